What follows belongs to an exercise in optimizing a design on an open flow for small area and a short achievable clock period; a production flow would make more cautious choices. The RTL was checked by simulation tests, not by an equivalence proof against the original design. The runs stand in the order in which they began. Some may have run side by side, so a run need not build on the results above it, and the first need not be the original design. Not every run is shown, and edits may drop behaviour that the tests do not exercise. No activity file was given, so power comes from the tool's default toggle rates.

==> design.v <==
module add32(
	input wire [31:0] a,
	input wire [31:0] b,
	output wire [31:0] y
);
assign y = a + b;
endmodule
module imm_extender(
	input wire [15:0] imm,
	input wire sign,
	output wire [31:0] imm_ext
);
	assign imm_ext = (sign) ? {{16{imm[15]}},imm} : {16'b0, imm};
endmodule
module shifter(
	input wire [31:0] a,
	input wire [4:0] shamt,  
	input wire [1:0] mode,  
	output wire [31:0] y
);
assign y = (mode == 2'b00) ? (a << shamt):  
				(mode == 2'b01) ? (a >> shamt) :  
				(mode == 2'b10) ? ($signed(a) >>> shamt) :  
				32'b0;
endmodule
module alu(
	input wire [31:0] a,
	input wire [31:0] b,
	input wire [4:0] shamt,  
	input wire [4:0] sel,  
	output wire [31:0] y,
	output wire zero  
);
wire [31:0] shift_result;
shifter shft_inst(
	.a(b),  
	.shamt(shamt),
	.mode(sel[1:0]),  
	.y(shift_result)
);
    wire [31:0] logic_res;
    wire [31:0] add_sub_res;
    wire        slt_res;
assign add_sub_res = (sel == 5'b00110) ? (a-b) : (a+b);
assign slt_res = ($signed(a) < $signed(b)) ? 1'b1 : 1'b0;
wire sltu_res = (a < b) ? 1'b1 : 1'b0;
assign y = (sel == 5'b00000) ? (a & b) :  
				(sel == 5'b00001) ? (a | b) :  
				(sel == 5'b00100) ? (a ^ b) :  
				(sel == 5'b00101) ? ~(a | b) :  
				(sel == 5'b00010) ? add_sub_res:  
				(sel == 5'b00110) ? add_sub_res:  
				(sel == 5'b00111) ? {31'b0, slt_res} :  
				(sel == 5'b01011) ? {31'b0, sltu_res} :  
				(sel[4:3] == 2'b01) ? shift_result:  
				32'b0;
assign zero = (y == 32'b0) ? 1'b1 : 1'b0;
endmodule
module alu_control(
	input wire [3:0] alu_op,
	input wire [5:0] funct ,  
	output wire [4:0] alu_sel  
);
wire [4:0] r_type_sel;
assign r_type_sel = (funct == 6'h20) ? 5'b00010:  
							(funct == 6'h21) ? 5'b00010:  
							(funct == 6'h22) ? 5'b00110:  
							(funct == 6'h23) ? 5'b00110:  
							(funct == 6'h24) ? 5'b00000:  
							(funct == 6'h25) ? 5'b00001:  
							(funct == 6'h26) ? 5'b00100:  
							(funct == 6'h27) ? 5'b00101:  
							(funct == 6'h2A) ? 5'b00111:  
							(funct == 6'h2B) ? 5'b01011:  
							(funct == 6'h20) ? 5'b01000:  
							(funct == 6'h00) ? 5'b01001:  
							(funct == 6'h02) ? 5'b00010:  
							5'b11111;
assign alu_sel = (alu_op == 4'b0010) ? r_type_sel:  
						(alu_op == 4'b0000) ? 5'b00010:  
						(alu_op == 4'b0001) ? 5'b00110:  
						(alu_op == 4'b0011) ? 5'b00000:  
						(alu_op == 4'b0100) ? 5'b00001:  
						(alu_op == 4'b0101) ? 5'b00111:  
						5'b00010;  
endmodule
module control_unit(
	input  wire [5:0] op,          
	input  wire [5:0] funct,       
	input  wire [4:0] rt,          
	output wire       reg_dst,     
	output wire       alu_src,     
	output wire       mem_to_reg,  
	output wire       reg_write,   
	output wire       mem_read,    
	output wire       mem_write,   
	output wire       branch,      
	output wire [2:0] branch_type, 
	output wire       jump,        
	output wire       link,        
	output wire       jr,          
	output wire [3:0] alu_op       
);
    localparam R_TYPE = 6'b000000;
    localparam LW     = 6'b100011;
    localparam SW     = 6'b101011;
    localparam BEQ    = 6'b000100;
    localparam BNE    = 6'b000101;
    localparam ADDI   = 6'b001000;
    localparam ADDIU  = 6'b001001;  
    localparam ANDI   = 6'b001100;
    localparam ORI    = 6'b001101;
    localparam XORI   = 6'b001110;
    localparam SLTI   = 6'b001010;
    localparam SLTIU  = 6'b001011;
    localparam LUI    = 6'b001111;  
    localparam J      = 6'b000010;
    localparam JAL    = 6'b000011;
    localparam REGIMM = 6'b000001;  
    localparam BLEZ   = 6'b000110;
    localparam BGTZ   = 6'b000111;
wire is_r_type = (op == R_TYPE);
wire is_jr = is_r_type && (funct == 6'b001000);  
assign jr = is_jr;
assign reg_dst = is_r_type;
assign alu_src = (op == LW || op == SW || op == ADDI || op == ADDIU ||
					op == ANDI || op == ORI || op == XORI || op == SLTI ||
					op == SLTIU || op == LUI);
assign mem_to_reg = (op == LW);
assign reg_write = (is_r_type && !is_jr) ||
							(op == LW) || (op == ADDI) || (op == ADDIU) ||
							(op == ANDI) || (op == ORI) || (op == XORI) ||
							(op == SLTI) || (op == SLTIU) || (op == LUI) ||
							(op == JAL);  
assign mem_read = (op == LW);
assign mem_write = (op == SW);
assign branch = (op == BEQ || op == BNE || op == BLEZ || op == BGTZ || op == REGIMM);
assign branch_type = (op == BEQ) ? 3'd0:
							(op == BNE) ? 3'd1 :
							(op == REGIMM && rt == 5'b00000) ? 3'd2 :  
							(op == REGIMM && rt == 5'b00001) ? 3'd3 :  
							(op == BLEZ) ? 3'd4 :
                     (op == BGTZ) ? 3'd5 : 3'd0;
assign jump = (op == J || op == JAL);
assign link = (op == JAL);  
assign alu_op = (is_r_type)   ? 4'b0010 :
                    (op == LW || op == SW || op == ADDI || op == ADDIU) ? 4'b0000 : 
                    (op == BEQ || op == BNE || op == BLEZ || op == BGTZ || op == REGIMM) ? 4'b0001 :  
                    (op == ANDI)  ? 4'b0011 :
                    (op == ORI)   ? 4'b0100 :
                    (op == SLTI)  ? 4'b0101 :
                    (op == LUI)   ? 4'b0110 :  
                    4'b0000;  
endmodule
module reg_file(
	input wire clk,
	input wire rst,
	input wire we,  
	input wire [4:0] ra1,  
	input wire [4:0] ra2,  
	input wire [4:0] wa,  
	input wire [31:0] wd,  
	output wire [31:0] rd1,  
	output wire [31:0] rd2  
);
reg [31:0] registers [31:0];
integer i;
assign rd1 = (ra1 == 5'b0) ? 32'b0: registers[ra1];
assign rd2 = (ra2 == 5'b0) ? 32'b0: registers[ra2];
always @(posedge clk or posedge rst) begin
	if(rst) begin
		for(i = 0;i< 32;i = i +1) begin
			registers[i] <= 32'b0;
		end
	end else begin
		if(we && (wa != 5'b0)) begin
			registers[wa] <= wd;
		end
	end
end
endmodule
module pc_reg(
	input wire clk,
	input wire rst,
	input wire [31:0] pc_next,
	output reg [31:0] pc
);
always @(posedge clk or posedge rst) begin
	if(rst) begin
		pc <= 32'b0;
	end else begin
		pc <= pc_next;
	end
end
endmodule
module mips_cpu (
    input  wire        clk,
    input  wire        rst,
    output wire [31:0] imem_addr,    
    input  wire [31:0] imem_rdata,   
    output wire [31:0] dmem_addr,    
    output wire [31:0] dmem_wdata,   
    output wire        dmem_we,      
    output wire        dmem_re,      
    input  wire [31:0] dmem_rdata    
);
    wire [31:0] pc, pc_next, pc_plus4;
    wire [31:0] instr;
    wire [31:0] rd1, rd2;        
    wire [31:0] result_w;        
    wire [31:0] sign_imm, zero_imm, imm_ext;  
    wire [31:0] src_a, src_b;    
    wire [31:0] alu_result;
    wire [31:0] read_data;       
    wire [4:0]  write_reg;       
    wire [31:0] branch_target;   
    wire [31:0] jump_target;     
    wire reg_dst, alu_src, mem_to_reg, reg_write, mem_read, mem_write;
    wire branch, jump, link, jr;
    wire [2:0] branch_type;
    wire [3:0] alu_op;
    wire [4:0] alu_sel;
    wire zero_flag;  
    assign imem_addr  = pc;
    assign instr      = imem_rdata;
    assign dmem_addr  = alu_result;
    assign dmem_wdata = rd2;
    assign dmem_we    = mem_write;
    assign dmem_re    = mem_read;
    assign read_data  = dmem_rdata;
    pc_reg pcreg_inst (
        .clk(clk),
        .rst(rst),
        .pc_next(pc_next),
        .pc(pc)
    );
    add32 pc_adder (
        .a(pc),
        .b(32'd4),
        .y(pc_plus4)
    );
    control_unit ctrl_inst (
        .op(instr[31:26]),
        .funct(instr[5:0]),
        .rt(instr[20:16]),
        .reg_dst(reg_dst),
        .alu_src(alu_src),
        .mem_to_reg(mem_to_reg),
        .reg_write(reg_write),
        .mem_read(mem_read),
        .mem_write(mem_write),
        .branch(branch),
        .branch_type(branch_type),
        .jump(jump),
        .link(link),
        .jr(jr),
        .alu_op(alu_op)
    );
    wire [4:0] write_reg_tmp;
    assign write_reg_tmp = (reg_dst) ? instr[15:11] : instr[20:16];
    assign write_reg = (link) ? 5'd31 : write_reg_tmp;
    reg_file rf_inst (
        .clk(clk),
        .rst(rst),
        .we(reg_write),
        .ra1(instr[25:21]),  
        .ra2(instr[20:16]),  
        .wa(write_reg),
        .wd(result_w),
        .rd1(rd1),
        .rd2(rd2)
    );
    imm_extender ext_inst (
        .imm(instr[15:0]),
        .sign(1'b1),  
        .imm_ext(sign_imm)
    );
    assign imm_ext = sign_imm;
    alu_control alu_ctrl_inst (
        .alu_op(alu_op),
        .funct(instr[5:0]),
        .alu_sel(alu_sel)
    );
    assign src_a = rd1;
    assign src_b = (alu_src) ? imm_ext : rd2;
    alu alu_inst (
        .a(src_a),
        .b(src_b),
        .shamt(instr[10:6]),  
        .sel(alu_sel),
        .y(alu_result),
        .zero(zero_flag)
    );
    wire is_lui = (instr[31:26] == 6'b001111);
    wire [31:0] lui_result = {instr[15:0], 16'b0};
    assign result_w = (link)       ? pc_plus4 :
                      (is_lui)     ? lui_result :
                      (mem_to_reg) ? read_data : 
                                     alu_result;
    wire [31:0] branch_offset = {imm_ext[29:0], 2'b00};
    add32 br_adder (
        .a(pc_plus4),
        .b(branch_offset),
        .y(branch_target)
    );
    assign jump_target = {pc_plus4[31:28], instr[25:0], 2'b00};
    wire is_equal = zero_flag;
    wire is_neg   = alu_result[31];  
    wire is_pos   = !is_neg && !is_equal;  
    reg take_branch;
    always @(*) begin
        case (branch_type)
            3'd0: take_branch = is_equal;             
            3'd1: take_branch = !is_equal;            
            3'd2: take_branch = is_neg;               
            3'd3: take_branch = !is_neg;              
            3'd4: take_branch = is_neg || is_equal;   
            3'd5: take_branch = is_pos;               
            default: take_branch = 1'b0;
        endcase
    end
    assign pc_next = (jr) ? rd1 :
                     (jump) ? jump_target :
                     (branch && take_branch) ? branch_target :
                     pc_plus4;
endmodule
==> run.sh <==
#!/bin/bash
# synth_recipe.tcl (not shown) runs the flow's synth.tcl, then flattens the netlist and writes it again
# the make line also repeats each setting of config.mk as NAME=value (left out here)
make -C /OpenROAD-flow-scripts/flow DESIGN_CONFIG=/design/flow/config.mk WORK_HOME=/design/flow/orfs CLKGATE_MAP_FILE= SYNTH_SCRIPT=/design/flow/synth_recipe.tcl finish
==> config.mk <==
export PLATFORM = sky130hd
export DESIGN_NAME = mips_cpu
export DESIGN_NICKNAME = mips_cpu
export VERILOG_FILES = /design/flow/design.v
export SDC_FILE = /design/flow/constraint.sdc
export NUM_CORES = 4
export LEC_CHECK = 0
export CAP_MARGIN = 20
export CORE_MARGIN = 2
export CORE_UTILIZATION = 40
export SETUP_SLACK_MARGIN = 0.5
export SLEW_MARGIN = 20
==> constraint.sdc <==
create_clock -name core_clock -period 15.0 [get_ports {clk}]
set_input_delay 3.0000 -clock core_clock [delete_from_list [all_inputs] [get_ports {clk}]]
set_output_delay 3.0000 -clock core_clock [all_outputs]
set_load 0.01 [all_outputs]
==> notes.md, run 1 <==
status=no timing/DRC/antenna violations; Setup Skew=0.0549 ns; Power Density=around 130 nW/um^2; MaxCap Viol Count=0; Total Power=around 9.1 mW; maximum buffer depth of the clock tree=3; post-synth net total=~7,700; sequential share of the synthesized area=0.409; met2 routed WL=roughly 160,000 microns; clock-pin slew on the worst setup and hold paths=around 0.060 ns; Min Hold Slack=between 0.5 and 0.6 ns; Area after DPL=67,600 sq um; Final #Nets=7,648; achievable frequency=a little under 70 MHz; PortBufs=163; synth-to-layout area growth=14.5%; met3 wire len=between 50,000 and 60,000 microns; share of cells above drive strength 1=0.105; boundary pin count=between 150 and 200; min cycle time layout=between 10 and 15 ns; drt via density=around 7.3; dpl hpwl=263,000 microns; Leak Pwr=31.9 nW; Peak VDD IR=0.000114 V; vias in the first global route=~64,000; CP dominant cell by count=buf_4; Highest Signal Layer=met5; startpoint types=input pin; fin crit share=0.965; Die W=400 microns; hold path depth=2; met1 wire length=~140,000 microns; Rel. slew slack=0.123; Top FF cell, synth=dfrtp_1; routed wire length=391,000 microns; ranking of synthesized cells by area=dfrtp_1, o21ai_0, nand2_1; DR iter-0 viols=between 10,000 and 15,000; flops & latches, synth=about 1,000; Largest register FFs=992; Initial Util=0.402; Yosys top cell by area=dfrtp_1; Slew @ Worst Pin=roughly 1.3 ns; post_cts resized=0; post-synth cell types=~110; critical path arrival=~11 ns; Post-Syn Area=62,700 sq um; number of synthesized flops with an enable pin=0; num rows=between 100 and 150; post-cts hold buffer count=0; core area=around 160,000 sq um; max incr delay on CP=between 0.8 and 0.9 ns; clock insertion delay at the later pin of the skew report=0.80 ns; drt pass-1 iters=10; Async S/R FF share, synth=1.00; Syn. warnings=4; WP data required=roughly 12 ns; max-slew violations=0; Final Cell Area=71,800 sq um; WL/cell=roughly 41 microns; Min-Delay Path Class=flip-flop to flip-flop; Post-DRT Antenna Nets=0; total grt overflow=0; largest net degree at the start of global routing=around 160; CTS tree=yes; clk sinks=about 1,000; DIE AREA=around 160,000 sq um; CP Class=input pin to primary output; GP Congestion=approximately 1.1; GRT Overall Usage=0.476; Setup Viol. Count Final=0; RSZ-0062 raised after global routing=false; Worst setup EP type=primary output; Synth Instances=~7,500; DRC viols=0; post-layout util=0.460; Max FO, Critical Path=29; CTS Buf Count=around 110; worst reg-to-reg path cell count=28; vias=roughly 70,000; Slowest cell on crit path=a211oi_1; CTS root buffer=clkbuf_16; initial antenna violation count=29; number of setup buffers added after CTS=0; Final Hold Vio Count=0; Vert. Die Dim=about 400 microns; first-pass GRT wire length=roughly 530,000 microns; syn_area_per_cell=roughly 8.3 sq um; area fraction of the dominant cell type after synthesis=0.409; H-Tree Depth=3
==> where the power goes <==
group	switching [mW]	internal, mW	total [mW]
registers	0.401	3.08	3.48
logic	1.77	0.838	2.61
clock network	1.28	1.71	2.99
total	3.45	5.63	9.08
==> synthesized netlist by cell type (all sizes together) (21+ instances only) <==
master / number
nand2: 1281
o21ai: 1132
dfrtp: 1024
clkbuf: 616
and3: 566
nor2: 284
a21oi: 274
a22oi: 216
a221oi: 167
a2111oi: 140
nand3: 134
inv: 129
a22o: 127
ha: 126
nand4: 122
buf: 119
nor3: 107
a211oi: 62
xnor2: 62
mux2i: 57
o22ai: 49
or2: 39
o211ai: 38
a222oi: 35
nor4: 33
a2111o: 30
nand2b: 30
a21o: 29
o31ai: 25
or3: 23
a221o: 22
nand3b: 22
o221ai: 22
a31oi: 21
xor2: 21
==> metrics by stage <==
step           worst slack [ns]  instances  TNS (ns)
2_1_floorplan             -2.11       7539  -2164.67
3_3_place_gp              0.984       9392         0
3_5_place_dp               1.05       9393         0
4_1_cts                    1.04       9600         0
5_1_grt                   0.538       9606         0
6_report                  0.526       9643         0
==> final timing paths <==
path                       slack, ns                             startpoint                                    end
max in group asynchronous       9.04                                    rst  rf_inst.registers[26][20]$_DFFE_PP0P_
hold / removal                  0.51  rf_inst.registers[19][10]$_DFFE_PP0P_  rf_inst.registers[19][10]$_DFFE_PP0P_
setup / recovery                0.53                         imem_rdata[19]                          dmem_addr[31]
setup reg to reg                5.91   rf_inst.registers[19][9]$_DFFE_PP0P_            pcreg_inst.pc[15]$_DFF_PP0_
min in group asynchronous       2.77                                    rst  rf_inst.registers[23][16]$_DFFE_PP0P_
hold reg to reg                 0.51  rf_inst.registers[19][10]$_DFFE_PP0P_  rf_inst.registers[19][10]$_DFFE_PP0P_
==> worst max-delay path: cells and delay by family <==
family | cells | cell delay (ns)
buffers and inverters | 8 | 2.67
AO/OA/AOI/OAI | 10 | 2.87
XOR/XNOR | 1 | 0.08
AND/OR/NAND/NOR | 7 | 2.46
adder cells (fa/ha/maj) | 1 | 0.33
==> layout by cell type (no fill, tap or decap), types with 122 or more instances in the layout <==
| cell type | instances |
|---|---|
| a221oi_1 | 166 |
| dfrtp_1 | 1024 |
| o21ai_0 | 1107 |
| buf_4 | 352 |
| nor2_1 | 231 |
| a22o_1 | 127 |
| nand2_1 | 1281 |
| inv_1 | 127 |
| ha_1 | 126 |
| nand4_1 | 122 |
| a22oi_1 | 210 |
| clkdlybuf4s50_1 | 156 |
| and3_1 | 565 |
| a21oi_1 | 252 |
| nand3_1 | 132 |
| a2111oi_0 | 138 |
==> layer usage <==
| layer | vias to the layer above | track usage |
|---|---|---|
| met2 | 6552 | 0.675 |
| li1 | 27650 | - |
| met3 | 2044 | 0.187 |
| met4 | 18 | 0.384 |
| met1 | 33838 | 0.570 |
| met5 | - | 0.00333 |
==> final cells by class <==
cell class                 count  area, sq um
clock buffer                 152         3210
inverter                     130          492
timing repair buffer         535         4680
tap                         2058         2570
multi-input combinational   5650        34400
fill                       15224        84100
antenna                       39         97.6
sequential                  1024        25600
clock inverter                55          726
==> cell families after synthesis <==
kind of cell / after synthesis / share of synthesized area
mux: 76 / 0.0136
compound gates: 2591 / 0.271
simple gates: 2770 / 0.214
fa+ha+maj: 130 / 0.0263
buf+inv: 865 / 0.0546
xor+xnor: 83 / 0.0116
flops: 1024 / 0.409
==> inputs of run 2 (changes only) <==
==> design.v (replaced) <==
module add32(
	input wire [31:0] an,
	input wire [15:0] imm,
	output wire [31:0] y
);
wire [15:0] b = imm;
wire [15:0] bn = ~imm;
wire [15:0] xx, yy;
add32_hi_pre pre (.an(an[31:16]), .s(imm[15]), .x(xx), .y(yy));
wire g0_0;
wire p0_0;
wire g0_1;
wire p0_1;
wire g0_2;
wire p0_2;
wire g0_3;
wire p0_3;
wire g0_4;
wire p0_4;
wire g0_5;
wire p0_5;
wire g0_6;
wire p0_6;
wire g0_7;
wire p0_7;
wire g0_8;
wire p0_8;
wire g0_9;
wire p0_9;
wire g0_10;
wire p0_10;
wire g0_11;
wire p0_11;
wire g0_12;
wire p0_12;
wire g0_13;
wire p0_13;
wire g0_14;
wire p0_14;
wire g0_15;
wire p0_15;
wire g1_0;
wire g1_1;
wire g1_2;
wire q1_2;
wire g1_3;
wire q1_3;
wire g1_4;
wire q1_4;
wire g1_5;
wire q1_5;
wire g1_6;
wire q1_6;
wire g1_7;
wire q1_7;
wire g1_8;
wire q1_8;
wire g1_9;
wire q1_9;
wire g1_10;
wire q1_10;
wire g1_11;
wire q1_11;
wire g1_12;
wire q1_12;
wire g1_13;
wire q1_13;
wire g1_14;
wire q1_14;
wire g1_15;
wire q1_15;
wire g2_0;
wire g2_1;
wire g2_2;
wire g2_3;
wire g2_4;
wire q2_4;
wire g2_5;
wire q2_5;
wire g2_6;
wire q2_6;
wire g2_7;
wire q2_7;
wire g2_8;
wire q2_8;
wire g2_9;
wire q2_9;
wire g2_10;
wire q2_10;
wire g2_11;
wire q2_11;
wire g2_12;
wire q2_12;
wire g2_13;
wire q2_13;
wire g2_14;
wire q2_14;
wire g2_15;
wire q2_15;
wire g3_0;
wire g3_1;
wire g3_2;
wire g3_3;
wire g3_4;
wire g3_5;
wire g3_6;
wire g3_7;
wire g3_8;
wire q3_8;
wire g3_9;
wire q3_9;
wire g3_10;
wire q3_10;
wire g3_11;
wire q3_11;
wire g3_12;
wire q3_12;
wire g3_13;
wire q3_13;
wire g3_14;
wire q3_14;
wire g3_15;
wire q3_15;
wire g4_0;
wire g4_1;
wire g4_2;
wire g4_3;
wire g4_4;
wire g4_5;
wire g4_6;
wire g4_7;
wire g4_8;
wire g4_9;
wire g4_10;
wire g4_11;
wire g4_12;
wire g4_13;
wire g4_14;
wire g4_15;
wire fn_0;
wire fn_1;
wire fn_2;
wire fn_3;
wire fn_4;
wire fn_5;
wire fn_6;
wire fn_7;
wire fn_8;
wire fn_9;
wire fn_10;
wire fn_11;
wire fn_12;
wire fn_13;
wire fn_14;
wire fn_15;
  c_nor2 u1 (.a(an[0]), .b(bn[0]), .y(g0_0));
  c_xnor2 u2 (.a(an[0]), .b(b[0]), .y(p0_0));
  c_nor2 u3 (.a(an[1]), .b(bn[1]), .y(g0_1));
  c_xnor2 u4 (.a(an[1]), .b(b[1]), .y(p0_1));
  c_nor2 u5 (.a(an[2]), .b(bn[2]), .y(g0_2));
  c_xnor2 u6 (.a(an[2]), .b(b[2]), .y(p0_2));
  c_nor2 u7 (.a(an[3]), .b(bn[3]), .y(g0_3));
  c_xnor2 u8 (.a(an[3]), .b(b[3]), .y(p0_3));
  c_nor2 u9 (.a(an[4]), .b(bn[4]), .y(g0_4));
  c_xnor2 u10 (.a(an[4]), .b(b[4]), .y(p0_4));
  c_nor2 u11 (.a(an[5]), .b(bn[5]), .y(g0_5));
  c_xnor2 u12 (.a(an[5]), .b(b[5]), .y(p0_5));
  c_nor2 u13 (.a(an[6]), .b(bn[6]), .y(g0_6));
  c_xnor2 u14 (.a(an[6]), .b(b[6]), .y(p0_6));
  c_nor2 u15 (.a(an[7]), .b(bn[7]), .y(g0_7));
  c_xnor2 u16 (.a(an[7]), .b(b[7]), .y(p0_7));
  c_nor2 u17 (.a(an[8]), .b(bn[8]), .y(g0_8));
  c_xnor2 u18 (.a(an[8]), .b(b[8]), .y(p0_8));
  c_nor2 u19 (.a(an[9]), .b(bn[9]), .y(g0_9));
  c_xnor2 u20 (.a(an[9]), .b(b[9]), .y(p0_9));
  c_nor2 u21 (.a(an[10]), .b(bn[10]), .y(g0_10));
  c_xnor2 u22 (.a(an[10]), .b(b[10]), .y(p0_10));
  c_nor2 u23 (.a(an[11]), .b(bn[11]), .y(g0_11));
  c_xnor2 u24 (.a(an[11]), .b(b[11]), .y(p0_11));
  c_nor2 u25 (.a(an[12]), .b(bn[12]), .y(g0_12));
  c_xnor2 u26 (.a(an[12]), .b(b[12]), .y(p0_12));
  c_nor2 u27 (.a(an[13]), .b(bn[13]), .y(g0_13));
  c_xnor2 u28 (.a(an[13]), .b(b[13]), .y(p0_13));
  c_nor2 u29 (.a(an[14]), .b(bn[14]), .y(g0_14));
  c_xnor2 u30 (.a(an[14]), .b(b[14]), .y(p0_14));
  c_nor2 u31 (.a(an[15]), .b(bn[15]), .y(g0_15));
  c_xnor2 u32 (.a(an[15]), .b(b[15]), .y(p0_15));
  c_inv u33 (.a(g0_0), .y(g1_0));
  c_a21oi u34 (.a1(p0_1), .a2(g0_0), .b1(g0_1), .y(g1_1));
  c_a21oi u35 (.a1(p0_2), .a2(g0_1), .b1(g0_2), .y(g1_2));
  c_nand2 u36 (.a(p0_2), .b(p0_1), .y(q1_2));
  c_a21oi u37 (.a1(p0_3), .a2(g0_2), .b1(g0_3), .y(g1_3));
  c_nand2 u38 (.a(p0_3), .b(p0_2), .y(q1_3));
  c_a21oi u39 (.a1(p0_4), .a2(g0_3), .b1(g0_4), .y(g1_4));
  c_nand2 u40 (.a(p0_4), .b(p0_3), .y(q1_4));
  c_a21oi u41 (.a1(p0_5), .a2(g0_4), .b1(g0_5), .y(g1_5));
  c_nand2 u42 (.a(p0_5), .b(p0_4), .y(q1_5));
  c_a21oi u43 (.a1(p0_6), .a2(g0_5), .b1(g0_6), .y(g1_6));
  c_nand2 u44 (.a(p0_6), .b(p0_5), .y(q1_6));
  c_a21oi u45 (.a1(p0_7), .a2(g0_6), .b1(g0_7), .y(g1_7));
  c_nand2 u46 (.a(p0_7), .b(p0_6), .y(q1_7));
  c_a21oi u47 (.a1(p0_8), .a2(g0_7), .b1(g0_8), .y(g1_8));
  c_nand2 u48 (.a(p0_8), .b(p0_7), .y(q1_8));
  c_a21oi u49 (.a1(p0_9), .a2(g0_8), .b1(g0_9), .y(g1_9));
  c_nand2 u50 (.a(p0_9), .b(p0_8), .y(q1_9));
  c_a21oi u51 (.a1(p0_10), .a2(g0_9), .b1(g0_10), .y(g1_10));
  c_nand2 u52 (.a(p0_10), .b(p0_9), .y(q1_10));
  c_a21oi u53 (.a1(p0_11), .a2(g0_10), .b1(g0_11), .y(g1_11));
  c_nand2 u54 (.a(p0_11), .b(p0_10), .y(q1_11));
  c_a21oi u55 (.a1(p0_12), .a2(g0_11), .b1(g0_12), .y(g1_12));
  c_nand2 u56 (.a(p0_12), .b(p0_11), .y(q1_12));
  c_a21oi u57 (.a1(p0_13), .a2(g0_12), .b1(g0_13), .y(g1_13));
  c_nand2 u58 (.a(p0_13), .b(p0_12), .y(q1_13));
  c_a21oi u59 (.a1(p0_14), .a2(g0_13), .b1(g0_14), .y(g1_14));
  c_nand2 u60 (.a(p0_14), .b(p0_13), .y(q1_14));
  c_a21oi u61 (.a1(p0_15), .a2(g0_14), .b1(g0_15), .y(g1_15));
  c_nand2 u62 (.a(p0_15), .b(p0_14), .y(q1_15));
  c_inv u63 (.a(g1_0), .y(g2_0));
  c_inv u64 (.a(g1_1), .y(g2_1));
  c_o21ai u65 (.a1(q1_2), .a2(g1_0), .b1(g1_2), .y(g2_2));
  c_o21ai u66 (.a1(q1_3), .a2(g1_1), .b1(g1_3), .y(g2_3));
  c_o21ai u67 (.a1(q1_4), .a2(g1_2), .b1(g1_4), .y(g2_4));
  c_nor2 u68 (.a(q1_4), .b(q1_2), .y(q2_4));
  c_o21ai u69 (.a1(q1_5), .a2(g1_3), .b1(g1_5), .y(g2_5));
  c_nor2 u70 (.a(q1_5), .b(q1_3), .y(q2_5));
  c_o21ai u71 (.a1(q1_6), .a2(g1_4), .b1(g1_6), .y(g2_6));
  c_nor2 u72 (.a(q1_6), .b(q1_4), .y(q2_6));
  c_o21ai u73 (.a1(q1_7), .a2(g1_5), .b1(g1_7), .y(g2_7));
  c_nor2 u74 (.a(q1_7), .b(q1_5), .y(q2_7));
  c_o21ai u75 (.a1(q1_8), .a2(g1_6), .b1(g1_8), .y(g2_8));
  c_nor2 u76 (.a(q1_8), .b(q1_6), .y(q2_8));
  c_o21ai u77 (.a1(q1_9), .a2(g1_7), .b1(g1_9), .y(g2_9));
  c_nor2 u78 (.a(q1_9), .b(q1_7), .y(q2_9));
  c_o21ai u79 (.a1(q1_10), .a2(g1_8), .b1(g1_10), .y(g2_10));
  c_nor2 u80 (.a(q1_10), .b(q1_8), .y(q2_10));
  c_o21ai u81 (.a1(q1_11), .a2(g1_9), .b1(g1_11), .y(g2_11));
  c_nor2 u82 (.a(q1_11), .b(q1_9), .y(q2_11));
  c_o21ai u83 (.a1(q1_12), .a2(g1_10), .b1(g1_12), .y(g2_12));
  c_nor2 u84 (.a(q1_12), .b(q1_10), .y(q2_12));
  c_o21ai u85 (.a1(q1_13), .a2(g1_11), .b1(g1_13), .y(g2_13));
  c_nor2 u86 (.a(q1_13), .b(q1_11), .y(q2_13));
  c_o21ai u87 (.a1(q1_14), .a2(g1_12), .b1(g1_14), .y(g2_14));
  c_nor2 u88 (.a(q1_14), .b(q1_12), .y(q2_14));
  c_o21ai u89 (.a1(q1_15), .a2(g1_13), .b1(g1_15), .y(g2_15));
  c_nor2 u90 (.a(q1_15), .b(q1_13), .y(q2_15));
  c_inv u91 (.a(g2_0), .y(g3_0));
  c_inv u92 (.a(g2_1), .y(g3_1));
  c_inv u93 (.a(g2_2), .y(g3_2));
  c_inv u94 (.a(g2_3), .y(g3_3));
  c_a21oi u95 (.a1(q2_4), .a2(g2_0), .b1(g2_4), .y(g3_4));
  c_a21oi u96 (.a1(q2_5), .a2(g2_1), .b1(g2_5), .y(g3_5));
  c_a21oi u97 (.a1(q2_6), .a2(g2_2), .b1(g2_6), .y(g3_6));
  c_a21oi u98 (.a1(q2_7), .a2(g2_3), .b1(g2_7), .y(g3_7));
  c_a21oi u99 (.a1(q2_8), .a2(g2_4), .b1(g2_8), .y(g3_8));
  c_nand2 u100 (.a(q2_8), .b(q2_4), .y(q3_8));
  c_a21oi u101 (.a1(q2_9), .a2(g2_5), .b1(g2_9), .y(g3_9));
  c_nand2 u102 (.a(q2_9), .b(q2_5), .y(q3_9));
  c_a21oi u103 (.a1(q2_10), .a2(g2_6), .b1(g2_10), .y(g3_10));
  c_nand2 u104 (.a(q2_10), .b(q2_6), .y(q3_10));
  c_a21oi u105 (.a1(q2_11), .a2(g2_7), .b1(g2_11), .y(g3_11));
  c_nand2 u106 (.a(q2_11), .b(q2_7), .y(q3_11));
  c_a21oi u107 (.a1(q2_12), .a2(g2_8), .b1(g2_12), .y(g3_12));
  c_nand2 u108 (.a(q2_12), .b(q2_8), .y(q3_12));
  c_a21oi u109 (.a1(q2_13), .a2(g2_9), .b1(g2_13), .y(g3_13));
  c_nand2 u110 (.a(q2_13), .b(q2_9), .y(q3_13));
  c_a21oi u111 (.a1(q2_14), .a2(g2_10), .b1(g2_14), .y(g3_14));
  c_nand2 u112 (.a(q2_14), .b(q2_10), .y(q3_14));
  c_a21oi u113 (.a1(q2_15), .a2(g2_11), .b1(g2_15), .y(g3_15));
  c_nand2 u114 (.a(q2_15), .b(q2_11), .y(q3_15));
  c_inv u115 (.a(g3_0), .y(g4_0));
  c_inv u116 (.a(g3_1), .y(g4_1));
  c_inv u117 (.a(g3_2), .y(g4_2));
  c_inv u118 (.a(g3_3), .y(g4_3));
  c_inv u119 (.a(g3_4), .y(g4_4));
  c_inv u120 (.a(g3_5), .y(g4_5));
  c_inv u121 (.a(g3_6), .y(g4_6));
  c_inv u122 (.a(g3_7), .y(g4_7));
  c_o21ai u123 (.a1(q3_8), .a2(g3_0), .b1(g3_8), .y(g4_8));
  c_o21ai u124 (.a1(q3_9), .a2(g3_1), .b1(g3_9), .y(g4_9));
  c_o21ai u125 (.a1(q3_10), .a2(g3_2), .b1(g3_10), .y(g4_10));
  c_o21ai u126 (.a1(q3_11), .a2(g3_3), .b1(g3_11), .y(g4_11));
  c_o21ai u127 (.a1(q3_12), .a2(g3_4), .b1(g3_12), .y(g4_12));
  c_o21ai u128 (.a1(q3_13), .a2(g3_5), .b1(g3_13), .y(g4_13));
  c_o21ai u129 (.a1(q3_14), .a2(g3_6), .b1(g3_14), .y(g4_14));
  c_o21ai u130 (.a1(q3_15), .a2(g3_7), .b1(g3_15), .y(g4_15));
  assign y[0] = p0_0;
  c_xor2 u131 (.a(p0_1), .b(g4_0), .y(y[1]));
  c_xor2 u132 (.a(p0_2), .b(g4_1), .y(y[2]));
  c_xor2 u133 (.a(p0_3), .b(g4_2), .y(y[3]));
  c_xor2 u134 (.a(p0_4), .b(g4_3), .y(y[4]));
  c_xor2 u135 (.a(p0_5), .b(g4_4), .y(y[5]));
  c_xor2 u136 (.a(p0_6), .b(g4_5), .y(y[6]));
  c_xor2 u137 (.a(p0_7), .b(g4_6), .y(y[7]));
  c_xor2 u138 (.a(p0_8), .b(g4_7), .y(y[8]));
  c_xor2 u139 (.a(p0_9), .b(g4_8), .y(y[9]));
  c_xor2 u140 (.a(p0_10), .b(g4_9), .y(y[10]));
  c_xor2 u141 (.a(p0_11), .b(g4_10), .y(y[11]));
  c_xor2 u142 (.a(p0_12), .b(g4_11), .y(y[12]));
  c_xor2 u143 (.a(p0_13), .b(g4_12), .y(y[13]));
  c_xor2 u144 (.a(p0_14), .b(g4_13), .y(y[14]));
  c_xor2 u145 (.a(p0_15), .b(g4_14), .y(y[15]));
  c_mux2i u146 (.a0(yy[0]), .a1(xx[0]), .s(g4_15), .y(fn_0));
  c_xor2 u147 (.a(an[16]), .b(fn_0), .y(y[16]));
  c_mux2i u148 (.a0(yy[1]), .a1(xx[1]), .s(g4_15), .y(fn_1));
  c_xor2 u149 (.a(an[17]), .b(fn_1), .y(y[17]));
  c_mux2i u150 (.a0(yy[2]), .a1(xx[2]), .s(g4_15), .y(fn_2));
  c_xor2 u151 (.a(an[18]), .b(fn_2), .y(y[18]));
  c_mux2i u152 (.a0(yy[3]), .a1(xx[3]), .s(g4_15), .y(fn_3));
  c_xor2 u153 (.a(an[19]), .b(fn_3), .y(y[19]));
  c_mux2i u154 (.a0(yy[4]), .a1(xx[4]), .s(g4_15), .y(fn_4));
  c_xor2 u155 (.a(an[20]), .b(fn_4), .y(y[20]));
  c_mux2i u156 (.a0(yy[5]), .a1(xx[5]), .s(g4_15), .y(fn_5));
  c_xor2 u157 (.a(an[21]), .b(fn_5), .y(y[21]));
  c_mux2i u158 (.a0(yy[6]), .a1(xx[6]), .s(g4_15), .y(fn_6));
  c_xor2 u159 (.a(an[22]), .b(fn_6), .y(y[22]));
  c_mux2i u160 (.a0(yy[7]), .a1(xx[7]), .s(g4_15), .y(fn_7));
  c_xor2 u161 (.a(an[23]), .b(fn_7), .y(y[23]));
  c_mux2i u162 (.a0(yy[8]), .a1(xx[8]), .s(g4_15), .y(fn_8));
  c_xor2 u163 (.a(an[24]), .b(fn_8), .y(y[24]));
  c_mux2i u164 (.a0(yy[9]), .a1(xx[9]), .s(g4_15), .y(fn_9));
  c_xor2 u165 (.a(an[25]), .b(fn_9), .y(y[25]));
  c_mux2i u166 (.a0(yy[10]), .a1(xx[10]), .s(g4_15), .y(fn_10));
  c_xor2 u167 (.a(an[26]), .b(fn_10), .y(y[26]));
  c_mux2i u168 (.a0(yy[11]), .a1(xx[11]), .s(g4_15), .y(fn_11));
  c_xor2 u169 (.a(an[27]), .b(fn_11), .y(y[27]));
  c_mux2i u170 (.a0(yy[12]), .a1(xx[12]), .s(g4_15), .y(fn_12));
  c_xor2 u171 (.a(an[28]), .b(fn_12), .y(y[28]));
  c_mux2i u172 (.a0(yy[13]), .a1(xx[13]), .s(g4_15), .y(fn_13));
  c_xor2 u173 (.a(an[29]), .b(fn_13), .y(y[29]));
  c_mux2i u174 (.a0(yy[14]), .a1(xx[14]), .s(g4_15), .y(fn_14));
  c_xor2 u175 (.a(an[30]), .b(fn_14), .y(y[30]));
  c_mux2i u176 (.a0(yy[15]), .a1(xx[15]), .s(g4_15), .y(fn_15));
  c_xor2 u177 (.a(an[31]), .b(fn_15), .y(y[31]));
endmodule
module add32_hi_pre(
	input wire [15:0] an,
	input wire s,
	output wire [15:0] x,
	output wire [15:0] y
);
genvar k;
generate
	for (k = 0; k < 16; k = k + 1) begin : g
		if (k == 0) begin : z
			assign x[k] = ~s;
			assign y[k] = s;
		end else begin : nz
			assign x[k] = ~s & ~|an[k-1:0];
			assign y[k] = s & &an[k-1:0];
		end
	end
endgenerate
endmodule
module c_inv(input wire a, output wire y); assign y = ~a; endmodule
module c_nand2(input wire a, b, output wire y); assign y = ~(a & b); endmodule
module c_nor2(input wire a, b, output wire y); assign y = ~(a | b); endmodule
module c_xor2(input wire a, b, output wire y); assign y = a ^ b; endmodule
module c_xnor2(input wire a, b, output wire y); assign y = ~(a ^ b); endmodule
module c_a21oi(input wire a1, a2, b1, output wire y); assign y = ~((a1 & a2) | b1); endmodule
module c_o21ai(input wire a1, a2, b1, output wire y); assign y = ~((a1 | a2) & b1); endmodule
module c_mux2i(input wire a0, a1, s, output wire y); assign y = ~(s ? a1 : a0); endmodule
module imm_extender(
	input wire sel_link,
	input wire sel_lui,
	input wire sel_load,
	input wire [31:0] pc_plus4,
	input wire [15:0] imm,
	input wire [31:0] load_data,
	input wire [31:0] alu_y,
	output wire [31:0] wd
);
assign wd = ({32{sel_link}} & pc_plus4) |
            ({32{sel_lui}}  & {imm, 16'd0}) |
            ({32{sel_load}} & load_data) |
            alu_y;
endmodule
module shifter(
	input wire [31:0] a,
	input wire [4:0] shamt,
	output wire [31:0] y
);
assign y = a >> shamt;
endmodule
module alu(
	input wire [31:0] an,        
	input wire [31:0] bn,        
	input wire [15:0] imm,
	input wire [31:0] addr,      
	input wire [4:0] shamt,
	input wire sel_add, sel_addr, sel_and, sel_or, sel_xor, sel_nor,
	input wire sel_slt, sel_sltu, sel_srl,
	input wire use_imm,
	input wire sub,
	output wire [31:0] y,
	output wire d_neg,           
	output wire eq               
);
wire [31:0] a = ~an;
wire [31:0] b = ~bn;
wire [31:0] simm = {{16{imm[15]}}, imm};
wire [31:0] bb = use_imm ? simm : b;
wire [32:0] s = {1'b0, a} + {1'b0, bb ^ {32{sub}}} + {32'd0, sub};
wire ltu = ~s[32];
wire lt = (a[31] ^ bb[31]) ? a[31] : s[31];
wire [31:0] sh;
shifter shft_inst(.a(b), .shamt(shamt), .y(sh));
assign d_neg = s[31];
assign eq = (an == bn);
assign y = ({32{sel_add}}  & s[31:0]) |
           ({32{sel_addr}} & addr) |
           ({32{sel_and}}  & (a & bb)) |
           ({32{sel_or}}   & (a | bb)) |
           ({32{sel_xor}}  & (a ^ bb)) |
           ({32{sel_nor}}  & ~(a | bb)) |
           ({32{sel_srl}}  & sh) |
           {31'd0, (sel_slt & lt) | (sel_sltu & ltu)};
endmodule
module alu_control(
	input wire [31:0] instr,
	output wire sel_add,      
	output wire sel_addr,     
	output wire sel_and,
	output wire sel_or,
	output wire sel_xor,
	output wire sel_nor,
	output wire sel_slt,
	output wire sel_sltu,
	output wire sel_srl,
	output wire sel_lui,
	output wire sel_load,
	output wire sel_link,
	output wire use_imm,      
	output wire sub           
);
wire [5:0] op = instr[31:26];
wire [5:0] fn = instr[5:0];
wire r = (op == 6'h00);
assign sel_add  = r & ((fn == 6'h20) | (fn == 6'h21) | (fn == 6'h02) | (fn == 6'h22) | (fn == 6'h23));
assign sel_addr = (op == 6'h08) | (op == 6'h09) | (op == 6'h0E) | (op == 6'h0B);
assign sel_and  = (r & (fn == 6'h24)) | (op == 6'h0C);
assign sel_or   = (r & (fn == 6'h25)) | (op == 6'h0D);
assign sel_xor  = r & (fn == 6'h26);
assign sel_nor  = r & (fn == 6'h27);
assign sel_slt  = (r & (fn == 6'h2A)) | (op == 6'h0A);
assign sel_sltu = r & (fn == 6'h2B);
assign sel_srl  = r & (fn == 6'h00);
assign sel_lui  = (op == 6'h0F);
assign sel_load = (op == 6'h23);
assign sel_link = (op == 6'h03);
assign use_imm  = ~r & (op != 6'h01) & (op[5:2] != 4'b0001);
assign sub      = ~r | (fn == 6'h22) | (fn == 6'h23) | (fn == 6'h2A) | (fn == 6'h2B);
endmodule
module control_unit(
	input  wire [31:0] instr,
	output wire        reg_write,
	output wire [4:0]  wa,
	output wire        mem_read,
	output wire        mem_write,
	output wire        jr,
	output wire        jump,
	output wire        br_eq,     
	output wire        br_ne,     
	output wire        br_neg,    
	output wire        br_nneg,   
	output wire        br_le,     
	output wire        br_gt      
);
wire [5:0] op = instr[31:26];
wire [5:0] fn = instr[5:0];
wire [4:0] rt = instr[20:16];
wire r = (op == 6'h00);
assign jr = r & (fn == 6'h08);
assign jump = (op == 6'h02) | (op == 6'h03);
assign mem_read = (op == 6'h23);
assign mem_write = (op == 6'h2B);
assign reg_write = (r & (fn != 6'h08)) | (op == 6'h23) | (op == 6'h03) |
                   (op[5:3] == 3'b001);
assign wa = (op == 6'h03) ? 5'd31 : r ? instr[15:11] : rt;
wire regimm = (op == 6'h01);
assign br_eq   = (op == 6'h04) | (regimm & (rt[4:1] != 4'd0));
assign br_ne   = (op == 6'h05);
assign br_neg  = regimm & (rt == 5'd0);
assign br_nneg = regimm & (rt == 5'd1);
assign br_le   = (op == 6'h06);
assign br_gt   = (op == 6'h07);
endmodule
module reg_file(
	input wire clk,
	input wire rst,
	input wire we,
	input wire [4:0] ra1,
	input wire [4:0] ra2,
	input wire [4:0] wa,
	input wire [31:0] wd,
	output wire [31:0] rd1n,  
	output wire [31:0] rd2n   
);
reg [31:0] registers [31:1];
reg [31:1] valid;
integer i;
always @(posedge clk) begin
	for (i = 1; i < 32; i = i + 1)
		if (we && wa == i)
			registers[i] <= wd;
end
always @(posedge clk or posedge rst) begin
	if (rst)
		valid <= 31'd0;
	else
		for (i = 1; i < 32; i = i + 1)
			if (we && wa == i)
				valid[i] <= 1'b1;
end
wire [31:1] sel1, sel2;
rf_dec dec1 (.ra(ra1), .valid(valid), .sel(sel1));
rf_dec dec2 (.ra(ra2), .valid(valid), .sel(sel2));
genvar b, r;
generate
	for (b = 0; b < 32; b = b + 1) begin : col
		wire [31:1] q;
		for (r = 1; r < 32; r = r + 1) begin : row
			assign q[r] = registers[r][b];
		end
		rf_mux31 m1 (.q(q), .sel(sel1), .yn(rd1n[b]));
		rf_mux31 m2 (.q(q), .sel(sel2), .yn(rd2n[b]));
	end
endgenerate
endmodule
module rf_dec(
	input wire [4:0] ra,
	input wire [31:1] valid,
	output wire [31:1] sel
);
genvar i;
generate
	for (i = 1; i < 32; i = i + 1) begin : s
		assign sel[i] = valid[i] & (ra == i);
	end
endgenerate
endmodule
module rf_mux31(
	input wire [31:1] q,
	input wire [31:1] sel,
	output wire yn
);
wire [10:0] n;
genvar g;
generate
	for (g = 0; g < 10; g = g + 1) begin : t
		rf_ao222n c (.a(q[3*g+1]), .b(sel[3*g+1]), .c(q[3*g+2]), .d(sel[3*g+2]),
		             .e(q[3*g+3]), .f(sel[3*g+3]), .y(n[g]));
	end
endgenerate
rf_nand2 c10 (.a(q[31]), .b(sel[31]), .y(n[10]));
wire [2:0] m;
rf_nand4 k0 (.a(n[0]), .b(n[1]), .c(n[2]), .d(n[3]), .y(m[0]));
rf_nand4 k1 (.a(n[4]), .b(n[5]), .c(n[6]), .d(n[7]), .y(m[1]));
rf_nand3 k2 (.a(n[8]), .b(n[9]), .c(n[10]), .y(m[2]));
rf_nor3 k3 (.a(m[0]), .b(m[1]), .c(m[2]), .y(yn));
endmodule
module rf_ao222n(input wire a, b, c, d, e, f, output wire y);
assign y = ~((a & b) | (c & d) | (e & f));
endmodule
module rf_nand2(input wire a, b, output wire y);
assign y = ~(a & b);
endmodule
module rf_nand4(input wire a, b, c, d, output wire y);
assign y = ~(a & b & c & d);
endmodule
module rf_nand3(input wire a, b, c, output wire y);
assign y = ~(a & b & c);
endmodule
module rf_nor3(input wire a, b, c, output wire y);
assign y = ~(a | b | c);
endmodule
module pc_reg(
	input wire clk,
	input wire rst,
	input wire [31:0] rsn,       
	input wire [25:0] instr,     
	input wire jr,
	input wire jump,
	input wire taken,
	output reg [31:0] pc,
	output wire [31:0] pc_plus4
);
wire [29:0] pc4_hi = pc[31:2] + 30'd1;
wire [29:0] br_hi = pc4_hi + {{14{instr[15]}}, instr[15:0]};
assign pc_plus4 = {pc4_hi, pc[1:0]};
wire [31:0] pc_next = jr    ? ~rsn :
                      jump  ? {pc4_hi[29:26], instr[25:0], 2'b00} :
                      taken ? {br_hi, pc[1:0]} :
                              pc_plus4;
always @(posedge clk or posedge rst) begin
	if (rst)
		pc <= 32'b0;
	else
		pc <= pc_next;
end
endmodule
module mips_cpu (
    input  wire        clk,
    input  wire        rst,
    output wire [31:0] imem_addr,    
    input  wire [31:0] imem_rdata,   
    output wire [31:0] dmem_addr,    
    output wire [31:0] dmem_wdata,   
    output wire        dmem_we,      
    output wire        dmem_re,      
    input  wire [31:0] dmem_rdata    
);
    wire [31:0] instr = imem_rdata;
    wire [31:0] pc, pc_plus4;
    wire [31:0] rs_n, rt_n;          
    wire [31:0] addr;
    wire [31:0] alu_y;
    wire [31:0] wd;
    wire d_neg, eq;
    wire reg_write, mem_read, mem_write, jr, jump;
    wire br_eq, br_ne, br_neg, br_nneg, br_le, br_gt;
    wire [4:0] wa;
    wire sel_add, sel_addr, sel_and, sel_or, sel_xor, sel_nor, sel_slt, sel_sltu, sel_srl;
    wire sel_lui, sel_load, sel_link, use_imm, sub;
    control_unit ctrl_inst (
        .instr(instr), .reg_write(reg_write), .wa(wa), .mem_read(mem_read),
        .mem_write(mem_write), .jr(jr), .jump(jump), .br_eq(br_eq), .br_ne(br_ne),
        .br_neg(br_neg), .br_nneg(br_nneg), .br_le(br_le), .br_gt(br_gt)
    );
    alu_control alu_ctrl_inst (
        .instr(instr), .sel_add(sel_add), .sel_addr(sel_addr), .sel_and(sel_and),
        .sel_or(sel_or), .sel_xor(sel_xor), .sel_nor(sel_nor), .sel_slt(sel_slt),
        .sel_sltu(sel_sltu), .sel_srl(sel_srl), .sel_lui(sel_lui), .sel_load(sel_load),
        .sel_link(sel_link), .use_imm(use_imm), .sub(sub)
    );
    reg_file rf_inst (
        .clk(clk), .rst(rst), .we(reg_write),
        .ra1(instr[25:21]), .ra2(instr[20:16]), .wa(wa), .wd(wd),
        .rd1n(rs_n), .rd2n(rt_n)
    );
    add32 addr_adder (.an(rs_n), .imm(instr[15:0]), .y(addr));
    alu alu_inst (
        .an(rs_n), .bn(rt_n), .imm(instr[15:0]), .addr(addr), .shamt(instr[10:6]),
        .sel_add(sel_add), .sel_addr(sel_addr), .sel_and(sel_and), .sel_or(sel_or),
        .sel_xor(sel_xor), .sel_nor(sel_nor), .sel_slt(sel_slt), .sel_sltu(sel_sltu),
        .sel_srl(sel_srl), .use_imm(use_imm), .sub(sub), .y(alu_y), .d_neg(d_neg), .eq(eq)
    );
    wire taken = (br_eq & eq) | (br_ne & ~eq) | (br_neg & d_neg) | (br_nneg & ~d_neg) |
                 (br_le & (d_neg | eq)) | (br_gt & ~d_neg & ~eq);
    pc_reg pcreg_inst (
        .clk(clk), .rst(rst), .rsn(rs_n), .instr(instr[25:0]), .jr(jr), .jump(jump),
        .taken(taken), .pc(pc), .pc_plus4(pc_plus4)
    );
    imm_extender wb_inst (
        .sel_link(sel_link), .sel_lui(sel_lui), .sel_load(sel_load),
        .pc_plus4(pc_plus4), .imm(instr[15:0]), .load_data(dmem_rdata), .alu_y(alu_y),
        .wd(wd)
    );
    assign imem_addr  = pc;
    assign dmem_addr  = addr;
    assign dmem_wdata = ~rt_n;
    assign dmem_we    = mem_write;
    assign dmem_re    = mem_read;
endmodule
--- a/config.mk
+++ b/config.mk
@@ -12 +12,2 @@
 export SLEW_MARGIN = 20
+export SYNTH_HIERARCHICAL = 1
==> run 2 against run 1 <==
  * Clock skew rose by 0.014 ns
  * Combinational power fell by 27%
  * Register-to-register slack improved by 0.74 ns
  * Flip-flop and latch count rose by 31
  * Die area fell by 14%
  * Area after synthesis fell by 14%
  * Routed wire length fell by 39%
  * Synthesized cell count fell by 46%
  * Largest power group unchanged
  * Maximum frequency rose by 14%
  * Setup slack improved by 1.8 ns
  * Power fell by 12%
  * Count of clock-buffer cells in the layout fell by 12
==> notes.md, run 2 <==
CTS root buffer=clkbuf_16; Syn. warnings=9 (+5); Min-Delay Path Class=flip-flop to flip-flop; Max FO, Critical Path=17 (-41%); most common cell after layout, fill and taps aside=edfxtp_1; ranking of synthesized cells by area=edfxtp_1, a222oi_1, ha_1; syn_area_per_cell=13.2 sq um (+59%); MaxCap Viol Count=0 (unchanged); flip-flop and latch area=31,400 sq um (+22%); routed wire length=238,000 microns (-39%); Crit path max-delay family=simple AND/OR/NAND/NOR gates; Synth Instances=4,085 (-46%); drt via density=7.26 (about the same); largest net degree at the start of global routing=50 (-69%); Async S/R FF share, synth=0.0597 (-0.940); post_cts resized=0 (unchanged); Peak VDD IR=0.000104 V (-8.2%); Final Hold Vio Count=0 (unchanged); H-Tree Depth=3 (unchanged); post-synthesis mux area share=0.0277 (+0.0141); Setup Viol. Count Final=0 (unchanged); Power Density=127 nW/um^2 (+0.74%); share of cells above drive strength 1=0.138 (+0.0326); Multi-input gate area=21,600 sq um (-37%); number of setup buffers added after CTS=0 (unchanged); Worst setup EP type=primary output; max-slew violations=0 (unchanged); area fraction of the dominant cell type after synthesis=0.553 (+0.144); dpl hpwl=156,000 microns (-41%); post-synthesis simple-gate area fraction=0.105 (-0.110); Yosys top cell by area=edfxtp_1; maximum buffer depth of the clock tree=3 (unchanged); Rel. slew slack=0.147 (+0.0244); Slowest cell on crit path=nor3_2; post-cts hold buffer count=0 (unchanged); Leak Pwr=22.5 nW (-29%); Die W=371 microns (-7.2%); total grt overflow=0 (unchanged); XOR/XNOR share of the synthesized area=0.0289 (+0.0173); CTS tree=yes; PortBufs=163 (unchanged); core area=134,000 sq um (-14%); vias=45,806 (-35%); clk sinks=1,055 (+3.0%); Vert. Die Dim=371 microns (-7.2%); Setup TNS=0 ns (unchanged); Min Hold Slack=0.493 ns (-0.0147 ns); Synth Area in Adders=0.0312 (+0.00489); GP Congestion=1.03 (-5.5%); clock insertion delay at the later pin of the skew report=0.75 ns (-0.05 ns); post-synth cell types=114 (+7.5%); min cycle time layout=12.69 ns (-1.78 ns); status=no timing/DRC/antenna violations; CTS Buf Count=110 (-1.8%); initial antenna violation count=6 (-79%); number of synthesized flops with an enable pin=992 (+992); Initial Util=0.403 (+0.00102); DIE AREA=138,000 sq um (-14%); Top FF cell, synth=edfxtp_1; WP data required=12.00 ns (about the same); crit path cell chain=clkdlybuf4s50_1 -> and3b_2 -> and3_2 -> buf_4 -> a222oi_1 -> nand4_1 -> nor3_2 -> xnor2_1 -> nand2_1 -> nor2_1 -> nand2_1 -> o21ai_2 -> buf_4 -> mux2i_1 -> xor2_1 -> clkdlybuf4s50_1; DR iter-0 viols=11,393 (-9.8%); startpoint types=input pin; CP Class=input pin to primary output; Slew @ Worst Pin=1.28 ns (-0.0374 ns); Setup Skew=0.0684 ns (+0.0135 ns); fin crit share=0.846 (-0.119); boundary pin count=164 (unchanged); flops & latches, synth=1,055 (+3.0%); post-synth net total=4,284 (-45%); WL/cell=37.8 microns (-6.7%); max incr delay on CP=1.15 ns (+0.30 ns); RSZ-0062 raised after global routing=false; Synth Area in Compound Gates=0.201 (-0.0698); Largest register FFs=992 (unchanged); first-pass GRT wire length=326,000 microns (-39%); achievable frequency=78.8 MHz (+14%); most frequent cells in the layout=edfxtp_1, a222oi_1, nand2_1, inv_1, buf_4; drt pass-1 iters=14 (+4); Final #Nets=4,639 (-39%); synth-to-layout area growth=16.0%; critical path arrival=9.69 ns (-1.78 ns); clock-pin slew on the worst setup and hold paths=0.06 ns (about the same); DRC viols=0 (unchanged); Post-Syn Area=53,900 sq um (-14%); most common cell in the netlist=edfxtp_1; main combinational cell family by area after synthesis=compound AO/OA/AOI/OAI gates; worst path buffer plus inverter count=4 (-4); sequential share of the synthesized area=0.582 (+0.173); Filler Cells Inserted=11,805 (-22%); GRT Overall Usage=0.334 (-0.142); num rows=134 (-7.6%); list of most frequent post-synthesis cells=edfxtp_1, a222oi_1, nand2_1; Post-DRT Antenna Nets=0 (unchanged); vias in the first global route=42,787 (-33%)
==> run 2: changes by cell type in the layout (fill, tap and decap cells not counted), sizes merged, moves of 137 or more <==
cell,change
edfxtp,+992
a221oi,-149
buf,-186
a21oi,-141
a2111oi,-139
and3,-483
o21ai,-1021
nand2,-1054
a22oi,-137
a222oi,+605
dfrtp,-961
==> run 2: final timing paths <==
kind                                                     from                            end  slack, ns  depth (start not counted)
worst max register to register  rf_inst.valid[15]$_DFFE_PP0P_    pcreg_inst.pc[31]$_DFF_PP0_       6.65                         21
worst min-delay path            rf_inst.valid[13]$_DFFE_PP0P_  rf_inst.valid[13]$_DFFE_PP0P_       0.49                          1
max in group asynchronous                                 rst     pcreg_inst.pc[2]$_DFF_PP0_      11.74                          3
worst max-delay path                           imem_rdata[22]                  dmem_addr[22]       2.31                         16
worst min register to register  rf_inst.valid[13]$_DFFE_PP0P_  rf_inst.valid[13]$_DFFE_PP0P_       0.49                          1
min in group asynchronous                                 rst  rf_inst.valid[11]$_DFFE_PP0P_       2.88                          3
==> run 2: per-module statistics from Yosys (local to each module, per instance), a selection <==
module / flip-flops and latches / times used / cells / cell area [sq um]
add32: 0 / 1 / 17 / 67.6
add32_hi_pre: 0 / 1 / 59 / 347
alu_control: 0 / 1 / 38 / 233
c_a21oi: 0 / 27 / 1 / 8.76
c_inv: 0 / 15 / 1 / 3.75
c_mux2i: 0 / 16 / 1 / 10.0
c_nand2: 0 / 22 / 1 / 3.75
c_xor2: 0 / 31 / 1 / 8.76
control_unit: 0 / 1 / 41 / 279
imm_extender: 0 / 1 / 72 / 492
reg_file: 1023 / 1 / 1114 / 31100
rf_ao222n: 0 / 640 / 1 / 10.0
rf_nor3: 0 / 64 / 1 / 10.0
==> run 2: cell type report <==
cell class                 instances  share of cell area
multi-input combinational       2718               0.345
sequential                      1055               0.502
antenna                            6            0.000240
timing repair buffer             353              0.0488
inverter                         202              0.0121
tap                             1768              0.0354
clock inverter                    64              0.0100
clock buffer                     140              0.0463
==> run 2: kinds of logic after synthesis <==
logic type	after synthesis
buffers and inverters	312
multiplexers	136
XOR/XNOR	178
AND/OR/NAND/NOR	1011
adder cells (fa/ha/maj)	133
AO/OA/AOI/OAI	1260
flip-flops	1055
==> run 2: layer usage <==
metal / vias to the layer above / wire, microns / GRT usage / share of wire
li1: 18445 / - / - / -
met1: 22550 / 86300 / 0.436 / 0.36
met2: 4108 / 99400 / 0.483 / 0.42
met3: 695 / 34600 / 0.102 / 0.15
met4: 8 / 17700 / 0.210 / 0.074
met5: - / 201 / 0.00874 / 0.00084
==> run 2: per-stage QoR <==
step / std cells / setup WS, ns / total power [mW] / area, sq um / utilization
final: 6306 / 2.31 / 7.96 / 62500 / 0.468
after floorplan: 4085 / 5.15 / 4.49 / 53900 / -
after global placement: 6096 / 2.62 / 5.28 / 59000 / 0.441
after detailed placement: 6096 / 2.78 / 5.27 / 59000 / 0.441
after global routing: 6300 / 2.33 / 8.19 / 62500 / 0.468
after CTS: 6300 / 2.75 / 7.92 / 62500 / 0.468
==> run 2: worst reg2reg max path: cells and delay by family (launching register included) <==
family,cells,cell delay (ns)
compound gates,9,2.51
simple gates,4,2.26
buf+inv,5,1.83
xor+xnor,2,0.84
fa+ha+maj,1,0.42
flops,1,0.38
==> run 2: report_power, final <==
part | internal [mW] | switching, mW
registers | 3.30 | 0.0833
logic | 0.686 | 1.22
clock network | 1.50 | 1.18
total | 5.48 | 2.48
==> inputs of run 3 (changes only) <==
--- a/config.mk
+++ b/config.mk
@@ -9,4 +9,4 @@
 export CORE_MARGIN = 2
-export CORE_UTILIZATION = 40
-export SETUP_SLACK_MARGIN = 0.5
+export CORE_UTILIZATION = 55
+export SETUP_SLACK_MARGIN = 5
 export SLEW_MARGIN = 20
==> run 3 against run 2 <==
  * Clock skew shrank 0.022 ns
  * Largest cell class unchanged
  * Cell count shrank 6.2%
  * Routed wire length grew 0.89%
  * Critical endpoint unchanged
  * Area after synthesis is the same
==> notes.md, run 3 <==
CP dominant cell by count=buf_12; drt pass-1 iters=13 (-1); Post-DRT Antenna Nets=0 (unchanged); first-pass GRT wire length=328,000 microns (+0.65%); critical path arrival=7.24 ns (-2.45 ns); dpl hpwl=154,000 microns (-1.4%); number of synthesized flops with an enable pin=992 (unchanged); Yosys top cell by area=edfxtp_1; Total Power=8.12 mW (+2.0%); Syn. warnings=9 (unchanged); CP Class=input pin to primary output; sequential share of the synthesized area=0.582 (unchanged); Leak Pwr=23.5 nW (+4.6%); Final Cell Area=63,900 sq um (+2.2%); worst path buffer plus inverter count=9 (+5); Vert. Die Dim=317 microns (-15%); post-synth net total=4,284 (unchanged); PortBufs=163 (unchanged); vias=47,268 (+3.2%); area fraction of the dominant cell type after synthesis=0.553 (unchanged); largest net degree at the start of global routing=50 (unchanged); post-synthesis mux area share=0.0277 (unchanged); Min-Delay Path Class=flip-flop to flip-flop; vias in the first global route=43,803 (+2.4%); cell count after placement=5,590 (-8.3%); main combinational cell family by area after synthesis=compound AO/OA/AOI/OAI gates; Peak VDD IR=0.000137 V (+32%); most frequent cells in the layout=edfxtp_1, a222oi_1, buf_4, nand2_1, inv_1; routed wire length=240,000 microns (+0.89%); Initial Util=0.556 (+0.153); num rows=114 (-15%); min cycle time layout=10.24 ns (-2.45 ns); Final #Nets=4,746 (+2.3%); achievable frequency=97.7 MHz (+24%); Max FO, Critical Path=8 (-9); startpoint types=input pin; post-cts hold buffer count=0 (unchanged); max incr delay on CP=0.47 ns (-0.68 ns); status=no timing/DRC/antenna violations; Crit path max-delay family=buffers and inverters; total grt overflow=0 (unchanged); initial antenna violation count=5 (-1); MaxCap Viol Count=0 (unchanged); fin crit share=0.683 (-0.164); crit path cell chain=buf_12 -> nor3b_4 -> and3_4 -> buf_12 -> buf_12 -> buf_4 -> a222oi_1 -> nand4_1 -> nor3_4 -> buf_4 -> buf_6 -> nor2_1 -> a21oi_2 -> o21ai_2 -> a21oi_2 -> o21ai_4 -> buf_12 -> buf_16 -> mux2i_1 -> xor2_1 -> buf_2; Area after DPL=58,200 sq um (-1.2%); synth-to-layout area growth=18.5%; DR iter-0 viols=12,444 (+9.2%); Final Hold Vio Count=0 (unchanged); Largest register FFs=992 (unchanged); Async S/R FF share, synth=0.0597 (unchanged); final non-filler cell total=5,915 (-6.2%); Synth Area in Adders=0.0312 (unchanged); XOR/XNOR share of the synthesized area=0.0289 (unchanged); maximum buffer depth of the clock tree=3 (unchanged); GRT Overall Usage=0.466 (+0.132); CTS root buffer=clkbuf_16; post-layout util=0.660 (+0.192); Rel. slew slack=0.232 (+0.0850); core area=96,900 sq um (-28%); drt via density=7.99 (+10%); Slowest cell on crit path=nand4_1; most common cell after layout, fill and taps aside=edfxtp_1; GP Congestion=1.04 (+0.97%); ranking of synthesized cells by area=edfxtp_1, a222oi_1, ha_1; clock-pin slew on the worst setup and hold paths=0.06 ns (about the same); CTS tree=yes; CTS Buf Count=105 (-4.5%); flops & latches, synth=1,055 (unchanged); boundary pin count=164 (unchanged); most common cell in the netlist=edfxtp_1; Worst setup EP type=primary output; syn_area_per_cell=13.2 sq um (unchanged); Setup Skew=0.0468 ns (-0.0216 ns); share of cells above drive strength 1=0.178 (+0.0401); WP data required=12.00 ns (about the same); Setup TNS=0 ns (unchanged); clk sinks=1,055 (unchanged); H-Tree Depth=3 (unchanged); Setup Viol. Count Final=0 (unchanged); Die W=317 microns (-15%); WL/cell=40.6 microns (+7.6%); DIE AREA=100,000 sq um (-27%); list of most frequent post-synthesis cells=edfxtp_1, a222oi_1, nand2_1; Power Density=127 nW/um^2 (-0.21%); Slew @ Worst Pin=1.15 ns (-0.127 ns); Top FF cell, synth=edfxtp_1; post-synth cell types=114 (unchanged); DRC viols=0 (unchanged); post-synthesis simple-gate area fraction=0.105 (unchanged); Synth Instances=4,085 (unchanged); Post-Syn Area=53,900 sq um (unchanged); RSZ-0062 raised after global routing=true; clock insertion delay at the later pin of the skew report=0.73 ns (-0.02 ns); max-slew violations=0 (unchanged); Synth Area in Compound Gates=0.201 (unchanged)
## run 3: report_power, final
| part | internal, mW | switching (mW) |
|---|---|---|
| registers | 3.30 | 0.0878 |
| clock network | 1.52 | 1.15 |
| logic | 0.756 | 1.30 |
## run 3: timing repair
action                     4_1_cts  5_1_grt
gates resized for setup        230       98
setup endpoints to repair      125      150
cloned                           6        6
setup buffers                   77       37
pin swaps                       79       34
## run 3: path summary, 6_finish.rpt
check / startpoint / end / slack (ns) / cells after the start
max: imem_rdata[24] / dmem_addr[22] / 4.76 / 21
min: rf_inst.valid[23]$_DFFE_PP0P_ / rf_inst.valid[23]$_DFFE_PP0P_ / 0.48 / 1
max reg2reg: rf_inst.valid[2]$_DFFE_PP0P_ / pcreg_inst.pc[24]$_DFF_PP0_ / 7.83 / 22
min reg2reg: rf_inst.valid[23]$_DFFE_PP0P_ / rf_inst.valid[23]$_DFFE_PP0P_ / 0.48 / 1
max in group asynchronous: rst / rf_inst.valid[16]$_DFFE_PP0P_ / 11.82 / 3
min in group asynchronous: rst / pcreg_inst.pc[25]$_DFF_PP0_ / 2.79 / 3
## run 3: final cells by class
class,count,area [sq um]
Antenna cell,4,10.0
Clock buffer,125,2700
Clock inverter,70,766
Fill cell,7214,33000
Inverter,202,761
Multi-Input combinational cell,2720,22300
Sequential cell,1055,31400
Tap cell,1276,1600
Timing Repair Buffer,463,4350
## run 3: per-module statistics from Yosys (local to each module, per instance), excerpt
module,cells inside,area [sq um],times used
c_nand2,1,3.75,22
mips_cpu,38,160,1
rf_ao222n,1,10.0,640
rf_dec,47,318,2
imm_extender,72,492,1
c_nor2,1,3.75,28
reg_file,1114,31100,1
rf_nand4,1,6.26,128
## run 3: cell families after synthesis
logic type | Yosys count
multiplexers | 136
AO/OA/AOI/OAI | 1260
adder cells (fa/ha/maj) | 133
XOR/XNOR | 178
buffers and inverters | 312
AND/OR/NAND/NOR | 1011
flip-flops | 1055
## run 3: metrics by stage
step	hold WS (ns)	setup WS, ns
2_1_floorplan	0.448	5.15
6_report	0.484	4.76
3_3_place_gp	0.476	2.49
5_1_grt	0.523	4.74
3_5_place_dp	0.471	2.44
4_1_cts	0.488	4.92
## run 3: metal layers
layer / up-vias / global-route usage / share of wire
li1: 18658 / - / -
met1: 22833 / 0.592 / 0.33
met2: 4785 / 0.673 / 0.41
met3: 990 / 0.155 / 0.17
met4: 2 / 0.334 / 0.091
met5: - / 0.00142 / 0.000054
==> inputs of run 4 (changes only) <==
--- a/design.v
+++ b/design.v
@@ -495,2 +495,3 @@
 	output wire [31:0] rd1n,  
+	output wire [31:0] rd1an,  
 	output wire [31:0] rd2n   
@@ -523,3 +524,3 @@
 		end
-		rf_mux31 m1 (.q(q), .sel(sel1), .yn(rd1n[b]));
+		rf_mux31d m1 (.q(q), .sel(sel1), .yn(rd1n[b]), .yn2(rd1an[b]));
 		rf_mux31 m2 (.q(q), .sel(sel2), .yn(rd2n[b]));
@@ -560,2 +561,24 @@
 endmodule
+module rf_mux31d(
+	input wire [31:1] q,
+	input wire [31:1] sel,
+	output wire yn,
+	output wire yn2
+);
+wire [10:0] n;
+genvar g;
+generate
+	for (g = 0; g < 10; g = g + 1) begin : t
+		rf_ao222n c (.a(q[3*g+1]), .b(sel[3*g+1]), .c(q[3*g+2]), .d(sel[3*g+2]),
+		             .e(q[3*g+3]), .f(sel[3*g+3]), .y(n[g]));
+	end
+endgenerate
+rf_nand2 c10 (.a(q[31]), .b(sel[31]), .y(n[10]));
+wire [2:0] m;
+rf_nand4 k0 (.a(n[0]), .b(n[1]), .c(n[2]), .d(n[3]), .y(m[0]));
+rf_nand4 k1 (.a(n[4]), .b(n[5]), .c(n[6]), .d(n[7]), .y(m[1]));
+rf_nand3 k2 (.a(n[8]), .b(n[9]), .c(n[10]), .y(m[2]));
+rf_nor3 k3 (.a(m[0]), .b(m[1]), .c(m[2]), .y(yn));
+rf_nor3 k4 (.a(m[0]), .b(m[1]), .c(m[2]), .y(yn2));
+endmodule
 module rf_ao222n(input wire a, b, c, d, e, f, output wire y);
@@ -614,2 +637,3 @@
     wire [31:0] rs_n, rt_n;          
+    wire [31:0] rs_an;               
     wire [31:0] addr;
@@ -637,5 +661,5 @@
         .ra1(instr[25:21]), .ra2(instr[20:16]), .wa(wa), .wd(wd),
-        .rd1n(rs_n), .rd2n(rt_n)
+        .rd1n(rs_n), .rd1an(rs_an), .rd2n(rt_n)
     );
-    add32 addr_adder (.an(rs_n), .imm(instr[15:0]), .y(addr));
+    add32 addr_adder (.an(rs_an), .imm(instr[15:0]), .y(addr));
     alu alu_inst (
==> flow/run.sh (new file) <==
#!/bin/bash
set -euo pipefail
export BUFFER_PORTS_ARGS="-buffer_cell sky130_fd_sc_hd__buf_2"
bash standard.sh SETUP_SLACK_MARGIN=${MARGIN:-7.5} finish > make_finish.log 2>&1
==> standard.sh (new file) <==
#!/bin/bash
# synth_recipe.tcl (not shown) runs the flow's synth.tcl, then flattens the netlist and writes it again
# the make line also repeats each setting of config.mk as NAME=value (left out here)
make -C /OpenROAD-flow-scripts/flow DESIGN_CONFIG=/design/flow/config.mk WORK_HOME=/design/flow/orfs CLKGATE_MAP_FILE= SYNTH_SCRIPT=/design/flow/synth_recipe.tcl "${@:-finish}"
--- a/config.mk
+++ b/config.mk
@@ -9,4 +9,3 @@
 export CORE_MARGIN = 2
-export CORE_UTILIZATION = 55
-export SETUP_SLACK_MARGIN = 5
+export CORE_UTILIZATION = 60
 export SLEW_MARGIN = 20
removed: run.sh
==> run 4 against run 3 <==
  * The run now fails in global routing
  * Area after synthesis increased by 0.59%
  * Synthesized cell count is 0.78% higher
==> notes.md, run 4 <==
area fraction of the dominant cell type after synthesis=0.550 (-0.00327); H-Tree Depth=3 (unchanged); Yosys top cell by area=edfxtp_1; CTS root buffer=clkbuf_16; clk sinks=1,055 (unchanged); Post-Syn Area=54,200 sq um (+0.59%); list of most frequent post-synthesis cells=edfxtp_1, a222oi_1, nand2_1; post-cts hold buffer count=0 (unchanged); Async S/R FF share, synth=0.0597 (unchanged); most common cell in the netlist=edfxtp_1; maximum buffer depth of the clock tree=3 (unchanged); dpl hpwl=155,000 microns (+0.76%); num rows=110 (-3.5%); Synth Instances=4,117 (+0.78%); PortBufs=163 (unchanged); boundary pin count=164 (unchanged); ranking of synthesized cells by area=edfxtp_1, a222oi_1, ha_1; sequential share of the synthesized area=0.579 (-0.00344); GP Congestion=1.06 (+2.3%); syn_area_per_cell=13.2 sq um (-0.19%); post-synth cell types=114 (unchanged); total grt overflow=8; status=stopped before the end; Initial Util=0.604 (+0.0477); flops & latches, synth=1,055 (unchanged); Vert. Die Dim=305 microns (-3.9%); post-synth net total=4,316 (+0.75%); CTS Buf Count=103 (-1.9%); Die W=305 microns (-3.9%); GRT Overall Usage=0.683; number of synthesized flops with an enable pin=992 (unchanged); Halt Stage=global routing; Top FF cell, synth=edfxtp_1; Err=[ERROR GRT-0232] Routing congestion too high. Check the congestion heatmap in the GUI.; Syn. warnings=9 (unchanged); largest net degree at the start of global routing=50
## run 4: cells by family after synthesis
kind of cell | count (synthesis) | share of synthesized area
compound gates | 1260 | 0.200
xor+xnor | 178 | 0.0288
fa+ha+maj | 133 | 0.0310
buf+inv | 312 | 0.0241
flops | 1055 | 0.579
mux | 136 | 0.0276
simple gates | 1043 | 0.110
## run 4: worst max path at each step
stage | start | endpoint | cells after the start
global placement | imem_rdata[21] | dmem_addr[30] | 14
detailed placement | imem_rdata[21] | dmem_addr[30] | 14
CTS | imem_rdata[21] | dmem_addr[30] | 14
floorplan | imem_rdata[25] | dmem_addr[18] | 12
## run 4: through the flow
stage                     cells  utilization  setup slack [ns]  area (sq um)  hold slack, ns
after CTS                  6198        0.774              5.43         69400           0.543
after detailed placement   5471        0.643              4.14         57700           0.488
after global placement     5471        0.643              4.18         57700           0.486
after floorplan            4117            -              6.21         54700           0.448
## run 4: per-module statistics from Yosys, one instance, submodules excluded, excerpt
module / cell area, sq um / copies in the design
c_o21ai: 5.00 / 22
alu_control: 233 / 1
rf_nor3: 10.0 / 96
shifter: 1840 / 1
rf_nand2: 3.75 / 64
c_a21oi: 8.76 / 27
pc_reg: 3920 / 1
add32_hi_pre: 347 / 1
c_mux2i: 10.0 / 16
imm_extender: 492 / 1
alu: 5220 / 1
mips_cpu: 160 / 1
## run 4: per-layer routing
metal / track usage / GRT overflow
met1: 0.730 / 0
met5: 0.286 / 0
met4: 0.606 / 3
met2: 0.834 / 5
met3: 0.518 / 0
## run 4: what timing repair did
item                       4_1_cts
gates cloned                   100
setup endpoints to repair     1086
setup buffers                  436
pin swaps                      407
resized for setup              700
## run 4: power by group through the flow
stage	Sequential, mW	Clock (mW)	Combinational [mW]
3_3_place_gp	3.45	0	1.77
2_1_floorplan	3.44	0	1.08
4_1_cts	3.42	2.65	2.16
3_5_place_dp	3.44	0	1.77
==> inputs of run 5 (changes only) <==
==> flow/run.sh (replaced) <==
#!/bin/bash
# Own layout flow: the standard flow (standard.sh, standard synthesis
# unchanged) with changes only to how the layout is made:
#  - the port buffers are sky130_fd_sc_hd__buf_2 instead of the delay cell
#    that buffer_ports picks by default;
#  - clock tree synthesis without dummy loads, with larger sink clusters.
# The clock period, constraints, tap cells and power grid are the standard ones.
# make's full output goes to make_finish.log; ORFS keeps each step's log in orfs/logs.
set -euo pipefail
export BUFFER_PORTS_ARGS="-buffer_cell sky130_fd_sc_hd__buf_2"
export CTS_ARGS="-sink_clustering_enable -repair_clock_nets -dont_use_dummy_load -sink_clustering_size 30 -sink_clustering_max_diameter 100"
bash standard.sh finish > make_finish.log 2>&1
--- a/config.mk
+++ b/config.mk
@@ -9,3 +9,4 @@
 export CORE_MARGIN = 2
-export CORE_UTILIZATION = 60
+export CORE_UTILIZATION = 55
+export SETUP_SLACK_MARGIN = 5
 export SLEW_MARGIN = 20
==> run 5 against run 4 <==
  * Area after synthesis unchanged
  * Synthesized cell count unchanged
  * Now clean on timing, DRC and antenna
==> notes.md, run 5 <==
status=no timing/DRC/antenna violations; DP Worst Slack=3.97 ns (-0.164 ns); clk sinks=1,055 (unchanged); core area=between 90,000 and 100,000 sq um; Initial Util=0.553 (-0.0509); crit path cell chain=clkbuf_4 -> and3b_2 -> and3_2 -> buf_4 -> a222oi_1 -> nand4_1 -> buf_4 -> nor3_4 -> xnor2_2 -> nand2_1 -> o21ai_1 -> a21oi_2 -> o21ai_1 -> xor2_1 -> buf_2; largest net degree at the start of global routing=50; most common cell after layout, fill and taps aside=edfxtp_1; Setup WS post-layout=about 5 ns; Die W=318 microns (+4.4%); drt via density=7.98; Highest Signal Layer=met5; WP data required=approximately 12 ns; clock-pin slew on the worst setup and hold paths=roughly 0.11 ns; vias in the first global route=41,873; Top FF cell, synth=edfxtp_1; Final #Nets=~4,700; DIE AREA=slightly above 100,000 sq um; dpl hpwl=156,000 microns (+0.90%); Crit path max-delay family=simple AND/OR/NAND/NOR gates; Post-Syn Area=54,200 sq um (unchanged); Peak VDD IR=between 0.0001 and 0.00015 V; Vert. Die Dim=318 microns (+4.4%); RSZ-0062 raised after global routing=false; Slowest cell on crit path=xor2_1; Yosys top cell by area=edfxtp_1; DRC viols=0; Leak Pwr=~22 nW; Area after DPL=57,700 sq um (about the same); CTS tree=yes; vias=approximately 46,000; Setup TNS=0 ns; most frequent cells in the layout=edfxtp_1, a222oi_1, buf_4, nand2_1, inv_1; fin crit share=0.670; CP Class=input pin to primary output; clock insertion delay at the later pin of the skew report=0.70 ns; startpoint types=input pin; met2 routed WL=98,900 microns; first-pass GRT wire length=roughly 320,000 microns; WL/cell=40.6 microns; Final Cell Area=approximately 60,000 sq um; Synth Instances=4,117 (unchanged); ranking of synthesized cells by area=edfxtp_1, a222oi_1, ha_1; max incr delay on CP=0.80 ns; post-synth net total=4,316 (unchanged); number of synthesized flops with an enable pin=992 (unchanged); flops & latches, synth=1,055 (unchanged); critical path arrival=around 7.0 ns; area fraction of the dominant cell type after synthesis=0.550 (unchanged); post-cts hold buffer count=0 (unchanged); PortBufs=163 (unchanged); Setup Skew=0.112 ns; MaxCap Viol Count=0; Largest register FFs=just under 1,000; Power Density=112 nW/um^2; Worst setup EP type=primary output; Min Hold Slack=between 0.5 and 0.6 ns; post-synth cell types=114 (unchanged); met3 wire len=roughly 37,000 microns; initial antenna violation count=8; Min-Delay Path Class=flip-flop to flip-flop; Final Hold Vio Count=0; Post-DRT Antenna Nets=0; met1 wire length=a little under 80,000 microns; syn_area_per_cell=13.2 sq um (unchanged); min cycle time layout=roughly 10 ns; Slew @ Worst Pin=roughly 1.2 ns; GRT Overall Usage=0.447; achievable frequency=approximately 100 MHz; drt pass-1 iters=22; maximum buffer depth of the clock tree=3 (unchanged); routed wire length=about 230,000 microns; Rel. slew slack=0.199; worst path buffer plus inverter count=4; total grt overflow=0; share of cells above drive strength 1=0.179; Max FO, Critical Path=32; boundary pin count=164 (unchanged); synth-to-layout area growth=10.6%; sequential share of the synthesized area=0.579 (unchanged); CTS root buffer=clkbuf_16; H-Tree Depth=2 (-1); Setup Viol. Count Final=0; num rows=115 (+4.5%); GP Congestion=1.07 (+0.80%); max-slew violations=0; Total Power=just under 7 mW; CTS Buf Count=43 (-58%); most common cell in the netlist=edfxtp_1; Async S/R FF share, synth=0.0597 (unchanged); Syn. warnings=9 (unchanged); list of most frequent post-synthesis cells=edfxtp_1, a222oi_1, nand2_1; DR iter-0 viols=roughly 12,000
## run 5: cell counts after synthesis
No cell type changed its count.
## run 5: modules after synthesis, one instance, submodules excluded, excerpt
module	cells inside	flops+latches
c_nand2	1	0
shifter	264	0
reg_file	1114	1023
c_nor2	1	0
c_inv	1	0
mips_cpu	38	0
add32_hi_pre	59	0
## run 5: final timing paths
check / start / endpoint / slack [ns] / cells past startpoint
max: imem_rdata[21] / dmem_addr[15] / 4.96 / 15
min: rf_inst.valid[2]$_DFFE_PP0P_ / rf_inst.valid[2]$_DFFE_PP0P_ / 0.52 / 1
max reg2reg: rf_inst.valid[3]$_DFFE_PP0P_ / pcreg_inst.pc[24]$_DFF_PP0_ / 7.51 / 22
min reg2reg: rf_inst.valid[2]$_DFFE_PP0P_ / rf_inst.valid[2]$_DFFE_PP0P_ / 0.52 / 1
max in group asynchronous: rst / pcreg_inst.pc[7]$_DFF_PP0_ / 12.09 / 3
min in group asynchronous: rst / rf_inst.valid[3]$_DFFE_PP0P_ / 2.49 / 3
## run 5: layer usage
layer  vias to the layer above  GRT usage
li1                      18448          -
met1                     22545      0.586
met2                      4242      0.653
met3                       695      0.125
met4                         4      0.294
met5                         -          0
## run 5: metrics by stage
step / std cells / util
after floorplan: 4117 / -
after global placement: 5624 / 0.589
after global routing: 5757 / 0.612
final: 5759 / 0.612
after CTS: 5727 / 0.608
after detailed placement: 5624 / 0.589
## run 5: power breakdown
group	total, mW	internal, mW	switching, mW
Sequential	3.39	3.30	0.0931
Combinational	1.96	0.646	1.32
Clock	1.39	0.517	0.871
Total	6.74	4.46	2.28
## run 5: final cells by class
class,count,area [sq um]
inverter,202,762
sequential,1055,31400
clock buffer,43,1080
multi-input combinational,2750,22400
tap,1287,1610
antenna,5,12.5
timing repair buffer,417,2790
fill,7758,38000
## run 5: repair_timing
| action | 4_1_cts | 5_1_grt |
|---|---|---|
| setup buffers | 60 | 27 |
| resized for setup | 58 | 40 |
| gates cloned | 0 | 0 |
| pin swaps | 46 | 35 |
| endpoints found under the setup margin | 38 | 39 |
## run 5: cells by family after synthesis
logic type / after synthesis / share of synthesized area
compound gates: 1260 / 0.200
flops: 1055 / 0.579
simple gates: 1043 / 0.110
buf+inv: 312 / 0.0241
xor+xnor: 178 / 0.0288
mux: 136 / 0.0276
fa+ha+maj: 133 / 0.0310
## run 5: worst reg2reg max path, stage by stage, from the launching register on
cell and delay (ns):
dfrtp_1 0.43, and3_1 0.43, buf_4 0.37, a222oi_1 0.38, nand4_1 0.49, nor3_2 0.82
inv_1 0.29, mux2i_1 0.35, xnor2_1 0.11, ha_1 0.39, a21oi_1 0.30, o211ai_1 0.15
a21bo_2 0.23, a32oi_2 0.32, a31oi_1 0.17, xnor2_1 0.30, inv_1 0.17, o2111ai_2 0.25
buf_4 0.39, nand2_1 0.18, a21oi_1 0.36, nor4b_2 0.40, nor3_1 0.08
==> inputs of run 6 (changes only) <==
--- a/design.v
+++ b/design.v
@@ -377,3 +377,3 @@
 module shifter(
-	input wire [31:0] a,
+	input wire [31:0] an,
 	input wire [4:0] shamt,
@@ -381,3 +381,3 @@
 );
-assign y = a >> shamt;
+assign y = (~an) >> shamt;
 endmodule
@@ -389,4 +389,4 @@
 	input wire [4:0] shamt,
-	input wire sel_add, sel_addr, sel_and, sel_or, sel_xor, sel_nor,
-	input wire sel_slt, sel_sltu, sel_srl,
+	input wire [3:0] lut,        
+	input wire sel_add, sel_addr, sel_slt, sel_sltu, sel_srl,
 	input wire use_imm,
@@ -397,19 +397,27 @@
 );
-wire [31:0] a = ~an;
-wire [31:0] b = ~bn;
-wire [31:0] simm = {{16{imm[15]}}, imm};
-wire [31:0] bb = use_imm ? simm : b;
-wire [32:0] s = {1'b0, a} + {1'b0, bb ^ {32{sub}}} + {32'd0, sub};
-wire ltu = ~s[32];
-wire lt = (a[31] ^ bb[31]) ? a[31] : s[31];
+wire [15:0] immn = ~imm;
+wire [31:0] simmn = {{16{immn[15]}}, immn};
+wire [31:0] bb;              
+wire [31:0] lg;              
+genvar i;
+generate
+	for (i = 0; i < 32; i = i + 1) begin : bt
+		c_mux2i bsel (.a0(bn[i]), .a1(simmn[i]), .s(use_imm), .y(bb[i]));
+		c_mux4 lop (.d0(lut[2]), .d1(lut[3]), .d2(lut[0]), .d3(lut[1]),
+		            .s0(bb[i]), .s1(an[i]), .y(lg[i]));
+	end
+endgenerate
+wire [31:0] s;
+wire co;
+alu_add add_inst (.an(an), .b(bb ^ {32{sub}}), .cin(sub), .s(s), .co(co));
+wire a31 = ~an[31];
+wire ltu = ~co;
+wire lt = (a31 ^ bb[31]) ? a31 : s[31];
 wire [31:0] sh;
-shifter shft_inst(.a(b), .shamt(shamt), .y(sh));
+shifter shft_inst(.an(bn), .shamt(shamt), .y(sh));
 assign d_neg = s[31];
 assign eq = (an == bn);
-assign y = ({32{sel_add}}  & s[31:0]) |
+assign y = ({32{sel_add}}  & s) |
            ({32{sel_addr}} & addr) |
-           ({32{sel_and}}  & (a & bb)) |
-           ({32{sel_or}}   & (a | bb)) |
-           ({32{sel_xor}}  & (a ^ bb)) |
-           ({32{sel_nor}}  & ~(a | bb)) |
+           lg |
            ({32{sel_srl}}  & sh) |
@@ -417,2 +425,14 @@
 endmodule
+module alu_add(
+	input wire [31:0] an,
+	input wire [31:0] b,
+	input wire cin,
+	output wire [31:0] s,
+	output wire co
+);
+assign {co, s} = {1'b0, ~an} + {1'b0, b} + {32'd0, cin};
+endmodule
+module c_mux4(input wire d0, d1, d2, d3, s0, s1, output wire y);
+assign y = s1 ? (s0 ? d3 : d2) : (s0 ? d1 : d0);
+endmodule
 module alu_control(
@@ -421,6 +441,3 @@
 	output wire sel_addr,     
-	output wire sel_and,
-	output wire sel_or,
-	output wire sel_xor,
-	output wire sel_nor,
+	output wire [3:0] lut,    
 	output wire sel_slt,
@@ -439,6 +456,7 @@
 assign sel_addr = (op == 6'h08) | (op == 6'h09) | (op == 6'h0E) | (op == 6'h0B);
-assign sel_and  = (r & (fn == 6'h24)) | (op == 6'h0C);
-assign sel_or   = (r & (fn == 6'h25)) | (op == 6'h0D);
-assign sel_xor  = r & (fn == 6'h26);
-assign sel_nor  = r & (fn == 6'h27);
+wire sel_and = (r & (fn == 6'h24)) | (op == 6'h0C);
+wire sel_or  = (r & (fn == 6'h25)) | (op == 6'h0D);
+wire sel_xor = r & (fn == 6'h26);
+wire sel_nor = r & (fn == 6'h27);
+assign lut = {sel_and | sel_or, sel_or | sel_xor, sel_or | sel_xor, sel_nor};
 assign sel_slt  = (r & (fn == 6'h2A)) | (op == 6'h0A);
@@ -645,3 +663,4 @@
     wire [4:0] wa;
-    wire sel_add, sel_addr, sel_and, sel_or, sel_xor, sel_nor, sel_slt, sel_sltu, sel_srl;
+    wire sel_add, sel_addr, sel_slt, sel_sltu, sel_srl;
+    wire [3:0] lut;
     wire sel_lui, sel_load, sel_link, use_imm, sub;
@@ -653,4 +672,3 @@
     alu_control alu_ctrl_inst (
-        .instr(instr), .sel_add(sel_add), .sel_addr(sel_addr), .sel_and(sel_and),
-        .sel_or(sel_or), .sel_xor(sel_xor), .sel_nor(sel_nor), .sel_slt(sel_slt),
+        .instr(instr), .sel_add(sel_add), .sel_addr(sel_addr), .lut(lut), .sel_slt(sel_slt),
         .sel_sltu(sel_sltu), .sel_srl(sel_srl), .sel_lui(sel_lui), .sel_load(sel_load),
@@ -666,4 +684,3 @@
         .an(rs_n), .bn(rt_n), .imm(instr[15:0]), .addr(addr), .shamt(instr[10:6]),
-        .sel_add(sel_add), .sel_addr(sel_addr), .sel_and(sel_and), .sel_or(sel_or),
-        .sel_xor(sel_xor), .sel_nor(sel_nor), .sel_slt(sel_slt), .sel_sltu(sel_sltu),
+        .sel_add(sel_add), .sel_addr(sel_addr), .lut(lut), .sel_slt(sel_slt), .sel_sltu(sel_sltu),
         .sel_srl(sel_srl), .use_imm(use_imm), .sub(sub), .y(alu_y), .d_neg(d_neg), .eq(eq)
--- a/flow/run.sh
+++ b/flow/run.sh
@@ -10,3 +10,3 @@
 export BUFFER_PORTS_ARGS="-buffer_cell sky130_fd_sc_hd__buf_2"
-export CTS_ARGS="-sink_clustering_enable -repair_clock_nets -dont_use_dummy_load -sink_clustering_size 30 -sink_clustering_max_diameter 100"
+export CTS_ARGS="-sink_clustering_enable -repair_clock_nets -dont_use_dummy_load -sink_clustering_size 25 -sink_clustering_max_diameter 90"
 bash standard.sh finish > make_finish.log 2>&1
==> run 6 against run 5 <==
  * Power rose by 0.47%
  * Synthesized cell count fell by 5.0%
  * Setup slack lost 0.055 ns
  * Sequential share of layout area increased by 0.89 points
  * Via count fell by 2.4%
  * Maximum frequency down 0.54%
  * Routed wire length shrank 1.8%
  * Utilization up 0.68 points
  * First-iteration DRC count up 0.32%
  * Largest cell class unchanged
==> notes.md, run 6 <==
GRT Overall Usage=0.444 (-0.00305); DP Worst Slack=3.74 ns (-0.232 ns); WL/cell=41.4 microns (+2.0%); largest net degree at the start of global routing=65 (+30%); Rel. slew slack=0.197 (-0.00171); synth-to-layout area growth=11.1%; GP Congestion=1.01 (-5.0%); crit path cell chain=clkbuf_4 -> nor3b_4 -> buf_4 -> buf_12 -> and3_2 -> a222oi_1 -> nand4_1 -> nor3_4 -> nand4_1 -> nor4_1 -> mux2i_2 -> xor2_2 -> buf_2; post-synth net total=4,046 (-6.3%); Setup TNS=0 ns (unchanged); most common cell after layout, fill and taps aside=edfxtp_1; Vert. Die Dim=315 microns (-1.0%); number of synthesized flops with an enable pin=992 (unchanged); drt via density=8.08 (+1.3%); post-synthesis mux area share=0.0378 (+0.0102); status=no timing/DRC/antenna violations; maximum buffer depth of the clock tree=3 (unchanged); CTS tree=yes; Synth Area in Adders=0.0169 (-0.0140); initial antenna violation count=6 (-2); PortBufs=163 (unchanged); DRC viols=0 (unchanged); post-synth cell types=110 (-3.5%); Worst setup EP type=primary output; MaxCap Viol Count=0 (unchanged); min cycle time layout=10.10 ns (+0.0546 ns); max incr delay on CP=0.65 ns (-0.15 ns); Max FO, Critical Path=16 (-50%); Largest register FFs=992 (unchanged); Synth Area in Compound Gates=0.193 (-0.00712); fin crit share=0.673 (+0.00364); Top FF cell, synth=edfxtp_1; Synth Instances=3,910 (-5.0%); Async S/R FF share, synth=0.0597 (unchanged); Final Hold Vio Count=0 (unchanged); Final #Nets=4,415 (-5.4%); XOR/XNOR share of the synthesized area=0.0309 (+0.00210); r2r setup slk=7.67 ns (+0.16 ns); list of most frequent post-synthesis cells=edfxtp_1, a222oi_1, nand2_1; startpoint types=input pin; flops & latches, synth=1,055 (unchanged); Syn. warnings=9 (unchanged); Yosys top cell by area=edfxtp_1; post-layout util=0.619 (+0.00682); dpl hpwl=147,000 microns (-5.9%); sequential share of the synthesized area=0.591 (+0.0124); Initial Util=0.557 (+0.00374); DR iter-0 viols=12,025 (+0.32%); area fraction of the dominant cell type after synthesis=0.561 (+0.0117); Setup Skew=0.0940 ns (-0.0181 ns); Post-DRT Antenna Nets=0 (unchanged); clock-pin slew on the worst setup and hold paths=0.10 ns (about the same); share of cells above drive strength 1=0.191 (+0.0117); RSZ-0062 raised after global routing=true; post-synthesis simple-gate area fraction=0.110 (+0.000368); first-pass GRT wire length=309,000 microns (-3.8%); worst path buffer plus inverter count=4 (unchanged); DIE AREA=99,000 sq um (-2.1%); Leak Pwr=21.2 nW (-3.7%); routed wire length=229,000 microns (-1.8%); total grt overflow=0 (unchanged); critical path arrival=7.10 ns (+0.06 ns); Peak VDD IR=0.0000951 V (-21%); clock insertion delay at the later pin of the skew report=0.70 ns (about the same); achievable frequency=99.0 MHz (-0.54%); num rows=113 (-1.7%); Area after DPL=56,500 sq um (-2.0%); ranking of synthesized cells by area=edfxtp_1, a222oi_1, dfrtp_1; Post-Syn Area=53,100 sq um (-2.1%); Final Cell Area=59,000 sq um (-1.7%); CTS root buffer=clkbuf_16; Setup WS post-layout=4.90 ns (-0.0546 ns); most frequent cells in the layout=edfxtp_1, a222oi_1, nand2_1, buf_4, buf_2; clk sinks=1,055 (unchanged); Power Density=115 nW/um^2 (+2.2%); H-Tree Depth=2 (unchanged); vias in the first global route=41,002 (-2.1%); WP data required=12.00 ns (about the same); Setup Viol. Count Final=0 (unchanged); vias=44,810 (-2.4%); syn_area_per_cell=13.6 sq um (+3.1%); CTS Buf Count=50 (+16%); boundary pin count=164 (unchanged); Total Power=6.77 mW (+0.47%); Min-Delay Path Class=flip-flop to flip-flop; CP Class=input pin to primary output; main combinational cell family by area after synthesis=compound AO/OA/AOI/OAI gates; most common cell in the netlist=edfxtp_1; CP dominant cell by count=nand4_1; drt pass-1 iters=14 (-36%); Die W=315 microns (-1.0%); max-slew violations=0 (unchanged); Crit path max-delay family=simple AND/OR/NAND/NOR gates; Slew @ Worst Pin=1.20 ns (+0.0243 ns); core area=95,300 sq um (-2.7%); Slowest cell on crit path=nor3_4
[run 6: changes by cell type after synthesis, moves of 24 or more]
cell	previous run	this run
ha_1	131	67
inv_1	199	154
mux4_2	6	43
xor2_1	92	125
a21oi_1	102	134
a22oi_1	78	50
clkbuf_1	68	41
xnor2_1	86	62
[run 6: power by group]
| part | internal (mW) | switching, mW | leakage (nW) |
|---|---|---|---|
| Clock | 0.594 | 0.883 | 0.616 |
| Combinational | 0.629 | 1.27 | 10.6 |
| Sequential | 3.30 | 0.0968 | 10.0 |
[run 6: metrics by stage]
step                instances  hold slack, ns
floorplan                3910           0.448
global placement         5406           0.464
detailed placement       5406           0.476
CTS                      5507           0.512
global route             5543           0.544
finish                   5546           0.521
[run 6: worst paths after layout]
| check | start | end | cells after the start |
|---|---|---|---|
| setup / recovery | imem_rdata[23] | dmem_addr[31] | 13 |
| hold / removal | rf_inst.valid[14]$_DFFE_PP0P_ | rf_inst.valid[14]$_DFFE_PP0P_ | 1 |
| setup reg to reg | rf_inst.valid[16]$_DFFE_PP0P_ | pcreg_inst.pc[10]$_DFF_PP0_ | 20 |
| hold reg to reg | rf_inst.valid[14]$_DFFE_PP0P_ | rf_inst.valid[14]$_DFFE_PP0P_ | 1 |
| max in group asynchronous | rst | pcreg_inst.pc[3]$_DFF_PP0_ | 3 |
| min in group asynchronous | rst | rf_inst.valid[10]$_DFFE_PP0P_ | 3 |
[run 6: cells by family after synthesis]
logic type               Yosys count
flip-flops                      1055
adder cells (fa/ha/maj)           70
XOR/XNOR                         187
multiplexers                     143
AND/OR/NAND/NOR                 1024
AO/OA/AOI/OAI                   1185
buffers and inverters            246
[run 6: per-layer routing]
layer | up-vias | routed length [microns] | GRT usage | share of wire
li1 | 17787 | - | - | -
met4 | 6 | 20400 | 0.312 | 0.089
met2 | 4302 | 96300 | 0.639 | 0.42
met3 | 811 | 37700 | 0.156 | 0.16
met5 | - | 84 | 0.00338 | 0.00037
met1 | 21904 | 75000 | 0.560 | 0.33
[run 6: layout make-up]
cell class | count | area, sq um
Antenna cell | 4 | 10.0
Inverter | 158 | 597
Fill cell | 7375 | 36300
Clock buffer | 50 | 1250
Sequential cell | 1055 | 31400
Multi-Input combinational cell | 2621 | 21500
Timing Repair Buffer | 393 | 2640
Tap cell | 1265 | 1580
[run 6: modules after synthesis, one instance, submodules excluded, excerpt]
module	times used	cells
reg_file	1	1114
shifter	1	220
alu	1	205
imm_extender	1	72
add32_hi_pre	1	59
mips_cpu	1	38
c_mux4	32	1
c_mux2i	48	1
rf_nand4	128	1
rf_nand3	64	1
c_nand2	22	1
c_nor2	28	1
[run 6: repair_timing]
action / in CTS / in global routing
endpoints found under the setup margin: 29 / 44
gates resized for setup: 46 / 65
pin swaps: 38 / 28
hold buffers: 0 / 0
buffers inserted: 46 / 28
cloned: 5 / 7
==> inputs of run 7 (changes only) <==
--- a/design.v
+++ b/design.v
@@ -627,5 +627,28 @@
 );
-wire [29:0] pc4_hi = pc[31:2] + 30'd1;
-wire [29:0] br_hi = pc4_hi + {{14{instr[15]}}, instr[15:0]};
+wire [29:0] hi = pc[31:2];
+wire [30:0] ci;
+wire [29:0] pc4_hi;
+assign ci[0] = 1'b1;
+wire [14:0] ui, ud;
+wire [13:0] up, dn;
+assign ui[0] = 1'b1;
+assign ud[0] = 1'b1;
+genvar k;
+generate
+	for (k = 0; k < 30; k = k + 1) begin : inc
+		assign ci[k+1] = ci[k] & hi[k];
+		assign pc4_hi[k] = hi[k] ^ ci[k];
+	end
+	for (k = 0; k < 14; k = k + 1) begin : updn
+		assign ui[k+1] = ui[k] & hi[16+k];
+		assign ud[k+1] = ud[k] & ~hi[16+k];
+		assign up[k] = hi[16+k] ^ ui[k];
+		assign dn[k] = hi[16+k] ^ ud[k];
+	end
+endgenerate
 assign pc_plus4 = {pc4_hi, pc[1:0]};
+wire [16:0] lo = {1'b0, hi[15:0]} + {1'b0, instr[15:0]} + 17'd1;
+wire c = lo[16], s = instr[15];
+wire [13:0] br_up = (c == s) ? hi[29:16] : c ? up : dn;
+wire [29:0] br_hi = {br_up, lo[15:0]};
 wire [31:0] pc_next = jr    ? ~rsn :
==> run 7 against run 6 <==
  * Combinational power decreased by 16%
  * Register-to-register slack got worse by 0.07 ns
  * Power decreased by 4.4%
  * Utilization decreased by 0.37 points
  * Largest cell class unchanged
  * Clock skew increased by 0.019 ns
  * Largest power group unchanged
  * Sequential share of layout area increased by 0.64 points
  * Count of clock-buffer cells in the layout increased by 1
  * Design area decreased by 1.2%
  * Setup slack improved by 0.016 ns
  * Highest routed layer unchanged
==> notes.md, run 7 <==
status=no timing/DRC/antenna violations; fin crit share=0.672 (-0.00106); flops & latches, synth=1,055 (unchanged); num rows=113 (unchanged); clock-pin slew on the worst setup and hold paths=0.07 ns (-0.03 ns); maximum buffer depth of the clock tree=3 (unchanged); worst path buffer plus inverter count=3 (-1); DIE AREA=97,700 sq um (-1.3%); Worst setup EP type=primary output; Min-Delay Path Class=flip-flop to flip-flop; cell count after placement=5,322 (-1.6%); Setup Viol. Count Final=0 (unchanged); DR iter-0 viols=12,630 (+5.0%); post-synth net total=3,943 (-2.5%); final non-filler cell total=5,437 (-2.0%); Leak Pwr=20.9 nW (-1.3%); most frequent cells in the layout=edfxtp_1, a222oi_1, buf_4, nand2_1, buf_2; Syn. warnings=9 (unchanged); share of cells above drive strength 1=0.195 (+0.00418); initial antenna violation count=3 (-3); drt via density=8.18 (+1.2%); number of synthesized flops with an enable pin=992 (unchanged); first-pass GRT wire length=310,000 microns (+0.21%); synth-to-layout area growth=11.3%; CTS root buffer=clkbuf_16; Async S/R FF share, synth=0.0597 (unchanged); post-synth cell types=108 (-1.8%); Yosys top cell by area=edfxtp_1; Post-DRT Antenna Nets=0 (unchanged); GP Congestion=0.999 (-1.6%); largest net degree at the start of global routing=65 (unchanged); Post-Syn Area=52,400 sq um (-1.3%); max incr delay on CP=0.56 ns (-0.09 ns); max-slew violations=0 (unchanged); H-Tree Depth=2 (unchanged); WL/cell=41.7 microns (+0.77%); drt pass-1 iters=17 (+3); most common cell in the netlist=edfxtp_1; Synth Instances=3,799 (-2.8%); Rel. slew slack=0.213 (+0.0161); Total Power=6.47 mW (-4.4%); dpl hpwl=147,000 microns (about the same); Final Hold Vio Count=0 (unchanged); area fraction of the dominant cell type after synthesis=0.569 (+0.00747); vias in the first global route=41,407 (+0.99%); Slowest cell on crit path=nor3_2; Largest register FFs=992 (unchanged); Vert. Die Dim=313 microns (-0.65%); achievable frequency=99.2 MHz (+0.16%); min cycle time layout=10.08 ns (-0.0160 ns); Max FO, Critical Path=16 (unchanged); ranking of synthesized cells by area=edfxtp_1, a222oi_1, dfrtp_1; CP Class=input pin to primary output; vias=44,474 (-0.75%); Die W=313 microns (-0.65%); Initial Util=0.553 (-0.00403); Crit path max-delay family=simple AND/OR/NAND/NOR gates; routed wire length=227,000 microns (-1.2%); most common cell after layout, fill and taps aside=edfxtp_1; core area=94,700 sq um (-0.59%); Slew @ Worst Pin=1.17 ns (-0.0220 ns); RSZ-0062 raised after global routing=true; CTS tree=yes; Peak VDD IR=0.000112 V (+18%); sequential share of the synthesized area=0.599 (+0.00786); PortBufs=163 (unchanged); list of most frequent post-synthesis cells=edfxtp_1, a222oi_1, nand2_1; clk sinks=1,055 (unchanged); boundary pin count=164 (unchanged); Area after DPL=56,000 sq um (-0.86%); GRT Overall Usage=0.448 (+0.00380); critical path arrival=7.08 ns (-0.02 ns); Final #Nets=4,316 (-2.2%); syn_area_per_cell=13.8 sq um (+1.6%); CTS Buf Count=51 (+2.0%); Setup TNS=0 ns (unchanged); Filler Cells Inserted=7,296 (-1.1%); WP data required=12.00 ns (about the same); crit path cell chain=buf_2 -> nor3b_4 -> buf_4 -> and3_2 -> a222oi_1 -> nand4_1 -> nor3_2 -> nand4_1 -> nor4_1 -> mux2i_1 -> xor2_1 -> buf_2; clock insertion delay at the later pin of the skew report=0.71 ns (about the same); Final Cell Area=58,300 sq um (-1.2%); startpoint types=input pin; Top FF cell, synth=edfxtp_1; total grt overflow=0 (unchanged); Power Density=111 nW/um^2 (-3.3%); Setup Skew=0.113 ns (+0.0187 ns); DRC viols=0 (unchanged); MaxCap Viol Count=0 (unchanged)
-- run 7: cell count changes after synthesis, moves of 7 or more --
cell,previous run,this run
nand3_1,102,88
o211ai_1,17,9
nand4_1,152,142
ha_1,67,75
nor3_1,39,29
o21ai_1,28,35
a21o_1,30,16
nand2_1,244,225
and3_1,75,68
xnor2_1,62,48
xor2_1,125,111
o21ai_0,60,45
-- run 7: per-module statistics from Yosys, one instance, submodules excluded, a selection --
module        copies in the design  cell area, sq um  cells  flops+latches
c_mux2i                         48              10.0      1              0
c_mux4                          32              22.5      1              0
c_o21ai                         22              5.00      1              0
control_unit                     1               279     41              0
rf_dec                           2               318     47              0
rf_nor3                         96              10.0      1              0
shifter                          1              1590    220              0
-- run 7: cell families (layout without fill, tap and decap cells) --
group,after synthesis,count (layout),synth area share
adders and majority gates,78,78,0.0191
AOI/OAI and AO/OA,1164,1164,0.193
DFF,1055,1055,0.599
xor gates and xnor gates,159,159,0.0266
and+or+nand+nor,950,951,0.104
muxes,141,141,0.0379
other,0,2,0
buffers and inverters,252,622,0.0210
-- run 7: layout make-up --
| class | count | area [sq um] | share of cell area |
|---|---|---|---|
| Multi-Input combinational cell | 2493 | 20600 | 0.354 |
| Antenna cell | 2 | 5.00 | 0.0000859 |
| Clock buffer | 51 | 1280 | 0.0219 |
| Timing Repair Buffer | 410 | 2810 | 0.0482 |
| Tap cell | 1265 | 1580 | 0.0272 |
| Sequential cell | 1055 | 31400 | 0.538 |
| Inverter | 161 | 604 | 0.0104 |
-- run 7: report_power, final --
| part | leakage [nW] | total [mW] | internal [mW] | switching [mW] |
|---|---|---|---|---|
| registers | 10.0 | 3.39 | 3.30 | 0.0913 |
| clock network | 0.628 | 1.49 | 0.605 | 0.880 |
| logic | 10.3 | 1.60 | 0.548 | 1.05 |
| total | 20.9 | 6.47 | 4.45 | 2.02 |
-- run 7: through the flow --
step / hold slack [ns] / util / setup slack (ns)
after global routing: 0.520 / 0.615 / 4.96
after CTS: 0.491 / 0.611 / 5.00
final: 0.498 / 0.615 / 4.92
after detailed placement: 0.475 / 0.591 / 3.68
after global placement: 0.475 / 0.591 / 3.62
after floorplan: 0.448 / - / 5.27
-- run 7: per-layer routing --
metal | vias to the layer above | share of wire | track usage
met2 | 4719 | 0.42 | 0.641
met4 | 2 | 0.080 | 0.286
met5 | - | 0.000097 | 0.00725
met3 | 853 | 0.17 | 0.137
met1 | 21534 | 0.34 | 0.595
li1 | 17366 | - | -
-- run 7: repair_timing --
action                                  in CTS  in global routing
endpoints found under the setup margin      35                 27
pin swaps                                   44                 16
resized for setup                           54                 39
setup buffers                               39                 20
cloned                                       0                  1
hold buffers                                 0                  0
-- run 7: final timing paths --
kind	from	endpoint	slack (ns)	cells past startpoint
max	imem_rdata[25]	dmem_addr[27]	4.92	12
min	rf_inst.valid[29]$_DFFE_PP0P_	rf_inst.valid[29]$_DFFE_PP0P_	0.50	1
max reg2reg	rf_inst.valid[1]$_DFFE_PP0P_	pcreg_inst.pc[20]$_DFFE_PP0P_	7.60	21
min reg2reg	rf_inst.valid[29]$_DFFE_PP0P_	rf_inst.valid[29]$_DFFE_PP0P_	0.50	1
max in group asynchronous	rst	pcreg_inst.pc[14]$_DFF_PP0_	12.00	3
min in group asynchronous	rst	rf_inst.valid[6]$_DFFE_PP0P_	2.47	3
==> inputs of run 8 (changes only) <==
==> flow/run.sh (replaced) <==
#!/bin/bash
# Own layout flow: the standard flow (standard.sh, standard synthesis
# unchanged) with changes only to how the layout is made:
#  - the port buffers are sky130_fd_sc_hd__buf_2 instead of the delay cell
#    that buffer_ports picks by default;
#  - clock tree synthesis without dummy loads, with larger sink clusters;
set -euo pipefail
export BUFFER_PORTS_ARGS="-buffer_cell sky130_fd_sc_hd__buf_2"
export CTS_ARGS="-sink_clustering_enable -repair_clock_nets -dont_use_dummy_load -sink_clustering_size 25 -sink_clustering_max_diameter 90"
bash standard.sh SETUP_SLACK_MARGIN=5.6 finish > make_finish.log 2>&1
--- a/config.mk
+++ b/config.mk
@@ -10,4 +10,4 @@
 export CORE_UTILIZATION = 55
-export SETUP_SLACK_MARGIN = 5
 export SLEW_MARGIN = 20
 export SYNTH_HIERARCHICAL = 1
+export TNS_END_PERCENT = 10
==> run 8 against run 7 <==
  * Register-to-register slack gained 0.31 ns
  * Sequential share of layout area down 1.8 points
  * Clock power barely moved
  * Still clean on timing, DRC and antenna
  * Sequential power is essentially flat
  * Synthesized cell count unchanged
  * Flip-flop and latch count stayed put
  * Maximum frequency rose by 3.0%
  * Power increased by 2.1%
  * Via count up 2.9%
  * Setup slack improved by 0.29 ns
  * Clock skew is essentially flat
==> notes.md, run 8 <==
status=no timing/DRC/antenna violations; Highest Signal Layer=met5; met3 wire len=41,800 microns (+10%); DRC viols=0 (unchanged); post-synth cell types=108 (unchanged); Top FF cell, synth=edfxtp_1; DR iter-0 viols=13,508 (+7.0%); clock insertion delay at the later pin of the skew report=0.71 ns (about the same); drt pass-1 iters=17 (unchanged); WP data required=12.00 ns (about the same); H-Tree Depth=2 (unchanged); share of cells above drive strength 1=0.222 (+0.0273); vias=45,753 (+2.9%); CTS tree=yes; most common cell after layout, fill and taps aside=edfxtp_1; Async S/R FF share, synth=0.0597 (unchanged); Sw Ratio=0.315 (+0.00233); Rel. slew slack=0.180 (-0.0331); Synth Area in Compound Gates=0.193 (unchanged); routed wire length=236,000 microns (+4.2%); flops & latches, synth=1,055 (unchanged); WL/cell=42.5 microns (+2.0%); Initial Util=0.553 (unchanged); Comb pwr share=0.259 (+0.012); Final #Nets=4,433 (+2.7%); vias in the first global route=42,544 (+2.7%); DIE AREA=97,700 sq um (unchanged); num rows=113 (unchanged); Largest register FFs=992 (unchanged); CTS root buffer=clkbuf_16; critical path arrival=6.79 ns (-0.29 ns); most common cell in the netlist=edfxtp_1; fin crit share=0.653 (-0.0194); cell-internal power=4.53 mW (+1.8%); maximum buffer depth of the clock tree=3 (unchanged); Post-DRT Antenna Nets=0 (unchanged); Filler Cells Inserted=7,072 (-3.1%); Worst setup EP type=primary output; sequential share of the synthesized area=0.599 (unchanged); post-synth net total=3,943 (unchanged); list of most frequent post-synthesis cells=edfxtp_1, a222oi_1, nand2_1; clock-pin slew on the worst setup and hold paths=0.07 ns (about the same); GRT Overall Usage=0.464 (+0.0160); Peak VDD IR=0.000122 V (+8.8%); Net Switching=2.08 mW (+2.9%); RSZ-0062 raised after global routing=true; Slew @ Worst Pin=1.22 ns (+0.0495 ns); drt via density=8.23 (+0.65%); Max FO, Critical Path=32 (+16); Setup Viol. Count Final=0 (unchanged); clock network power share=0.229 (about the same); Syn. warnings=9 (unchanged); main combinational cell family by area after synthesis=compound AO/OA/AOI/OAI gates; clk sinks=1,055 (unchanged); Post-Syn Area=52,400 sq um (unchanged); largest net degree at the start of global routing=65 (unchanged); Die W=313 microns (unchanged); XOR/XNOR share of the synthesized area=0.0266 (unchanged); Synth Instances=3,799 (unchanged); Setup TNS=0 ns (unchanged); PortBufs=163 (unchanged); syn_area_per_cell=13.8 sq um (unchanged); core area=94,700 sq um (unchanged); Yosys top cell by area=edfxtp_1; startpoint types=input pin; CP Class=input pin to primary output; Min Hold Slack=0.506 ns (+0.00746 ns); achievable frequency=102 MHz (+3.0%); Min-Delay Path Class=flip-flop to flip-flop; post-synthesis mux area share=0.0379 (unchanged); most frequent cells in the layout=edfxtp_1, a222oi_1, buf_4, nand2_1, inv_1; Power Density=110 nW/um^2 (-1.3%); GP Congestion=1.01 (+0.99%); max-slew violations=0 (unchanged); Final Hold Vio Count=0 (unchanged); post-synthesis simple-gate area fraction=0.104 (unchanged); ranking of synthesized cells by area=edfxtp_1, a222oi_1, dfrtp_1; min cycle time layout=9.79 ns (-0.292 ns); boundary pin count=164 (unchanged); met2 routed WL=95,700 microns (+1.5%); dpl hpwl=145,000 microns (-1.2%); initial antenna violation count=8 (+5); first-pass GRT wire length=320,000 microns (+3.3%); MaxCap Viol Count=0 (unchanged); area fraction of the dominant cell type after synthesis=0.569 (unchanged); met1 wire length=77,600 microns (+1.5%); total grt overflow=0 (unchanged); CTS Buf Count=52 (+2.0%); Synth Area in Adders=0.0191 (unchanged); Vert. Die Dim=313 microns (unchanged); sequential power share=0.513 (-0.010); Setup Skew=0.112 ns (-0.000329 ns); synth-to-layout area growth=15.1%; number of synthesized flops with an enable pin=992 (unchanged); Leak Pwr=21.9 nW (+4.4%)
-- run 8: cell count changes in the layout (fill, tap and decap cells not counted), moves of 5 or more --
cell       before  now
xor2_2          4    9
nor3_4         20   34
bufbuf_16       0    6
buf_16          1    9
and3_2         12    3
and3_4          2   14
xor2_1        107  102
buf_2         161  156
buf_4         223  293
buf_12          3   27
nor3_2         80   66
clkbuf_16      51   57
buf_6          18   26
-- run 8: routing by layer --
layer,global-route usage,vias up
met3,0.182,1003
met1,0.597,22006
li1,-,17629
met5,0.00677,-
met2,0.642,5107
met4,0.325,8
-- run 8: worst max-delay path, cell delays in order --
cell      delay [ns]
buf_6           0.14
nor3b_2         0.18
and3_1          0.20
buf_6           0.22
a222oi_1        0.42
nand4_1         0.38
nor3_2          1.06
nand3_1         0.14
nor4_1          0.40
mux2i_2         0.15
xor2_1          0.25
buf_2           0.18
-- run 8: through the flow --
step | std cells | power, mW | area (sq um) | setup WS [ns] | utilization
final | 5557 | 6.61 | 60300 | 5.21 | 0.637
after global routing | 5552 | 6.76 | 60300 | 5.20 | 0.637
after CTS | 5482 | 6.47 | 59300 | 5.34 | 0.626
after detailed placement | 5320 | 4.93 | 56000 | 3.50 | 0.591
after global placement | 5317 | 4.90 | 55900 | 3.54 | 0.590
after floorplan | 3799 | 4.29 | 52400 | 5.69 | -
-- run 8: path summary, 6_finish.rpt --
| check | start | end | slack [ns] | cells after the start |
|---|---|---|---|---|
| worst max-delay path | imem_rdata[24] | dmem_addr[30] | 5.21 | 12 |
| worst min-delay path | rf_inst.valid[17]$_DFFE_PP0P_ | rf_inst.valid[17]$_DFFE_PP0P_ | 0.51 | 1 |
| worst max register to register | pcreg_inst.pc[3]$_DFF_PP0_ | rf_inst.registers[21][31]$_DFFE_PP_ | 7.91 | 32 |
| worst min register to register | rf_inst.valid[17]$_DFFE_PP0P_ | rf_inst.valid[17]$_DFFE_PP0P_ | 0.51 | 1 |
| max in group asynchronous | rst | pcreg_inst.pc[13]$_DFF_PP0_ | 12.09 | 3 |
| min in group asynchronous | rst | rf_inst.valid[30]$_DFFE_PP0P_ | 2.43 | 3 |
-- run 8: final cells by class --
class	count	area, sq um	area share
repair buffers	527	4460	0.0739
diodes	5	12.5	0.000207
clock buffers	52	1300	0.0216
multi-input cells	2492	21000	0.348
flip-flops and latches	1055	31400	0.520
inverters	161	608	0.0101
well taps	1265	1580	0.0262
-- run 8: per-module statistics from Yosys (local to each module, per instance), excerpt --
module	copies in the design	cells	flops+latches
add32	1	17	0
add32_hi_pre	1	59	0
c_a21oi	27	1	0
c_inv	15	1	0
c_mux2i	48	1	0
c_o21ai	22	1	0
c_xor2	31	1	0
control_unit	1	41	0
pc_reg	1	395	32
rf_ao222n	640	1	0
rf_dec	2	47	0
rf_nand3	64	1	0
rf_nor3	96	1	0
-- run 8: logic make-up (layout without fill, tap and decap cells) --
logic type	Yosys count	count (layout)
simple gates	950	950
compound gates	1164	1164
buf+inv	252	740
mux	141	141
xor+xnor	159	159
flops	1055	1055
fa+ha+maj	78	78
other cells	0	5
-- run 8: what timing repair did --
item	CTS	global route
pin swaps	121	75
hold buffers	0	0
resized for setup	199	66
endpoints found under the setup margin	128	65
buffers inserted	97	65
gates cloned	13	5
-- run 8: power by group through the flow --
stage                     Sequential (mW)  Combinational [mW]  Clock, mW
after detailed placement             3.45                1.48          0
after floorplan                      3.43               0.864          0
after global routing                 3.39                1.77       1.60
after global placement               3.44                1.46          0
final                                3.39                1.71       1.51
after CTS                            3.38                1.58       1.50
==> inputs of run 9 (changes only) <==
--- a/flow/run.sh
+++ b/flow/run.sh
@@ -5,3 +5,5 @@
 #    that buffer_ports picks by default;
-#  - clock tree synthesis without dummy loads, with larger sink clusters;
+#  - clock tree synthesis without dummy loads, with larger sink clusters.
+# The clock period, constraints, tap cells and power grid are the standard ones.
+# make's full output goes to make_finish.log; ORFS keeps each step's log in orfs/logs.
 set -euo pipefail
@@ -9,2 +11,2 @@
 export CTS_ARGS="-sink_clustering_enable -repair_clock_nets -dont_use_dummy_load -sink_clustering_size 25 -sink_clustering_max_diameter 90"
-bash standard.sh SETUP_SLACK_MARGIN=5.6 finish > make_finish.log 2>&1
+bash standard.sh finish > make_finish.log 2>&1
--- a/config.mk
+++ b/config.mk
@@ -7,7 +7,7 @@
 export LEC_CHECK = 0
-export CAP_MARGIN = 20
+export CAP_MARGIN = 10
 export CORE_MARGIN = 2
 export CORE_UTILIZATION = 55
-export SLEW_MARGIN = 20
+export SETUP_SLACK_MARGIN = 5
+export SLEW_MARGIN = 10
 export SYNTH_HIERARCHICAL = 1
-export TNS_END_PERCENT = 10
==> run 9 against run 8 <==
  * Combinational power down 7%
  * Design area down 3.6%
  * Synthesized cell count unchanged
  * Sequential share of layout area up 1.9 points
  * Via count down 3.4%
  * Highest routed layer unchanged
  * Non-clock buffer count down 125
  * Worst hold slack worse by 0.0071 ns
  * Clock power about the same
  * Still clean on timing, DRC and antenna
  * Maximum frequency down 3.8%
==> notes.md, run 9 <==
status=no timing/DRC/antenna violations; Die W=313 microns (unchanged); DIE AREA=97,700 sq um (unchanged); num rows=113 (unchanged); CTS Buf Count=51 (-1.9%); boundary pin count=164 (unchanged); Max FO, Critical Path=32 (unchanged); number of synthesized flops with an enable pin=992 (unchanged); GP Congestion=0.999 (-0.98%); Setup Viol. Count Final=0 (unchanged); CP Class=input pin to primary output; Final Hold Vio Count=0 (unchanged); RSZ-0062 raised after global routing=true; Sw Ratio=0.312 (-0.00274); Net Switching=2.02 mW (-3.1%); Setup TNS=0 ns (unchanged); initial antenna violation count=7 (-1); Largest register FFs=992 (unchanged); Synth Instances=3,799 (unchanged); PortBufs=163 (unchanged); startpoint types=input pin; Setup Skew=0.113 ns (+0.000529 ns); WL/cell=41.6 microns (-2.2%); MaxCap Viol Count=0 (unchanged); clock insertion delay at the later pin of the skew report=0.70 ns (about the same); Yosys top cell by area=edfxtp_1; largest net degree at the start of global routing=65 (unchanged); Min-Delay Path Class=flip-flop to flip-flop; Initial Util=0.553 (unchanged); WP data required=12.00 ns (about the same); fin crit share=0.679 (+0.0259); share of cells above drive strength 1=0.192 (-0.0300); Top FF cell, synth=edfxtp_1; flops & latches, synth=1,055 (unchanged); ranking of synthesized cells by area=edfxtp_1, a222oi_1, dfrtp_1; core area=94,700 sq um (unchanged); Slew @ Worst Pin=1.32 ns (+0.101 ns); Final Cell Area=58,200 sq um (-3.6%); clock network power share=0.230 (about the same); min cycle time layout=10.18 ns (+0.388 ns); CTS tree=yes; total grt overflow=0 (unchanged); routed wire length=226,000 microns (-4.4%); list of most frequent post-synthesis cells=edfxtp_1, a222oi_1, nand2_1; clk sinks=1,055 (unchanged); GRT Overall Usage=0.447 (-0.0168); H-Tree Depth=2 (unchanged); DR iter-0 viols=12,018 (-11%); Area after DPL=56,000 sq um (about the same); dpl hpwl=147,000 microns (+1.1%); Post-Syn Area=52,400 sq um (unchanged); most frequent cells in the layout=edfxtp_1, a222oi_1, buf_4, nand2_1, buf_2; drt via density=8.14 (-1.1%); CTS root buffer=clkbuf_16; DRC viols=0 (unchanged); Async S/R FF share, synth=0.0597 (unchanged); Peak VDD IR=0.000132 V (+8.1%); Worst setup EP type=primary output; Post-DRT Antenna Nets=0 (unchanged); Leak Pwr=20.9 nW (-4.5%); clock-pin slew on the worst setup and hold paths=0.09 ns (+0.02 ns); Filler Cells Inserted=7,258 (+2.6%); most common cell after layout, fill and taps aside=edfxtp_1; Min Hold Slack=0.499 ns (-0.00707 ns); first-pass GRT wire length=309,000 microns (-3.3%); Final #Nets=4,307 (-2.8%); critical path arrival=7.18 ns (+0.39 ns); post-synth cell types=108 (unchanged); drt pass-1 iters=22 (+5); max-slew violations=0 (unchanged); most common cell in the netlist=edfxtp_1; post-synth net total=3,943 (unchanged); cell-internal power=4.44 mW (-1.9%); achievable frequency=98.2 MHz (-3.8%); maximum buffer depth of the clock tree=3 (unchanged); synth-to-layout area growth=11.0%; vias=44,197 (-3.4%); Comb pwr share=0.246 (-0.013); area fraction of the dominant cell type after synthesis=0.569 (unchanged); Rel. slew slack=0.115 (-0.0652); Power Density=111 nW/um^2 (+1.3%); Vert. Die Dim=313 microns (unchanged); sequential share of the synthesized area=0.599 (unchanged); Syn. warnings=9 (unchanged); syn_area_per_cell=13.8 sq um (unchanged); sequential power share=0.524 (+0.011); vias in the first global route=41,571 (-2.3%)
==> run 9: metal layers <==
layer	routed length, microns	part of all wire	GRT usage
met1	76000	0.34	0.592
met2	93700	0.42	0.640
met3	37700	0.17	0.141
met4	18200	0.081	0.281
met5	91	0.00040	0.00629
==> run 9: cells by family (layout without fill, tap and decap cells) <==
logic type      after synthesis  after routing  share of synthesized area
flops                      1055           1055                      0.599
fa+ha+maj                    78             78                     0.0191
other cells                   0              4                          0
compound gates             1164           1164                      0.193
mux                         141            141                     0.0379
simple gates                950            950                      0.104
xor+xnor                    159            159                     0.0266
buf+inv                     252            614                     0.0210
==> run 9: cell type report <==
cell class	instances	area, sq um	share of cell area
flip-flops and latches	1055	31400	0.539
multi-input cells	2492	20600	0.354
repair buffers	402	2720	0.0468
well taps	1265	1580	0.0272
clock buffers	51	1280	0.0219
inverters	161	604	0.0104
diodes	4	10.0	0.000172
==> run 9: critical path: stages <==
cell and delay, ns:
buf_2 0.26, nor3b_2 0.38, and3_1 0.35, buf_6 0.39, a222oi_1 0.22, nand4_1 0.29
nor3_4 0.13, nor2_1 0.39, a21oi_2 0.15, o21ai_2 0.21, a21oi_2 0.11, o21ai_4 0.20
buf_12 0.23, mux2i_4 0.27, xor2_2 0.31, buf_2 0.20
==> run 9: final timing paths <==
path / to / cells past startpoint / startpoint / slack [ns]
max: dmem_addr[16] / 16 / imem_rdata[25] / 4.82
min: rf_inst.valid[28]$_DFFE_PP0P_ / 1 / rf_inst.valid[28]$_DFFE_PP0P_ / 0.50
max reg2reg: pcreg_inst.pc[13]$_DFF_PP0_ / 21 / rf_inst.valid[1]$_DFFE_PP0P_ / 7.39
min reg2reg: rf_inst.valid[28]$_DFFE_PP0P_ / 1 / rf_inst.valid[28]$_DFFE_PP0P_ / 0.50
max in group asynchronous: pcreg_inst.pc[13]$_DFF_PP0_ / 3 / rst / 12.00
min in group asynchronous: rf_inst.valid[13]$_DFFE_PP0P_ / 3 / rst / 2.49
==> run 9: Yosys stat by module, one instance, submodules excluded, excerpt <==
module | flip-flops and latches | cell area (sq um) | copies in the design | cells inside
add32_hi_pre | 0 | 347 | 1 | 59
c_mux2i | 0 | 10.0 | 48 | 1
alu | 0 | 1310 | 1 | 205
c_xnor2 | 0 | 8.76 | 16 | 1
rf_ao222n | 0 | 10.0 | 640 | 1
c_nor2 | 0 | 3.75 | 28 | 1
c_nand2 | 0 | 3.75 | 22 | 1
rf_nand4 | 0 | 6.26 | 128 | 1
pc_reg | 32 | 3350 | 1 | 395
mips_cpu | 0 | 160 | 1 | 38
control_unit | 0 | 279 | 1 | 41
rf_dec | 0 | 318 | 2 | 47
add32 | 0 | 67.6 | 1 | 17
alu_control | 0 | 273 | 1 | 41
==> run 9: stage by stage <==
step	total power, mW	setup slack, ns	util	cells
6_report	6.46	4.82	0.614	5430
5_1_grt	6.62	4.98	0.614	5426
4_1_cts	6.38	5.00	0.611	5409
3_5_place_dp	4.93	3.63	0.591	5321
3_3_place_gp	4.91	3.62	0.591	5321
2_1_floorplan	4.29	5.27	-	3799
==> run 9: power groups by stage <==
stage          Combinational (mW)  Sequential (mW)  Clock, mW
4_1_cts                      1.51             3.38       1.49
3_5_place_dp                 1.48             3.45          0
6_report                     1.59             3.38       1.48
3_3_place_gp                 1.46             3.44          0
5_1_grt                      1.65             3.39       1.58
2_1_floorplan               0.864             3.43          0
==> run 9: what timing repair did <==
action / in CTS / in global routing
hold endpoints to repair: 0 / 0
setup buffers: 37 / 17
resized for setup: 57 / 36
hold buffers: 0 / 0
endpoints found under the setup margin: 35 / 32
pin swaps: 46 / 37
==> inputs of run 10 (changes only) <==
--- a/config.mk
+++ b/config.mk
@@ -7,7 +7,8 @@
 export LEC_CHECK = 0
-export CAP_MARGIN = 10
+export CAP_MARGIN = 20
 export CORE_MARGIN = 2
 export CORE_UTILIZATION = 55
+export PLACE_DENSITY = 0.7
 export SETUP_SLACK_MARGIN = 5
-export SLEW_MARGIN = 10
+export SLEW_MARGIN = 20
 export SYNTH_HIERARCHICAL = 1
==> run 10 against run 9 <==
  * Sequential power hardly changed
  * Synthesized cell count stayed put
  * Still clean
  * Largest cell class unchanged
  * Maximum frequency is 1.5% higher
==> notes.md, run 10 <==
status=no timing/DRC/antenna violations; Final #Nets=4,311 (+0.093%); list of most frequent post-synthesis cells=edfxtp_1, a222oi_1, nand2_1; core area=94,700 sq um (unchanged); PortBufs=163 (unchanged); Syn. warnings=9 (unchanged); DR iter-0 viols=11,412 (-5.0%); Min-Delay Path Class=flip-flop to flip-flop; Slew @ Worst Pin=1.10 ns (-0.226 ns); initial antenna violation count=4 (-3); max-slew violations=0 (unchanged); Largest register FFs=992 (unchanged); MaxCap Viol Count=0 (unchanged); boundary pin count=164 (unchanged); Yosys top cell by area=edfxtp_1; vias=43,646 (-1.2%); Power Density=110 nW/um^2 (-0.69%); most common cell after layout, fill and taps aside=edfxtp_1; Rel. slew slack=0.264 (+0.149); Synth Instances=3,799 (unchanged); sequential share of the synthesized area=0.599 (unchanged); most frequent cells in the layout=edfxtp_1, a222oi_1, nand2_1, buf_4, buf_2; synth-to-layout area growth=11.3%; Post-DRT Antenna Nets=0 (unchanged); Die W=313 microns (unchanged); post-synth net total=3,943 (unchanged); Sw Ratio=0.309 (-0.00316); startpoint types=input pin; clk sinks=1,055 (unchanged); DRC viols=0 (unchanged); flops & latches, synth=1,055 (unchanged); post-synth cell types=108 (unchanged); Initial Util=0.553 (unchanged); DIE AREA=97,700 sq um (unchanged); routed wire length=215,000 microns (-4.6%); area fraction of the dominant cell type after synthesis=0.569 (unchanged); Final Hold Vio Count=0 (unchanged); clock network power share=0.232 (+0.002); vias in the first global route=40,106 (-3.5%); FF-to-FF Start=rf_inst.valid[10]$_DFFE_PP0P_; cell-internal power=4.44 mW (about the same); Top FF cell, synth=edfxtp_1; Vert. Die Dim=313 microns (unchanged); number of synthesized flops with an enable pin=992 (unchanged); drt via density=8.04 (-1.3%); most common cell in the netlist=edfxtp_1; clock-pin slew on the worst setup and hold paths=0.07 ns (-0.02 ns); CTS root buffer=clkbuf_16; GP Congestion=1.01 (+1.2%); RSZ-0062 raised after global routing=false; Filler Cells Inserted=7,265 (+0.096%); achievable frequency=99.7 MHz (+1.5%); Setup Skew=0.0917 ns (-0.0212 ns); Comb pwr share=0.242 (-0.004); ranking of synthesized cells by area=edfxtp_1, a222oi_1, dfrtp_1; CP Class=input pin to primary output; sequential power share=0.527 (+0.003); Setup Viol. Count Final=0 (unchanged); drt pass-1 iters=14 (-36%); syn_area_per_cell=13.8 sq um (unchanged); critical path arrival=7.03 ns (-0.15 ns); Setup WS post-layout=4.97 ns (+0.154 ns); Max FO, Critical Path=32 (unchanged); clock insertion delay at the later pin of the skew report=0.70 ns (about the same); dpl hpwl=139,000 microns (-5.2%); Post-Syn Area=52,400 sq um (unchanged); share of cells above drive strength 1=0.192 (-0.000665); hold path start=rf_inst.valid[25]$_DFFE_PP0P_; Critical Path Source=imem_rdata[25]; Leak Pwr=20.9 nW (+0.27%); Async S/R FF share, synth=0.0597 (unchanged); min cycle time layout=10.03 ns (-0.154 ns); WP data required=12.00 ns (about the same); num rows=113 (unchanged); H-Tree Depth=2 (unchanged); Net Switching=1.99 mW (-1.5%); DP Worst Slack=3.60 ns (-0.0333 ns); WL/cell=39.7 microns (-4.6%); largest net degree at the start of global routing=65 (unchanged); GRT Overall Usage=0.424 (-0.0227); fin crit share=0.668 (-0.0102); Worst setup EP type=primary output; first-pass GRT wire length=296,000 microns (-4.3%); maximum buffer depth of the clock tree=3 (unchanged); CTS Buf Count=51 (unchanged); Peak VDD IR=0.000111 V (-16%); Setup TNS=0 ns (unchanged); CTS tree=yes; total grt overflow=0 (unchanged)
## run 10: cell counts after synthesis
Identical to the previous run, type by type.
## run 10: final cells by class
cell class | instances | area, sq um | area share
Timing Repair Buffer | 404 | 2820 | 0.0484
Antenna cell | 1 | 2.50 | 0.0000429
Inverter | 161 | 604 | 0.0104
Multi-Input combinational cell | 2494 | 20600 | 0.354
Tap cell | 1265 | 1580 | 0.0272
Sequential cell | 1055 | 31400 | 0.538
Clock buffer | 51 | 1280 | 0.0219
## run 10: cells by family (layout without fill, tap and decap cells)
group / count (synthesis) / after routing / synth area share
and+or+nand+nor: 950 / 952 / 0.104
buffers and inverters: 252 / 616 / 0.0210
xor gates and xnor gates: 159 / 159 / 0.0266
AOI/OAI and AO/OA: 1164 / 1164 / 0.193
DFF: 1055 / 1055 / 0.599
other: 0 / 1 / 0
muxes: 141 / 141 / 0.0379
adders and majority gates: 78 / 78 / 0.0191
## run 10: repair_timing
item                       4_1_cts  5_1_grt
cloned                           0        3
gates resized for setup         30       68
setup buffers                   27       26
setup endpoints to repair       40       32
hold buffers                     0        0
pin swaps                       28       42
## run 10: critical path, cell delays in order
cell	delay [ns]
buf_2	0.26
nor2b_1	0.37
and3_4	0.65
a222oi_1	0.16
nand4_1	0.31
nor3_2	0.14
nor2_1	0.42
a21oi_2	0.13
o21ai_2	0.22
a21oi_2	0.11
o21ai_4	0.28
clkbuf_16	0.25
mux2i_1	0.22
xor2_1	0.27
buf_2	0.18
## run 10: per-module statistics from Yosys, one instance, submodules excluded, a selection
module,cells inside,cell area [sq um],flops+latches,times used
alu,205,1310,0,1
alu_control,41,273,0,1
c_mux2i,1,10.0,0,48
c_nor2,1,3.75,0,28
c_xnor2,1,8.76,0,16
c_xor2,1,8.76,0,31
imm_extender,72,492,0,1
reg_file,1114,31100,1023,1
rf_nand4,1,6.26,0,128
## run 10: final timing paths
check / endpoint / slack [ns] / depth (start not counted)
worst max register to register: pcreg_inst.pc[31]$_DFFE_PP0P_ / 7.57 / 24
min in group asynchronous: pcreg_inst.pc[27]$_DFFE_PP0P_ / 2.40 / 2
max in group asynchronous: pcreg_inst.pc[13]$_DFF_PP0_ / 11.76 / 3
worst min-delay path: rf_inst.valid[25]$_DFFE_PP0P_ / 0.50 / 1
worst max-delay path: dmem_addr[21] / 4.97 / 15
worst min register to register: rf_inst.valid[25]$_DFFE_PP0P_ / 0.50 / 1
## run 10: metal layers
metal | track usage | wire length [microns] | vias to the layer above
li1 | - | - | 17380
met4 | 0.285 | 17900 | 4
met1 | 0.552 | 72400 | 21141
met2 | 0.611 | 90000 | 4356
met5 | 0.0150 | 264 | -
met3 | 0.132 | 34900 | 765
## run 10: power groups by stage
stage / Sequential, mW / Combinational, mW / Clock (mW)
CTS: 3.38 / 1.46 / 1.49
global placement: 3.45 / 1.44 / 0
global route: 3.39 / 1.62 / 1.58
finish: 3.39 / 1.55 / 1.49
floorplan: 3.43 / 0.864 / 0
detailed placement: 3.45 / 1.44 / 0
## run 10: per-stage QoR
step	util	instance area, sq um	power, mW	std cells	hold WS, ns
final	0.615	58300	6.43	5431	0.504
after global routing	0.615	58300	6.60	5430	0.519
after CTS	0.609	57700	6.33	5401	0.499
after detailed placement	0.591	56000	4.88	5323	0.474
after global placement	0.591	56000	4.88	5322	0.478
after floorplan	-	52400	4.29	3799	0.448
==> inputs of run 11 (changes only) <==
--- a/design.v
+++ b/design.v
@@ -418,3 +418,3 @@
 assign d_neg = s[31];
-assign eq = (an == bn);
+assign eq = (s == 32'd0);
 assign y = ({32{sel_add}}  & s) |
--- a/config.mk
+++ b/config.mk
@@ -10,3 +10,2 @@
 export CORE_UTILIZATION = 55
-export PLACE_DENSITY = 0.7
 export SETUP_SLACK_MARGIN = 5
==> run 11 against run 10 <==
  * Sequential power barely moved
  * Setup slack got worse by 0.24 ns
  * Die area fell by 0.48%
  * Critical endpoint is now dmem_addr[17]
==> notes.md, run 11 <==
clk sinks=1,055 (unchanged); Final #Nets=4,282 (-0.67%); first-pass GRT wire length=304,000 microns (+2.7%); Async S/R FF share, synth=0.0597 (unchanged); CTS root buffer=clkbuf_16; worst path buffer plus inverter count=7 (+4); drt pass-1 iters=15 (+1); status=no timing/DRC/antenna violations; post-layout util=0.628 (+0.0126); maximum buffer depth of the clock tree=3 (unchanged); Critical Path Source=imem_rdata[25]; Rel. slew slack=0.194 (-0.0692); crit path cell chain=buf_12 -> and2_4 -> and3_4 -> buf_12 -> a222oi_1 -> nand3_1 -> nor3_4 -> buf_12 -> xnor2_4 -> nand2_2 -> o21ai_4 -> a21oi_4 -> o21ai_4 -> buf_12 -> buf_16 -> mux2i_2 -> xor2_2 -> buf_4 -> buf_2; clock-pin slew on the worst setup and hold paths=0.06 ns (about the same); ranking of synthesized cells by area=edfxtp_1, a222oi_1, dfrtp_1; routed wire length=221,000 microns (+2.7%); critical path arrival=7.26 ns (+0.23 ns); Crit path max-delay family=compound AO/OA/AOI/OAI gates; Initial Util=0.557 (+0.00391); sequential share of the synthesized area=0.602 (+0.00290); Syn. warnings=9 (unchanged); total grt overflow=0 (unchanged); most common cell after layout, fill and taps aside=edfxtp_1; most common cell in the netlist=edfxtp_1; post-synth net total=3,910 (-0.84%); Largest register FFs=992 (unchanged); Die W=312 microns (-0.24%); fin crit share=0.684 (+0.0160); RSZ-0062 raised after global routing=true; sequential power share=0.521 (-0.006); DR iter-0 viols=12,884 (+13%); Net Switching=2.03 mW (+2.4%); Setup TNS=0 ns (unchanged); num rows=112 (-0.88%); Min Hold Slack=0.508 ns (+0.00325 ns); Leak Pwr=21.1 nW (+0.70%); CP Class=input pin to primary output; vias in the first global route=41,061 (+2.4%); Post-DRT Antenna Nets=0 (unchanged); Setup Viol. Count Final=0 (unchanged); Synth Area in Compound Gates=0.194 (+0.000982); boundary pin count=164 (unchanged); Final Hold Vio Count=0 (unchanged); Power Density=111 nW/um^2 (+0.34%); achievable frequency=97.4 MHz (-2.3%); syn_area_per_cell=13.8 sq um (+0.39%); clock network power share=0.231 (about the same); WL/cell=41.0 microns (+3.5%); post-synthesis simple-gate area fraction=0.105 (+0.000744); Top FF cell, synth=edfxtp_1; cell-internal power=4.47 mW (+0.65%); synth-to-layout area growth=12.7%; flops & latches, synth=1,055 (unchanged); core area=93,600 sq um (-1.2%); Worst setup EP type=primary output; GRT Overall Usage=0.438 (+0.0142); dpl hpwl=145,000 microns (+4.1%); post-synthesis mux area share=0.0381 (+0.000184); Comb pwr share=0.248 (+0.006); Final Cell Area=58,800 sq um (+0.84%); XOR/XNOR share of the synthesized area=0.0213 (-0.00525); main combinational cell family by area after synthesis=compound AO/OA/AOI/OAI gates; share of cells above drive strength 1=0.201 (+0.00956); PortBufs=163 (unchanged); initial antenna violation count=9 (+5); Post-Syn Area=52,100 sq um (-0.48%); Yosys top cell by area=edfxtp_1; r2r setup slk=7.30 ns (-0.27 ns); startpoint types=input pin; Total Power=6.50 mW (+1.2%); Slew @ Worst Pin=1.20 ns (+0.103 ns); post-synth cell types=108 (unchanged); most frequent cells in the layout=edfxtp_1, a222oi_1, nand2_1, buf_4, inv_1; Min-Delay Path Class=flip-flop to flip-flop; Area after DPL=55,500 sq um (-0.87%); CTS tree=yes; H-Tree Depth=2 (unchanged); largest net degree at the start of global routing=65 (unchanged); WP data required=12.00 ns (about the same); post-cts hold buffer count=0 (unchanged); max incr delay on CP=0.91 ns (+0.26 ns); vias=43,891 (+0.56%); Slowest cell on crit path=a222oi_1; DIE AREA=97,200 sq um (-0.48%); clock insertion delay at the later pin of the skew report=0.74 ns (+0.04 ns); list of most frequent post-synthesis cells=edfxtp_1, a222oi_1, nand2_1; number of synthesized flops with an enable pin=992 (unchanged); worst reg-to-reg path cell count=29 (+21%); max-slew violations=0 (unchanged); Peak VDD IR=0.000111 V (+0.45%); DRC viols=0 (unchanged); Synth Area in Adders=0.0192 (+0.0000924); CTS Buf Count=52 (+2.0%); CP dominant cell by count=buf_12; Sw Ratio=0.313 (+0.00365); Vert. Die Dim=312 microns (-0.24%); Max FO, Critical Path=8 (-75%); drt via density=8.14 (+1.3%); RR Endpoint=pcreg_inst.pc[21]$_DFFE_PP0P_; area fraction of the dominant cell type after synthesis=0.572 (+0.00276); min cycle time layout=10.26 ns (+0.239 ns); GP Congestion=1.06 (+4.4%); Synth Instances=3,766 (-0.87%); Setup Skew=0.133 ns (+0.0412 ns); Levels on crit path=19 (+4); MaxCap Viol Count=0 (unchanged); end of the critical path=dmem_addr[17]; FF-to-FF Start=rf_inst.valid[28]$_DFFE_PP0P_
[run 11: cell types whose count changed in the layout (fill, tap and decap cells not counted), sizes merged, moves of 2 or more]
cell / before / now
and3: 72 / 70
clkbuf: 55 / 53
xor2: 111 / 79
diode: 1 / 3
buf: 400 / 407
inv: 160 / 158
[run 11: per-layer routing]
metal  track usage  share of wire  vias up
met5        0.0203        0.00047        -
met4         0.282          0.087        8
met3         0.144           0.16      835
met2         0.653           0.43     4399
met1         0.550           0.32    21377
li1              -              -    17272
[run 11: kinds of logic (layout without fill, tap and decap cells)]
group                    Yosys count  in the layout
AO/OA/AOI/OAI                   1164           1164
flip-flops                      1055           1055
AND/OR/NAND/NOR                  950            950
buffers and inverters            251            621
multiplexers                     141            141
XOR/XNOR                         127            127
adder cells (fa/ha/maj)           78             78
other                              0              3
[run 11: worst min-delay path by stage]
| stage | slack (ns) | start | depth (start not counted) | end |
|---|---|---|---|---|
| 3_5_place_dp | 0.48 | rf_inst.valid[14]$_DFFE_PP0P_ | 1 | rf_inst.valid[14]$_DFFE_PP0P_ |
| 3_3_place_gp | 0.48 | rf_inst.valid[24]$_DFFE_PP0P_ | 1 | rf_inst.valid[24]$_DFFE_PP0P_ |
| 6_report | 0.51 | rf_inst.valid[23]$_DFFE_PP0P_ | 1 | rf_inst.valid[23]$_DFFE_PP0P_ |
| 2_1_floorplan | 0.45 | rf_inst.valid[1]$_DFFE_PP0P_ | 1 | rf_inst.valid[1]$_DFFE_PP0P_ |
| 5_1_grt | 0.52 | rf_inst.valid[12]$_DFFE_PP0P_ | 1 | rf_inst.valid[12]$_DFFE_PP0P_ |
| 4_1_cts | 0.50 | rf_inst.valid[14]$_DFFE_PP0P_ | 1 | rf_inst.valid[14]$_DFFE_PP0P_ |
[run 11: timing repair]
action,in CTS,in global routing
pin swaps,60,56
resized for setup,106,90
buffers inserted,64,24
gates cloned,2,1
setup endpoints to repair,58,37
[run 11: Yosys stat by module, one instance, submodules excluded, excerpt]
module,times used,cell area [sq um]
add32,1,67.6
c_nor2,28,3.75
alu_control,1,273
c_a21oi,27,8.76
c_nand2,22,3.75
c_inv,15,3.75
imm_extender,1,492
alu_add,1,1820
rf_nand2,64,3.75
reg_file,1,31100
rf_dec,2,318
rf_nand4,128,6.26
c_mux4,32,22.5
c_mux2i,48,10.0
[run 11: power by group through the flow]
stage	Clock (mW)	Sequential (mW)	Combinational, mW
global route	1.59	3.39	1.68
finish	1.50	3.39	1.61
floorplan	0	3.43	0.838
CTS	1.50	3.38	1.50
global placement	0	3.44	1.41
detailed placement	0	3.45	1.43
[run 11: through the flow]
step / setup WS [ns] / cells
global route: 4.86 / 5390
CTS: 5.00 / 5363
global placement: 2.70 / 5241
floorplan: 5.27 / 3766
finish: 4.74 / 5393
detailed placement: 2.71 / 5245
[run 11: layout make-up]
cell class,instances,area [sq um]
fillers,7107,34800
inverters,160,604
repair buffers,409,3170
flip-flops and latches,1055,31400
multi-input cells,2460,20700
clock buffers,52,1300
diodes,3,7.51
well taps,1254,1570
==> inputs of run 12 (changes only) <==
--- a/config.mk
+++ b/config.mk
@@ -10,2 +10,3 @@
 export CORE_UTILIZATION = 55
+export PLACE_DENSITY = 0.75
 export SETUP_SLACK_MARGIN = 5
==> run 12 against run 11 <==
  * Maximum frequency grew 2.0%
  * Clock skew fell by 0.0082 ns
  * Die area is the same
  * Design area down 0.81%
  * Clock power is essentially flat
  * Area after synthesis unchanged
  * Sequential share of layout area is 0.43 points higher
  * Setup slack improved by 0.20 ns
  * Global-route usage decreased by 3.1 points
  * Critical path depth down 2
  * Combinational power shrank 5%
  * Critical endpoint is now dmem_addr[23]
  * Still clean on timing, DRC and antenna
==> notes.md, run 12 <==
crit path cell chain=clkbuf_4 -> nor3b_2 -> and3_1 -> buf_6 -> a222oi_1 -> nand4_1 -> buf_4 -> nor3_4 -> xnor2_2 -> a21oi_2 -> o21ai_4 -> a21oi_2 -> o21ai_4 -> buf_12 -> mux2i_2 -> xor2_2 -> buf_2; flops & latches, synth=1,055 (unchanged); GP Congestion=1.04 (-1.8%); Yosys top cell by area=edfxtp_1; clk sinks=1,055 (unchanged); Setup Skew=0.125 ns (-0.00823 ns); MaxCap Viol Count=0 (unchanged); FF-to-FF Start=rf_inst.valid[7]$_DFFE_PP0P_; hold path start=rf_inst.valid[29]$_DFFE_PP0P_; achievable frequency=99.4 MHz (+2.0%); main combinational cell family by area after synthesis=compound AO/OA/AOI/OAI gates; vias in the first global route=40,062 (-2.4%); most frequent cells in the layout=edfxtp_1, a222oi_1, nand2_1, buf_4, inv_1; most common cell in the netlist=edfxtp_1; boundary pin count=164 (unchanged); CTS Buf Count=51 (-1.9%); vias=43,041 (-1.9%); Slew @ Worst Pin=1.13 ns (-0.0720 ns); dpl hpwl=135,000 microns (-7.0%); Initial Util=0.557 (unchanged); maximum buffer depth of the clock tree=3 (unchanged); Rel. slew slack=0.245 (+0.0506); post-synthesis mux area share=0.0381 (unchanged); CTS root buffer=clkbuf_16; WL/cell=38.3 microns (-6.7%); Synth Area in Adders=0.0192 (unchanged); Setup TNS=0 ns (unchanged); post-synth net total=3,910 (unchanged); Vert. Die Dim=312 microns (unchanged); largest net degree at the start of global routing=65 (unchanged); min cycle time layout=10.06 ns (-0.202 ns); clock insertion delay at the later pin of the skew report=0.70 ns (-0.04 ns); Worst setup EP type=primary output; H-Tree Depth=2 (unchanged); Final #Nets=4,268 (-0.33%); Total Power=6.40 mW (-1.6%); Setup WS post-layout=4.94 ns (+0.202 ns); Largest register FFs=992 (unchanged); max-slew violations=0 (unchanged); XOR/XNOR share of the synthesized area=0.0213 (unchanged); Max FO, Critical Path=32 (+24); number of synthesized flops with an enable pin=992 (unchanged); hold path depth=1 (unchanged); CTS tree=yes; DP Worst Slack=3.34 ns (+0.633 ns); Area after DPL=55,500 sq um (about the same); DR iter-0 viols=11,623 (-9.8%); synth-to-layout area growth=11.8%; list of most frequent post-synthesis cells=edfxtp_1, a222oi_1, nand2_1; status=no timing/DRC/antenna violations; Setup Viol. Count Final=0 (unchanged); total grt overflow=0 (unchanged); Post-DRT Antenna Nets=0 (unchanged); clock-pin slew on the worst setup and hold paths=0.06 ns (about the same); post-synth cell types=108 (unchanged); Filler Cells Inserted=7,262 (+2.2%); post-synthesis simple-gate area fraction=0.105 (unchanged); most common cell after layout, fill and taps aside=edfxtp_1; initial antenna violation count=2 (-7); Peak VDD IR=0.000107 V (-3.8%); Top FF cell, synth=edfxtp_1; critical path arrival=7.06 ns (-0.20 ns); Min-Delay Path Class=flip-flop to flip-flop; routed wire length=206,000 microns (-6.9%); first-pass GRT wire length=286,000 microns (-6.1%); Async S/R FF share, synth=0.0597 (unchanged); num rows=112 (unchanged); Final Cell Area=58,300 sq um (-0.81%); Final Hold Vio Count=0 (unchanged); area fraction of the dominant cell type after synthesis=0.572 (unchanged); Post-Syn Area=52,100 sq um (unchanged); GRT Overall Usage=0.407 (-0.0309); Power Density=110 nW/um^2 (-0.81%); Synth Instances=3,766 (unchanged); drt via density=8.00 (-1.7%); sequential share of the synthesized area=0.602 (unchanged); startpoint types=input pin; DIE AREA=97,200 sq um (unchanged); ranking of synthesized cells by area=edfxtp_1, a222oi_1, dfrtp_1; CP Class=input pin to primary output; Syn. warnings=9 (unchanged); RSZ-0062 raised after global routing=true; post-cts hold buffer count=0 (unchanged); fin crit share=0.671 (-0.0135); Min Hold Slack=0.497 ns (-0.0105 ns); worst reg-to-reg path cell count=28 (-3.4%); Slowest cell on crit path=a222oi_1; share of cells above drive strength 1=0.195 (-0.00659); WP data required=12.00 ns (about the same); PortBufs=163 (unchanged); max incr delay on CP=0.55 ns (-0.36 ns); RR Endpoint=pcreg_inst.pc[7]$_DFF_PP0_; DRC viols=0 (unchanged); r2r setup slk=7.56 ns (+0.26 ns); Min-Delay Endpoint=rf_inst.valid[29]$_DFFE_PP0P_; drt pass-1 iters=17 (+2); syn_area_per_cell=13.8 sq um (unchanged); Leak Pwr=20.9 nW (-0.80%); Die W=312 microns (unchanged); Synth Area in Compound Gates=0.194 (unchanged); core area=93,600 sq um (unchanged)
run 12: cell counts after synthesis:
No cell type changed its count.
run 12: cells by family after synthesis:
family          count (synthesis)
simple gates                  950
flops                        1055
fa+ha+maj                      78
xor+xnor                      127
compound gates               1164
buf+inv                       251
mux                           141
run 12: critical path: cells and delay by family:
family / cells / cell delay (ns)
mux: 1 / 0.27
xor+xnor: 2 / 0.53
simple gates: 4 / 0.89
compound gates: 5 / 1.25
buf+inv: 5 / 1.07
run 12: per-module statistics from Yosys (local to each module, per instance), excerpt:
module | flops+latches | cells | times used
reg_file | 1023 | 1114 | 1
c_xor2 | 0 | 1 | 31
add32 | 0 | 17 | 1
alu_add | 0 | 270 | 1
alu_control | 0 | 41 | 1
c_nor2 | 0 | 1 | 28
rf_nand2 | 0 | 1 | 64
shifter | 0 | 220 | 1
rf_ao222n | 0 | 1 | 640
run 12: worst max-delay path by stage:
stage	from	to	slack (ns)	cells past startpoint
2_1_floorplan	imem_rdata[23]	dmem_addr[16]	5.27	12
3_3_place_gp	imem_rdata[16]	pcreg_inst.pc[31]$_DFFE_PP0P_	3.42	31
3_5_place_dp	imem_rdata[17]	pcreg_inst.pc[31]$_DFFE_PP0P_	3.34	31
4_1_cts	imem_rdata[22]	dmem_addr[17]	4.98	17
5_1_grt	imem_rdata[23]	dmem_addr[18]	4.97	18
6_report	imem_rdata[24]	dmem_addr[23]	4.94	17
run 12: routing by layer:
metal / track usage / share of wire
met4: 0.229 / 0.074
met5: 0 / 0.00011
met2: 0.597 / 0.42
met1: 0.538 / 0.34
met3: 0.130 / 0.17
run 12: where the power goes:
part | internal (mW) | switching [mW] | total, mW
logic | 0.538 | 0.989 | 1.53
registers | 3.29 | 0.0916 | 3.39
clock network | 0.605 | 0.880 | 1.49
run 12: final cells by class:
cell class	count	area, sq um	area share
diodes	4	10.0	0.000172
well taps	1254	1570	0.0269
multi-input cells	2460	20500	0.353
inverters	160	604	0.0104
flip-flops and latches	1055	31400	0.538
repair buffers	396	2920	0.0501
clock buffers	51	1280	0.0219
run 12: through the flow:
stage               instances   util
floorplan                3766      -
global placement         5237  0.592
detailed placement       5243  0.593
CTS                      5353  0.615
global route             5376  0.623
finish                   5380  0.623
run 12: what timing repair did:
action / 4_1_cts / 5_1_grt
setup buffers: 59 / 18
pin swaps: 52 / 52
gates resized for setup: 54 / 109
cloned: 0 / 3
setup endpoints to repair: 43 / 43
==> inputs of run 13 (changes only) <==
--- a/design.v
+++ b/design.v
@@ -418,3 +418,3 @@
 assign d_neg = s[31];
-assign eq = (s == 32'd0);
+assign eq = (an == bn);
 assign y = ({32{sel_add}}  & s) |
--- a/config.mk
+++ b/config.mk
@@ -9,4 +9,4 @@
 export CORE_MARGIN = 2
-export CORE_UTILIZATION = 55
-export PLACE_DENSITY = 0.75
+export CORE_UTILIZATION = 58
+export PLACE_DENSITY = 0.7
 export SETUP_SLACK_MARGIN = 5
==> run 13 against run 12 <==
  * Still clean on timing, DRC and antenna
  * First-iteration DRC count is 5.7% higher
  * Design area is 0.20% lower
  * Global-route usage is 3.8 points higher
  * Utilization is 2.6 points higher
  * Critical path type unchanged
  * Largest power group unchanged
==> notes.md, run 13 <==
status=no timing/DRC/antenna violations; number of synthesized flops with an enable pin=992 (unchanged); routed wire length=214,000 microns (+3.9%); RR Endpoint=pcreg_inst.pc[31]$_DFFE_PP0P_; area fraction of the dominant cell type after synthesis=0.569 (-0.00276); Final #Nets=4,298 (+0.70%); max incr delay on CP=0.43 ns (-0.12 ns); Syn. warnings=9 (unchanged); flops & latches, synth=1,055 (unchanged); Leak Pwr=20.9 nW (-0.13%); Initial Util=0.584 (+0.0269); PortBufs=163 (unchanged); WP data required=12.00 ns (about the same); clock insertion delay at the later pin of the skew report=0.69 ns (about the same); post-synth cell types=108 (unchanged); H-Tree Depth=2 (unchanged); GP Congestion=1.05 (+0.95%); DRC viols=0 (unchanged); Die W=305 microns (-2.4%); most common cell in the netlist=edfxtp_1; CTS Buf Count=51 (unchanged); Yosys top cell by area=edfxtp_1; Rel. slew slack=0.290 (+0.0446); core area=89,700 sq um (-4.1%); Final Hold Vio Count=0 (unchanged); Slew @ Worst Pin=1.06 ns (-0.0700 ns); Crit path max-delay family=simple AND/OR/NAND/NOR gates; fin crit share=0.669 (-0.00177); synth-to-layout area growth=11.1%; DP Worst Slack=3.79 ns (+0.448 ns); Worst setup EP type=primary output; Vert. Die Dim=305 microns (-2.4%); Min-Delay Path Class=flip-flop to flip-flop; MaxCap Viol Count=0 (unchanged); Setup TNS=0 ns (unchanged); clk sinks=1,055 (unchanged); CP dominant cell by count=nand2_1; r2r setup slk=7.64 ns (+0.08 ns); ranking of synthesized cells by area=edfxtp_1, a222oi_1, dfrtp_1; dpl hpwl=137,000 microns (+1.4%); most common cell after layout, fill and taps aside=edfxtp_1; total grt overflow=0 (unchanged); Max FO, Critical Path=32 (unchanged); Setup Viol. Count Final=0 (unchanged); Total Power=6.42 mW (+0.36%); hold path start=rf_inst.valid[21]$_DFFE_PP0P_; share of cells above drive strength 1=0.191 (-0.00406); vias=43,676 (+1.5%); Setup WS post-layout=4.96 ns (+0.0266 ns); Slowest cell on crit path=a222oi_1; Post-Syn Area=52,400 sq um (+0.48%); max-slew violations=0 (unchanged); hold path depth=1 (unchanged); Largest register FFs=992 (unchanged); Post-DRT Antenna Nets=0 (unchanged); largest net degree at the start of global routing=65 (unchanged); FF-to-FF Start=rf_inst.valid[10]$_DFFE_PP0P_; worst path buffer plus inverter count=4 (-1); CTS tree=yes; list of most frequent post-synthesis cells=edfxtp_1, a222oi_1, nand2_1; DIE AREA=92,700 sq um (-4.7%); Power Density=110 nW/um^2 (+0.56%); most frequent cells in the layout=edfxtp_1, a222oi_1, nand2_1, buf_4, inv_1; syn_area_per_cell=13.8 sq um (-0.39%); clock-pin slew on the worst setup and hold paths=0.11 ns (+0.05 ns); Peak VDD IR=0.000115 V (+7.2%); Top FF cell, synth=edfxtp_1; Setup Skew=0.105 ns (-0.0194 ns); post-cts hold buffer count=0 (unchanged); initial antenna violation count=1 (-1); post-synth net total=3,943 (+0.84%); CP Class=input pin to primary output; DR iter-0 viols=12,284 (+5.7%); crit path cell chain=buf_4 -> and3b_1 -> and3_2 -> buf_6 -> a222oi_1 -> nand4_1 -> nor3_4 -> xnor2_2 -> nand2_1 -> nor2_4 -> nand2_1 -> o21ai_4 -> buf_12 -> mux2i_1 -> xor2_1 -> buf_2; num rows=110 (-1.8%); Async S/R FF share, synth=0.0597 (unchanged); GRT Overall Usage=0.446 (+0.0385); boundary pin count=164 (unchanged); Min-Delay Endpoint=rf_inst.valid[21]$_DFFE_PP0P_; startpoint types=input pin; WL/cell=40.1 microns (+4.9%); vias in the first global route=40,526 (+1.2%); min cycle time layout=10.04 ns (-0.0266 ns); worst reg-to-reg path cell count=24 (-14%); Synth Instances=3,799 (+0.88%); achievable frequency=99.6 MHz (+0.26%); maximum buffer depth of the clock tree=3 (unchanged); drt via density=8.20 (+2.4%); sequential share of the synthesized area=0.599 (-0.00290); first-pass GRT wire length=295,000 microns (+3.2%); RSZ-0062 raised after global routing=true; drt pass-1 iters=14 (-3); critical path arrival=7.04 ns (-0.02 ns); CTS root buffer=clkbuf_16
==> run 13: report_power, final <==
part           leakage (nW)  internal, mW  total [mW]  switching (mW)
Sequential             9.99          3.29        3.38          0.0903
Combinational          10.3         0.542        1.55            1.01
Clock                 0.628         0.605        1.49           0.880
==> run 13: per-stage QoR <==
step | hold WS (ns) | std cells | area [sq um] | utilization
4_1_cts | 0.499 | 5305 | 57500 | 0.641
6_report | 0.505 | 5329 | 58200 | 0.648
5_1_grt | 0.522 | 5328 | 58200 | 0.648
3_3_place_gp | 0.470 | 5225 | 55800 | 0.622
3_5_place_dp | 0.474 | 5225 | 55800 | 0.622
2_1_floorplan | 0.448 | 3799 | 52400 | -
==> run 13: repair_timing <==
item                                    in CTS  in global routing
cloned                                       0                  1
endpoints found under the setup margin      35                 32
resized for setup                           40                 86
setup buffers                               29                 22
pin swaps                                   31                 37
==> run 13: layout make-up <==
type | instances | area (sq um)
diodes | 1 | 2.50
clock buffers | 51 | 1280
flip-flops and latches | 1055 | 31400
fillers | 6674 | 31600
well taps | 1176 | 1470
repair buffers | 393 | 2810
multi-input cells | 2492 | 20600
inverters | 161 | 604
==> run 13: kinds of logic after synthesis <==
group / count (synthesis) / synth area share
and+or+nand+nor: 950 / 0.104
AOI/OAI and AO/OA: 1164 / 0.193
DFF: 1055 / 0.599
xor gates and xnor gates: 159 / 0.0266
adders and majority gates: 78 / 0.0191
muxes: 141 / 0.0379
buffers and inverters: 252 / 0.0210
==> run 13: per-module statistics from Yosys (local to each module, per instance), a selection <==
module | cell area, sq um | times used | flip-flops and latches | cells
add32_hi_pre | 347 | 1 | 0 | 59
alu | 1310 | 1 | 0 | 205
alu_add | 1820 | 1 | 0 | 270
c_inv | 3.75 | 15 | 0 | 1
c_mux2i | 10.0 | 48 | 0 | 1
c_nor2 | 3.75 | 28 | 0 | 1
mips_cpu | 160 | 1 | 0 | 38
reg_file | 31100 | 1 | 1023 | 1114
rf_nor3 | 10.0 | 96 | 0 | 1
==> run 13: worst max path at each step <==
| stage | startpoint | endpoint | slack (ns) | cells after the start |
|---|---|---|---|---|
| 2_1_floorplan | imem_rdata[23] | dmem_addr[16] | 5.27 | 12 |
| 3_3_place_gp | imem_rdata[19] | pcreg_inst.pc[31]$_DFFE_PP0P_ | 3.97 | 27 |
| 3_5_place_dp | imem_rdata[17] | pcreg_inst.pc[31]$_DFFE_PP0P_ | 3.79 | 27 |
| 4_1_cts | imem_rdata[23] | dmem_addr[18] | 4.97 | 16 |
| 5_1_grt | imem_rdata[21] | dmem_addr[17] | 4.93 | 18 |
| 6_report | imem_rdata[23] | dmem_addr[27] | 4.96 | 16 |
==> run 13: routing by layer <==
| metal | wire (microns) | share of wire | vias to the layer above | GRT usage |
|---|---|---|---|---|
| met1 | 71000 | 0.33 | 21046 | 0.583 |
| met5 | 0 | 0 | - | 0 |
| li1 | - | - | 17336 | - |
| met2 | 88300 | 0.41 | 4509 | 0.634 |
| met4 | 17800 | 0.083 | 0 | 0.305 |
| met3 | 36900 | 0.17 | 785 | 0.146 |
==> inputs of run 14 (changes only) <==
--- a/design.v
+++ b/design.v
@@ -418,3 +418,3 @@
 assign d_neg = s[31];
-assign eq = (an == bn);
+assign eq = (s == 32'd0);
 assign y = ({32{sel_add}}  & s) |
--- a/config.mk
+++ b/config.mk
@@ -10,3 +10,3 @@
 export CORE_UTILIZATION = 58
-export PLACE_DENSITY = 0.7
+export PLACE_DENSITY = 0.75
 export SETUP_SLACK_MARGIN = 5
==> run 14 against run 13 <==
  * Flip-flop and latch count did not move
  * Design area rose by 0.41%
  * Maximum frequency fell by 0.50%
  * Non-clock buffer count fell by 3
  * Sequential share of layout area fell by 0.22 points
  * Register-to-register slack got worse by 0.03 ns
  * Cell count fell by 0.86%
==> notes.md, run 14 <==
status=no timing/DRC/antenna violations; drt via density=8.15 (-0.55%); post-synth net total=3,910 (-0.84%); sequential share of the synthesized area=0.602 (+0.00290); dpl hpwl=135,000 microns (-1.1%); WL/cell=38.6 microns (-3.8%); DIE AREA=92,300 sq um (-0.48%); Post-DRT Antenna Nets=0 (unchanged); Final #Nets=4,263 (-0.81%); Syn. warnings=9 (unchanged); MaxCap Viol Count=0 (unchanged); num rows=109 (-0.91%); CP Class=input pin to primary output; number of synthesized flops with an enable pin=992 (unchanged); CP dominant cell by count=nand2_1; Setup WS post-layout=4.91 ns (-0.0503 ns); H-Tree Depth=2 (unchanged); RR Endpoint=pcreg_inst.pc[23]$_DFFE_PP0P_; main combinational cell family by area after synthesis=compound AO/OA/AOI/OAI gates; clk sinks=1,055 (unchanged); Crit path max-delay family=simple AND/OR/NAND/NOR gates; Slowest cell on crit path=a222oi_1; largest net degree at the start of global routing=65 (unchanged); DRC viols=0 (unchanged); CTS root buffer=clkbuf_16; FF-to-FF Start=rf_inst.valid[10]$_DFFE_PP0P_; Yosys top cell by area=edfxtp_1; GR Util met1=0.568 (-0.0148); worst reg-to-reg path cell count=26 (+8.3%); Die W=304 microns (-0.24%); critical path arrival=7.09 ns (+0.05 ns); post-synthesis mux area share=0.0381 (+0.000184); share of cells above drive strength 1=0.197 (+0.00696); RSZ-0062 raised after global routing=false; drt pass-1 iters=20 (+6); GR peak layer=met2; WP data required=12.00 ns (about the same); Setup TNS=0 ns (unchanged); CTS tree=yes; Min-Delay Path Class=flip-flop to flip-flop; Async S/R FF share, synth=0.0597 (unchanged); vias in the first global route=39,519 (-2.5%); Synth Area in Adders=0.0192 (+0.0000924); area fraction of the dominant cell type after synthesis=0.572 (+0.00276); Max FO, Critical Path=32 (unchanged); GRT Overall Usage=0.425 (-0.0205); Power Density=109 nW/um^2 (-1.1%); synth-to-layout area growth=12.1%; Min-Delay Endpoint=rf_inst.valid[12]$_DFFE_PP0P_; post-synth cell types=108 (unchanged); post-synthesis simple-gate area fraction=0.105 (+0.000744); hold path start=rf_inst.valid[12]$_DFFE_PP0P_; max incr delay on CP=0.55 ns (+0.12 ns); core area=88,800 sq um (-1.1%); worst path buffer plus inverter count=5 (+1); Peak VDD IR=0.000110 V (-3.7%); maximum buffer depth of the clock tree=3 (unchanged); Largest register FFs=992 (unchanged); fin crit share=0.672 (+0.00335); flops & latches, synth=1,055 (unchanged); r2r setup slk=7.61 ns (-0.03 ns); most frequent cells in the layout=edfxtp_1, a222oi_1, nand2_1, buf_4, inv_1; initial antenna violation count=2 (+1); Setup Viol. Count Final=0 (unchanged); Levels on crit path=17 (+1); met3 usage=0.134 (-0.0127); PortBufs=163 (unchanged); Synth Area in Compound Gates=0.194 (+0.000982); XOR/XNOR share of the synthesized area=0.0213 (-0.00525); hold path depth=1 (unchanged); CTS Buf Count=50 (-2.0%); first-pass GRT wire length=284,000 microns (-3.8%); DR iter-0 viols=11,040 (-10%); Vert. Die Dim=304 microns (-0.24%); Top FF cell, synth=edfxtp_1; Setup Skew=0.163 ns (+0.0579 ns); crit path cell chain=clkbuf_4 -> nor2b_2 -> and3_1 -> buf_6 -> a222oi_1 -> nand4_1 -> buf_4 -> nor3_2 -> xnor2_2 -> nand2_1 -> nor2_2 -> nand2_1 -> o21ai_4 -> buf_12 -> mux2i_4 -> xor2_2 -> buf_2; startpoint types=input pin; Post-Syn Area=52,100 sq um (-0.48%); Final Hold Vio Count=0 (unchanged); DP Worst Slack=3.16 ns (-0.629 ns); Slew @ Worst Pin=1.03 ns (-0.0275 ns); Rel. slew slack=0.312 (+0.0222); total grt overflow=0 (unchanged); vias=43,063 (-1.4%); most common cell after layout, fill and taps aside=edfxtp_1; achievable frequency=99.1 MHz (-0.50%); boundary pin count=164 (unchanged); most common cell in the netlist=edfxtp_1; Synth Instances=3,766 (-0.87%); clock insertion delay at the later pin of the skew report=0.71 ns (+0.02 ns); clock-pin slew on the worst setup and hold paths=0.10 ns (about the same); min cycle time layout=10.09 ns (+0.0503 ns); grt met2 use=0.613 (-0.0209); Leak Pwr=20.9 nW (+0.14%); max-slew violations=0 (unchanged); ranking of synthesized cells by area=edfxtp_1, a222oi_1, dfrtp_1; Worst setup EP type=primary output; routed wire length=204,000 microns (-4.6%); GP Congestion=1.05 (+0.36%); Initial Util=0.587 (+0.00341); list of most frequent post-synthesis cells=edfxtp_1, a222oi_1, nand2_1; syn_area_per_cell=13.8 sq um (+0.39%)
==> run 14: cell count changes in the layout (fill, tap and decap cells not counted), moves of 7 or more <==
cell     change
nor3_4      +10
nor4_1       -7
buf_16       +7
and3_1      +12
nor4_2       +7
mux2i_1      -9
buf_6        +7
nor3_2      -10
buf_4       -22
xor2_1      -38
and3_2      -14
==> run 14: power by group <==
part	total, mW	switching, mW	leakage (nW)	internal, mW
sequential	3.39	0.0940	10.0	3.29
clock	1.46	0.863	0.616	0.594
combinational	1.53	0.992	10.3	0.542
==> run 14: routing by layer <==
| layer | vias to the layer above | wire [microns] |
|---|---|---|
| li1 | 17245 | - |
| met1 | 20951 | 68000 |
| met2 | 4228 | 85500 |
| met3 | 635 | 34200 |
| met4 | 4 | 16300 |
| met5 | - | 30 |
==> run 14: cell families after synthesis <==
family                   count (synthesis)
buffers and inverters                  251
multiplexers                           141
adder cells (fa/ha/maj)                 78
AND/OR/NAND/NOR                        950
XOR/XNOR                               127
AO/OA/AOI/OAI                         1164
flip-flops                            1055
==> run 14: Yosys stat by module, one instance, submodules excluded, a selection <==
module        area (sq um)  cells  times used
c_a21oi               8.76      1          27
shifter               1590    220           1
rf_nor3               10.0      1          96
rf_dec                 318     47           2
imm_extender           492     72           1
c_xnor2               8.76      1          16
rf_nand4              6.26      1         128
==> run 14: what timing repair did <==
action,in CTS,in global routing
endpoints found under the setup margin,40,39
gates cloned,0,4
hold buffers,0,0
resized for setup,61,127
pin swaps,46,59
buffers inserted,55,24
==> run 14: layout make-up <==
class	count	area, sq um
flip-flops and latches	1055	31400
fillers	6529	30400
multi-input cells	2462	20700
repair buffers	390	3030
well taps	1165	1460
clock buffers	50	1250
inverters	160	604
diodes	1	2.50
==> run 14: worst max path at each step <==
stage | from | endpoint | slack (ns)
after floorplan | imem_rdata[23] | dmem_addr[16] | 5.27
after global placement | imem_rdata[17] | pcreg_inst.pc[31]$_DFFE_PP0P_ | 3.34
after detailed placement | imem_rdata[18] | pcreg_inst.pc[31]$_DFFE_PP0P_ | 3.16
after CTS | imem_rdata[18] | pcreg_inst.pc[31]$_DFFE_PP0P_ | 4.98
after global routing | imem_rdata[21] | dmem_addr[18] | 4.96
final | imem_rdata[21] | dmem_addr[18] | 4.91
==> run 14: per-stage QoR <==
stage	utilization	instance area (sq um)	hold WS [ns]	power, mW	cells
floorplan	-	52100	0.448	4.27	3766
global placement	0.621	55200	0.465	4.81	5131
detailed placement	0.625	55500	0.475	4.82	5144
CTS	0.647	57500	0.501	6.26	5249
global route	0.658	58400	0.531	6.55	5282
finish	0.658	58400	0.509	6.38	5283
==> inputs of run 15 (changes only) <==
--- a/design.v
+++ b/design.v
@@ -418,3 +418,3 @@
 assign d_neg = s[31];
-assign eq = (s == 32'd0);
+assign eq = (an == bn);
 assign y = ({32{sel_add}}  & s) |
==> flow/run.sh (replaced) <==
#!/bin/bash
# Own layout flow: the standard flow (standard.sh, standard synthesis
# unchanged) with changes only to how the layout is made:
#  - the port buffers are sky130_fd_sc_hd__buf_2 instead of the delay cell
#    that buffer_ports picks by default;
#  - clock tree synthesis without dummy loads, with larger sink clusters;
set -euo pipefail
export BUFFER_PORTS_ARGS="-buffer_cell sky130_fd_sc_hd__buf_2"
export CTS_ARGS="-sink_clustering_enable -repair_clock_nets -dont_use_dummy_load -sink_clustering_size 25 -sink_clustering_max_diameter 90"
bash standard.sh SETUP_SLACK_MARGIN=5.3 finish > make_finish.log 2>&1
--- a/config.mk
+++ b/config.mk
@@ -9,6 +9,6 @@
 export CORE_MARGIN = 2
-export CORE_UTILIZATION = 58
-export PLACE_DENSITY = 0.75
-export SETUP_SLACK_MARGIN = 5
+export CORE_UTILIZATION = 55
+export PLACE_DENSITY = 0.7
 export SLEW_MARGIN = 20
 export SYNTH_HIERARCHICAL = 1
+export TNS_END_PERCENT = 10
==> run 15 against run 14 <==
  * First-iteration DRC count rose by 13%
  * Global-route usage is 1.0 points lower
  * Setup slack improved by 0.29 ns
  * Power is 1.2% higher
  * Synthesized cell count is 0.88% higher
  * Non-clock buffer count is 65 higher
  * Sequential share of layout area fell by 0.62 points
  * Register-to-register slack improved by 0.25 ns
  * Critical path depth is 5 lower
  * Cell count rose by 3.7%
  * Area after synthesis increased by 0.48%
==> notes.md, run 15 <==
Filler Cells Inserted=7,190 (+10%); Min-Delay Path Class=flip-flop to flip-flop; syn_area_per_cell=13.8 sq um (-0.39%); GP Congestion=1.05 (about the same); maximum buffer depth of the clock tree=3 (unchanged); achievable frequency=102 MHz (+3.0%); routed wire length=213,000 microns (+4.3%); Leak Pwr=21.3 nW (+1.8%); Top FF cell, synth=edfxtp_1; flops & latches, synth=1,055 (unchanged); dpl hpwl=133,000 microns (-1.5%); GRT Overall Usage=0.415 (-0.0100); most common cell in the netlist=edfxtp_1; Multi-input gate area=20,700 sq um (+0.11%); Slew @ Worst Pin=1.22 ns (+0.192 ns); list of most frequent post-synthesis cells=edfxtp_1, a222oi_1, nand2_1; min cycle time layout=9.80 ns (-0.290 ns); Setup TNS=0 ns (unchanged); post-synth net total=3,943 (+0.84%); critical path arrival=6.80 ns (-0.29 ns); Post-Syn Area=52,400 sq um (+0.48%); Sw Ratio=0.309 (+0.00346); Net Switching=1.99 mW (+2.3%); share of cells above drive strength 1=0.203 (+0.00594); RSZ-0062 raised after global routing=true; status=no timing/DRC/antenna violations; Largest register FFs=992 (unchanged); H-Tree Depth=2 (unchanged); Final Hold Vio Count=0 (unchanged); Yosys top cell by area=edfxtp_1; initial antenna violation count=3 (+1); vias in the first global route=40,755 (+3.1%); Initial Util=0.553 (-0.0342); drt pass-1 iters=12 (-40%); max-slew violations=0 (unchanged); CTS Buf Count=50 (unchanged); cell-internal power=4.46 mW (+0.66%); Worst setup EP type=primary output; CP Class=input pin to primary output; most frequent cells in the layout=edfxtp_1, a222oi_1, buf_4, nand2_1; clock-pin slew on the worst setup and hold paths=0.10 ns (about the same); fin crit share=0.653 (-0.0193); CTS root buffer=clkbuf_16; clock network power share=0.230 (+0.002); sequential share of the synthesized area=0.599 (-0.00290); max incr delay on CP=0.97 ns (+0.42 ns); CTS tree=yes; Final Cell Area=59,100 sq um (+1.2%); Async S/R FF share, synth=0.0597 (unchanged); DR iter-0 viols=12,463 (+13%); most common cell after layout, fill and taps aside=edfxtp_1; drt via density=8.02 (-1.6%); sequential power share=0.525 (-0.006); crit path cell chain=buf_6 -> and3b_2 -> and3_1 -> buf_12 -> a222oi_1 -> nand4_1 -> nor3_4 -> inv_1 -> nor4_1 -> mux2i_1 -> xor2_1 -> buf_2; first-pass GRT wire length=290,000 microns (+2.3%); number of synthesized flops with an enable pin=992 (unchanged); startpoint types=input pin; WL/cell=38.8 microns (+0.51%); total grt overflow=0 (unchanged); flip-flop and latch area=31,400 sq um (unchanged); Setup Skew=0.110 ns (-0.0529 ns); Setup Viol. Count Final=0 (unchanged); synth-to-layout area growth=12.8%; Syn. warnings=9 (unchanged); Power Density=109 nW/um^2 (about the same); ranking of synthesized cells by area=edfxtp_1, a222oi_1, dfrtp_1; DIE AREA=97,700 sq um (+5.9%); Rel. slew slack=0.179 (-0.132); post-synth cell types=108 (unchanged); core area=94,700 sq um (+6.7%); PortBufs=163 (unchanged); num rows=113 (+3.7%); WP data required=12.00 ns (about the same); Post-DRT Antenna Nets=0 (unchanged); DRC viols=0 (unchanged); area fraction of the dominant cell type after synthesis=0.569 (-0.00276); Slowest cell on crit path=nor3_4; clock insertion delay at the later pin of the skew report=0.73 ns (+0.02 ns); boundary pin count=164 (unchanged); Synth Instances=3,799 (+0.88%); vias=43,970 (+2.1%); Max FO, Critical Path=32 (unchanged); largest net degree at the start of global routing=65 (unchanged); Peak VDD IR=0.0000933 V (-15%); Comb pwr share=0.246 (+0.006); MaxCap Viol Count=0 (unchanged); Final #Nets=4,359 (+2.3%); Area after DPL=56,000 sq um (+0.95%); Die W=313 microns (+2.9%); clk sinks=1,055 (unchanged); Vert. Die Dim=313 microns (+2.9%)
run 15: changes by cell type in the layout (fill, tap and decap cells not counted), moves of 7 or more:
cell       change
clkbuf_16      +7
nor3_2         +9
buf_6         -16
mux2i_1        +8
clkbuf_4       -7
nor3_4         -9
buf_4         +72
xor2_1        +37
run 15: per-module statistics from Yosys, one instance, submodules excluded, excerpt:
module | times used | cells | area, sq um
reg_file | 1 | 1114 | 31100
pc_reg | 1 | 395 | 3350
alu | 1 | 205 | 1310
imm_extender | 1 | 72 | 492
mips_cpu | 1 | 38 | 160
c_mux4 | 32 | 1 | 22.5
rf_nand2 | 64 | 1 | 3.75
run 15: power by group through the flow:
| stage | registers [mW] | clock network (mW) | logic (mW) |
|---|---|---|---|
| 2_1_floorplan | 3.43 | 0 | 0.864 |
| 3_3_place_gp | 3.44 | 0 | 1.41 |
| 3_5_place_dp | 3.45 | 0 | 1.42 |
| 4_1_cts | 3.38 | 1.48 | 1.46 |
| 5_1_grt | 3.39 | 1.57 | 1.65 |
| 6_report | 3.39 | 1.48 | 1.58 |
run 15: final timing paths:
check	from	end	slack [ns]	depth (start not counted)
max	imem_rdata[23]	dmem_addr[28]	5.20	12
min	rf_inst.valid[27]$_DFFE_PP0P_	rf_inst.valid[27]$_DFFE_PP0P_	0.51	1
max reg2reg	rf_inst.valid[10]$_DFFE_PP0P_	pcreg_inst.pc[31]$_DFFE_PP0P_	7.86	25
min reg2reg	rf_inst.valid[27]$_DFFE_PP0P_	rf_inst.valid[27]$_DFFE_PP0P_	0.51	1
max in group asynchronous	rst	pcreg_inst.pc[14]$_DFF_PP0_	12.09	3
min in group asynchronous	rst	pcreg_inst.pc[29]$_DFFE_PP0P_	2.46	3
run 15: worst max-delay path: cells and delay by family:
kind,cells,cell delay [ns]
muxes,1,0.13
xor gates and xnor gates,1,0.18
AOI/OAI and AO/OA,1,0.48
buffers and inverters,4,0.75
and+or+nand+nor,5,2.19
run 15: final cells by class:
| type | count | area share |
|---|---|---|
| clock buffer | 50 | 0.0212 |
| sequential | 1055 | 0.531 |
| timing repair buffer | 455 | 0.0602 |
| antenna | 2 | 0.0000847 |
| multi-input combinational | 2492 | 0.351 |
| inverter | 161 | 0.0103 |
| tap | 1265 | 0.0268 |
run 15: cell families after synthesis:
kind of cell / Yosys count / share of synthesized area
muxes: 141 / 0.0379
DFF: 1055 / 0.599
xor gates and xnor gates: 159 / 0.0266
adders and majority gates: 78 / 0.0191
AOI/OAI and AO/OA: 1164 / 0.193
buffers and inverters: 252 / 0.0210
and+or+nand+nor: 950 / 0.104
run 15: timing repair:
action                                 in CTS  in global routing
hold buffers                                0                  0
endpoints found under the hold margin       0                  0
gates cloned                                0                  9
pin swaps                                  51                 80
setup buffers                              52                 45
setup endpoints to repair                  43                 36
resized for setup                          63                128
run 15: through the flow:
step / util / power, mW / setup slack, ns / instances / hold WS, ns
2_1_floorplan: - / 4.29 / 5.69 / 3799 / 0.448
3_3_place_gp: 0.591 / 4.86 / 3.97 / 5319 / 0.473
3_5_place_dp: 0.591 / 4.87 / 3.84 / 5320 / 0.477
4_1_cts: 0.612 / 6.32 / 5.25 / 5422 / 0.503
5_1_grt: 0.624 / 6.61 / 5.23 / 5478 / 0.530
6_report: 0.624 / 6.45 / 5.20 / 5480 / 0.511
run 15: routing by layer:
metal  GRT usage  wire [microns]  vias to the layer above
met1       0.529           69500                    21190
met5     0.00484              53                        -
met2       0.589           87400                     4512
met4       0.297           19300                        2
li1            -               -                    17464
met3       0.149           36600                      802
==> inputs of run 16 (changes only) <==
--- a/flow/run.sh
+++ b/flow/run.sh
@@ -9,2 +9,2 @@
 export CTS_ARGS="-sink_clustering_enable -repair_clock_nets -dont_use_dummy_load -sink_clustering_size 25 -sink_clustering_max_diameter 90"
-bash standard.sh SETUP_SLACK_MARGIN=5.3 finish > make_finish.log 2>&1
+bash standard.sh SETUP_SLACK_MARGIN=5.5 finish > make_finish.log 2>&1
--- a/config.mk
+++ b/config.mk
@@ -10,3 +10,3 @@
 export CORE_UTILIZATION = 55
-export PLACE_DENSITY = 0.7
+export PLACE_DENSITY = 0.75
 export SLEW_MARGIN = 20
==> run 16 against run 15 <==
  * Largest cell class unchanged
  * Critical path type is now input pin to flip-flop
  * Via count increased by 1.6%
  * Largest power group unchanged
  * Design area increased by 1.3%
  * Global-route usage increased by 1.7 points
  * Worst hold slack got worse by 0.0090 ns
  * First-iteration DRC count increased by 9.8%
==> notes.md, run 16 <==
status=no timing/DRC/antenna violations; H-Tree Depth=2 (unchanged); Vert. Die Dim=313 microns (unchanged); GP Congestion=1.02 (-2.7%); Worst setup EP type=flip-flop; Initial Util=0.553 (unchanged); num rows=113 (unchanged); Leak Pwr=21.6 nW (+1.5%); RSZ-0062 raised after global routing=true; max-slew violations=0 (unchanged); Setup TNS=0 ns (unchanged); vias=44,658 (+1.6%); Post-DRT Antenna Nets=0 (unchanged); startpoint types=input pin; achievable frequency=103 MHz (+0.49%); flops & latches, synth=1,055 (unchanged); MaxCap Viol Count=0 (unchanged); flip-flop and latch area=31,400 sq um (unchanged); DIE AREA=97,700 sq um (unchanged); vias in the first global route=41,309 (+1.4%); Yosys top cell by area=edfxtp_1; Final #Nets=4,398 (+0.89%); area fraction of the dominant cell type after synthesis=0.569 (unchanged); initial antenna violation count=1 (-2); Slew @ Worst Pin=0.954 ns (-0.270 ns); PortBufs=163 (unchanged); routed wire length=221,000 microns (+4.1%); syn_area_per_cell=13.8 sq um (unchanged); Multi-input gate area=20,800 sq um (+0.59%); ranking of synthesized cells by area=edfxtp_1, a222oi_1, dfrtp_1; clk sinks=1,055 (unchanged); critical path arrival=10.20 ns (+3.40 ns); total grt overflow=0 (unchanged); CP dominant cell by count=mux2i_1; drt via density=8.09 (+0.87%); clock-pin slew on the worst setup and hold paths=0.06 ns (-0.04 ns); dpl hpwl=137,000 microns (+3.1%); number of synthesized flops with an enable pin=992 (unchanged); Synth Instances=3,799 (unchanged); DR iter-0 viols=13,687 (+9.8%); sequential share of the synthesized area=0.599 (unchanged); synth-to-layout area growth=14.3%; WL/cell=40.1 microns (+3.4%); most common cell in the netlist=edfxtp_1; post-synth cell types=108 (unchanged); CTS tree=yes; CTS Buf Count=51 (+2.0%); Setup Viol. Count Final=0 (unchanged); first-pass GRT wire length=301,000 microns (+3.9%); Rel. slew slack=0.360 (+0.181); DRC viols=0 (unchanged); boundary pin count=164 (unchanged); Min Hold Slack=0.502 ns (-0.00896 ns); core area=94,700 sq um (unchanged); Setup Skew=0.0981 ns (-0.0123 ns); post-synth net total=3,943 (unchanged); Max FO, Critical Path=34 (+6.3%); GRT Overall Usage=0.432 (+0.0170); Top FF cell, synth=edfxtp_1; Post-Syn Area=52,400 sq um (unchanged); most frequent cells in the layout=edfxtp_1, a222oi_1, buf_4, nand2_1; share of cells above drive strength 1=0.214 (+0.0101); list of most frequent post-synthesis cells=edfxtp_1, a222oi_1, nand2_1; crit path cell chain=buf_2 -> nor2b_1 -> and3_2 -> buf_4 -> a222oi_1 -> nand4_1 -> nor3_2 -> mux2i_1 -> xor2_1 -> ha_1 -> nand2_1 -> a211o_1 -> o211ai_1 -> o21ai_1 -> o311a_1 -> a21oi_1 -> xor2_2 -> nand3_1 -> o2111ai_2 -> buf_6 -> nor2_1 -> a221oi_1 -> mux2i_1; most common cell after layout, fill and taps aside=edfxtp_1; min cycle time layout=9.75 ns (-0.0480 ns); largest net degree at the start of global routing=65 (unchanged); Power Density=109 nW/um^2 (-0.29%); fin crit share=0.650 (-0.00320); drt pass-1 iters=21 (+9); max incr delay on CP=0.79 ns (-0.18 ns); Slowest cell on crit path=nor3_2; WP data required=15.45 ns (+3.45 ns); Die W=313 microns (unchanged); Min-Delay Path Class=flip-flop to flip-flop; CP Class=input pin to flip-flop; Async S/R FF share, synth=0.0597 (unchanged); Syn. warnings=9 (unchanged); CTS root buffer=clkbuf_16; maximum buffer depth of the clock tree=3 (unchanged); Filler Cells Inserted=7,053 (-1.9%); clock insertion delay at the later pin of the skew report=0.71 ns (-0.02 ns); Peak VDD IR=0.000102 V (+9.5%); Final Hold Vio Count=0 (unchanged); Largest register FFs=992 (unchanged)
## run 16: cell type report
cell class / count / area share
Antenna cell: 1 / 0.0000418
Clock buffer: 51 / 0.0213
Inverter: 161 / 0.0102
Multi-Input combinational cell: 2492 / 0.348
Sequential cell: 1055 / 0.524
Tap cell: 1265 / 0.0264
Timing Repair Buffer: 493 / 0.0696
## run 16: cell families after synthesis
| kind of cell | Yosys count | share of synthesized area |
|---|---|---|
| XOR/XNOR | 159 | 0.0266 |
| flip-flops | 1055 | 0.599 |
| adder cells (fa/ha/maj) | 78 | 0.0191 |
| multiplexers | 141 | 0.0379 |
| AND/OR/NAND/NOR | 950 | 0.104 |
| buffers and inverters | 252 | 0.0210 |
| AO/OA/AOI/OAI | 1164 | 0.193 |
## run 16: metal layers
metal	wire length, microns	GRT usage	vias to the layer above	part of all wire
met5	44	0.00290	-	0.00020
met3	39700	0.155	947	0.18
met1	71600	0.559	21305	0.32
met2	90000	0.611	4847	0.41
li1	-	-	17557	-
met4	20100	0.296	2	0.091
## run 16: final timing paths
check,startpoint,endpoint,slack (ns),cells past startpoint
setup reg to reg,rf_inst.valid[1]$_DFFE_PP0P_,pcreg_inst.pc[13]$_DFF_PP0_,7.61,21
hold / removal,rf_inst.valid[31]$_DFFE_PP0P_,rf_inst.valid[31]$_DFFE_PP0P_,0.50,1
max in group asynchronous,rst,pcreg_inst.pc[14]$_DFF_PP0_,12.09,3
min in group asynchronous,rst,rf_inst.valid[2]$_DFFE_PP0P_,2.41,3
setup / recovery,imem_rdata[17],pcreg_inst.pc[13]$_DFF_PP0_,5.25,23
hold reg to reg,rf_inst.valid[31]$_DFFE_PP0P_,rf_inst.valid[31]$_DFFE_PP0P_,0.50,1
## run 16: timing repair
action | 4_1_cts | 5_1_grt
pin swaps | 72 | 82
hold endpoints to repair | 0 | 0
hold buffers | 0 | 0
setup endpoints to repair | 78 | 64
cloned | 6 | 13
gates resized for setup | 136 | 117
setup buffers | 64 | 53
## run 16: critical path, delay by kind of cell
kind                     cells  cell delay [ns]
AND/OR/NAND/NOR              7             2.54
AO/OA/AOI/OAI                8             2.32
buffers and inverters        3             0.90
XOR/XNOR                     2             0.55
multiplexers                 2             0.43
adder cells (fa/ha/maj)      1             0.40
## run 16: where the power goes
group	leakage, nW	switching [mW]	total [mW]	internal, mW
logic	11.0	1.05	1.64	0.586
clock network	0.628	0.894	1.50	0.606
registers	10.0	0.0860	3.38	3.29
total	21.6	2.03	6.52	4.49
## run 16: stage by stage
| step | util | cell area [sq um] | total power, mW | setup WS [ns] | cells |
|---|---|---|---|---|---|
| finish | 0.632 | 59800 | 6.52 | 5.25 | 5518 |
| global route | 0.632 | 59800 | 6.67 | 5.10 | 5517 |
| CTS | 0.619 | 58600 | 6.39 | 5.36 | 5449 |
| detailed placement | 0.592 | 56000 | 4.89 | 3.54 | 5328 |
| global placement | 0.591 | 56000 | 4.88 | 3.72 | 5327 |
| floorplan | - | 52400 | 4.29 | 5.69 | 3799 |
## run 16: per-module statistics from Yosys, one instance, submodules excluded, a selection
module / cells / copies in the design / area (sq um) / flip-flops and latches
reg_file: 1114 / 1 / 31100 / 1023
pc_reg: 395 / 1 / 3350 / 32
alu_add: 270 / 1 / 1820 / 0
imm_extender: 72 / 1 / 492 / 0
alu_control: 41 / 1 / 273 / 0
c_mux4: 1 / 32 / 22.5 / 0
c_mux2i: 1 / 48 / 10.0 / 0
rf_nand4: 1 / 128 / 6.26 / 0
c_o21ai: 1 / 22 / 5.00 / 0
rf_nand3: 1 / 64 / 5.00 / 0
c_nor2: 1 / 28 / 3.75 / 0
rf_nand2: 1 / 64 / 3.75 / 0

==> separate check: timing with driven ports <==
In the flow no input, the clock included, has a driving cell. The finished layouts below were timed again as built, in two steps.
Step 1 (the two cells are an assumption about what drives the block):
set clk [get_ports {clk}]
set_driving_cell -lib_cell sky130_fd_sc_hd__clkbuf_16 $clk
set_driving_cell -lib_cell sky130_fd_sc_hd__buf_2 [delete_from_list [all_inputs] $clk]
Step 2 times the ports against the registers' clock, not the clock port: input delays grow and output delays shrink by t, the midpoint of the rising clock arrivals with the driver on.
Three values: ideal ports, drivers, drivers and shift; two values: the first two.
| run | shift t [ns] | slack for setup (ns) | cell pins on the clock port's net |
|---|---|---|---|
| run 1 | 0.851 | 0.526 / 0.503 / 0.503 | 1 |
| run 2 | 0.783 | 2.307 / 2.272 / 2.272 | 1 |
| run 3 | 0.774 | 4.761 / 4.641 / 4.328 | 1 |
| run 5 | 0.718 | 4.956 / 4.916 / 4.370 | 1 |
| run 6 | 0.726 | 4.901 / 4.862 / 4.654 | 1 |
| run 7 | 0.726 | 4.917 / 4.888 / 4.517 | 1 |
| run 8 | 0.723 | 5.209 / 5.119 / 4.956 | 1 |
| run 9 | 0.716 | 4.821 / 4.785 / 4.279 | 1 |
| run 10 | 0.724 | 4.974 / 4.936 / 4.537 | 1 |
| run 11 | 0.746 | 4.735 / 4.684 / 4.256 | 1 |
| run 12 | 0.715 | 4.937 / 4.916 / 4.458 | 1 |
| run 13 | 0.709 | 4.964 / 4.928 / 4.523 | 1 |
| run 14 | 0.699 | 4.913 / 4.883 / 4.490 | 1 |
| run 15 | 0.746 | 5.203 / 5.154 / 4.743 | 1 |
| run 16 | 0.730 | 5.251 / 5.160 / 4.562 | 1 |
After both steps setup and hold are still met in every run listed. The setup slack of run 16, which loses most, moves by -0.091 ns with the drivers and by -0.689 ns with both steps.
